Background: an optimization exercise with open tools, aiming at small area. Do not read the settings as production practice.
At most, simulation tests tie the RTL to the original design; equivalence was not proved.
The runs stand in the order in which they began. Some may have run side by side, so a run need not build on the results above it, and the first need not be the original design.
Not every run is shown, and edits may drop behaviour that the tests do not exercise.
For run 3, only the layout was checked, not whether the RTL still works.
Power figures rest on the tool's default switching activity, not on a simulated workload. No driver is modelled on the clock port, so clocking that relies on it looks cheaper here than on a real chip.

==> design/flow/design.v <==
module letter_div(clk, rst, data_in, data_wr, write_free, letter_out, out_en);
	parameter data_size = 32;	
	parameter START		= 4'b0000;
	parameter IDLE 		= 4'b0001;
	parameter RECEIVE	= 4'b0010;
	parameter CHECK_BL	= 4'b0011;
	input clk;	
	input rst;
	input [data_size-1:0] data_in;	 	 
	input data_wr;						 
	output reg write_free;				 
	output [7:0] letter_out;			 
	output out_en;						 
	reg [7:0] letter_out_reg;			 
	reg data_wr_0;
	reg data_wr_1;
	reg data_wr_2;
	reg data_wr_3;
	reg data_wr_4;	   
	reg data_wr_5;
	reg data_wr_6;	  
	reg data_wr_7;
	reg letter_out_en; 
	reg letter_out_en_1;
	assign out_en = letter_out_en;
	always@(posedge clk or negedge rst)
		if(!rst)
			data_wr_0 <= 0;
		else
			data_wr_0 <= data_wr;
	always@(posedge clk or negedge rst)
		if(!rst)
			data_wr_1 <= 0;
		else
			data_wr_1 <= data_wr_0;
	always@(posedge clk or negedge rst)
		if(!rst)
			data_wr_2 <= 0;
		else
			data_wr_2 <= data_wr_1;
	always@(posedge clk or negedge rst)
		if(!rst)
			data_wr_3 <= 0;
		else
			data_wr_3 <= data_wr_2;
	always@(posedge clk or negedge rst)
		if(!rst)
			data_wr_4 <= 0;
		else
			data_wr_4 <= data_wr_3;
	always@(posedge clk or negedge rst)
		if(!rst)
			data_wr_5 <= 0;
		else
			data_wr_5 <= data_wr_4;
	always@(posedge clk or negedge rst)
		if(!rst)
			data_wr_6 <= 0;
		else
			data_wr_6 <= data_wr_5;
	always@(posedge clk or negedge rst)
		if(!rst)
			data_wr_7 <= 0;
		else
			data_wr_7 <= data_wr_6;
	always@(posedge clk or negedge rst)
		if(!rst)
			letter_out_en <= 0;
		else if(data_wr_1)
			letter_out_en <= 1;
		else if(data_wr_6)
			letter_out_en <= 0;		
	always@(posedge clk or negedge rst)
		if(!rst)
			letter_out_en_1 <= 0;
		else if(data_wr_2)
			letter_out_en_1 <= 1;
		else if(data_wr_6)
			letter_out_en_1 <= 0;
	assign letter_out = letter_out_en_1==1?letter_out_reg:8'h00;
	reg [data_size-1:0] mem_receive;		     
	reg [7:0] mem_letter [15:0];				 
	reg [4:0] current_state;
	reg [3:0] next_state;	  
	reg [3:0] check_pt;					 
	reg [3:0] letter_pt;				 
	reg [3:0] out_pt;					 
	always@(posedge clk or negedge rst)
		if(!rst)
			out_pt <= 0;
		else
			out_pt <= letter_pt;
	always@(posedge clk or negedge rst)
		if(!rst)
			letter_out_reg <= 8'h00;
		else
			letter_out_reg <= mem_letter[out_pt];
	always@(posedge clk or negedge rst)
		if(!rst)
			current_state <= IDLE;
		else
			current_state <= next_state;
	always@*
		begin
			case(current_state)	  
				START:	begin
					if(data_wr == 1)	next_state = RECEIVE;	
					else 				next_state = START;
				end	   
				IDLE:	begin
							if(data_wr == 1)	next_state = RECEIVE;		  
							else 				next_state = IDLE;	  
						end
				RECEIVE:	begin
								next_state = CHECK_BL;		
				end
				CHECK_BL:	begin
								if(check_pt == 1)	next_state = IDLE;	   
								else				next_state = CHECK_BL;
				end
				default:	begin
								next_state = START;
				end
			endcase
		end
	always@(posedge clk)
		case(current_state)	 
			START:	begin
				letter_pt <= 1;		 
				write_free <= 1'b1;
				check_pt <= 7;	
			end
			IDLE:	begin
						write_free <= 1'b1;
						check_pt <= 7;					
			end
			RECEIVE:	begin
							write_free <= 1'b0;
							mem_receive[data_size-1:0] <= data_in;
			end
			CHECK_BL:	begin
							write_free <= 1'b0;					 
							mem_letter[0] <= 8'h00;	 
							case(check_pt)
								7: begin
										if( (mem_receive[7:0]<=8'h2f && mem_receive[7:0]>=8'h20)||(mem_receive[7:0]==8'h3a)||(mem_receive[7:0]==8'h3b)||(mem_receive[7:0]==8'h3f) ) begin
											mem_letter[letter_pt] <= 8'h00;	
										end
										else begin
											mem_letter[letter_pt] <= mem_receive[7:0];
										end	
									end	   
								5: begin
										if( (mem_receive[15:8]<=8'h2f && mem_receive[15:8]>=8'h20)||(mem_receive[15:8]==8'h3a)||(mem_receive[15:8]==8'h3b)||(mem_receive[15:8]==8'h3f) ) begin
											mem_letter[letter_pt] <= 8'h00;	
										end
										else begin
											mem_letter[letter_pt] <= mem_receive[15:8];
										end	
								end
								3: begin
										if( (mem_receive[23:16]<=8'h2f && mem_receive[23:16]>=8'h20)||(mem_receive[23:16]==8'h3a)||(mem_receive[23:16]==8'h3b)||(mem_receive[23:16]==8'h3f) ) begin
											mem_letter[letter_pt] <= 8'h00;	
										end
										else begin
											mem_letter[letter_pt] <= mem_receive[23:16];
										end	
								end
								1: begin
										if( (mem_receive[31:24]<=8'h2f && mem_receive[31:24]>=8'h20)||(mem_receive[31:24]==8'h3a)||(mem_receive[31:24]==8'h3b)||(mem_receive[31:24]==8'h3f) ) begin
											mem_letter[letter_pt] <= 8'h00;	
										end
										else begin
											mem_letter[letter_pt] <= mem_receive[31:24];
										end	
									end
								default: begin
										end
							endcase	
							if(letter_pt == 15) letter_pt <= 1;
							else letter_pt <= letter_pt + 1'b1; 
							check_pt <= check_pt - 2;
			end
			default: begin  end	
		endcase
endmodule
module word_com(clk, rst, data_in, letter_in, row_pt, last_word);
	parameter letter_size = 8; 
	parameter word_length = 128;	 
	parameter word_num	  = 16;		 
	parameter START		= 4'b0000;
	parameter IDLE 		= 4'b0001; 
	parameter COMBINE	= 4'b0010;
	input clk;
	input rst;	
	input data_in;		 
	input [letter_size-1:0] letter_in;		 
	output reg [3:0] row_pt;				 
	output [word_length-1:0] last_word;		 
	reg [word_length-1:0] mem_word [word_num-1:0];		 
	reg [7:0] col_pt;			 
	reg [6:0] i;				 
	wire [3:0] prev_row = row_pt - 4'd1;
	assign last_word = mem_word[prev_row];
	reg [3:0] current_state;
	reg [3:0] next_state; 
	always@(posedge clk or negedge rst)	
		if(!rst)
			current_state <= START;
		else
			current_state <= next_state;
	always@*	  
		begin
			case(current_state)	
				START:	begin  
					if(data_in == 1)	next_state = COMBINE;
					else	next_state = START;
					end
				IDLE:	begin  
					if(data_in == 1)	next_state = COMBINE;
					else	next_state = IDLE;	
					end	
				COMBINE: begin 
					if(data_in == 0)	next_state = IDLE;
					else	next_state = COMBINE;
					end
				default: begin	
					next_state = START;
					end
			endcase
		end	  
	always@(posedge clk)
		case(current_state)
			START: begin 
				row_pt <= 0;
				col_pt <= 0;	  
				for(i=0; i<word_num; i=i+1)
					mem_word[i] <= 128'b0; 
			end
			IDLE: begin
			end	  
			COMBINE: begin	  
				if( data_in && (letter_in==8'h00)&&(col_pt==0)) begin
					row_pt <= row_pt;	
				end
				else if ( data_in && (letter_in==8'h00)&&(col_pt!=0) ) begin	 
					row_pt <= row_pt + 1; 
					col_pt <= 0;
				end	
				else if (col_pt == 128) begin
					row_pt <= row_pt + 1;
					col_pt <= 0;
				end
				else if(data_in == 1) begin
					mem_word[row_pt] <= mem_word[row_pt] + (letter_in<<col_pt);	  
					col_pt <= col_pt + 8;
				end
				else begin
				end
			end
			default: begin
			end
		endcase
endmodule
module mapper(clk, rst, data_in_1, keyword, key_en, data_wr, write_free, pair, pair_out); 
	parameter data_size = 32;	 
	parameter IDLE		=	3'b000;
	parameter RECEIVE0	=	3'b001;
	parameter RECEIVE1	=	3'b010;
	parameter RECEIVE2	=	3'b011;
	parameter RECEIVE3	=	3'b100;	 	 
	parameter COM_IDLE	=	4'b0101;
	parameter COM_DO	=	4'b0110;
	parameter COM_SEND	=	4'b0111;
	parameter SEND0	=	4'b1000;	 
	parameter SEND1	=	4'b1001;
	parameter SEND2	=	4'b1010;
	parameter SEND3	=	4'b1011;
	parameter SEND4 =	4'b1100;
	input clk;
	input rst;
	input [data_size-1:0] data_in_1;	 
	input [data_size-1:0] keyword;		 
	input data_wr;						 
	input key_en;
	wire key_en_reg;
	reg key_en_0;
	reg key_en_1;
	output write_free;					 
	output reg [data_size-1:0] pair;		 
	output pair_out;
	wire data_in_2;						 
	wire [7:0] letter;					 
	reg [3:0] row_pt_reg;						 
	wire row_pt_pulse;
	reg [2:0] current_state;
	reg [2:0] next_state;  
	reg [3:0] com_cu_state;
	reg [3:0] com_ne_state;
	reg [3:0] send_cu_state;
	reg [3:0] send_ne_state;
	reg [data_size-1:0] keyword_0;
	reg [data_size-1:0] keyword_1;
	reg [127:0] keyword_conv;
	wire [3:0] wc_row_pt;					 
	wire [127:0] wc_last_word;				 
	assign pair_out = (send_cu_state == SEND1)||(send_cu_state == SEND2)||(send_cu_state == SEND3)||(send_cu_state == SEND4);		
	always@(posedge clk or negedge rst)
		if(!rst)
			key_en_0 <= 0;
		else
			key_en_0 <= key_en; 
	always@(posedge clk or negedge rst)
		if(!rst)
			key_en_1 <= 0;
		else
			key_en_1 <= key_en_0;
	assign key_en_reg = key_en_1 | key_en;
	always@(posedge clk or negedge rst)
		if(!rst)
			keyword_0 <= 0;
		else if(key_en_reg || key_en)
			keyword_0 <= keyword;
		else
			keyword_0 <= 0;	 
	always@(posedge clk or negedge rst)
		if(!rst)
			keyword_1 <= 0;
		else if(key_en_reg || key_en)
			keyword_1 <= keyword_0;
		else
			keyword_1 <= 0;
	always@(posedge clk or negedge rst)
		if(!rst)
			com_cu_state <= COM_IDLE;
		else
			com_cu_state <= com_ne_state;
	always@*
		case(com_cu_state)
			COM_IDLE: begin	
				if(row_pt_pulse == 1) com_ne_state = COM_DO;
				else com_ne_state = COM_IDLE;
			end
			COM_DO: begin
				if(keyword_conv == wc_last_word) com_ne_state = COM_SEND;
				else	com_ne_state = COM_IDLE;
			end
			COM_SEND: begin	
				com_ne_state = COM_IDLE;
			end		  
			default: begin 
				com_ne_state = COM_IDLE;
			end
		endcase	
	always@(posedge clk)
		case(com_cu_state)	 
			COM_IDLE: begin
			end
			COM_DO: begin 
			end
			default: begin
			end
		endcase
	always@(posedge clk or negedge rst)
		if(!rst)
			row_pt_reg <= 0;
		else
			row_pt_reg <= wc_row_pt; 
	assign row_pt_pulse = wc_row_pt ^ row_pt_reg;		
	always@(posedge clk or negedge rst)
		 if(!rst)
			send_cu_state <= SEND0;
		else
			send_cu_state <= send_ne_state;	
	always@*
		case(send_cu_state)
			SEND0: begin 
				if(com_cu_state == COM_SEND) send_ne_state = SEND1;
				else send_ne_state = SEND0; 
			end
			SEND1: begin 
				send_ne_state = SEND2; 
			end
			SEND2: begin
				send_ne_state = SEND3; 
			end
			SEND3: begin 
				send_ne_state = SEND4; 
			end
			SEND4: begin			 
				send_ne_state = SEND0; 
			end
			default: begin
				send_ne_state = SEND0;
			end
		endcase
	always@(posedge clk)
		case(send_cu_state)
			SEND0: begin 
				pair <= 0;
			end
			SEND1: begin 
				pair <= keyword_conv[31:0];
			end
			SEND2: begin
				pair <= keyword_conv[63:32]; 
			end
			SEND3: begin 
				pair <= keyword_conv[95:64]; 
			end
			SEND4: begin			 
				pair <= keyword_conv[127:96]; 
			end
		endcase
	always@(posedge clk or negedge rst)
		if(!rst)
			current_state <= IDLE;
		else
			current_state <= next_state;
	always@*
		case(current_state)
			IDLE: begin
				if(key_en == 1) next_state = RECEIVE0;
				else	next_state = IDLE;
			end	
			RECEIVE0: begin
				if(key_en == 1) next_state = RECEIVE1;
				else	next_state = IDLE;
			end				
			RECEIVE1: begin
				if(key_en == 1) next_state = RECEIVE2;
				else	next_state = IDLE;
			end
			RECEIVE2: begin
				if(key_en == 1) next_state = RECEIVE3;
				else	next_state = IDLE;
			end
			RECEIVE3: begin
				if(key_en == 1) next_state = IDLE;
				else	next_state = IDLE;
			end
			default: next_state = IDLE;
		endcase
	always@(posedge clk)
		case(current_state)
			IDLE: begin
			end
			RECEIVE0: begin
				keyword_conv[7:0] <= keyword_0[7:0];
				keyword_conv[15:8] <= keyword_0[15:8];
				keyword_conv[23:16] <= keyword_0[23:16];
				keyword_conv[31:24] <= keyword_0[31:24];
			end	 
			RECEIVE1: begin
				keyword_conv[39:32] <= keyword_0[7:0];
				keyword_conv[47:40] <= keyword_0[15:8];
				keyword_conv[55:48] <= keyword_0[23:16];
				keyword_conv[63:56] <= keyword_0[31:24];
			end
			RECEIVE2: begin
				keyword_conv[71:64] <= keyword_0[7:0];
				keyword_conv[79:72] <= keyword_0[15:8];
				keyword_conv[87:80] <= keyword_0[23:16];
				keyword_conv[95:88] <= keyword_0[31:24];
			end
			RECEIVE3: begin
				keyword_conv[103:96] <= keyword_0[7:0];
				keyword_conv[111:104] <= keyword_0[15:8];
				keyword_conv[119:112] <= keyword_0[23:16];
				keyword_conv[127:120] <= keyword_0[31:24];
			end
			default: begin
			end
		endcase	  
	letter_div ld0(
	.clk(clk),
	.rst(rst), 
	.data_in(data_in_1),	 
	.data_wr(data_wr), 
	.write_free(write_free),
	.letter_out(letter),	  
	.out_en(data_in_2));
	word_com wc0(
	.clk(clk),
	.rst(rst), 
	.data_in(data_in_2),  
	.letter_in(letter),
	.row_pt(wc_row_pt),
	.last_word(wc_last_word));
endmodule
module reducer(clk, rst, write_in, pair_in, result);
	parameter data_size = 32; 
	parameter word_length = 128;	
	parameter word_num	  = 16;		
	parameter START		= 4'b0000;
	parameter IDLE 		= 4'b0001; 
	parameter COMBINE	= 4'b0010;
	input clk;
	input rst;	
	input write_in;		 
	input [data_size-1:0] pair_in;		 
	output reg [31:0] result;
	reg [3:0] count; 
	reg count_flag;	  
	reg count_flag_1;
  	always@(posedge clk or negedge rst)
		  if(!rst) begin
			 count_flag <= 0;
		  end
	  	  else 
			count_flag <= write_in;
	always@(posedge clk or negedge rst)
		  if(!rst) begin
			 count_flag_1 <= 0;
		  end
		  else if(write_in && ~count_flag) 
		     count_flag_1 <= 1;
		else
			count_flag_1 <= 0;	   
	always@(posedge clk or negedge rst)	
		if(!rst)
			count <= 0;
		else if(count_flag_1)
			count <= count + 1;
	reg [word_length-1:0] mem_word [word_num-1:0];		 
	reg [word_length-1:0] key_lut [3:0];
	reg [3:0] row_pt;			 
	reg [3:0] row_pt_pre;
	reg [7:0] col_pt;			 
	reg [7:0] pt;                
	reg [2:0] lut_pt;            
	reg [6:0] i;				 
	reg [3:0] current_state;
	reg [3:0] next_state; 
	always@(posedge clk or negedge rst)
		if(!rst)
			row_pt_pre <= 4'b0;
		else
			row_pt_pre <= row_pt;
	wire row_change;		
	assign row_change = (row_pt != row_pt_pre);		
	wire [3:0] prev_row = row_pt - 4'd1;
	always@(posedge clk)	
		if(!rst)
			current_state <= START;
		else
			current_state <= next_state;
	always@*	  
		begin
			case(current_state)	
				START:	begin  
					if(write_in == 1)	next_state = COMBINE;
					else	next_state = START;
					end
				IDLE:	begin  
					if(write_in == 1)	next_state = COMBINE;
					else	next_state = IDLE;	
					end	
				COMBINE: begin 
					if(write_in == 0)	next_state = IDLE;
					else	next_state = COMBINE;
					end
				default: begin	
					next_state = START;
					end
			endcase
		end	  
	always@(posedge clk)
		case(current_state)
			START: begin 
				row_pt <= 0;
				col_pt <= 0;	  
				for(i=0; i<word_num; i=i+1)
					mem_word[i] <= 128'b0; 
			end
			IDLE: begin
			end	  
			COMBINE: begin	  
				if (col_pt == 128) begin
					row_pt <= row_pt + 1;
					col_pt <= 0;
				end
				else if(write_in == 1) begin
					mem_word[row_pt] <= mem_word[row_pt] + (pair_in<<col_pt);	  
					col_pt <= col_pt + 32;
				end
			end
		endcase
  always@(posedge clk)
  if (!rst)
    begin
    lut_pt <= 0;
    pt<= 0;
    result <= 32'b0;
    key_lut[0] <= 128'b0;
    key_lut[1] <= 128'b0;
    key_lut[2] <= 128'b0;
    key_lut[3] <= 128'b0;
  end
    else if ((mem_word[prev_row]!=key_lut[0]) && (mem_word[prev_row]!=key_lut[1]) && (mem_word[prev_row]!=key_lut[2]) && (mem_word[prev_row]!=key_lut[3])  && (col_pt==0)&&(row_change==1))
      begin
        result <= result + (8'b00000001 << pt);
        key_lut[lut_pt] <= mem_word[prev_row];
        lut_pt <= lut_pt +1;
        pt <= pt+8;
      end
      else if ((mem_word[prev_row]==key_lut[0]) && (key_lut[0]!=0)&& (col_pt==0)&&(row_change==1))
      begin
      result[7:0] <= result[7:0] + 1;
      end
      else if ((mem_word[prev_row]==key_lut[1]) && (key_lut[1]!=0)&& (col_pt==0)&&(row_change==1))
           begin
           result[15:8] <= result[15:8] + 1;
           end
      else if ((mem_word[prev_row]==key_lut[2]) && (key_lut[2]!=0)&& (col_pt==0)&&(row_change==1))
                 begin
                 result[23:16] <= result[23:16] + 1;
                 end
                 else if ((mem_word[prev_row]==key_lut[3]) && (key_lut[3]!=0)&& (col_pt==0)&&(row_change==1))
                            begin
                            result[31:24] <= result[31:24] + 1;
                            end
endmodule
module node(clk, rst, textfile, keyword, data_wr, key_en, result);
	parameter data_size = 32;
	input clk;
	input rst;
	input [data_size-1:0] textfile;							 
	input [data_size-1:0] keyword;							 
	input data_wr;											 
	input key_en;											 
	output [31:0] result;								 
	wire [data_size-1:0] pair;								 
	wire pair_out;											 
	wire write_in;											 
	reg pair_out_reg;
	wire pair_out_ext;
	always@(posedge clk or negedge rst)
		if(!rst)
			pair_out_reg <= 1'b0;
		else
			pair_out_reg <= pair_out;  
	assign pair_out_ext = pair_out|pair_out_reg;
	assign write_in = pair_out_ext;		
	wire write_free;
	mapper mapper0(
	.clk(clk),
	.rst(rst),
	.data_in_1(textfile),
	.keyword(keyword),
	.key_en(key_en),
	.data_wr(data_wr),
	.write_free(write_free),
	.pair(pair),
	.pair_out(pair_out)
	);
	reducer reducer0(
	.clk(clk),
	.rst(rst),
	.write_in(write_in),
	.pair_in(pair),
	.result(result)
	);
endmodule
==> design/flow/run.sh <==
#!/bin/bash
# synth_recipe.tcl (not shown) runs the flow's synth.tcl, then flattens the netlist and writes it again
# the make line also repeats each setting of config.mk as NAME=value (left out here)
make -C /OpenROAD-flow-scripts/flow DESIGN_CONFIG=/design/flow/config.mk WORK_HOME=/design/flow/orfs CLKGATE_MAP_FILE= SYNTH_SCRIPT=/design/flow/synth_recipe.tcl finish
==> design/flow/config.mk <==
export PLATFORM = sky130hd
export DESIGN_NAME = node
export DESIGN_NICKNAME = node
export VERILOG_FILES = /design/flow/design.v
export SDC_FILE = /design/flow/constraint.sdc
export NUM_CORES = 4
export LEC_CHECK = 0
export CAP_MARGIN = 20
export CORE_MARGIN = 2
export CORE_UTILIZATION = 40
export SLEW_MARGIN = 20
export SYNTH_MEMORY_MAX_BITS = 8192
==> design/flow/constraint.sdc <==
create_clock -name core_clock -period 10.0 [get_ports {clk}]
set_input_delay 2.0000 -clock core_clock [delete_from_list [all_inputs] [get_ports {clk}]]
set_output_delay 2.0000 -clock core_clock [all_outputs]
set_load 0.01 [all_outputs]
==> out/metrics.yaml, run 1 <==
setup_ws_ns: 1.32
rrSetupSlack_ns: 1.32
syn_area_mm2: 0.266
grt_first_pass_wirelength_um: 1430000
avgRoutedWirePerCell_um: 37.2
avgSynthCellArea_um2: 14.2
hold_buffers: 0
yosys_warnings: 5
cts_root_buffer: "clkbuf_16"
dp_slack_ns: 1.37
cts_tree: "built"
slowest_delay_ns: 0.91
arrival_ns: 9.51
syn2layout_area_growth_pct: 11.6
skew_ns: 0.0877
wl_met3_um: 123000
wl_met1_um: 356000
status: "no timing/DRC/antenna violations"
finalSetupTns_ns: 0
design.core.area_mm2: 0.663
gp_congestion: 1.03
hold_path_depth: 0
ys_ff_latch: 5076
ant_nets: 0
drv_cap: 0
drc: 0
grt_max_degree: 129
worstPathMaxFanout: 16
cts.sinks: 5076
path_clk_slew_ns: 0.06
grtUsageTotal: 0.302
clock_path_buffers: 4
regToRegStartpoint: "mapper0.wc0.col_pt[0]"
grt.overflow.total: 0
drt_iter0_drc: 27100
cts_buffers: 568
criticalPathCategory: "flop to flop"
hold_path_end: "mapper0.key_en_1"
slowest_stage: "a21oi_2"
r2r-end: "mapper0.wc0.mem_word[8][123]"
fmax_mhz: 115
die-width_um: 819
top_regs: "mapper0.wc0.mem_word x2048, reducer0.mem_word x2048, reducer0.key_lut x512"
async_flop_share: 0.0144
slew_viol_final: 0
met2_length_um: 477000
grt_pass1_vias: 179000
post_synth_num_cell_types: 94
fin_crit_sh: 0.868
final_hold_viol_count: 0
yosysSeqAreaShare: 0.570
syn_inst: 18800
layout.nets: 18800
finalSetupViolCount: 0
dp_hpwl_um: 636000
placed_cells: 26700
htreeDepth: 6
hp-class: "flop to flop"
die_h_um: 819
top_layer_used: "met5"
core.rowCount: 299
ys.flop_type: "edfxtp_1"
antenna_found_initial: 58
ioPinCount: 100
avgViaCountPerCell: 6.54
drive_above_1_share: 0.221
synth_edf_count: 4954
io_buffers: 99
clk_latency_ns: 1.14
dr.pass1.iters: 8
startpoint_type: "flop"
fin_cells: 27800
cts_resized: 0
relSlewSlack: 0.118
period_minus_slack_ns: 8.68
cp.required_ns: 10.82
start_util: 0.401
rr_worst_depth: 24
die-area_mm2: 0.671
postCtsSetupBuffers: 0
drt-total-wl_um: 1040000
worstPathCellList: "mux2_2 -> nand2_1 -> o22ai_1 -> and2_0 -> a31oi_1 -> nor2_1 -> a21oi_2 -> nor2_1 -> ha_1 -> nand2_1 -> o21ai_0 -> a21oi_1 -> o211a_1 -> nor4b_1 -> nor3_1 -> a21oi_1 -> a41oi_1 -> o31ai_1 -> a21oi_1 -> o21ai_0 -> a221oi_1 -> xor2_1 -> buf_4 -> nor2_1"
tightestPinTransition_ns: 1.32
fillCellCount: 58500
vias: 182000
worstHoldStart: "mapper0.key_en_0"
cp-end-kind: "flop"
grt_setup_unrepaired: "no"
placed cells by master (no fill, tap or decap), drive strengths merged, types with 66 or more instances in the layout:
cell / Yosys / final
inv: 244 / 278
mux2i: 202 / 202
nor2b: 98 / 98
nand2: 477 / 477
clkinv: 0 / 241
nor4: 267 / 267
nor3: 141 / 141
a21o: 195 / 195
and2: 311 / 311
a21oi: 419 / 419
edfxtp: 4954 / 4954
ha: 295 / 295
mux4: 2507 / 2507
xor2: 502 / 502
dfrtp: 71 / 71
nand3: 109 / 109
clkbuf: 1272 / 710
xnor2: 367 / 367
clkdlybuf4s50: 0 / 98
o21bai: 78 / 78
nor2: 4701 / 4701
nand2b: 66 / 66
buf: 339 / 618
o21ai: 250 / 250
nand4: 242 / 242
cells in the mapped netlist, drive strengths merged (109+ instances only):
cell type,instances,area [µm²]
edfxtp,4954,149000
nor4,267,1690
nand4,242,1510
o21ai,250,1250
xor2,502,4400
a21oi,419,2100
xnor2,367,3210
clkbuf,1272,4770
and2,311,1950
buf,339,1630
inv,244,916
nor3,141,716
a21o,195,1460
nor2,4701,17700
mux2i,202,2030
ha,295,3690
nand2,477,1800
nand3,109,556
mux4,2507,56500
worst max-delay path: cells and delay by family, from the launching register on:
family	cells	cell delay, ns
xor+xnor	1	0.28
compound gates	12	4.83
mux	1	0.40
fa+ha+maj	1	0.47
simple gates	8	1.42
buf+inv	1	0.28
flops	1	0.71
per-stage QoR:
step | hold WS, ns | util | area, µm²
global placement | 0.333 | 0.420 | 278000
finish | 0.347 | 0.448 | 297000
CTS | 0.349 | 0.447 | 296000
floorplan | 0.331 | - | 266000
global route | 0.354 | 0.447 | 296000
detailed placement | 0.337 | 0.420 | 278000
logic make-up (layout without fill, tap and decap cells):
logic type                 Yosys count  after routing  share of synthesized area
buffers and inverters             1855           1992                     0.0276
DFF                               5076           5076                      0.570
AOI/OAI and AO/OA                 1345           1345                     0.0326
xor gates and xnor gates           869            869                     0.0286
other                                0             47                          0
adders and majority gates          297            297                     0.0140
muxes                             2740           2740                      0.221
and+or+nand+nor                   6572           6572                      0.106
cell type report:
| class | count | area (µm²) | share of cell area |
|---|---|---|---|
| Sequential cell | 5076 | 152000 | 0.511 |
| Timing Repair Buffer | 716 | 6630 | 0.0224 |
| Clock buffer | 710 | 15000 | 0.0505 |
| Tap cell | 8879 | 11100 | 0.0375 |
| Antenna cell | 47 | 118 | 0.000397 |
| Inverter | 244 | 916 | 0.00309 |
| Multi-Input combinational cell | 11800 | 108000 | 0.365 |
| Clock inverter | 322 | 2810 | 0.00949 |
routing by layer:
layer,track usage,vias up
met4,0.190,52
li1,-,71100
met5,0,-
met3,0.0742,2822
met1,0.376,94400
met2,0.476,13700
how the worst max path moves through the flow:
stage / slack, ns / end / start / cells after the start
after global placement: 1.62 / mapper0.wc0.mem_word[10][98] / mapper0.wc0.col_pt[6] / 20
after CTS: 1.32 / mapper0.wc0.mem_word[13][98] / mapper0.wc0.col_pt[6] / 20
final: 1.32 / mapper0.wc0.mem_word[8][123] / mapper0.wc0.col_pt[0] / 24
after floorplan: -0.66 / reducer0.key_lut[1][0] / reducer0.row_pt[0] / 21
after detailed placement: 1.37 / mapper0.wc0.mem_word[13][98] / mapper0.wc0.col_pt[6] / 20
after global routing: 1.14 / mapper0.wc0.mem_word[2][122] / mapper0.wc0.col_pt[7] / 22
Power of run 1 is left out: the tool's default activity adds up to more than one toggle a clock period on the data nets, which glitch-free logic cannot reach.
==> inputs of run 2 (changes only) <==
==> design/flow/design.v (replaced) <==
module node(clk, rst, textfile, keyword, data_wr, key_en, result);
	input clk;
	input rst;
	input [31:0] textfile;
	input [31:0] keyword;
	input data_wr;
	input key_en;
	output [31:0] result;
	reg [127:0] kc, ka, kb;
	reg ken_d;
	reg eq_c, eq_a, eq_b;
	reg cur_valid;		 
	reg cur_stored;		 
	reg [1:0] cur_slot;	 
	reg a_valid, b_valid;
	reg [1:0] a_slot, b_slot;
	reg [1:0] nslots;	 
	wire kfirst = key_en & ~ken_d;
	wire kdone  = ken_d & ~key_en;
	wire st_a = cur_valid & ~cur_stored & ~a_valid;
	wire st_b = cur_valid & ~cur_stored & a_valid & ~b_valid;
	always @(posedge clk) begin
		ken_d <= key_en;
		if (key_en) begin
			kc <= {keyword, kc[127:32]};
			ka <= {(st_a ? kc[31:0] : ka[31:0]), ka[127:32]};
			kb <= {(st_b ? kc[31:0] : kb[31:0]), kb[127:32]};
			eq_c <= (kfirst | eq_c) & (keyword == kc[31:0]);
			eq_a <= (kfirst | eq_a) & (keyword == ka[31:0]);
			eq_b <= (kfirst | eq_b) & (keyword == kb[31:0]);
		end
	end
	reg d1, d2, d3, d4;
	reg [15:0] t1;
	reg [7:0] t2;
	always @(posedge clk) begin
		d1 <= data_wr;
		d2 <= d1;
		d3 <= d2;
		d4 <= d3;
		t1 <= textfile[31:16];
		t2 <= t1[15:8];
	end
	wire [7:0] b = data_wr ? textfile[7:0] :
	               d1      ? textfile[15:8] :
	               d2      ? t1[7:0] : t2;
	wire lv = data_wr | d1 | d2 | d3;
	wire sep = (b == 8'h00) || (b[7:4] == 4'h2) || (b == 8'h3a) || (b == 8'h3b) || (b == 8'h3f);
	reg [4:0] col;		 
	reg match;		 
	wire [7:0] kl = kc[{col[3:0], 3'b000} +: 8];
	wire full = col[4];
	wire comp = (lv & sep & (col != 5'd0)) | ((lv & ~sep | d4) & full);
	wire eqw = match & (full | (kl == 8'h00));
	always @(posedge clk or negedge rst)
		if (!rst) begin
			col <= 5'd0;
		end else if (comp) begin
			col <= 5'd0;
		end else if (lv & ~sep) begin
			col <= col + 5'd1;
		end
	always @(posedge clk)
		if (lv & ~sep & ~full)
			match <= ((col == 5'd0) | match) & (b == kl);
	reg s1, s2;
	reg [13:0] r;
	wire s = comp & eqw & ~s2;
	wire f = s & ~(r[0] | r[1] | r[2] | r[3]);
	always @(posedge clk) begin
		s1 <= s;
		s2 <= s1;
	end
	always @(posedge clk or negedge rst)
		if (!rst)
			r <= 14'd0;
		else
			r <= {r[12:0], f};
	wire upd = r[13];
	reg [4:0] c0;
	reg [3:0] c1, c2, c3;
	always @(posedge clk or negedge rst)
		if (!rst) begin
			c0 <= 0; c1 <= 0; c2 <= 0; c3 <= 0;
			cur_valid <= 0; cur_stored <= 0; cur_slot <= 0;
			a_valid <= 0; b_valid <= 0; a_slot <= 0; b_slot <= 0;
			nslots <= 0;
		end else begin
			if (upd) begin
				case (cur_slot)
					2'd0: c0 <= c0 + 5'd1;
					2'd1: c1 <= c1 + 4'd1;
					2'd2: c2 <= c2 + 4'd1;
					2'd3: c3 <= c3 + 4'd1;
				endcase
				if (!cur_valid) begin
					cur_valid <= 1'b1;
					nslots <= nslots + 2'd1;
				end
			end
			if (kdone) begin
				if (st_a) begin a_valid <= 1'b1; a_slot <= cur_slot; end
				if (st_b) begin b_valid <= 1'b1; b_slot <= cur_slot; end
				if (eq_c & cur_valid) begin
					cur_stored <= cur_stored | st_a | st_b;
				end else if (eq_a & a_valid) begin
					cur_valid <= 1'b1; cur_stored <= 1'b1; cur_slot <= a_slot;
				end else if (eq_b & b_valid) begin
					cur_valid <= 1'b1; cur_stored <= 1'b1; cur_slot <= b_slot;
				end else begin
					cur_valid <= 1'b0; cur_stored <= 1'b0; cur_slot <= nslots;
				end
			end
		end
	assign result = {4'b0, c3, 4'b0, c2, 4'b0, c1, 3'b0, c0};
endmodule
==> run 2 against run 1 <==
Via count down 95%. First-iteration DRC count down 97%. Cell area is 93% lower. Register-to-register slack gained 5.8 ns. Synthesized cell count fell by 95%. Critical path depth decreased by 17. Final cell count fell by 94%. Clock skew fell by 0.075 ns. Utilization increased by 2.4 points.
==> out/metrics.yaml, run 2 <==
die-width_um: 215
dp_hpwl_um: 23200
p_total_uw: 4900
grt_pass1_vias: 8614
avgSynthCellArea_um2: 18.9
cts.sinks: 467
final_common_cell: "edfxtp_1"
grt_max_degree: 194
slowest_delay_ns: 0.71
clkPwrFrac: 0.359
netlist_top_cells_count: "edfxtp_1, xnor2_1, mux2_2, dfrtp_1, xor2_1"
finalSetupTns_ns: 0
grtUsageTotal: 0.155
grt_first_pass_wirelength_um: 53800
cts_resized: 0
fmax_mhz: 245
drv_cap: 0
drt-total-wl_um: 35500
vdd_drop_max_mv: 0.151
switching_share: 0.247
finish.utilization: 0.472
timing.hold.ws_ns: 0.325
internal_power_uw: 3690
layout.nets: 1131
syn2layout_area_growth_pct: 16.8
rrSetupSlack_ns: 7.16
die-area_mm2: 0.0463
final_cell_mix: "edfxtp_1, xnor2_1, clkdlybuf4s50_1"
core.rowCount: 77
io_buffers: 84
syn_area_mm2: 0.0178
antenna_cells: 0
antenna_found_initial: 0
dr.pass1.iters: 5
comb_power_share: 0.150
hold_path_depth: 0
htreeDepth: 2
status: "no timing/DRC/antenna violations"
slowest_stage: "clkdlybuf4s50_1"
final_hold_viol_count: 0
ys_ff_latch: 467
setup_ws_ns: 5.91
fin_crit_sh: 0.409
arrival_ns: 4.37
worstPathCellList: "clkdlybuf4s50_1 -> or2b_2 -> o221a_2 -> and2_2 -> a211oi_4 -> o21ai_0 -> inv_1"
finalSetupViolCount: 0
path_clk_slew_ns: 0.06
rr_worst_depth: 6
synth_top_cell_by_area: "edfxtp_1"
p_leak_uw: 0.00721
cp.required_ns: 10.28
cts_root_buffer: "clkbuf_16"
ant_nets: 0
cts_tree: "built"
slew_viol_final: 0
design.core.area_mm2: 0.0441
hp-class: "flop to flop"
skew_ns: 0.0126
drt_iter0_drc: 883
dp_slack_ns: 5.39
post_synth_num_cell_types: 57
start_util: 0.404
die_h_um: 215
clk_latency_ns: 0.57
criticalPathCategory: "input pin to flop"
syn_inst: 942
switching_power_uw: 1210
ys.flop_type: "edfxtp_1"
hold_buffers: 0
synth_top_area_frac: 0.654
period_minus_slack_ns: 4.09
synth.most_common_cell: "edfxtp_1"
avgRoutedWirePerCell_um: 21.1
power_density_mw_per_mm2: 235
top_regs: "ka x128, kb x128, kc x128"
yosys_warnings: 1
ioPinCount: 100
gp_congestion: 0.804
synth_area_leaders: "edfxtp_1, dfrtp_1, mux2_2"
cp-end-kind: "flop"
synth_edf_count: 388
grt_setup_unrepaired: "no"
grt.overflow.total: 0
worstPathMaxFanout: 19
vias: 8504
async_flop_share: 0.103
yosysSeqAreaShare: 0.756
p_seq_frac: 0.492
postCtsSetupBuffers: 0
relSlewSlack: 0.311
clock_path_buffers: 3
drc: 0
cts_buffers: 48
tightestPinTransition_ns: 1.03
startpoint_type: "input pin"
drive_above_1_share: 0.189
avgViaCountPerCell: 5.05
[run 2: area by class of cell]
class | instances | area [µm²]
Clock buffer | 69 | 1360
Inverter | 5 | 18.8
Multi-Input combinational cell | 444 | 4120
Clock inverter | 17 | 183
Timing Repair Buffer | 91 | 908
Fill cell | 3788 | 23300
Sequential cell | 467 | 13500
Tap cell | 592 | 741
[run 2: critical path, delay by kind of cell]
kind | cells | cell delay, ns
AOI/OAI and AO/OA | 3 | 0.86
buffers and inverters | 2 | 0.80
and+or+nand+nor | 2 | 0.71
[run 2: logic make-up after synthesis]
family / synth area share
buffers and inverters: 0.0168
XOR/XNOR: 0.0600
AND/OR/NAND/NOR: 0.0416
flip-flops: 0.756
other: 0.000210
AO/OA/AOI/OAI: 0.0189
adder cells (fa/ha/maj): 0.00421
multiplexers: 0.102
[run 2: worst paths after layout]
| path | startpoint | to |
|---|---|---|
| min reg2reg | t1[12] | t2[4] |
| min | t1[12] | t2[4] |
| max reg2reg | col[0] | s1 |
| max | data_wr | match |
| min in group asynchronous | rst | c0[4] |
| max in group asynchronous | rst | col[0] |
[run 2: metal layers]
layer | wire [µm] | vias to the layer above | share of wire | global-route usage
li1 | - | 3846 | - | -
met1 | 16700 | 4375 | 0.47 | 0.227
met2 | 16200 | 227 | 0.46 | 0.233
met3 | 1920 | 56 | 0.054 | 0.0318
met4 | 713 | 0 | 0.020 | 0.0469
met5 | 0 | - | 0 | 0
[run 2: stage by stage]
step	cell area, µm²	std cells
2_1_floorplan	17900	956
3_3_place_gp	19300	1599
3_5_place_dp	19300	1599
4_1_cts	20800	1685
5_1_grt	20800	1685
6_report	20800	1685
[run 2: power by group through the flow]
stage	clock network [µW]	logic (µW)	registers [µW]
2_1_floorplan	0	529	2390
3_3_place_gp	0	741	2440
3_5_place_dp	0	744	2450
4_1_cts	1810	747	2410
5_1_grt	1880	791	2430
6_report	1760	733	2410
==> inputs of run 3 (changes only) <==
==> design/flow/design.v (replaced) <==
module node(clk, rst, textfile, keyword, data_wr, key_en, result);
	input clk;
	input rst;
	input [31:0] textfile;
	input [31:0] keyword;
	input data_wr;
	input key_en;
	output [31:0] result;
	reg [2:0] ph;
	reg [127:0] kc;
	reg [255:0] kr;
	reg ken_d;
	reg eq_c;		 
	reg er;			 
	reg eqa, eqb;		 
	reg cur_valid;		 
	reg [1:0] cur_slot;	 
	reg a_valid, b_valid;
	reg [1:0] a_slot, b_slot;
	reg [1:0] nslots;	 
	wire kfirst = key_en & ~ken_d;
	wire kdone  = ken_d & ~key_en;
	wire [31:0] m = kc[{ph[1:0], 5'b00000} +: 32];
	wire mr = (kr[31:0] == m);
	wire cp = ~key_en & ~ken_d & (ph[2] ? (a_valid & ~b_valid) : ~a_valid);
	always @(posedge clk or negedge rst)
		if (!rst)
			ph <= 3'd0;
		else
			ph <= ph + 3'd1;
	always @(posedge clk) begin
		ken_d <= key_en;
		if (key_en) begin
			kc <= {keyword, kc[127:32]};
			eq_c <= (kfirst | eq_c) & (keyword == kc[31:0]);
		end
		kr <= {(cp ? m : kr[31:0]), kr[255:32]};
		er <= ((ph[1:0] == 2'd0) | er) & mr;
		if (ph == 3'd3)
			eqa <= er & mr;
		if (ph == 3'd7)
			eqb <= er & mr;
	end
	wire hit_a = eqa & a_valid;
	wire hit_b = eqb & b_valid;
	wire [1:0] idx = cur_valid ? cur_slot : hit_a ? a_slot : hit_b ? b_slot : nslots;
	reg d1, d2, d3, d4;
	reg [7:0] p, q;
	always @(posedge clk) begin
		d1 <= data_wr;
		d2 <= d1;
		d3 <= d2;
		d4 <= d3;
		q <= textfile[31:24];
		p <= d2 ? q : textfile[23:16];
	end
	wire [7:0] b = data_wr ? textfile[7:0] : d1 ? textfile[15:8] : p;
	wire lv = data_wr | d1 | d2 | d3;
	wire sep = (b == 8'h00) || (b[7:4] == 4'h2) || (b == 8'h3a) || (b == 8'h3b) || (b == 8'h3f);
	reg [4:0] col;		 
	reg match;		 
	wire [7:0] kl = kc[{col[3:0], 3'b000} +: 8];
	wire full = col[4];
	wire comp = (lv & sep & (col != 5'd0)) | ((lv & ~sep | d4) & full);
	wire eqw = match & (full | (kl == 8'h00));
	always @(posedge clk or negedge rst)
		if (!rst)
			col <= 5'd0;
		else if (comp)
			col <= 5'd0;
		else if (lv & ~sep)
			col <= col + 5'd1;
	always @(posedge clk)
		if (lv & ~sep & ~full)
			match <= ((col == 5'd0) | match) & (b == kl);
	reg s1, s2;
	reg [13:0] r;
	wire s = comp & eqw & ~s2;
	wire f = s & ~(r[0] | r[1] | r[2] | r[3]);
	always @(posedge clk) begin
		s1 <= s;
		s2 <= s1;
	end
	always @(posedge clk or negedge rst)
		if (!rst)
			r <= 14'd0;
		else
			r <= {r[12:0], f};
	wire upd = r[13];
	reg [4:0] c0;
	reg [3:0] c1, c2, c3;
	always @(posedge clk or negedge rst)
		if (!rst) begin
			c0 <= 0; c1 <= 0; c2 <= 0; c3 <= 0;
			cur_valid <= 0; cur_slot <= 0;
			a_valid <= 0; b_valid <= 0; a_slot <= 0; b_slot <= 0;
			nslots <= 0;
		end else begin
			if (upd) begin
				case (idx)
					2'd0: c0 <= c0 + 5'd1;
					2'd1: c1 <= c1 + 4'd1;
					2'd2: c2 <= c2 + 4'd1;
					2'd3: c3 <= c3 + 4'd1;
				endcase
				cur_valid <= 1'b1;
				cur_slot <= idx;
				if (!cur_valid & !hit_a & !hit_b)
					nslots <= nslots + 2'd1;
			end
			if (kdone) begin
				if (cur_valid & ~a_valid) begin
					a_valid <= 1'b1; a_slot <= cur_slot;
				end else if (cur_valid & ~b_valid) begin
					b_valid <= 1'b1; b_slot <= cur_slot;
				end
				cur_valid <= cur_valid & eq_c;
			end
		end
	assign result = {4'b0, c3, 4'b0, c2, 4'b0, c1, 3'b0, c0};
endmodule
==> run 3 against run 2 <==
Non-clock buffer count is 2 higher. Worst hold slack lost 0.0048 ns. Synthesized cell count fell by 6.2%. Total power decreased by 3.2%. Critical endpoint is now col[2]. Highest routed layer unchanged.
==> out/metrics.yaml, run 3 <==
status: "no timing/DRC/antenna violations"
syn_inst: 884
drt-total-wl_um: 29000
hp-class: "flop to flop"
final_cell_mix: "dfxtp_1, edfxtp_1, clkdlybuf4s50_1"
post_synth_num_cell_types: 51
synth_top_area_frac: 0.373
fmax_mhz: 256
clk_latency_ns: 0.55
netlist_top_cells_count: "dfxtp_1, edfxtp_1, xnor2_1, mux4_2"
critPathLaunch: "data_wr"
dr.pass1.iters: 4
syn2layout_area_growth_pct: 20.3
worstPathCellList: "clkdlybuf4s50_1 -> o21ai_0 -> o31ai_1 -> and4_1 -> a21oi_2 -> a21bo_2 -> a21oi_1"
switching_power_uw: 1130
cp-end-kind: "flop"
grt_max_degree: 70
ys_ff_latch: 462
met2_length_um: 13400
clock_path_buffers: 3
p_leak_uw: 0.00694
synth_area_leaders: "dfxtp_1, edfxtp_1, dfrtp_1"
async_flop_share: 0.108
power_density_mw_per_mm2: 263
core.rowCount: 70
htreeDepth: 2
grt_first_pass_wirelength_um: 45400
worstHoldStart: "kr[179]"
fin_crit_sh: 0.390
drc: 0
ant_nets: 0
avgViaCountPerCell: 4.89
drt_iter0_drc: 475
cts_root_buffer: "clkbuf_16"
grt.overflow.total: 0
regMostFlops: "kr"
start_util: 0.408
final_hold_viol_count: 0
grtUsageTotal: 0.154
ioPinCount: 100
cts_resized: 0
internal_power_uw: 3610
criticalPathCategory: "input pin to flop"
largest_reg_flops: 256
top_layer_used: "met4"
regToRegStartpoint: "ph[0]"
die_h_um: 198
design.core.area_mm2: 0.0368
dp_hpwl_um: 19000
syn_area_mm2: 0.0150
vias: 7385
vdd_drop_max_mv: 0.147
finalSetupViolCount: 0
hold_buffers: 0
clkPwrFrac: 0.395
p_seq_frac: 0.474
ys.flop_type: "dfxtp_1"
synth.most_common_cell: "dfxtp_1"
worstPathMaxFanout: 16
drv_cap: 0
slowest_stage: "clkdlybuf4s50_1"
antenna_found_initial: 1
comb_power_share: 0.131
tightestPinTransition_ns: 1.15
path_clk_slew_ns: 0.06
layout.nets: 1079
period_minus_slack_ns: 3.90
cts_buffers: 48
grt_pass1_vias: 7774
io_buffers: 84
final_common_cell: "dfxtp_1"
switching_share: 0.238
startpoint_type: "input pin"
p_total_uw: 4740
cp.required_ns: 10.46
die-width_um: 198
cts_tree: "built"
top_regs: "kr x256, kc x128, r x14"
relSlewSlack: 0.231
avgRoutedWirePerCell_um: 19.2
die-area_mm2: 0.0391
yosys_warnings: 1
wl_met1_um: 13300
slew_viol_final: 0
skew_ns: 0.0183
cts.sinks: 462
postCtsSetupBuffers: 0
grt_setup_unrepaired: "no"
arrival_ns: 4.36
synth_edf_count: 132
finalSetupTns_ns: 0
gp_congestion: 0.795
yosysSeqAreaShare: 0.721
wl_met3_um: 1530
synth_top_cell_by_area: "dfxtp_1"
avgSynthCellArea_um2: 17.0
drive_above_1_share: 0.198
slowest_delay_ns: 0.80
==> run 3: routing by layer <==
layer | track usage | vias to the layer above
met2 | 0.241 | 177
li1 | - | 3462
met4 | 0.0540 | 0
met3 | 0.0356 | 47
met5 | 0 | -
met1 | 0.212 | 3699
==> run 3: worst paths after layout <==
check                               end  cells past startpoint  slack, ns
worst max-delay path             col[2]                      7       6.10
worst min-delay path            kr[147]                      0       0.32
worst max register to register      eqb                      6       6.84
worst min register to register  kr[147]                      0       0.32
max in group asynchronous         ph[0]                      2       7.99
min in group asynchronous          r[2]                      2       1.55
==> run 3: cells by family (layout without fill, tap and decap cells) <==
family | count (synthesis) | count (layout) | synth area share
flops | 462 | 462 | 0.721
xor+xnor | 89 | 89 | 0.0519
simple gates | 106 | 106 | 0.0373
buf+inv | 47 | 190 | 0.0180
mux | 123 | 123 | 0.142
compound gates | 46 | 46 | 0.0214
other cells | 1 | 16 | 0.000250
fa+ha+maj | 10 | 10 | 0.00834
==> run 3: per-stage QoR <==
| step | cells | instance area (µm²) | setup slack, ns | utilization | hold WS [ns] |
|---|---|---|---|---|---|
| global route | 1509 | 18100 | 5.93 | 0.491 | 0.327 |
| CTS | 1509 | 18100 | 6.13 | 0.491 | 0.321 |
| finish | 1510 | 18100 | 6.10 | 0.491 | 0.320 |
| global placement | 1419 | 16300 | 5.71 | 0.443 | 0.310 |
| floorplan | 898 | 15100 | 6.32 | - | 0.310 |
| detailed placement | 1419 | 16300 | 5.59 | 0.443 | 0.312 |
==> run 3: layout make-up <==
class	count	area, µm²
antenna	1	2.50
clock buffer	69	1520
clock inverter	21	225
fill	3144	18700
inverter	7	26.3
multi-input combinational	389	3970
sequential	462	10800
tap	468	586
timing repair buffer	93	901
==> run 3: worst max-delay path: cells and delay by family <==
| family | cells | cell delay [ns] |
|---|---|---|
| buf+inv | 1 | 0.80 |
| simple gates | 1 | 0.33 |
| compound gates | 5 | 1.23 |
==> run 3: power groups by stage <==
stage	clock (µW)	combinational (µW)	sequential, µW
final	1870	623	2250
after global routing	2010	674	2270
after CTS	1930	633	2250
after detailed placement	0	628	2280
after global placement	0	624	2280
after floorplan	0	463	2240
==> inputs of run 4 (changes only) <==
--- a/design/flow/design.v
+++ b/design/flow/design.v
@@ -81,19 +81,27 @@
 		s1 <= s;
 		s2 <= s1;
 	end
+	always @(posedge clk) begin
+		r[3:0] <= {r[2:0], f};
+		r[8:5] <= r[7:4];
+		r[13:10] <= r[12:9];
+	end
 	always @(posedge clk or negedge rst)
-		if (!rst)
-			r <= 14'd0;
-		else
-			r <= {r[12:0], f};
+		if (!rst) begin
+			r[4] <= 1'b0;
+			r[9] <= 1'b0;
+		end else begin
+			r[4] <= r[3];
+			r[9] <= r[8];
+		end
 	wire upd = r[13];
 	reg [4:0] c0;
 	reg [3:0] c1, c2, c3;
 	always @(posedge clk or negedge rst)
 		if (!rst) begin
 			c0 <= 0; c1 <= 0; c2 <= 0; c3 <= 0;
-			cur_valid <= 0; cur_slot <= 0;
-			a_valid <= 0; b_valid <= 0; a_slot <= 0; b_slot <= 0;
+			cur_valid <= 0;
+			a_valid <= 0; b_valid <= 0;
 			nslots <= 0;
 		end else begin
 			if (upd) begin
@@ -104,18 +112,24 @@
 					2'd3: c3 <= c3 + 4'd1;
 				endcase
 				cur_valid <= 1'b1;
-				cur_slot <= idx;
 				if (!cur_valid & !hit_a & !hit_b)
 					nslots <= nslots + 2'd1;
 			end
 			if (kdone) begin
-				if (cur_valid & ~a_valid) begin
-					a_valid <= 1'b1; a_slot <= cur_slot;
-				end else if (cur_valid & ~b_valid) begin
-					b_valid <= 1'b1; b_slot <= cur_slot;
-				end
+				if (cur_valid & ~a_valid)
+					a_valid <= 1'b1;
+				else if (cur_valid & ~b_valid)
+					b_valid <= 1'b1;
 				cur_valid <= cur_valid & eq_c;
 			end
 		end
+	always @(posedge clk) begin
+		if (upd)
+			cur_slot <= idx;
+		if (kdone & cur_valid & ~a_valid)
+			a_slot <= cur_slot;
+		if (kdone & cur_valid & a_valid & ~b_valid)
+			b_slot <= cur_slot;
+	end
 	assign result = {4'b0, c3, 4'b0, c2, 4'b0, c1, 3'b0, c0};
 endmodule
--- a/design/flow/config.mk
+++ b/design/flow/config.mk
@@ -7,6 +7,9 @@
 export LEC_CHECK = 0
 export CAP_MARGIN = 20
 export CORE_MARGIN = 2
-export CORE_UTILIZATION = 40
+export CORE_UTILIZATION = 70
+export CTS_BUF_LIST = sky130_fd_sc_hd__clkbuf_16
+export CTS_CLUSTER_DIAMETER = 60
+export CTS_CLUSTER_SIZE = 30
 export SLEW_MARGIN = 20
 export SYNTH_MEMORY_MAX_BITS = 8192
==> run 4 against run 3 <==
Sequential power rose by 6%. Non-clock buffer count decreased by 4. Clock skew down 0.0018 ns. Combinational power down 9.5%. Count of clock-buffer cells in the layout is 44 lower. Clock power fell by 41%. Sequential cell count did not move. Critical path type unchanged. Largest power group unchanged.
==> out/metrics.yaml, run 4 <==
ys_ff_latch: 462
cts_buffers: 23
postCtsSetupBuffers: 0
finalSetupViolCount: 0
dp_hpwl_um: 18600
worstHoldStart: "kr[95]"
cts_tree: "built"
cts_resized: 0
arrival_ns: 4.51
grt_pass1_vias: 7509
power_density_mw_per_mm2: 241
die_h_um: 150
vias: 7477
finalSetupTns_ns: 0
rr_worst_depth: 6
syn_area_mm2: 0.0150
syn2layout_area_growth_pct: 12.0
io_buffers: 84
cp.required_ns: 10.49
largest_reg_flops: 256
critPathLaunch: "data_wr"
grtUsageTotal: 0.250
multiInputGateArea_mm2: 0.00394
ff_latch_area_mm2: 0.0108
placed_cells: 1211
hp-class: "flop to flop"
top_layer_used: "met4"
design.core.area_mm2: 0.0210
vdd_drop_max_mv: 0.194
criticalPathCategory: "input pin to flop"
fin_crit_sh: 0.402
synth_area_leaders: "dfxtp_1, edfxtp_1, mux4_2"
worstPathMaxFanout: 16
cts_root_buffer: "clkbuf_16"
synth_top_family_by_area: "multiplexers"
clk_latency_ns: 0.55
relSlewSlack: 0.211
netlist_top_cells_count: "dfxtp_1, edfxtp_1, xnor2_1, mux4_2, mux2_2"
grt.overflow.total: 0
clock_path_buffers: 3
layout.nets: 1039
synthMuxAreaShare: 0.142
avgSynthCellArea_um2: 17.2
avgRoutedWirePerCell_um: 22.1
final_hold_viol_count: 0
drc: 0
hold_buffers: 0
ys.flop_type: "dfxtp_1"
final_common_cell: "dfxtp_1"
wl_met1_um: 11600
fillCellCount: 1096
drv_cap: 0
synth_edf_count: 138
antenna_cells: 0
fin_cells: 1252
wl_met3_um: 1880
avgViaCountPerCell: 5.97
drt-total-wl_um: 27700
synth_xor_xnor_area_share: 0.0508
status: "no timing/DRC/antenna violations"
gp_congestion: 0.856
synthAdderAreaFrac: 0.00835
grt_first_pass_wirelength_um: 42500
rrSetupSlack_ns: 6.67
async_flop_share: 0.0693
fmax_mhz: 249
hold_path_end: "kr[63]"
synth_top_cell_by_area: "dfxtp_1"
yosysSeqAreaShare: 0.720
grt_setup_unrepaired: "no"
period_minus_slack_ns: 4.02
start_util: 0.713
regMostFlops: "kr"
synthSimpleGateAreaFrac: 0.0346
die-area_mm2: 0.0226
cp-end-kind: "flop"
path_clk_slew_ns: 0.10
post_synth_num_cell_types: 57
ant_nets: 0
p_leak_uw: 0.00631
yosys_warnings: 1
die-width_um: 150
skew_ns: 0.0165
startpoint_type: "input pin"
final_cell_mix: "dfxtp_1, edfxtp_1, clkdlybuf4s50_1"
antenna_found_initial: 0
drive_above_1_share: 0.163
synth_top_area_frac: 0.390
drt_iter0_drc: 725
grt_max_degree: 75
top_regs: "kr x256, kc x128, r x14"
htreeDepth: 1
regToRegStartpoint: "ph[0]"
hold_path_depth: 0
r2r-end: "eqa"
core.rowCount: 53
dr.pass1.iters: 5
met2_length_um: 13500
syn_inst: 873
synth.most_common_cell: "dfxtp_1"
synth-compound-area-share: 0.0235
slew_viol_final: 0
tightestPinTransition_ns: 1.18
cts.sinks: 462
ioPinCount: 100
[run 4: cell types whose count changed after synthesis, moves of 3 or more]
cell      change
mux2_2        -5
mux2i_1       -4
nor2_1        -6
nand4_1       -3
dfrtp_1      -18
or4_1         +3
nor3_1        +5
edfxtp_1      +6
nor2b_1       -4
inv_1         +4
dfxtp_1      +12
[run 4: final cells by class]
type | instances | area share
flip-flops and latches | 462 | 0.643
multi-input cells | 374 | 0.235
repair buffers | 89 | 0.0519
clock buffers | 25 | 0.0373
well taps | 275 | 0.0205
clock inverters | 16 | 0.00977
inverters | 11 | 0.00246
[run 4: cells by family after synthesis]
group / Yosys count
flops: 462
mux: 120
simple gates: 95
xor+xnor: 87
buf+inv: 51
compound gates: 47
fa+ha+maj: 10
other cells: 1
[run 4: worst max path at each step]
stage | end | slack (ns) | cells after the start
2_1_floorplan | s1 | 6.48 | 6
3_3_place_gp | s1 | 5.59 | 6
3_5_place_dp | s1 | 5.45 | 6
4_1_cts | s1 | 6.01 | 6
5_1_grt | s1 | 5.85 | 6
6_report | s1 | 5.98 | 6
[run 4: per-stage QoR]
stage / setup slack, ns / area (µm²) / hold WS [ns] / power, µW / util
2_1_floorplan: 6.48 / 15000 / 0.310 / 2780 / -
3_3_place_gp: 5.59 / 16000 / 0.309 / 2930 / 0.761
3_5_place_dp: 5.45 / 16000 / 0.312 / 2980 / 0.761
4_1_cts: 6.01 / 16800 / 0.331 / 4070 / 0.798
5_1_grt: 5.85 / 16800 / 0.329 / 4190 / 0.798
6_report: 5.98 / 16800 / 0.325 / 4050 / 0.798
[run 4: power by group]
group	internal [µW]	switching, µW
Clock	486	613
Sequential	2220	161
Combinational	288	275
Total	3000	1050
[run 4: per-layer routing]
layer | global-route usage | vias to the layer above
li1 | - | 3347
met1 | 0.349 | 3742
met2 | 0.415 | 336
met3 | 0.0394 | 52
met4 | 0.0712 | 0
met5 | 0 | -
[run 4: critical path, stage by stage]
cell	delay, ns
clkdlybuf4s50_1	0.89
mux2i_4	0.36
o211ai_1	0.19
a2111o_1	0.52
o21ai_2	0.30
and4bb_1	0.24
==> inputs of run 5 (changes only) <==
--- a/design/flow/config.mk
+++ b/design/flow/config.mk
@@ -8,8 +8,8 @@
 export CAP_MARGIN = 20
 export CORE_MARGIN = 2
 export CORE_UTILIZATION = 70
-export CTS_BUF_LIST = sky130_fd_sc_hd__clkbuf_16
-export CTS_CLUSTER_DIAMETER = 60
-export CTS_CLUSTER_SIZE = 30
+export CTS_BUF_LIST = sky130_fd_sc_hd__clkbuf_8 sky130_fd_sc_hd__clkbuf_16
+export CTS_CLUSTER_DIAMETER = 100
+export CTS_CLUSTER_SIZE = 24
 export SLEW_MARGIN = 20
 export SYNTH_MEMORY_MAX_BITS = 8192
==> run 5 against run 4 <==
Area after synthesis is the same. Count of clock-buffer cells in the layout shrank 2. Die area is the same. Highest routed layer unchanged.
==> out/metrics.yaml, run 5 <==
status: "no timing/DRC/antenna violations"
async_flop_share: 0.0693
die-width_um: 150
internal_power_uw: 2940
syn_area_mm2: 0.0150
layout.nets: 1039
worstPathMaxFanout: 16
ff_latch_area_mm2: 0.0108
synth_top_cell_by_area: "dfxtp_1"
switching_power_uw: 994
grt_first_pass_wirelength_um: 42400
vdd_drop_max_mv: 0.254
power_density_mw_per_mm2: 236
multiInputGateArea_mm2: 0.00394
synth_area_leaders: "dfxtp_1, edfxtp_1, mux4_2"
switching_share: 0.253
relSlewSlack: 0.237
cts_root_buffer: "clkbuf_16"
ioPinCount: 100
io_buffers: 84
hold_path_end: "kr[179]"
grt_max_degree: 75
finalSetupViolCount: 0
final_common_cell: "dfxtp_1"
drive_above_1_share: 0.149
fillCellCount: 1112
cts_tree: "built"
synth_edf_count: 138
fin_crit_sh: 0.403
largest_reg_flops: 256
synth_top_area_frac: 0.390
p_total_uw: 3930
comb_power_share: 0.143
grtUsageTotal: 0.249
grt_setup_unrepaired: "no"
yosys_warnings: 1
clkPwrFrac: 0.251
synth.most_common_cell: "dfxtp_1"
path_clk_slew_ns: 0.09
post_synth_num_cell_types: 57
grt_pass1_vias: 7499
syn2layout_area_growth_pct: 11.1
p_leak_uw: 0.00629
rrSetupSlack_ns: 6.64
hold_path_depth: 0
clk_latency_ns: 0.54
top_regs: "kr x256, kc x128, r x14"
start_util: 0.713
worstHoldStart: "kr[211]"
dr.pass1.iters: 5
netlist_top_cells_count: "dfxtp_1, edfxtp_1, xnor2_1, mux4_2, mux2_2"
regToRegStartpoint: "ph[0]"
clock_path_buffers: 3
final_hold_viol_count: 0
drt-total-wl_um: 27600
slew_viol_final: 0
drc: 0
drt_iter0_drc: 621
hold_buffers: 0
drv_cap: 0
finalSetupTns_ns: 0
gp_congestion: 0.856
cts_resized: 0
criticalPathCategory: "input pin to flop"
dp_hpwl_um: 18600
r2r-end: "eqb"
ys_ff_latch: 462
syn_inst: 873
ys.flop_type: "dfxtp_1"
avgSynthCellArea_um2: 17.2
finish.utilization: 0.792
cts.sinks: 462
period_minus_slack_ns: 4.03
regMostFlops: "kr"
ant_nets: 0
vias: 7447
cp-end-kind: "flop"
fin_cells: 1251
p_seq_frac: 0.606
core.rowCount: 53
placed_cells: 1211
cp.required_ns: 10.47
avgRoutedWirePerCell_um: 22.1
htreeDepth: 1
grt.overflow.total: 0
avgViaCountPerCell: 5.95
antenna_cells: 0
yosysSeqAreaShare: 0.720
postCtsSetupBuffers: 0
fmax_mhz: 248
tightestPinTransition_ns: 1.14
cts_buffers: 23
die-area_mm2: 0.0226
die_h_um: 150
final_cell_mix: "dfxtp_1, edfxtp_1, clkdlybuf4s50_1"
rr_worst_depth: 6
design.core.area_mm2: 0.0210
arrival_ns: 4.50
skew_ns: 0.0291
startpoint_type: "input pin"
antenna_found_initial: 0
hp-class: "flop to flop"
==> run 5: worst max path at each step <==
stage	startpoint	endpoint	slack, ns	cells after the start
after detailed placement	data_wr	s1	5.45	6
final	data_wr	s1	5.97	6
after CTS	data_wr	s1	6.01	6
after floorplan	textfile[8]	s1	6.48	6
after global placement	data_wr	s1	5.59	6
after global routing	data_wr	s1	5.83	6
==> run 5: power groups by stage <==
stage / registers [µW] / clock network (µW) / logic (µW)
after floorplan: 2330 / 0 / 443
after global placement: 2400 / 0 / 533
after detailed placement: 2420 / 0 / 556
after CTS: 2390 / 1000 / 561
after global routing: 2420 / 1070 / 590
final: 2380 / 988 / 562
==> run 5: cell type report <==
type,count,area share
timing repair buffer,89,0.0523
multi-input combinational,374,0.237
sequential,462,0.648
inverter,11,0.00248
clock buffer,23,0.0346
clock inverter,17,0.00511
tap,275,0.0207
==> run 5: layer usage <==
metal / wire, µm / up-vias / part of all wire / global-route usage
met5: 0 / - / 0 / 0
met4: 625 / 0 / 0.023 / 0.0632
met3: 1550 / 42 / 0.056 / 0.0333
met2: 13700 / 288 / 0.50 / 0.420
met1: 11800 / 3783 / 0.43 / 0.348
li1: - / 3334 / - / -
==> run 5: logic make-up after synthesis <==
family                     after synthesis  share of synthesized area
buffers and inverters                   51                     0.0206
adders and majority gates               10                    0.00835
muxes                                  120                      0.142
DFF                                    462                      0.720
xor gates and xnor gates                87                     0.0508
and+or+nand+nor                         95                     0.0347
other                                    1                   0.000250
AOI/OAI and AO/OA                       47                     0.0235
==> run 5: critical path, cell delays in order <==
cell,delay [ns]
clkdlybuf4s50_1,0.89
mux2i_4,0.36
o211ai_1,0.19
a2111o_1,0.52
o21ai_2,0.30
and4bb_1,0.24
==> run 5: metrics by stage <==
step                hold WS, ns  setup WS (ns)  cell area [µm²]
detailed placement        0.312           5.45            16000
global placement          0.309           5.59            16000
global route              0.328           5.83            16700
finish                    0.319           5.97            16700
CTS                       0.319           6.01            16600
floorplan                 0.310           6.48            15000
==> inputs of run 6 (changes only) <==
==> design/flow/config.mk (replaced) <==
export PLATFORM = sky130hd
export DESIGN_NAME = node
export DESIGN_NICKNAME = node
export VERILOG_FILES = /design/flow/design.v
export SDC_FILE = /design/flow/constraint.sdc
export NUM_CORES = 4
export LEC_CHECK = 0
export CAP_MARGIN = 20
export CORE_MARGIN = 2
export CORE_UTILIZATION = 70
export CTS_BUF_LIST = sky130_fd_sc_hd__clkbuf_16
export CTS_CLUSTER_DIAMETER = 60
export CTS_CLUSTER_SIZE = 34
export SLEW_MARGIN = 20
export SYNTH_MEMORY_MAX_BITS = 8192
==> run 6 against run 5 <==
Via count is 0.31% higher. Non-clock buffer count is the same. Clock power grew 12%. Global-route usage increased by 0.20 points. Highest routed layer unchanged. Final cell count about the same. Still clean. Count of clock-buffer cells in the layout stayed put.
==> out/metrics.yaml, run 6 <==
ioPinCount: 100
largest_reg_flops: 256
drt-total-wl_um: 27800
drive_above_1_share: 0.163
hp-class: "flop to flop"
post_synth_num_cell_types: 57
skew_ns: 0.0257
finalSetupViolCount: 0
path_clk_slew_ns: 0.11
clock_path_buffers: 3
syn_inst: 873
htreeDepth: 1
finalSetupTns_ns: 0
startpoint_type: "input pin"
cp.required_ns: 10.49
synth-compound-area-share: 0.0235
multiInputGateArea_mm2: 0.00394
vias: 7470
io_buffers: 84
slew_viol_final: 0
netlist_top_cells_count: "dfxtp_1, edfxtp_1, xnor2_1, mux4_2, mux2_2"
vdd_drop_max_mv: 0.208
hold_buffers: 0
regMostFlops: "kr"
die-area_mm2: 0.0226
start_util: 0.713
gp_congestion: 0.856
grt.overflow.total: 0
grt_setup_unrepaired: "no"
cts_tree: "built"
fmax_mhz: 249
grtUsageTotal: 0.251
avgSynthCellArea_um2: 17.2
cts_buffers: 23
top_regs: "kr x256, kc x128, r x14"
die_h_um: 150
fin_crit_sh: 0.401
grt_first_pass_wirelength_um: 42600
cp-end-kind: "flop"
synth.most_common_cell: "dfxtp_1"
syn_area_mm2: 0.0150
avgViaCountPerCell: 5.97
drv_cap: 0
drt_iter0_drc: 690
layout.nets: 1039
synthAdderAreaFrac: 0.00835
ys_ff_latch: 462
antenna_found_initial: 0
final_cell_mix: "dfxtp_1, edfxtp_1, clkdlybuf4s50_1"
die-width_um: 150
grt_max_degree: 75
grt_pass1_vias: 7480
period_minus_slack_ns: 4.01
yosysSeqAreaShare: 0.720
dp_hpwl_um: 18600
synth_area_leaders: "dfxtp_1, edfxtp_1, mux4_2"
p_leak_uw: 0.00631
synthSimpleGateAreaFrac: 0.0346
relSlewSlack: 0.248
async_flop_share: 0.0693
synth_top_area_frac: 0.390
postCtsSetupBuffers: 0
ant_nets: 0
core.rowCount: 53
yosys_warnings: 1
syn2layout_area_growth_pct: 12.1
avgRoutedWirePerCell_um: 22.2
power_density_mw_per_mm2: 241
final_hold_viol_count: 0
synth_xor_xnor_area_share: 0.0508
arrival_ns: 4.50
tightestPinTransition_ns: 1.13
synth_top_cell_by_area: "dfxtp_1"
rrSetupSlack_ns: 6.64
ys.flop_type: "dfxtp_1"
ff_latch_area_mm2: 0.0108
synthMuxAreaShare: 0.142
synth_top_family_by_area: "multiplexers"
cts_resized: 0
design.core.area_mm2: 0.0210
fillCellCount: 1102
status: "no timing/DRC/antenna violations"
final_common_cell: "dfxtp_1"
finish.utilization: 0.799
criticalPathCategory: "input pin to flop"
cts_root_buffer: "clkbuf_16"
antenna_cells: 0
worstPathMaxFanout: 16
drc: 0
cts.sinks: 462
clk_latency_ns: 0.56
synth_edf_count: 138
dr.pass1.iters: 5
==> run 6: area by class of cell <==
class | instances | area share
clock inverters | 18 | 0.0136
well taps | 275 | 0.0205
inverters | 11 | 0.00246
repair buffers | 89 | 0.0519
multi-input cells | 374 | 0.235
clock buffers | 23 | 0.0343
flip-flops and latches | 462 | 0.643
==> run 6: where the power goes <==
part	internal [µW]	leakage (µW)	total, µW	switching [µW]
clock network	469	0.000398	1110	640
logic	288	0.00173	563	274
registers	2220	0.00418	2380	161
total	2980	0.00631	4050	1080
==> run 6: cell families after synthesis <==
kind of cell / count (synthesis)
flip-flops: 462
multiplexers: 120
AND/OR/NAND/NOR: 95
XOR/XNOR: 87
buffers and inverters: 51
AO/OA/AOI/OAI: 47
adder cells (fa/ha/maj): 10
other: 1
==> run 6: through the flow <==
stage	std cells	cell area, µm²	total power (µW)	hold WS, ns	worst slack, ns
after detailed placement	1211	16000	2980	0.312	5.45
after global routing	1252	16800	4200	0.319	5.85
after global placement	1211	16000	2930	0.309	5.59
after floorplan	887	15000	2780	0.310	6.48
final	1252	16800	4050	0.322	5.99
after CTS	1252	16800	4080	0.321	6.01
==> run 6: layer usage <==
| metal | global-route usage | vias up | routed length [µm] |
|---|---|---|---|
| met1 | 0.351 | 3778 | 11700 |
| met4 | 0.0764 | 0 | 699 |
| met3 | 0.0361 | 49 | 1790 |
| met5 | 0 | - | 0 |
| met2 | 0.416 | 291 | 13700 |
| li1 | - | 3352 | - |
==> run 6: worst paths after layout <==
check / from / depth (start not counted) / end
min in group asynchronous: rst / 1 / col[2]
worst min-delay path: kr[71] / 0 / kr[39]
worst max register to register: ph[0] / 6 / eqa
max in group asynchronous: rst / 1 / col[0]
worst min register to register: kr[71] / 0 / kr[39]
worst max-delay path: data_wr / 6 / s1
==> run 6: critical path, stage by stage <==
cell and delay, ns:
clkdlybuf4s50_1 0.89, mux2i_4 0.36, o211ai_1 0.19, a2111o_1 0.51, o21ai_2 0.30, and4bb_1 0.24
==> inputs of run 7 (changes only) <==
==> design/flow/flow/run.sh (new file) <==
#!/bin/bash
# Standard ORFS layout with three changes to how it is made:
#  - port buffers use the smallest buffer cell,
#  - buffers inserted by ABC are removed before placement (repair re-adds
#    any that timing or slew needs),
#  - CTS clusters more flip-flops per clock buffer and adds no dummy loads.
set -euo pipefail
export BUFFER_PORTS_ARGS="-buffer_cell sky130_fd_sc_hd__buf_1"
export REMOVE_ABC_BUFFERS=1
export CTS_ARGS="-sink_clustering_enable -repair_clock_nets -sink_clustering_size 34 -sink_clustering_max_diameter 60 -buf_list sky130_fd_sc_hd__clkbuf_16 -dont_use_dummy_load"
bash standard.sh synth > synth.log 2>&1
bash standard.sh finish > layout.log 2>&1
==> design/flow/standard.sh (new file) <==
#!/bin/bash
# synth_recipe.tcl (not shown) runs the flow's synth.tcl, then flattens the netlist and writes it again
# the make line also repeats each setting of config.mk as NAME=value (left out here)
make -C /OpenROAD-flow-scripts/flow DESIGN_CONFIG=/design/flow/config.mk WORK_HOME=/design/flow/orfs CLKGATE_MAP_FILE= SYNTH_SCRIPT=/design/flow/synth_recipe.tcl "${@:-finish}"
--- a/design/flow/config.mk
+++ b/design/flow/config.mk
@@ -8,8 +8,5 @@
 export CAP_MARGIN = 20
 export CORE_MARGIN = 2
 export CORE_UTILIZATION = 70
-export CTS_BUF_LIST = sky130_fd_sc_hd__clkbuf_16
-export CTS_CLUSTER_DIAMETER = 60
-export CTS_CLUSTER_SIZE = 34
 export SLEW_MARGIN = 20
 export SYNTH_MEMORY_MAX_BITS = 8192
removed: design/flow/run.sh
==> run 7 against run 6 <==
Critical path depth stayed put. Critical endpoint is now r[0]. Non-clock buffer count rose by 1. Still clean. Sequential share of layout area increased by 2.9 points. Utilization decreased by 3.5 points. Largest power group unchanged. Highest routed layer unchanged. Worst setup slack improved by 0.21 ns. Largest cell class unchanged.
==> out/metrics.yaml, run 7 <==
yosysSeqAreaShare: 0.720
final_common_cell: "dfxtp_1"
design.core.area_mm2: 0.0210
relSlewSlack: 0.287
largest_reg_flops: 256
fillCellCount: 1189
fmax_mhz: 263
p_total_uw: 3850
final_cell_mix: "dfxtp_1, edfxtp_1, buf_1"
power_density_mw_per_mm2: 240
die-width_um: 150
clock_path_buffers: 3
path_clk_slew_ns: 0.11
start_util: 0.713
postCtsSetupBuffers: 0
avgViaCountPerCell: 5.97
vias: 7373
grt_max_degree: 85
core.rowCount: 53
htreeDepth: 1
r2r-end: "eqb"
cts.sinks: 462
vdd_drop_max_mv: 0.173
hold_buffers: 0
hp-class: "flop to flop"
arrival_ns: 4.25
netlist_top_cells_count: "dfxtp_1, edfxtp_1, xnor2_1, mux4_2, mux2_2"
synth_top_cell_by_area: "dfxtp_1"
io_buffers: 84
grtUsageTotal: 0.249
avgSynthCellArea_um2: 17.2
post_synth_num_cell_types: 57
cts_tree: "built"
skew_ns: 0.0537
rr_worst_depth: 6
grt_first_pass_wirelength_um: 42100
drv_cap: 0
cts_root_buffer: "clkbuf_16"
avgRoutedWirePerCell_um: 22.1
drive_above_1_share: 0.150
criticalPathCategory: "input pin to flop"
rrSetupSlack_ns: 7.00
worstPathMaxFanout: 16
multiInputGateArea_mm2: 0.00394
timing.hold.ws_ns: 0.294
cts_resized: 0
ys.flop_type: "dfxtp_1"
finalSetupTns_ns: 0
gp_congestion: 0.886
clk_latency_ns: 0.54
ys_ff_latch: 462
hold_path_end: "kr[139]"
synth_area_leaders: "dfxtp_1, edfxtp_1, mux4_2"
cp-end-kind: "flop"
die-area_mm2: 0.0226
period_minus_slack_ns: 3.80
dr.pass1.iters: 5
dp_hpwl_um: 18400
antenna_cells: 0
hold_path_depth: 0
regToRegStartpoint: "ph[0]"
cp.required_ns: 10.45
final_hold_viol_count: 0
cts_buffers: 23
layout.nets: 1040
die_h_um: 150
grt.overflow.total: 0
worstHoldStart: "kr[171]"
synth_edf_count: 138
syn2layout_area_growth_pct: 7.17
syn_area_mm2: 0.0150
status: "no timing/DRC/antenna violations"
p_leak_uw: 0.00599
async_flop_share: 0.0693
ioPinCount: 100
drt-total-wl_um: 27300
top_regs: "kr x256, kc x128, r x14"
grt_pass1_vias: 7590
tightestPinTransition_ns: 1.07
antenna_found_initial: 0
synth_top_area_frac: 0.390
synth.most_common_cell: "dfxtp_1"
ant_nets: 0
startpoint_type: "input pin"
grt_setup_unrepaired: "no"
slew_viol_final: 0
drt_iter0_drc: 703
syn_inst: 873
ff_latch_area_mm2: 0.0108
fin_crit_sh: 0.380
drc: 0
finalSetupViolCount: 0
regMostFlops: "kr"
yosys_warnings: 1
==> run 7: cell counts after synthesis <==
Identical to the previous run, type by type.
==> run 7: routing by layer <==
layer	vias to the layer above	wire length, µm	global-route usage
li1	3324	-	-
met1	3728	11500	0.346
met2	278	13300	0.417
met3	43	1720	0.0388
met4	0	743	0.0651
met5	-	0	0
==> run 7: how the worst max path moves through the flow <==
stage | start | end | slack, ns | depth (start not counted)
after floorplan | textfile[8] | s1 | 6.48 | 6
after global placement | data_wr | s1 | 5.88 | 6
after detailed placement | data_wr | r[0] | 5.70 | 6
after CTS | data_wr | r[0] | 6.21 | 6
after global routing | data_wr | r[0] | 6.04 | 6
final | data_wr | r[0] | 6.20 | 6
==> run 7: worst max-delay path: stages <==
cell and delay [ns]:
buf_1 0.60, o21ai_0 0.38, a21bo_2 0.31, a2111o_1 0.43
o21ai_2 0.30, nor3b_2 0.22
==> run 7: per-stage QoR <==
| step | utilization | std cells | cell area, µm² | worst slack [ns] |
|---|---|---|---|---|
| global placement | 0.737 | 1212 | 15500 | 5.88 |
| global route | 0.764 | 1235 | 16100 | 6.04 |
| finish | 0.764 | 1235 | 16100 | 6.20 |
| floorplan | - | 847 | 14800 | 6.48 |
| detailed placement | 0.737 | 1212 | 15500 | 5.70 |
| CTS | 0.764 | 1235 | 16100 | 6.21 |
==> run 7: cell type report <==
cell class,instances,share of cell area
Sequential cell,462,0.672
Multi-Input combinational cell,374,0.245
Clock buffer,23,0.0358
Timing Repair Buffer,90,0.0227
Tap cell,275,0.0214
Inverter,11,0.00257
==> run 7: power by group <==
part	switching (µW)	internal, µW
Sequential	162	2220
Clock	519	411
Combinational	269	265
==> run 7: cells by family (layout without fill, tap and decap cells) <==
| family | count (synthesis) | count (layout) | share of synthesized area |
|---|---|---|---|
| adders and majority gates | 10 | 10 | 0.00835 |
| other | 1 | 15 | 0.000250 |
| xor gates and xnor gates | 87 | 87 | 0.0508 |
| DFF | 462 | 462 | 0.720 |
| and+or+nand+nor | 95 | 95 | 0.0347 |
| muxes | 120 | 120 | 0.142 |
| buffers and inverters | 51 | 124 | 0.0206 |
| AOI/OAI and AO/OA | 47 | 47 | 0.0235 |
==> inputs of run 8 (changes only) <==
--- a/design/flow/design.v
+++ b/design/flow/design.v
@@ -7,6 +7,7 @@
 	input key_en;
 	output [31:0] result;
 	reg [2:0] ph;
+	reg [1:0] cph;
 	reg [127:0] kc;
 	reg [255:0] kr;
 	reg ken_d;
@@ -20,9 +21,11 @@
 	reg [1:0] nslots;	 
 	wire kfirst = key_en & ~ken_d;
 	wire kdone  = ken_d & ~key_en;
-	wire [31:0] m = kc[{ph[1:0], 5'b00000} +: 32];
-	wire mr = (kr[31:0] == m);
-	wire cp = ~key_en & ~ken_d & (ph[2] ? (a_valid & ~b_valid) : ~a_valid);
+	wire full3  = a_valid & b_valid & cur_valid;
+	wire align  = (cph == ph[1:0]);
+	wire rot    = ~key_en & (full3 ? (cph != 2'd0) : align);
+	wire mr = (kr[31:0] == kc[31:0]);
+	wire cp = ~key_en & ~ken_d & align & (ph[2] ? (a_valid & ~b_valid) : ~a_valid);
 	always @(posedge clk or negedge rst)
 		if (!rst)
 			ph <= 3'd0;
@@ -30,11 +33,15 @@
 			ph <= ph + 3'd1;
 	always @(posedge clk) begin
 		ken_d <= key_en;
-		if (key_en) begin
-			kc <= {keyword, kc[127:32]};
+		if (key_en | rot)
+			kc <= {(key_en ? keyword : kc[31:0]), kc[127:32]};
+		if (key_en)
+			cph <= 2'd0;
+		else if (rot)
+			cph <= cph + 2'd1;
+		if (key_en)
 			eq_c <= (kfirst | eq_c) & (keyword == kc[31:0]);
-		end
-		kr <= {(cp ? m : kr[31:0]), kr[255:32]};
+		kr <= {(cp ? kc[31:0] : kr[31:0]), kr[255:32]};
 		er <= ((ph[1:0] == 2'd0) | er) & mr;
 		if (ph == 3'd3)
 			eqa <= er & mr;
@@ -59,7 +66,8 @@
 	wire sep = (b == 8'h00) || (b[7:4] == 4'h2) || (b == 8'h3a) || (b == 8'h3b) || (b == 8'h3f);
 	reg [4:0] col;		 
 	reg match;		 
-	wire [7:0] kl = kc[{col[3:0], 3'b000} +: 8];
+	wire [1:0] kch = col[3:2] - cph;
+	wire [7:0] kl = kc[{kch, col[1:0], 3'b000} +: 8];
 	wire full = col[4];
 	wire comp = (lv & sep & (col != 5'd0)) | ((lv & ~sep | d4) & full);
 	wire eqw = match & (full | (kl == 8'h00));
@@ -82,17 +90,20 @@
 		s2 <= s1;
 	end
 	always @(posedge clk) begin
-		r[3:0] <= {r[2:0], f};
-		r[8:5] <= r[7:4];
-		r[13:10] <= r[12:9];
+		r[2:0] <= {r[1:0], f};
+		r[6:4] <= r[5:3];
+		r[10:8] <= r[9:7];
+		r[13:12] <= r[12:11];
 	end
 	always @(posedge clk or negedge rst)
 		if (!rst) begin
-			r[4] <= 1'b0;
-			r[9] <= 1'b0;
+			r[3] <= 1'b0;
+			r[7] <= 1'b0;
+			r[11] <= 1'b0;
 		end else begin
-			r[4] <= r[3];
-			r[9] <= r[8];
+			r[3] <= r[2];
+			r[7] <= r[6];
+			r[11] <= r[10];
 		end
 	wire upd = r[13];
 	reg [4:0] c0;
@@ -120,7 +131,7 @@
 					a_valid <= 1'b1;
 				else if (cur_valid & ~b_valid)
 					b_valid <= 1'b1;
-				cur_valid <= cur_valid & eq_c;
+				cur_valid <= full3 & eq_c;
 			end
 		end
 	always @(posedge clk) begin
==> run 8 against run 7 <==
Via count decreased by 3.4%. Critical path depth decreased by 2. Largest cell class unchanged. Clock power is 0.9% higher.
==> out/metrics.yaml, run 8 <==
syn_area_mm2: 0.0148
antenna_found_initial: 0
dr.pass1.iters: 5
ff_latch_area_mm2: 0.0108
hold_buffers: 0
slew_viol_final: 0
cts.sinks: 464
vias: 7122
fin_crit_sh: 0.405
multiInputGateArea_mm2: 0.00371
gr-usage-met3: 0.0306
avgSynthCellArea_um2: 16.6
die-width_um: 149
drv_cap: 0
dpl_cell_area_mm2: 0.0153
hold_path_end: "kr[217]"
tightestPinTransition_ns: 0.970
startpoint_type: "input pin"
antenna_cells: 0
clock_path_buffers: 3
finalSetupViolCount: 0
ioPinCount: 100
syn_inst: 890
drc: 0
fin_cells: 1253
layout.nets: 1060
grtUsageTotal: 0.236
ant_nets: 0
final_cell_mix: "dfxtp_1, edfxtp_1, buf_1"
syn2layout_area_growth_pct: 7.37
arrival_ns: 4.17
hold_path_depth: 0
ys.flop_type: "dfxtp_1"
grt_use_met1: 0.325
synth_top_area_frac: 0.396
relSlewSlack: 0.354
dp_hpwl_um: 17100
regMostFlops: "kr"
grt.overflow.total: 0
design.core.area_mm2: 0.0209
async_flop_share: 0.0711
grt_util_met2: 0.402
yosys_warnings: 1
drt-total-wl_um: 25600
fmax_mhz: 247
rr_worst_depth: 5
avgRoutedWirePerCell_um: 20.4
path_delay_family: "buffers and inverters"
drt_iter0_drc: 396
crit_buf_inv: 3
start_util: 0.708
regToRegStartpoint: "cur_valid"
gp_congestion: 0.799
htreeDepth: 1
worstPathMaxFanout: 79
largest_reg_flops: 256
timing.hold.ws_ns: 0.290
period_minus_slack_ns: 4.05
grt_setup_unrepaired: "no"
finalSetupTns_ns: 0
yosysSeqAreaShare: 0.732
final_area_mm2: 0.0159
grt_pass1_vias: 7345
worstPathCellList: "clkbuf_2 -> buf_4 -> nand2b_4 -> buf_4"
rrSetupSlack_ns: 7.14
vdd_drop_max_mv: 0.204
synth.most_common_cell: "dfxtp_1"
synth_edf_count: 138
final_common_cell: "dfxtp_1"
drive_above_1_share: 0.154
ys_ff_latch: 464
cts_buffers: 23
critPathLaunch: "key_en"
cts_resized: 0
power_density_mw_per_mm2: 252
worstHoldStart: "kr[249]"
p_leak_uw: 0.00608
path_clk_slew_ns: 0.10
post_synth_num_cell_types: 48
top_regs: "kr x256, kc x128, r x14"
grt_first_pass_wirelength_um: 40100
skew_ns: 0.0527
cp.required_ns: 10.12
grt-busiest-layer: "met2"
grt_max_degree: 80
postCtsSetupBuffers: 0
r2r-end: "kc[113]"
slowest_stage: "buf_4"
clk_latency_ns: 0.55
placed_cells: 1230
io_buffers: 84
cp-end-kind: "flop"
fillCellCount: 1239
avgViaCountPerCell: 5.68
dp_slack_ns: 5.45
final_hold_viol_count: 0
die-area_mm2: 0.0223
synth_top_cell_by_area: "dfxtp_1"
die_h_um: 149
status: "no timing/DRC/antenna violations"
cts_tree: "built"
hp-class: "flop to flop"
netlist_top_cells_count: "dfxtp_1, edfxtp_1, mux2_2, xnor2_1"
cp_common_cell: "buf_4"
synth_area_leaders: "dfxtp_1, edfxtp_1, mux2_2"
criticalPathCategory: "input pin to flop"
core.rowCount: 53
slowest_delay_ns: 0.86
cts_root_buffer: "clkbuf_16"
setup_ws_ns: 5.95
[run 8: cell count changes after synthesis, sizes merged, moves of 8 or more]
cell	change
a22oi	-16
mux2	+31
mux2i	+25
mux4	-32
nand2	-8
[run 8: per-stage QoR]
stage                     utilization  total power (µW)
after floorplan                     -              2860
after global placement          0.733              3070
after detailed placement        0.733              3110
after CTS                       0.760              4030
after global routing            0.760              4160
final                           0.760              4010
[run 8: cells by family (layout without fill, tap and decap cells)]
group           Yosys count  after routing  synth area share
compound gates           34             34            0.0152
simple gates             91             91            0.0349
buf+inv                  53            127            0.0211
mux                     144            144             0.131
other cells               1             15          0.000253
fa+ha+maj                12             12            0.0101
xor+xnor                 91             91            0.0548
flops                   464            464             0.732
[run 8: worst max-delay path by stage]
stage / end / cells past startpoint
after floorplan: kr[224] / 2
after global placement: kc[13] / 4
after detailed placement: kc[45] / 4
after CTS: kc[24] / 4
after global routing: kc[105] / 4
final: kc[113] / 4
[run 8: final cells by class]
type / instances / area share
Timing Repair Buffer: 90 / 0.0228
Inverter: 14 / 0.00331
Multi-Input combinational cell: 387 / 0.234
Tap cell: 275 / 0.0217
Sequential cell: 464 / 0.682
Clock buffer: 23 / 0.0362
[run 8: power breakdown]
group	switching, µW	internal (µW)	total, µW
sequential	129	2180	2310
clock	527	411	938
combinational	396	366	761
[run 8: layer usage]
layer | vias to the layer above | share of wire
met5 | - | 0
met4 | 0 | 0.021
met3 | 38 | 0.040
met2 | 178 | 0.50
met1 | 3601 | 0.44
li1 | 3305 | -
==> inputs of run 9 (changes only) <==
--- a/design/flow/flow/run.sh
+++ b/design/flow/flow/run.sh
@@ -7,6 +7,6 @@
 set -euo pipefail
 export BUFFER_PORTS_ARGS="-buffer_cell sky130_fd_sc_hd__buf_1"
 export REMOVE_ABC_BUFFERS=1
-export CTS_ARGS="-sink_clustering_enable -repair_clock_nets -sink_clustering_size 34 -sink_clustering_max_diameter 60 -buf_list sky130_fd_sc_hd__clkbuf_16 -dont_use_dummy_load"
+export CTS_ARGS="-sink_clustering_enable -repair_clock_nets -sink_clustering_size 50 -sink_clustering_max_diameter 50 -buf_list sky130_fd_sc_hd__clkbuf_16 -dont_use_dummy_load"
 bash standard.sh synth > synth.log 2>&1
 bash standard.sh finish > layout.log 2>&1
==> run 9 against run 8 <==
Global-route usage is 0.99 points higher. Synthesized cell count stayed put. Area after synthesis stayed put. Cell area is 1.9% higher. Sequential cell count stayed put. Sequential power hardly changed. Worst setup slack worse by 0.017 ns. Combinational power is 0.9% higher. Total power is 6.5% higher. Register-to-register slack hardly changed.
==> out/metrics.yaml, run 9 <==
status: "no timing/DRC/antenna violations"
arrival_ns: 4.17
drive_above_1_share: 0.165
design.core.area_mm2: 0.0209
syn2layout_area_growth_pct: 9.40
dr.pass1.iters: 5
cp.required_ns: 10.10
avgRoutedWirePerCell_um: 21.0
startpoint_type: "input pin"
dp_slack_ns: 5.45
finish.utilization: 0.775
synth_top_area_frac: 0.396
criticalPathCategory: "input pin to flop"
ys.flop_type: "dfxtp_1"
final_common_cell: "dfxtp_1"
synthAdderAreaFrac: 0.0101
cp-end-kind: "flop"
clock_path_buffers: 3
largest_reg_flops: 256
drt-total-wl_um: 26500
power_density_mw_per_mm2: 263
antenna_cells: 0
ioPinCount: 100
regMostFlops: "kr"
start_util: 0.708
period_minus_slack_ns: 4.07
cts_tree: "built"
yosys_warnings: 1
relSlewSlack: 0.351
die-area_mm2: 0.0223
avgSynthCellArea_um2: 16.6
synthMuxAreaShare: 0.131
gp_congestion: 0.799
switching_share: 0.258
avgViaCountPerCell: 5.74
grt_max_degree: 80
syn_area_mm2: 0.0148
ys_ff_latch: 464
cts_root_buffer: "clkbuf_16"
grtUsageTotal: 0.246
layout.nets: 1072
placed_cells: 1230
cts.sinks: 464
antenna_found_initial: 0
synth-compound-area-share: 0.0152
synth_edf_count: 138
top_regs: "kr x256, kc x128, r x14"
p_seq_frac: 0.542
netlist_top_cells_count: "dfxtp_1, edfxtp_1, mux2_2, xnor2_1"
core.rowCount: 53
comb_power_share: 0.180
final_hold_viol_count: 0
async_flop_share: 0.0711
post_synth_num_cell_types: 48
slew_viol_final: 0
skew_ns: 0.0398
fin_cells: 1265
worstPathMaxFanout: 79
finalSetupTns_ns: 0
fmax_mhz: 246
setup_ws_ns: 5.93
syn_inst: 890
io_buffers: 84
yosysSeqAreaShare: 0.732
p_leak_uw: 0.00622
drt_iter0_drc: 426
clk_latency_ns: 0.51
grt_pass1_vias: 7542
internal_power_uw: 3160
fin_crit_sh: 0.407
die_h_um: 149
switching_power_uw: 1100
vias: 7258
tightestPinTransition_ns: 0.973
synth_area_leaders: "dfxtp_1, edfxtp_1, mux2_2"
hold_buffers: 0
path_clk_slew_ns: 0.09
synth_top_cell_by_area: "dfxtp_1"
synth_xor_xnor_area_share: 0.0548
htreeDepth: 2
grt_setup_unrepaired: "no"
p_total_uw: 4260
grt.overflow.total: 0
cts_buffers: 35
final_cell_mix: "dfxtp_1, edfxtp_1, buf_1"
vdd_drop_max_mv: 0.193
synth.most_common_cell: "dfxtp_1"
drc: 0
postCtsSetupBuffers: 0
die-width_um: 149
synthSimpleGateAreaFrac: 0.0349
synth_top_family_by_area: "multiplexers"
finalSetupViolCount: 0
ant_nets: 0
drv_cap: 0
grt_first_pass_wirelength_um: 41200
cts_resized: 0
dp_hpwl_um: 17100
hp-class: "flop to flop"
clkPwrFrac: 0.278
-- run 9: cell counts after synthesis --
Identical to the previous run, type by type.
-- run 9: final cells by class --
cell class	instances	area, µm²
clock buffer	35	876
fill	1186	4700
sequential	464	10800
tap	275	344
timing repair buffer	90	363
multi-input combinational	387	3710
inverter	14	52.6
-- run 9: per-layer routing --
metal | vias to the layer above | GRT usage | wire, µm
li1 | 3336 | - | -
met3 | 52 | 0.0431 | 1380
met4 | 0 | 0.0771 | 647
met1 | 3637 | 0.328 | 11100
met5 | - | 0 | 0
met2 | 233 | 0.417 | 13400
-- run 9: through the flow --
| step | hold WS [ns] | cell area (µm²) |
|---|---|---|
| 2_1_floorplan | 0.310 | 14600 |
| 3_5_place_dp | 0.312 | 15300 |
| 3_3_place_gp | 0.310 | 15300 |
| 6_report | 0.286 | 16200 |
| 4_1_cts | 0.291 | 16200 |
| 5_1_grt | 0.284 | 16200 |
-- run 9: critical path: stages --
cell      delay [ns]
clkbuf_2        0.08
buf_4           0.45
nand2b_4        0.67
buf_4           0.84
-- run 9: cell families after synthesis --
kind of cell,after synthesis
AO/OA/AOI/OAI,34
XOR/XNOR,91
adder cells (fa/ha/maj),12
buffers and inverters,53
flip-flops,464
multiplexers,144
other,1
AND/OR/NAND/NOR,91
-- run 9: final timing paths --
path	from	slack (ns)	depth (start not counted)	to
worst max-delay path	key_en	5.93	4	kc[33]
worst min-delay path	kr[229]	0.29	0	kr[197]
worst max register to register	col[0]	7.14	7	s1
worst min register to register	kr[229]	0.29	0	kr[197]
max in group asynchronous	rst	7.86	1	col[0]
min in group asynchronous	rst	1.56	1	c2[0]
-- run 9: power by group through the flow --
| stage | Combinational [µW] | Sequential (µW) | Clock [µW] |
|---|---|---|---|
| after floorplan | 516 | 2350 | 0 |
| after CTS | 773 | 2310 | 1210 |
| final | 768 | 2310 | 1190 |
| after global placement | 743 | 2330 | 0 |
| after detailed placement | 765 | 2340 | 0 |
| after global routing | 822 | 2330 | 1270 |
==> inputs of run 10 (changes only) <==
--- a/design/flow/flow/run.sh
+++ b/design/flow/flow/run.sh
@@ -7,6 +7,6 @@
 set -euo pipefail
 export BUFFER_PORTS_ARGS="-buffer_cell sky130_fd_sc_hd__buf_1"
 export REMOVE_ABC_BUFFERS=1
-export CTS_ARGS="-sink_clustering_enable -repair_clock_nets -sink_clustering_size 50 -sink_clustering_max_diameter 50 -buf_list sky130_fd_sc_hd__clkbuf_16 -dont_use_dummy_load"
+export CTS_ARGS="-sink_clustering_enable -repair_clock_nets -sink_clustering_size 30 -sink_clustering_max_diameter 120 -buf_list sky130_fd_sc_hd__clkbuf_16 -dont_use_dummy_load"
 bash standard.sh synth > synth.log 2>&1
 bash standard.sh finish > layout.log 2>&1
==> run 10 against run 9 <==
Still clean on timing, DRC and antenna. Via count is 2.5% lower. Clock power decreased by 28%. First-iteration DRC count fell by 6.1%. Largest cell class unchanged.
==> out/metrics.yaml, run 10 <==
cp-end-kind: "flop"
cts_buffers: 19
cp.required_ns: 10.13
synth_top_area_frac: 0.396
fmax_mhz: 247
top_regs: "kr x256, kc x128, r x14"
met2_length_um: 12600
fillCellCount: 1251
drc: 0
hold_path_depth: 0
clock_path_buffers: 3
syn_area_mm2: 0.0148
drive_above_1_share: 0.151
cp_common_cell: "buf_4"
htreeDepth: 1
drv_cap: 0
drt-total-wl_um: 25400
finalSetupViolCount: 0
die_h_um: 149
hp-class: "flop to flop"
ys_ff_latch: 464
arrival_ns: 4.19
design.core.area_mm2: 0.0209
dp_hpwl_um: 17100
avgSynthCellArea_um2: 16.6
avgRoutedWirePerCell_um: 20.3
grt_setup_unrepaired: "no"
largest_reg_flops: 256
regMostFlops: "kr"
fin_crit_sh: 0.405
grt_first_pass_wirelength_um: 39800
core.rowCount: 53
regToRegStartpoint: "col[0]"
drt_iter0_drc: 400
vdd_drop_max_mv: 0.180
power_density_mw_per_mm2: 249
cts_resized: 0
timing.hold.ws_ns: 0.287
grt_max_degree: 80
slew_viol_final: 0
synth_top_cell_by_area: "dfxtp_1"
synth_area_leaders: "dfxtp_1, edfxtp_1, mux2_2"
dr.pass1.iters: 5
top_layer_used: "met4"
die-width_um: 149
cts_root_buffer: "clkbuf_16"
tightestPinTransition_ns: 0.974
async_flop_share: 0.0711
postCtsSetupBuffers: 0
die-area_mm2: 0.0223
synth.most_common_cell: "dfxtp_1"
syn_inst: 890
grt_pass1_vias: 7294
hold_path_end: "kr[52]"
layout.nets: 1056
criticalPathCategory: "input pin to flop"
slowest_delay_ns: 0.85
syn2layout_area_growth_pct: 6.69
grt.overflow.total: 0
startpoint_type: "input pin"
final_hold_viol_count: 0
path_clk_slew_ns: 0.10
worstPathMaxFanout: 79
io_buffers: 84
cts.sinks: 464
wl_met3_um: 1150
antenna_found_initial: 0
yosys_warnings: 1
wl_met1_um: 11000
ant_nets: 0
gp_congestion: 0.799
netlist_top_cells_count: "dfxtp_1, edfxtp_1, mux2_2, xnor2_1"
grtUsageTotal: 0.234
final_common_cell: "dfxtp_1"
synth_edf_count: 138
r2r-end: "s1"
start_util: 0.708
ys.flop_type: "dfxtp_1"
antenna_cells: 0
period_minus_slack_ns: 4.05
rr_worst_depth: 7
status: "no timing/DRC/antenna violations"
p_leak_uw: 0.00603
skew_ns: 0.0472
critPathLaunch: "key_en"
final_cell_mix: "dfxtp_1, edfxtp_1, buf_1"
worstPathCellList: "clkbuf_2 -> buf_4 -> nand2b_4 -> buf_4"
relSlewSlack: 0.350
post_synth_num_cell_types: 48
rrSetupSlack_ns: 7.15
clk_latency_ns: 0.55
finalSetupTns_ns: 0
vias: 7073
hold_buffers: 0
avgViaCountPerCell: 5.66
cts_tree: "built"
yosysSeqAreaShare: 0.732
worstHoldStart: "kr[84]"
slowest_stage: "buf_4"
ioPinCount: 100
==> run 10: changes by cell type in the layout (fill, tap and decap cells not counted), sizes merged <==
cell	delta
clkbuf	-16
==> run 10: critical path, delay by kind of cell <==
family	cells	cell delay [ns]
AND/OR/NAND/NOR	1	0.66
buffers and inverters	3	1.39
==> run 10: worst max-delay path by stage <==
stage          slack (ns)      end
6_report             5.95   kc[13]
5_1_grt              5.84   kc[13]
4_1_cts              6.00   kc[45]
3_5_place_dp         5.45   kc[45]
3_3_place_gp         5.54   kc[13]
2_1_floorplan        4.21  kr[224]
==> run 10: layout make-up <==
cell class	count	area (µm²)	area share
multi-input combinational	387	3710	0.235
inverter	14	52.6	0.00333
clock buffer	19	475	0.0301
timing repair buffer	90	363	0.0230
tap	275	344	0.0218
sequential	464	10800	0.687
==> run 10: stage by stage <==
step | worst slack, ns | power (µW) | cell area, µm² | cells | utilization
finish | 5.95 | 3920 | 15800 | 1249 | 0.756
global route | 5.84 | 4080 | 15800 | 1249 | 0.756
global placement | 5.54 | 3070 | 15300 | 1230 | 0.733
CTS | 6.00 | 3950 | 15800 | 1249 | 0.756
detailed placement | 5.45 | 3110 | 15300 | 1230 | 0.733
floorplan | 4.21 | 2860 | 14600 | 865 | -
==> run 10: power by group <==
group	internal (µW)	total (µW)	leakage [µW]	switching, µW
logic	366	760	0.00157	394
clock network	344	859	0.000234	515
registers	2180	2300	0.00423	129
total	2890	3920	0.00603	1040
==> run 10: kinds of logic (layout without fill, tap and decap cells) <==
group / after synthesis / after routing / share of synthesized area
other: 1 / 15 / 0.000253
AO/OA/AOI/OAI: 34 / 34 / 0.0152
adder cells (fa/ha/maj): 12 / 12 / 0.0101
XOR/XNOR: 91 / 91 / 0.0548
AND/OR/NAND/NOR: 91 / 91 / 0.0349
buffers and inverters: 53 / 123 / 0.0211
multiplexers: 144 / 144 / 0.131
flip-flops: 464 / 464 / 0.732
==> run 10: layer usage <==
layer / global-route usage / vias to the layer above
met5: 0 / -
met2: 0.397 / 184
li1: - / 3290
met3: 0.0287 / 44
met1: 0.326 / 3555
met4: 0.0624 / 0
==> inputs of run 11 (changes only) <==
--- a/design/flow/flow/run.sh
+++ b/design/flow/flow/run.sh
@@ -7,6 +7,6 @@
 set -euo pipefail
 export BUFFER_PORTS_ARGS="-buffer_cell sky130_fd_sc_hd__buf_1"
 export REMOVE_ABC_BUFFERS=1
-export CTS_ARGS="-sink_clustering_enable -repair_clock_nets -sink_clustering_size 30 -sink_clustering_max_diameter 120 -buf_list sky130_fd_sc_hd__clkbuf_16 -dont_use_dummy_load"
+export CTS_ARGS="-sink_clustering_enable -repair_clock_nets -sink_clustering_size 27 -sink_clustering_max_diameter 90 -buf_list sky130_fd_sc_hd__clkbuf_16 -dont_use_dummy_load"
 bash standard.sh synth > synth.log 2>&1
 bash standard.sh finish > layout.log 2>&1
==> run 11 against run 10 <==
Still clean. Area after synthesis unchanged. Critical path depth unchanged. Combinational power about the same. Sequential share of layout area decreased by 0.22 points. Via count increased by 0.78%. Clock skew rose by 0.0087 ns. Cell area up 0.32%. Non-clock buffer count unchanged. Synthesized cell count did not move. Worst hold slack worse by 0.013 ns. Largest cell class unchanged.
==> out/metrics.yaml, run 11 <==
htreeDepth: 1
hp-class: "flop to flop"
placed_cells: 1230
drt-total-wl_um: 25700
postCtsSetupBuffers: 0
finalSetupViolCount: 0
avgViaCountPerCell: 5.70
vias: 7128
status: "no timing/DRC/antenna violations"
dr.pass1.iters: 5
worstPathMaxFanout: 79
top_regs: "kr x256, kc x128, r x14"
grt_pass1_vias: 7429
fin_crit_sh: 0.403
tightestPinTransition_ns: 0.973
cp-end-kind: "flop"
drive_above_1_share: 0.153
synth_top_cell_by_area: "dfxtp_1"
drt_iter0_drc: 395
design.core.area_mm2: 0.0209
vdd_drop_max_mv: 0.208
cts_buffers: 21
start_util: 0.708
regMostFlops: "kr"
final_cell_mix: "dfxtp_1, edfxtp_1, buf_1"
synth_area_leaders: "dfxtp_1, edfxtp_1, mux2_2"
grt_max_degree: 80
io_buffers: 84
drv_cap: 0
ys_ff_latch: 464
cts_resized: 0
startpoint_type: "input pin"
power_density_mw_per_mm2: 250
ioPinCount: 100
dp_slack_ns: 5.45
largest_reg_flops: 256
criticalPathCategory: "input pin to flop"
clock_path_buffers: 3
finish.utilization: 0.758
final_common_cell: "dfxtp_1"
cp.required_ns: 10.16
grt.overflow.total: 0
drc: 0
fin_cells: 1251
post_synth_num_cell_types: 48
path_clk_slew_ns: 0.10
skew_ns: 0.0559
yosys_warnings: 1
period_minus_slack_ns: 4.03
rr_worst_depth: 7
cts_root_buffer: "clkbuf_16"
clk_latency_ns: 0.53
ys.flop_type: "dfxtp_1"
timing.hold.ws_ns: 0.274
netlist_top_cells_count: "dfxtp_1, edfxtp_1, mux2_2, xnor2_1"
grt_first_pass_wirelength_um: 40100
grtUsageTotal: 0.236
gp_congestion: 0.799
arrival_ns: 4.19
cts_tree: "built"
ant_nets: 0
final_hold_viol_count: 0
synth.most_common_cell: "dfxtp_1"
die_h_um: 149
core.rowCount: 53
relSlewSlack: 0.351
die-area_mm2: 0.0223
layout.nets: 1058
yosysSeqAreaShare: 0.732
avgSynthCellArea_um2: 16.6
setup_ws_ns: 5.97
dp_hpwl_um: 17100
hold_buffers: 0
synth_edf_count: 138
avgRoutedWirePerCell_um: 20.6
async_flop_share: 0.0711
grt_setup_unrepaired: "no"
slew_viol_final: 0
finalSetupTns_ns: 0
p_leak_uw: 0.00605
synth_top_area_frac: 0.396
syn_area_mm2: 0.0148
syn2layout_area_growth_pct: 7.03
die-width_um: 149
syn_inst: 890
fmax_mhz: 248
antenna_cells: 0
hold_path_depth: 0
cts.sinks: 464
antenna_found_initial: 0
## run 11: changes by cell type in the layout (fill, tap and decap cells not counted), sizes merged
cell	before	now
clkbuf	21	23
## run 11: critical path: stages
cell and delay, ns:
clkbuf_2 0.08, buf_4 0.46, nand2b_4 0.66, buf_4 0.84
## run 11: layout make-up
type	count	area, µm²
clock buffers	21	526
well taps	275	344
fillers	1246	5050
flip-flops and latches	464	10800
repair buffers	90	363
multi-input cells	387	3710
inverters	14	52.6
## run 11: where the power goes
| group | switching (µW) | internal [µW] |
|---|---|---|
| sequential | 129 | 2180 |
| combinational | 394 | 366 |
| clock | 517 | 378 |
## run 11: kinds of logic after synthesis
| logic type | after synthesis | share of synthesized area |
|---|---|---|
| compound gates | 34 | 0.0152 |
| xor+xnor | 91 | 0.0548 |
| fa+ha+maj | 12 | 0.0101 |
| buf+inv | 53 | 0.0211 |
| flops | 464 | 0.732 |
| mux | 144 | 0.131 |
| other cells | 1 | 0.000253 |
| simple gates | 91 | 0.0349 |
## run 11: metrics by stage
stage	total power (µW)	area, µm²
after floorplan	2860	14600
after global placement	3070	15300
after detailed placement	3110	15300
after CTS	3990	15800
after global routing	4120	15800
final	3960	15800
## run 11: final timing paths
| path | from | end | slack [ns] |
|---|---|---|---|
| min | kr[44] | kr[12] | 0.27 |
| max reg2reg | col[0] | s1 | 7.19 |
| min reg2reg | kr[44] | kr[12] | 0.27 |
| min in group asynchronous | rst | col[3] | 1.55 |
| max in group asynchronous | rst | col[0] | 7.88 |
| max | key_en | kc[32] | 5.97 |
## run 11: per-layer routing
| metal | share of wire | global-route usage |
|---|---|---|
| met1 | 0.43 | 0.319 |
| met2 | 0.51 | 0.405 |
| met3 | 0.045 | 0.0364 |
| met4 | 0.018 | 0.0576 |
| met5 | 0 | 0 |
==> inputs of run 12 (changes only) <==
--- a/design/flow/flow/run.sh
+++ b/design/flow/flow/run.sh
@@ -7,6 +7,6 @@
 set -euo pipefail
 export BUFFER_PORTS_ARGS="-buffer_cell sky130_fd_sc_hd__buf_1"
 export REMOVE_ABC_BUFFERS=1
-export CTS_ARGS="-sink_clustering_enable -repair_clock_nets -sink_clustering_size 27 -sink_clustering_max_diameter 90 -buf_list sky130_fd_sc_hd__clkbuf_16 -dont_use_dummy_load"
+export CTS_ARGS="-sink_clustering_enable -repair_clock_nets -sink_clustering_size 33 -sink_clustering_max_diameter 120 -buf_list sky130_fd_sc_hd__clkbuf_16 -dont_use_dummy_load"
 bash standard.sh synth > synth.log 2>&1
 bash standard.sh finish > layout.log 2>&1
--- a/design/flow/config.mk
+++ b/design/flow/config.mk
@@ -7,6 +7,6 @@
 export LEC_CHECK = 0
 export CAP_MARGIN = 20
 export CORE_MARGIN = 2
-export CORE_UTILIZATION = 70
+export CORE_UTILIZATION = 85
 export SLEW_MARGIN = 20
 export SYNTH_MEMORY_MAX_BITS = 8192
==> run 12 against run 11 <==
Still clean. Combinational power grew 11%. Sequential power is essentially flat. Non-clock buffer count is the same. Final cell count shrank 4.2%. Cell area shrank 0.84%. Utilization grew 16 points. Critical path depth grew 2. Fmax is essentially flat. Clock skew grew 0.025 ns. Via count grew 15%. Die area shrank 17%. Global-route usage grew 16 points. Critical path type unchanged. Critical endpoint is now col[2]. Largest power group unchanged.
==> out/metrics.yaml, run 12 <==
status: "no timing/DRC/antenna violations"
syn_inst: 890
gp_congestion: 0.843
die_h_um: 136
top_regs: "kr x256, kc x128, r x14"
die-area_mm2: 0.0185
drt-total-wl_um: 36000
avgRoutedWirePerCell_um: 30.1
grt_setup_unrepaired: "no"
cts_resized: 0
antenna_found_initial: 0
path_clk_slew_ns: 0.12
avgSynthCellArea_um2: 16.6
ys.flop_type: "dfxtp_1"
final_hold_viol_count: 0
design.core.area_mm2: 0.0172
cp_common_cell: "o21ai_0"
yosys_warnings: 1
p_total_uw: 4040
synth_top_area_frac: 0.396
period_minus_slack_ns: 4.04
p_leak_uw: 0.00602
netlist_top_cells_count: "dfxtp_1, edfxtp_1, mux2_2, xnor2_1"
slew_viol_final: 0
drive_above_1_share: 0.151
finalSetupViolCount: 0
rr_worst_depth: 8
skew_ns: 0.0807
hold_buffers: 0
clk_latency_ns: 0.54
dp_hpwl_um: 21300
slowest_stage: "or4_4"
fin_crit_sh: 0.404
core.rowCount: 48
postCtsSetupBuffers: 0
cts_tree: "built"
regMostFlops: "kr"
synth_edf_count: 138
finalSetupTns_ns: 0
avgViaCountPerCell: 6.85
cp-end-kind: "flop"
drv_cap: 0
final_common_cell: "dfxtp_1"
fillCellCount: 510
startpoint_type: "input pin"
grt_max_degree: 97
vias: 8210
post_synth_num_cell_types: 48
cp.depth: 6
timing.hold.ws_ns: 0.314
hp-class: "flop to flop"
drc: 0
async_flop_share: 0.0711
io_buffers: 84
grt_pass1_vias: 8526
ioPinCount: 100
fmax_mhz: 248
arrival_ns: 4.51
ys_ff_latch: 464
grt_first_pass_wirelength_um: 52800
synth_area_leaders: "dfxtp_1, edfxtp_1, mux2_2"
grtUsageTotal: 0.400
grt.overflow.total: 0
dr.pass1.iters: 10
tightestPinTransition_ns: 0.880
relSlewSlack: 0.408
largest_reg_flops: 256
die-width_um: 136
slowest_delay_ns: 0.60
syn_area_mm2: 0.0148
drt_iter0_drc: 928
criticalPathCategory: "input pin to flop"
worstPathCellList: "buf_1 -> o21ai_0 -> or4_4 -> a211oi_2 -> o21ai_0 -> a21oi_1"
cp.required_ns: 10.47
clock_path_buffers: 3
antenna_cells: 0
ant_nets: 0
cts_buffers: 18
cts_root_buffer: "clkbuf_16"
final_cell_mix: "dfxtp_1, edfxtp_1, buf_1"
layout.nets: 1055
hold_path_depth: 0
cts.sinks: 464
worstPathMaxFanout: 17
multiInputGateArea_mm2: 0.00371
power_density_mw_per_mm2: 257
finish.utilization: 0.914
syn2layout_area_growth_pct: 6.13
crit_buf_inv: 1
path_delay_family: "compound AO/OA/AOI/OAI gates"
synth_top_cell_by_area: "dfxtp_1"
ff_latch_area_mm2: 0.0108
start_util: 0.861
synth.most_common_cell: "dfxtp_1"
vdd_drop_max_mv: 0.239
htreeDepth: 1
yosysSeqAreaShare: 0.732
==> run 12: where the power goes <==
| group | switching (µW) | internal [µW] | total (µW) |
|---|---|---|---|
| registers | 166 | 2180 | 2340 |
| logic | 477 | 367 | 844 |
| clock network | 521 | 327 | 848 |
==> run 12: metal layers <==
layer / share of wire / up-vias / routed length, µm / GRT usage
met2: 0.50 / 667 / 18000 / 0.669
met5: 0 / - / 0 / 0
li1: - / 3298 / - / -
met4: 0.068 / 0 / 2450 / 0.231
met3: 0.094 / 206 / 3380 / 0.0951
met1: 0.34 / 4039 / 12200 / 0.480
==> run 12: kinds of logic (layout without fill, tap and decap cells) <==
group | Yosys count | after routing | synth area share
xor gates and xnor gates | 91 | 91 | 0.0548
buffers and inverters | 53 | 122 | 0.0211
AOI/OAI and AO/OA | 34 | 34 | 0.0152
other | 1 | 15 | 0.000253
adders and majority gates | 12 | 12 | 0.0101
and+or+nand+nor | 91 | 91 | 0.0349
DFF | 464 | 464 | 0.732
muxes | 144 | 144 | 0.131
==> run 12: cell type report <==
cell class	count	area share
timing repair buffer	90	0.0233
multi-input combinational	387	0.237
clock buffer	18	0.0287
inverter	14	0.00335
tap	225	0.0179
sequential	464	0.690
==> run 12: path summary, 6_finish.rpt <==
path	from	to	slack [ns]
setup / recovery	data_wr	col[2]	5.96
hold / removal	kr[250]	kr[218]	0.31
setup reg to reg	col[2]	s1	6.84
hold reg to reg	kr[250]	kr[218]	0.31
max in group asynchronous	rst	col[0]	7.91
min in group asynchronous	rst	c2[0]	1.53
==> run 12: worst register-to-register path, cell delays in order, from the launching register on <==
cell	delay (ns)
dfrtp_1	0.51
inv_1	0.11
ha_1	0.20
xnor3_2	0.69
mux2i_1	0.23
mux2i_1	0.61
nor4_1	0.12
a21oi_1	0.34
and4bb_1	0.26
==> run 12: through the flow <==
stage          cells  area [µm²]  setup WS (ns)
3_5_place_dp    1180       15200           5.45
2_1_floorplan    865       14600           4.21
3_3_place_gp    1180       15200           5.62
4_1_cts         1198       15700           5.99
5_1_grt         1198       15700           5.83
6_report        1198       15700           5.96
==> inputs of run 13 (changes only) <==
--- a/design/flow/flow/run.sh
+++ b/design/flow/flow/run.sh
@@ -7,6 +7,6 @@
 set -euo pipefail
 export BUFFER_PORTS_ARGS="-buffer_cell sky130_fd_sc_hd__buf_1"
 export REMOVE_ABC_BUFFERS=1
-export CTS_ARGS="-sink_clustering_enable -repair_clock_nets -sink_clustering_size 33 -sink_clustering_max_diameter 120 -buf_list sky130_fd_sc_hd__clkbuf_16 -dont_use_dummy_load"
+export CTS_ARGS="-sink_clustering_enable -repair_clock_nets -sink_clustering_size 32 -sink_clustering_max_diameter 120 -buf_list sky130_fd_sc_hd__clkbuf_16 -dont_use_dummy_load"
 bash standard.sh synth > synth.log 2>&1
 bash standard.sh finish > layout.log 2>&1
--- a/design/flow/config.mk
+++ b/design/flow/config.mk
@@ -7,6 +7,6 @@
 export LEC_CHECK = 0
 export CAP_MARGIN = 20
 export CORE_MARGIN = 2
-export CORE_UTILIZATION = 85
+export CORE_UTILIZATION = 70
 export SLEW_MARGIN = 20
 export SYNTH_MEMORY_MAX_BITS = 8192
==> run 13 against run 12 <==
Synthesized cell count unchanged. Sequential share of layout area fell by 0.25 points. Non-clock buffer count stayed put. Global-route usage decreased by 17 points. Fmax is essentially flat. Die area grew 21%. Clock skew fell by 0.035 ns. Critical path depth down 2. Largest power group unchanged.
==> out/metrics.yaml, run 13 <==
status: "no timing/DRC/antenna violations"
syn_area_mm2: 0.0148
timing.hold.ws_ns: 0.288
async_flop_share: 0.0711
dp_slack_ns: 5.45
yosys_warnings: 1
avgRoutedWirePerCell_um: 20.3
netlist_top_cells_count: "dfxtp_1, edfxtp_1, mux2_2, xnor2_1"
ant_nets: 0
grt_setup_unrepaired: "no"
top_regs: "kr x256, kc x128, r x14"
core.rowCount: 53
hold_buffers: 0
postCtsSetupBuffers: 0
synth.most_common_cell: "dfxtp_1"
hold_path_end: "kr[12]"
hp-class: "flop to flop"
slew_viol_final: 0
final_common_cell: "dfxtp_1"
grtUsageTotal: 0.232
finish.utilization: 0.754
hold_path_depth: 0
drt_iter0_drc: 452
final_hold_viol_count: 0
grt_max_degree: 80
arrival_ns: 4.18
post_synth_num_cell_types: 48
finalSetupTns_ns: 0
cp-end-kind: "flop"
p_seq_frac: 0.591
grt.overflow.total: 0
clock_path_buffers: 3
regToRegStartpoint: "col[0]"
synth_area_leaders: "dfxtp_1, edfxtp_1, mux2_2"
drv_cap: 0
antenna_found_initial: 0
cts_root_buffer: "clkbuf_16"
cts_buffers: 18
vias: 7025
ys.flop_type: "dfxtp_1"
path_clk_slew_ns: 0.12
power_density_mw_per_mm2: 248
regMostFlops: "kr"
drive_above_1_share: 0.150
start_util: 0.708
switching_share: 0.264
startpoint_type: "input pin"
dp_hpwl_um: 17100
layout.nets: 1055
syn_inst: 890
io_buffers: 84
criticalPathCategory: "input pin to flop"
synth_top_cell_by_area: "dfxtp_1"
syn2layout_area_growth_pct: 6.52
htreeDepth: 1
gp_congestion: 0.799
p_leak_uw: 0.00601
grt_pass1_vias: 7262
worstPathMaxFanout: 79
fmax_mhz: 248
ioPinCount: 100
avgViaCountPerCell: 5.63
grt_first_pass_wirelength_um: 39500
largest_reg_flops: 256
cts_tree: "built"
period_minus_slack_ns: 4.04
switching_power_uw: 1030
die-width_um: 149
ys_ff_latch: 464
avgSynthCellArea_um2: 16.6
tightestPinTransition_ns: 0.967
design.core.area_mm2: 0.0209
synth_edf_count: 138
synth_top_area_frac: 0.396
dr.pass1.iters: 4
cts_resized: 0
cp.required_ns: 10.14
vdd_drop_max_mv: 0.182
fin_crit_sh: 0.404
rr_worst_depth: 7
finalSetupViolCount: 0
skew_ns: 0.0452
clk_latency_ns: 0.53
drt-total-wl_um: 25300
worstHoldStart: "kr[44]"
internal_power_uw: 2870
die_h_um: 149
relSlewSlack: 0.355
rrSetupSlack_ns: 7.13
final_cell_mix: "dfxtp_1, edfxtp_1, buf_1"
p_total_uw: 3900
cts.sinks: 464
setup_ws_ns: 5.96
yosysSeqAreaShare: 0.732
comb_power_share: 0.195
antenna_cells: 0
drc: 0
clkPwrFrac: 0.215
die-area_mm2: 0.0223
r2r-end: "s1"
## run 13: final cells by class
| class | instances | area [µm²] |
|---|---|---|
| Fill cell | 1252 | 5130 |
| Sequential cell | 464 | 10800 |
| Tap cell | 275 | 344 |
| Clock buffer | 18 | 450 |
| Inverter | 14 | 52.6 |
| Timing Repair Buffer | 90 | 363 |
| Multi-Input combinational cell | 387 | 3710 |
## run 13: power groups by stage
stage / Sequential [µW] / Clock, µW / Combinational (µW)
after CTS: 2310 / 850 / 769
after floorplan: 2350 / 0 / 516
final: 2300 / 838 / 759
after global routing: 2330 / 909 / 819
after detailed placement: 2340 / 0 / 765
after global placement: 2330 / 0 / 743
## run 13: worst max-delay path by stage
stage                start      end  slack [ns]  cells after the start
finish              key_en   kc[85]        5.96                      4
global route        key_en    kc[5]        5.85                      4
CTS                 key_en   kc[29]        6.00                      4
detailed placement  key_en   kc[45]        5.45                      4
global placement    key_en   kc[13]        5.54                      4
floorplan           key_en  kr[224]        4.21                      2
## run 13: worst max-delay path: stages
cell and delay [ns]:
clkbuf_2 0.07, buf_4 0.45, nand2b_4 0.66, buf_4 0.86
## run 13: routing by layer
metal	global-route usage	vias up	share of wire
li1	-	3296	-
met1	0.326	3519	0.43
met2	0.395	175	0.50
met3	0.0284	35	0.054
met4	0.0505	0	0.017
met5	0	-	0
## run 13: metrics by stage
step	instances	cell area (µm²)
after floorplan	865	14600
after global placement	1230	15300
after detailed placement	1230	15300
after CTS	1248	15800
after global routing	1248	15800
final	1248	15800
## run 13: logic make-up (layout without fill, tap and decap cells)
group,Yosys count,in the layout,share of synthesized area
AOI/OAI and AO/OA,34,34,0.0152
xor gates and xnor gates,91,91,0.0548
adders and majority gates,12,12,0.0101
buffers and inverters,53,122,0.0211
DFF,464,464,0.732
muxes,144,144,0.131
other,1,15,0.000253
and+or+nand+nor,91,91,0.0349
==> inputs of run 14 (changes only) <==
--- a/design/flow/flow/run.sh
+++ b/design/flow/flow/run.sh
@@ -7,6 +7,6 @@
 set -euo pipefail
 export BUFFER_PORTS_ARGS="-buffer_cell sky130_fd_sc_hd__buf_1"
 export REMOVE_ABC_BUFFERS=1
-export CTS_ARGS="-sink_clustering_enable -repair_clock_nets -sink_clustering_size 32 -sink_clustering_max_diameter 120 -buf_list sky130_fd_sc_hd__clkbuf_16 -dont_use_dummy_load"
+export CTS_ARGS="-sink_clustering_enable -repair_clock_nets -sink_clustering_size 34 -sink_clustering_max_diameter 110 -buf_list sky130_fd_sc_hd__clkbuf_16 -dont_use_dummy_load"
 bash standard.sh synth > synth.log 2>&1
 bash standard.sh finish > layout.log 2>&1
==> run 14 against run 13 <==
Synthesized cell count stayed put. Global-route usage is 0.088 points higher. Worst hold slack better by 0.0060 ns. Non-clock buffer count stayed put. Register-to-register slack better by 0.05 ns. Routed wire length hardly changed. Largest cell class unchanged.
==> out/metrics.yaml, run 14 <==
syn_area_mm2: 0.0148
clk_latency_ns: 0.51
regToRegStartpoint: "cur_valid"
grt_pass1_vias: 7308
ant_nets: 0
grt_max_degree: 80
drt_iter0_drc: 353
syn_inst: 890
final_cell_mix: "dfxtp_1, edfxtp_1, buf_1"
dr.pass1.iters: 5
design.core.area_mm2: 0.0209
cts_buffers: 17
cts_resized: 0
avgSynthCellArea_um2: 16.6
fin_cells: 1247
antenna_cells: 0
relSlewSlack: 0.342
synth_edf_count: 138
die-area_mm2: 0.0223
grt_first_pass_wirelength_um: 39700
gp_congestion: 0.799
cp.required_ns: 10.14
power_density_mw_per_mm2: 246
synth.most_common_cell: "dfxtp_1"
worstPathMaxFanout: 79
hp-class: "flop to flop"
synth_area_leaders: "dfxtp_1, edfxtp_1, mux2_2"
cts.sinks: 464
fmax_mhz: 246
p_leak_uw: 0.00600
grtUsageTotal: 0.233
finalSetupViolCount: 0
cp-end-kind: "flop"
path_clk_slew_ns: 0.11
drive_above_1_share: 0.149
period_minus_slack_ns: 4.07
startpoint_type: "input pin"
criticalPathCategory: "input pin to flop"
fin_crit_sh: 0.407
top_regs: "kr x256, kc x128, r x14"
avgRoutedWirePerCell_um: 20.3
drc: 0
yosys_warnings: 1
ys_ff_latch: 464
io_buffers: 84
critPathLaunch: "key_en"
slew_viol_final: 0
post_synth_num_cell_types: 48
die_h_um: 149
final_hold_viol_count: 0
placed_cells: 1230
layout.nets: 1054
ioPinCount: 100
fillCellCount: 1252
drv_cap: 0
grt_setup_unrepaired: "no"
async_flop_share: 0.0711
synth_top_area_frac: 0.396
dp_hpwl_um: 17100
clock_path_buffers: 3
hold_buffers: 0
tightestPinTransition_ns: 0.987
start_util: 0.708
worstHoldStart: "kr[84]"
die-width_um: 149
status: "no timing/DRC/antenna violations"
largest_reg_flops: 256
netlist_top_cells_count: "dfxtp_1, edfxtp_1, mux2_2, xnor2_1"
finalSetupTns_ns: 0
avgViaCountPerCell: 5.68
htreeDepth: 1
arrival_ns: 4.21
drt-total-wl_um: 25300
vdd_drop_max_mv: 0.177
cts_root_buffer: "clkbuf_16"
vias: 7088
postCtsSetupBuffers: 0
syn2layout_area_growth_pct: 6.35
cts_tree: "built"
synth_top_cell_by_area: "dfxtp_1"
ys.flop_type: "dfxtp_1"
antenna_found_initial: 0
core.rowCount: 53
grt.overflow.total: 0
regMostFlops: "kr"
skew_ns: 0.0346
yosysSeqAreaShare: 0.732
final_common_cell: "dfxtp_1"
-- run 14: cell counts after synthesis --
Identical to the previous run, type by type.
-- run 14: cells by family after synthesis --
group / synth area share
buffers and inverters: 0.0211
AO/OA/AOI/OAI: 0.0152
XOR/XNOR: 0.0548
AND/OR/NAND/NOR: 0.0349
adder cells (fa/ha/maj): 0.0101
multiplexers: 0.131
flip-flops: 0.732
other: 0.000253
-- run 14: final timing paths --
| check | endpoint | slack [ns] | cells after the start |
|---|---|---|---|
| min in group asynchronous | r[3] | 1.56 | 1 |
| max in group asynchronous | col[0] | 7.88 | 1 |
| setup reg to reg | kc[13] | 7.18 | 5 |
| hold / removal | kr[52] | 0.29 | 0 |
| setup / recovery | kc[13] | 5.93 | 4 |
| hold reg to reg | kr[52] | 0.29 | 0 |
-- run 14: metrics by stage --
stage	utilization	hold slack, ns	setup WS, ns	total power, µW	cell area [µm²]
floorplan	-	0.310	4.21	2860	14600
global placement	0.733	0.310	5.54	3070	15300
detailed placement	0.733	0.312	5.45	3110	15300
CTS	0.753	0.300	6.01	3910	15700
global route	0.753	0.301	5.84	4040	15700
finish	0.753	0.294	5.93	3880	15700
-- run 14: worst max-delay path, stage by stage --
cell and delay, ns:
clkbuf_2 0.08, buf_4 0.46, nand2b_4 0.66, buf_4 0.85
-- run 14: per-layer routing --
| layer | routed length, µm | part of all wire | vias to the layer above | track usage |
|---|---|---|---|---|
| met5 | 0 | 0 | - | 0 |
| met4 | 507 | 0.020 | 0 | 0.0543 |
| met3 | 1280 | 0.050 | 39 | 0.0339 |
| met2 | 12600 | 0.50 | 188 | 0.399 |
| met1 | 10900 | 0.43 | 3569 | 0.320 |
| li1 | - | - | 3292 | - |
-- run 14: cell type report --
cell class                 instances  area, µm²  share of cell area
sequential                       464      10800               0.689
inverter                          14       52.6             0.00334
multi-input combinational        387       3710               0.236
tap                              275        344              0.0219
timing repair buffer              90        363              0.0231
clock buffer                      17        425              0.0270
-- run 14: power by group --
group	switching, µW	total (µW)	internal, µW
logic	394	759	366
registers	128	2300	2180
clock network	503	813	310
total	1020	3880	2850
==> inputs of run 15 (changes only) <==
--- a/design/flow/design.v
+++ b/design/flow/design.v
@@ -14,11 +14,12 @@
 	reg eq_c;		 
 	reg er;			 
 	reg eqa, eqb;		 
+	reg [4:0] c0;
+	reg [3:0] c1, c2, c3;
 	reg cur_valid;		 
 	reg [1:0] cur_slot;	 
-	reg a_valid, b_valid;
-	reg [1:0] a_slot, b_slot;
-	reg [1:0] nslots;	 
+	reg a_valid;		 
+	reg b_valid;		 
 	wire kfirst = key_en & ~ken_d;
 	wire kdone  = ken_d & ~key_en;
 	wire full3  = a_valid & b_valid & cur_valid;
@@ -50,7 +51,8 @@
 	end
 	wire hit_a = eqa & a_valid;
 	wire hit_b = eqb & b_valid;
-	wire [1:0] idx = cur_valid ? cur_slot : hit_a ? a_slot : hit_b ? b_slot : nslots;
+	reg [1:0] nslots;	 
+	wire [1:0] idx = cur_valid ? cur_slot : hit_a ? 2'd0 : hit_b ? 2'd1 : nslots;
 	reg d1, d2, d3, d4;
 	reg [7:0] p, q;
 	always @(posedge clk) begin
@@ -106,8 +108,6 @@
 			r[11] <= r[10];
 		end
 	wire upd = r[13];
-	reg [4:0] c0;
-	reg [3:0] c1, c2, c3;
 	always @(posedge clk or negedge rst)
 		if (!rst) begin
 			c0 <= 0; c1 <= 0; c2 <= 0; c3 <= 0;
@@ -129,7 +129,7 @@
 			if (kdone) begin
 				if (cur_valid & ~a_valid)
 					a_valid <= 1'b1;
-				else if (cur_valid & ~b_valid)
+				else if (cur_valid & ~b_valid & (cur_slot != 2'd0))
 					b_valid <= 1'b1;
 				cur_valid <= full3 & eq_c;
 			end
@@ -137,10 +137,6 @@
 	always @(posedge clk) begin
 		if (upd)
 			cur_slot <= idx;
-		if (kdone & cur_valid & ~a_valid)
-			a_slot <= cur_slot;
-		if (kdone & cur_valid & a_valid & ~b_valid)
-			b_slot <= cur_slot;
 	end
 	assign result = {4'b0, c3, 4'b0, c2, 4'b0, c1, 3'b0, c0};
 endmodule
==> design/flow/flow/run.sh (replaced) <==
#!/bin/bash
# Standard ORFS layout with these changes to how it is made:
#  - port buffers use the smallest buffer cell,
#  - buffers inserted by ABC are removed before placement (repair re-adds
#    any that timing or slew needs),
#  - CTS clusters more flip-flops per clock buffer and adds no dummy loads,
#  - the constant outputs share the tie cell synthesis made.
set -euo pipefail
export BUFFER_PORTS_ARGS="-buffer_cell sky130_fd_sc_hd__buf_1"
export REMOVE_ABC_BUFFERS=1
export SKIP_REPAIR_TIE_FANOUT=1
export CTS_ARGS="-sink_clustering_enable -repair_clock_nets -sink_clustering_size 32 -sink_clustering_max_diameter 120 -buf_list sky130_fd_sc_hd__clkbuf_16 -dont_use_dummy_load"
bash standard.sh synth > synth.log 2>&1
bash standard.sh finish > layout.log 2>&1
==> run 15 against run 14 <==
Total power increased by 1.0%. Count of clock-buffer cells in the layout increased by 1. Cell area decreased by 0.67%. Die area decreased by 0.49%.
==> out/metrics.yaml, run 15 <==
ioPinCount: 100
ys.flop_type: "dfxtp_1"
clkPwrFrac: 0.210
fmax_mhz: 250
finalSetupTns_ns: 0
slowest_stage: "buf_4"
tightestPinTransition_ns: 1.12
syn2layout_area_growth_pct: 6.18
largest_reg_flops: 256
layout.nets: 1032
synth_top_area_frac: 0.398
endpoint: "kc[107]"
internal_power_uw: 2880
cts.sinks: 460
syn_inst: 881
ant_nets: 0
finalSetupViolCount: 0
final_cell_mix: "dfxtp_1, edfxtp_1, buf_1"
antenna_found_initial: 0
cts_root_buffer: "clkbuf_16"
drc: 0
netlist_top_cells_count: "dfxtp_1, edfxtp_1, mux2_2, xnor2_1, dfrtp_1"
worstPathMaxFanout: 83
design.core.area_mm2: 0.0208
grt_setup_unrepaired: "no"
slowest_delay_ns: 0.89
finish.utilization: 0.751
drt-total-wl_um: 24900
grt_use_met1: 0.320
grt-busiest-layer: "met2"
avgRoutedWirePerCell_um: 20.3
die_h_um: 149
cp_common_cell: "buf_4"
cp.depth: 4
grtUsageTotal: 0.229
avgSynthCellArea_um2: 16.7
io_buffers: 84
grt_first_pass_wirelength_um: 38600
async_flop_share: 0.0717
postCtsSetupBuffers: 0
final_hold_viol_count: 0
critPathLaunch: "key_en"
gp_congestion: 0.869
top_regs: "kr x256, kc x128, r x14"
slew_viol_final: 0
dr.pass1.iters: 5
antenna_cells: 0
start_util: 0.707
vias: 6997
die-width_um: 149
syn_area_mm2: 0.0147
synth_top_cell_by_area: "dfxtp_1"
regToRegStartpoint: "col[2]"
relSlewSlack: 0.252
crit_buf_inv: 3
gr-usage-met3: 0.0266
htreeDepth: 1
ys_ff_latch: 460
yosysSeqAreaShare: 0.728
dp_slack_ns: 5.46
criticalPathCategory: "input pin to flop"
synth_edf_count: 134
cp.required_ns: 10.15
p_seq_frac: 0.594
grt_pass1_vias: 7196
regMostFlops: "kr"
post_synth_num_cell_types: 52
r2r-end: "r[0]"
period_minus_slack_ns: 4.01
fin_crit_sh: 0.401
hold_buffers: 0
arrival_ns: 4.16
path_delay_family: "buffers and inverters"
status: "no timing/DRC/antenna violations"
vdd_drop_max_mv: 0.202
startpoint_type: "input pin"
clk_latency_ns: 0.52
switching_share: 0.264
drv_cap: 0
drt_iter0_drc: 359
rr_worst_depth: 8
skew_ns: 0.0485
comb_power_share: 0.196
grt_util_met2: 0.385
clock_path_buffers: 3
power_density_mw_per_mm2: 251
p_leak_uw: 0.00593
hp-class: "flop to flop"
grt.overflow.total: 0
drive_above_1_share: 0.151
dp_hpwl_um: 17200
grt_max_degree: 84
path_clk_slew_ns: 0.11
synth_area_leaders: "dfxtp_1, edfxtp_1, mux2_2"
worstPathCellList: "clkbuf_2 -> buf_4 -> nand2b_4 -> buf_4"
yosys_warnings: 1
synth.most_common_cell: "dfxtp_1"
core.rowCount: 53
final_common_cell: "dfxtp_1"
setup_ws_ns: 5.99
cp-end-kind: "flop"
avgViaCountPerCell: 5.71
rrSetupSlack_ns: 6.86
cts_resized: 0
die-area_mm2: 0.0222
switching_power_uw: 1030
cts_tree: "built"
cts_buffers: 18
run 15: cell types whose count changed after synthesis, moves of 4 or more:
cell,change
mux4_1,+7
a211oi_1,+4
edfxtp_1,-4
mux4_2,-7
and3_1,-4
run 15: metrics by stage:
stage	std cells	power (µW)	hold slack (ns)	cell area, µm²
finish	1225	3920	0.274	15600
global route	1225	4090	0.283	15600
CTS	1225	3950	0.279	15600
detailed placement	1207	3130	0.312	15200
global placement	1207	3100	0.310	15200
floorplan	842	2890	0.310	14500
run 15: worst min path at each step:
stage                        from       to  slack [ns]  cells after the start
final                      kr[71]   kr[39]        0.27                      0
after global routing      kr[151]  kr[119]        0.28                      0
after CTS                  kr[71]   kr[39]        0.28                      0
after detailed placement  kr[198]  kr[166]        0.31                      0
after global placement    kr[169]  kr[137]        0.31                      0
after floorplan            kr[32]    kr[0]        0.31                      0
run 15: cell families (layout without fill, tap and decap cells):
| logic type | count (synthesis) | after routing | synth area share |
|---|---|---|---|
| buf+inv | 50 | 119 | 0.0207 |
| other cells | 1 | 1 | 0.000255 |
| xor+xnor | 91 | 91 | 0.0551 |
| fa+ha+maj | 12 | 12 | 0.0102 |
| flops | 460 | 460 | 0.728 |
| compound gates | 38 | 38 | 0.0188 |
| simple gates | 83 | 83 | 0.0309 |
| mux | 146 | 146 | 0.136 |
run 15: power by group through the flow:
stage	clock network, µW	logic [µW]	registers (µW)
2_1_floorplan	0	526	2360
3_3_place_gp	0	750	2350
3_5_place_dp	0	766	2370
4_1_cts	848	771	2330
5_1_grt	909	830	2350
6_report	823	768	2330
run 15: per-layer routing:
layer / vias up / part of all wire
met5: - / 0
met4: 0 / 0.028
met3: 46 / 0.048
met2: 220 / 0.48
met1: 3468 / 0.44
li1: 3263 / -
run 15: cell type report:
| type | count | area (µm²) |
|---|---|---|
| sequential | 460 | 10700 |
| fill | 1243 | 5190 |
| multi-input combinational | 371 | 3710 |
| clock buffer | 18 | 450 |
| timing repair buffer | 90 | 363 |
| tap | 275 | 344 |
| inverter | 11 | 41.3 |
run 15: worst reg2reg max path, delay by kind of cell, from the launching register on:
family | cells | cell delay (ns)
xor+xnor | 1 | 0.97
simple gates | 1 | 0.33
flops | 1 | 0.43
compound gates | 2 | 0.51
buf+inv | 1 | 0.10
fa+ha+maj | 1 | 0.19
mux | 2 | 0.52
==> inputs of run 16 (changes only) <==
--- a/design/flow/design.v
+++ b/design/flow/design.v
@@ -115,13 +115,11 @@
 			a_valid <= 0; b_valid <= 0;
 			nslots <= 0;
 		end else begin
+			c0 <= c0 + {4'd0, upd & (idx == 2'd0)};
+			c1 <= c1 + {3'd0, upd & (idx == 2'd1)};
+			c2 <= c2 + {3'd0, upd & (idx == 2'd2)};
+			c3 <= c3 + {3'd0, upd & (idx == 2'd3)};
 			if (upd) begin
-				case (idx)
-					2'd0: c0 <= c0 + 5'd1;
-					2'd1: c1 <= c1 + 4'd1;
-					2'd2: c2 <= c2 + 4'd1;
-					2'd3: c3 <= c3 + 4'd1;
-				endcase
 				cur_valid <= 1'b1;
 				if (!cur_valid & !hit_a & !hit_b)
 					nslots <= nslots + 2'd1;
==> run 16 against run 15 <==
Still clean on timing, DRC and antenna. Cell area shrank 1.5%. Sequential share of layout area grew 1.1 points. Final cell count fell by 2.1%.
==> out/metrics.yaml, run 16 <==
avgSynthCellArea_um2: 16.8
die-area_mm2: 0.0218
arrival_ns: 4.38
synth_top_area_frac: 0.406
cts_tree: "built"
drv_cap: 0
synth_top_cell_by_area: "dfxtp_1"
hp-class: "flop to flop"
multiInputGateArea_mm2: 0.00346
criticalPathCategory: "input pin to flop"
avgRoutedWirePerCell_um: 21.1
die_h_um: 148
final_cell_mix: "dfxtp_1, edfxtp_1, buf_1"
ys_ff_latch: 460
synth_area_leaders: "dfxtp_1, edfxtp_1, mux2_2"
grt.overflow.total: 0
power_density_mw_per_mm2: 264
drc: 0
fmax_mhz: 254
postCtsSetupBuffers: 0
ioPinCount: 100
comb_power_share: 0.203
htreeDepth: 1
yosysSeqAreaShare: 0.741
dr.pass1.iters: 5
clkPwrFrac: 0.203
dp_hpwl_um: 17300
antenna_cells: 0
worstPathMaxFanout: 13
internal_power_uw: 2960
ff_latch_area_mm2: 0.0107
slew_viol_final: 0
finalSetupTns_ns: 0
vias: 6784
syn2layout_area_growth_pct: 6.47
cts_root_buffer: "clkbuf_16"
antenna_found_initial: 0
p_seq_frac: 0.594
die-width_um: 148
cp-end-kind: "flop"
grtUsageTotal: 0.238
ant_nets: 0
finalSetupViolCount: 0
core.rowCount: 52
grt_max_degree: 97
layout.nets: 1015
clock_path_buffers: 3
netlist_top_cells_count: "dfxtp_1, edfxtp_1, mux2_2, xnor2_1, dfrtp_1"
avgViaCountPerCell: 5.66
design.core.area_mm2: 0.0202
period_minus_slack_ns: 3.94
grt_setup_unrepaired: "no"
final_hold_viol_count: 0
yosys_warnings: 1
dp_slack_ns: 5.50
clk_latency_ns: 0.53
skew_ns: 0.0480
cts.sinks: 460
hold_buffers: 0
grt_pass1_vias: 7062
synth_edf_count: 134
rr_worst_depth: 7
final_common_cell: "dfxtp_1"
relSlewSlack: 0.395
tightestPinTransition_ns: 0.904
vdd_drop_max_mv: 0.213
regMostFlops: "kr"
ys.flop_type: "dfxtp_1"
gp_congestion: 0.830
hold_path_depth: 0
timing.hold.ws_ns: 0.274
start_util: 0.714
grt_first_pass_wirelength_um: 39500
syn_inst: 860
path_clk_slew_ns: 0.11
switching_share: 0.272
p_leak_uw: 0.00581
drt_iter0_drc: 452
async_flop_share: 0.0717
switching_power_uw: 1110
startpoint_type: "input pin"
cp.required_ns: 10.44
top_regs: "kr x256, kc x128, r x14"
fillCellCount: 1180
drt-total-wl_um: 25300
syn_area_mm2: 0.0145
status: "no timing/DRC/antenna violations"
cts_buffers: 18
cts_resized: 0
post_synth_num_cell_types: 45
drive_above_1_share: 0.150
fin_crit_sh: 0.394
largest_reg_flops: 256
synth.most_common_cell: "dfxtp_1"
io_buffers: 84
setup_ws_ns: 6.06
[run 16: through the flow]
stage | instance area (µm²) | instances | util | total power (µW)
2_1_floorplan | 14200 | 821 | - | 2990
3_3_place_gp | 14900 | 1181 | 0.738 | 3230
3_5_place_dp | 14900 | 1181 | 0.738 | 3280
4_1_cts | 15400 | 1199 | 0.760 | 4090
5_1_grt | 15400 | 1199 | 0.761 | 4240
6_report | 15400 | 1199 | 0.761 | 4070
[run 16: cells by family after synthesis]
| group | count (synthesis) | share of synthesized area |
|---|---|---|
| AOI/OAI and AO/OA | 42 | 0.0223 |
| and+or+nand+nor | 79 | 0.0291 |
| buffers and inverters | 53 | 0.0199 |
| xor gates and xnor gates | 91 | 0.0571 |
| DFF | 460 | 0.741 |
| other | 1 | 0.000259 |
| muxes | 118 | 0.116 |
| adders and majority gates | 16 | 0.0139 |
[run 16: layout make-up]
cell class                      count  area share
Sequential cell                   460       0.696
Multi-Input combinational cell    347       0.225
Clock buffer                       18      0.0293
Timing Repair Buffer               90      0.0238
Tap cell                          270      0.0220
Inverter                           14     0.00341
[run 16: power by group through the flow]
stage	combinational, µW	sequential [µW]	clock [µW]
CTS	828	2420	847
global placement	798	2430	0
finish	825	2420	828
floorplan	546	2440	0
detailed placement	823	2460	0
global route	879	2450	910
[run 16: worst paths after layout]
path / from / to / slack (ns)
max in group asynchronous: rst / col[0] / 7.90
min: kr[198] / kr[166] / 0.27
min in group asynchronous: rst / col[0] / 1.55
min reg2reg: kr[198] / kr[166] / 0.27
max reg2reg: col[0] / s1 / 7.08
max: data_wr / s1 / 6.06
[run 16: critical path, stage by stage]
cell,delay (ns)
buf_1,0.43
mux2i_1,0.42
a21boi_0,0.18
o2111ai_1,0.48
a21oi_1,0.16
o22ai_1,0.45
nor3b_1,0.26
[run 16: routing by layer]
metal,vias to the layer above,part of all wire,GRT usage
met5,-,0,0
met2,202,0.49,0.399
met1,3368,0.44,0.333
met3,32,0.056,0.0361
li1,3182,-,-
met4,0,0.019,0.0587
==> inputs of run 17 (changes only) <==
--- a/design/flow/flow/run.sh
+++ b/design/flow/flow/run.sh
@@ -9,6 +9,6 @@
 export BUFFER_PORTS_ARGS="-buffer_cell sky130_fd_sc_hd__buf_1"
 export REMOVE_ABC_BUFFERS=1
 export SKIP_REPAIR_TIE_FANOUT=1
-export CTS_ARGS="-sink_clustering_enable -repair_clock_nets -sink_clustering_size 32 -sink_clustering_max_diameter 120 -buf_list sky130_fd_sc_hd__clkbuf_16 -dont_use_dummy_load"
+export CTS_ARGS="-sink_clustering_enable -repair_clock_nets -sink_clustering_size 33 -sink_clustering_max_diameter 80 -buf_list sky130_fd_sc_hd__clkbuf_16 -dont_use_dummy_load"
 bash standard.sh synth > synth.log 2>&1
 bash standard.sh finish > layout.log 2>&1
--- a/design/flow/config.mk
+++ b/design/flow/config.mk
@@ -7,6 +7,7 @@
 export LEC_CHECK = 0
 export CAP_MARGIN = 20
 export CORE_MARGIN = 2
-export CORE_UTILIZATION = 70
+export CORE_UTILIZATION = 80
+export PLACE_DENSITY = 0.92
 export SLEW_MARGIN = 20
 export SYNTH_MEMORY_MAX_BITS = 8192
==> run 17 against run 16 <==
Synthesized cell count did not move. Routed wire length is 12% higher. Global-route usage rose by 6.0 points. Sequential power is essentially flat. Final cell count shrank 3.5%. Highest routed layer unchanged. Sequential cell count did not move.
==> out/metrics.yaml, run 17 <==
p_leak_uw: 0.00580
antenna_found_initial: 0
path_clk_slew_ns: 0.11
fin_crit_sh: 0.411
grt_max_degree: 80
relSlewSlack: 0.316
synth_area_leaders: "dfxtp_1, edfxtp_1, mux2_2"
regMostFlops: "kr"
period_minus_slack_ns: 4.11
hp-class: "flop to flop"
fillCellCount: 772
startpoint_type: "input pin"
dp_slack_ns: 5.47
rr_worst_depth: 6
cts.sinks: 460
switching_power_uw: 1160
antenna_cells: 0
hold_path_depth: 0
dr.pass1.iters: 5
die-width_um: 138
cts_root_buffer: "clkbuf_16"
syn_area_mm2: 0.0145
fmax_mhz: 244
yosys_warnings: 1
internal_power_uw: 2950
vdd_drop_max_mv: 0.240
hold_buffers: 0
path_delay_family: "buffers and inverters"
top_regs: "kr x256, kc x128, r x14"
largest_reg_flops: 256
slowest_delay_ns: 0.89
design.core.area_mm2: 0.0178
cts_buffers: 17
grt.overflow.total: 0
fin_cells: 1157
final_hold_viol_count: 0
drc: 0
avgViaCountPerCell: 6.28
placed_cells: 1140
ys.flop_type: "dfxtp_1"
synth.most_common_cell: "dfxtp_1"
worstPathCellList: "clkbuf_2 -> buf_4 -> nand2b_4 -> buf_4"
clk_latency_ns: 0.54
gp_congestion: 0.874
drt_iter0_drc: 651
die_h_um: 138
layout.nets: 1014
finalSetupViolCount: 0
worstPathMaxFanout: 79
ys_ff_latch: 460
post_synth_num_cell_types: 45
drive_above_1_share: 0.149
setup_ws_ns: 5.89
p_seq_frac: 0.594
criticalPathCategory: "input pin to flop"
drv_cap: 0
avgSynthCellArea_um2: 16.8
synth_edf_count: 134
grtUsageTotal: 0.298
switching_share: 0.282
cp.depth: 4
clkPwrFrac: 0.200
cp-end-kind: "flop"
cp_common_cell: "buf_4"
synth_top_cell_by_area: "dfxtp_1"
start_util: 0.810
htreeDepth: 1
cts_tree: "built"
core.rowCount: 49
status: "no timing/DRC/antenna violations"
arrival_ns: 4.24
slowest_stage: "buf_4"
ioPinCount: 100
syn2layout_area_growth_pct: 5.91
cts_resized: 0
ant_nets: 0
async_flop_share: 0.0717
final_common_cell: "dfxtp_1"
grt_pass1_vias: 7513
drt-total-wl_um: 28400
netlist_top_cells_count: "dfxtp_1, edfxtp_1, mux2_2, xnor2_1, dfrtp_1"
crit_buf_inv: 3
io_buffers: 84
clock_path_buffers: 3
vias: 7262
final_cell_mix: "dfxtp_1, edfxtp_1, buf_1"
die-area_mm2: 0.0192
comb_power_share: 0.206
synth_top_area_frac: 0.406
grt_setup_unrepaired: "no"
skew_ns: 0.0494
syn_inst: 860
avgRoutedWirePerCell_um: 24.6
finalSetupTns_ns: 0
power_density_mw_per_mm2: 268
grt_first_pass_wirelength_um: 43400
yosysSeqAreaShare: 0.741
tightestPinTransition_ns: 1.03
dp_hpwl_um: 18400
postCtsSetupBuffers: 0
cp.required_ns: 10.13
slew_viol_final: 0
[run 17: worst paths after layout]
path	startpoint	end	slack, ns
max	key_en	kc[111]	5.89
min	kr[58]	kr[26]	0.32
max reg2reg	cph[1]	kc[111]	7.08
min reg2reg	kr[58]	kr[26]	0.32
max in group asynchronous	rst	col[0]	7.87
min in group asynchronous	rst	col[4]	1.57
[run 17: kinds of logic after synthesis]
family / Yosys count / share of synthesized area
buffers and inverters: 53 / 0.0199
and+or+nand+nor: 79 / 0.0291
xor gates and xnor gates: 91 / 0.0571
adders and majority gates: 16 / 0.0139
muxes: 118 / 0.116
AOI/OAI and AO/OA: 42 / 0.0223
DFF: 460 / 0.741
other: 1 / 0.000259
[run 17: cell type report]
| class | instances | area [µm²] | area share |
|---|---|---|---|
| inverters | 14 | 52.6 | 0.00343 |
| multi-input cells | 347 | 3460 | 0.226 |
| clock buffers | 17 | 425 | 0.0278 |
| repair buffers | 90 | 363 | 0.0237 |
| flip-flops and latches | 460 | 10700 | 0.700 |
| well taps | 229 | 287 | 0.0187 |
[run 17: metrics by stage]
stage / instance area (µm²) / hold slack (ns) / util / total power (µW)
floorplan: 14200 / 0.310 / - / 2990
global placement: 14900 / 0.310 / 0.834 / 3210
detailed placement: 14900 / 0.312 / 0.834 / 3290
CTS: 15300 / 0.315 / 0.858 / 4090
global route: 15300 / 0.327 / 0.858 / 4230
finish: 15300 / 0.318 / 0.858 / 4110
[run 17: metal layers]
| metal | vias to the layer above | track usage | part of all wire |
|---|---|---|---|
| met1 | 3587 | 0.391 | 0.37 |
| met2 | 417 | 0.511 | 0.51 |
| met3 | 84 | 0.0558 | 0.085 |
| li1 | 3174 | - | - |
| met5 | - | 0 | 0 |
| met4 | 0 | 0.102 | 0.038 |
[run 17: power by group through the flow]
| stage | sequential (µW) | combinational, µW | clock (µW) |
|---|---|---|---|
| 3_5_place_dp | 2470 | 820 | 0 |
| 3_3_place_gp | 2430 | 783 | 0 |
| 5_1_grt | 2460 | 889 | 876 |
| 4_1_cts | 2440 | 835 | 822 |
| 2_1_floorplan | 2440 | 546 | 0 |
| 6_report | 2440 | 847 | 819 |
==> inputs of run 18 (changes only) <==
--- a/design/flow/flow/run.sh
+++ b/design/flow/flow/run.sh
@@ -9,6 +9,6 @@
 export BUFFER_PORTS_ARGS="-buffer_cell sky130_fd_sc_hd__buf_1"
 export REMOVE_ABC_BUFFERS=1
 export SKIP_REPAIR_TIE_FANOUT=1
-export CTS_ARGS="-sink_clustering_enable -repair_clock_nets -sink_clustering_size 33 -sink_clustering_max_diameter 80 -buf_list sky130_fd_sc_hd__clkbuf_16 -dont_use_dummy_load"
+export CTS_ARGS="-sink_clustering_enable -repair_clock_nets -sink_clustering_size 32 -sink_clustering_max_diameter 120 -buf_list {sky130_fd_sc_hd__clkbuf_8 sky130_fd_sc_hd__clkbuf_16} -sink_clustering_buffer sky130_fd_sc_hd__clkbuf_16 -root_buf sky130_fd_sc_hd__clkbuf_8 -tree_buf sky130_fd_sc_hd__clkbuf_8 -dont_use_dummy_load"
 bash standard.sh synth > synth.log 2>&1
 bash standard.sh finish > layout.log 2>&1
--- a/design/flow/config.mk
+++ b/design/flow/config.mk
@@ -7,7 +7,6 @@
 export LEC_CHECK = 0
 export CAP_MARGIN = 20
 export CORE_MARGIN = 2
-export CORE_UTILIZATION = 80
-export PLACE_DENSITY = 0.92
+export CORE_UTILIZATION = 70
 export SLEW_MARGIN = 20
 export SYNTH_MEMORY_MAX_BITS = 8192
==> run 18 against run 17 <==
Still clean. Via count shrank 6.3%. Final cell count grew 3.6%. Routed wire length shrank 11%. Count of clock-buffer cells in the layout grew 1. Register-to-register slack is essentially flat. Critical path depth grew 3. Worst hold slack lost 0.040 ns. Die area grew 14%. Sequential power is essentially flat. Critical path type unchanged.
==> out/metrics.yaml, run 18 <==
grt_max_degree: 97
layout.nets: 1015
postCtsSetupBuffers: 0
slowest_stage: "o2111ai_1"
htreeDepth: 1
die-area_mm2: 0.0218
cts.sinks: 460
relSlewSlack: 0.372
startpoint_type: "input pin"
start_util: 0.714
cp-end-kind: "flop"
synth_area_leaders: "dfxtp_1, edfxtp_1, mux2_2"
dp_hpwl_um: 17300
hold_buffers: 0
ff_latch_area_mm2: 0.0107
syn2layout_area_growth_pct: 6.23
p_leak_uw: 0.00580
cts_resized: 0
top_regs: "kr x256, kc x128, r x14"
skew_ns: 0.0496
yosysSeqAreaShare: 0.741
slew_viol_final: 0
design.core.area_mm2: 0.0202
vdd_drop_max_mv: 0.210
status: "no timing/DRC/antenna violations"
grt_first_pass_wirelength_um: 39400
multiInputGateArea_mm2: 0.00346
regMostFlops: "kr"
drt-total-wl_um: 25200
period_minus_slack_ns: 3.89
final_common_cell: "dfxtp_1"
synth_edf_count: 134
path_clk_slew_ns: 0.11
gp_congestion: 0.830
worstPathMaxFanout: 13
synth.most_common_cell: "dfxtp_1"
grt.overflow.total: 0
avgRoutedWirePerCell_um: 21.0
finalSetupViolCount: 0
antenna_found_initial: 0
async_flop_share: 0.0717
core.rowCount: 52
clk_latency_ns: 0.59
power_density_mw_per_mm2: 263
arrival_ns: 4.39
final_hold_viol_count: 0
drc: 0
syn_inst: 860
die_h_um: 148
io_buffers: 84
drt_iter0_drc: 523
vias: 6803
drive_above_1_share: 0.150
worstPathCellList: "buf_1 -> mux2i_1 -> a21boi_0 -> o2111ai_1 -> a21oi_1 -> o22ai_1 -> nor3b_1"
die-width_um: 148
hp-class: "flop to flop"
finalSetupTns_ns: 0
cts_buffers: 18
fillCellCount: 1183
antenna_cells: 0
cts_root_buffer: "clkbuf_8"
cp.required_ns: 10.50
dr.pass1.iters: 7
grt_setup_unrepaired: "no"
largest_reg_flops: 256
synth_top_cell_by_area: "dfxtp_1"
clock_path_buffers: 3
ys_ff_latch: 460
ys.flop_type: "dfxtp_1"
cts_tree: "built"
slowest_delay_ns: 0.49
tightestPinTransition_ns: 0.938
ioPinCount: 100
yosys_warnings: 1
p_total_uw: 4030
fin_crit_sh: 0.389
final_cell_mix: "dfxtp_1, edfxtp_1, buf_1"
drv_cap: 0
grtUsageTotal: 0.237
fmax_mhz: 257
synth_top_area_frac: 0.406
syn_area_mm2: 0.0145
ant_nets: 0
netlist_top_cells_count: "dfxtp_1, edfxtp_1, mux2_2, xnor2_1, dfrtp_1"
criticalPathCategory: "input pin to flop"
avgSynthCellArea_um2: 16.8
grt_pass1_vias: 7056
post_synth_num_cell_types: 45
avgViaCountPerCell: 5.67
[run 18: cell counts after synthesis]
No cell type changed its count.
[run 18: metal layers]
layer	routed length, µm	global-route usage	share of wire	vias to the layer above
li1	-	-	-	3184
met1	10900	0.333	0.43	3373
met2	12300	0.397	0.49	215
met3	1510	0.0370	0.060	31
met4	455	0.0577	0.018	0
met5	0	0	0	-
[run 18: cell families (layout without fill, tap and decap cells)]
logic type      Yosys count  in the layout  synth area share
xor+xnor                 91             91            0.0571
other cells               1              1          0.000259
buf+inv                  53            122            0.0199
flops                   460            460             0.741
mux                     118            118             0.116
compound gates           42             42            0.0223
fa+ha+maj                16             16            0.0139
simple gates             79             79            0.0291
[run 18: path summary, 6_finish.rpt]
kind | slack [ns] | cells past startpoint | end | from
hold / removal | 0.28 | 0 | kr[102] | kr[134]
hold reg to reg | 0.28 | 0 | kr[102] | kr[134]
max in group asynchronous | 7.96 | 1 | col[0] | rst
setup reg to reg | 7.08 | 7 | s1 | col[0]
setup / recovery | 6.11 | 7 | s1 | data_wr
min in group asynchronous | 1.49 | 1 | col[0] | rst
[run 18: report_power, final]
group	total [µW]	internal (µW)	leakage [µW]	switching, µW
Sequential	2420	2250	0.00418	169
Clock	793	298	0.000206	496
Combinational	824	387	0.00142	437
[run 18: cell type report]
cell class                      instances  area share
Clock buffer                           18      0.0271
Multi-Input combinational cell        347       0.226
Inverter                               14     0.00342
Tap cell                              270      0.0220
Timing Repair Buffer                   90      0.0239
Sequential cell                       460       0.698
[run 18: per-stage QoR]
stage	cells	setup slack, ns	hold WS, ns	util	cell area [µm²]
final	1199	6.11	0.277	0.759	15400
after global routing	1199	5.86	0.273	0.759	15400
after global placement	1181	5.62	0.310	0.738	14900
after detailed placement	1181	5.50	0.312	0.738	14900
after CTS	1199	6.14	0.277	0.759	15400
after floorplan	821	4.21	0.310	-	14200
[run 18: critical path, delay by kind of cell]
kind            cells  cell delay (ns)
compound gates      4             1.28
buf+inv             1             0.43
mux                 1             0.42
simple gates        1             0.26
==> inputs of run 19 (changes only) <==
==> design/flow/flow/run.sh (replaced) <==
#!/bin/bash
# Standard ORFS layout with these changes to how it is made:
#  - port buffers use the smallest buffer cell,
#  - buffers inserted by ABC are removed before placement (repair re-adds
#    any that timing or slew needs),
#  - CTS clusters more flip-flops per clock buffer and adds no dummy loads,
#  - the constant outputs share the tie cell synthesis made.
set -euo pipefail
export BUFFER_PORTS_ARGS="-buffer_cell sky130_fd_sc_hd__buf_1"
export REMOVE_ABC_BUFFERS=1
export SKIP_REPAIR_TIE_FANOUT=1
export CTS_ARGS="-sink_clustering_enable -repair_clock_nets -sink_clustering_size 32 -sink_clustering_max_diameter 120 -buf_list {sky130_fd_sc_hd__clkbuf_4 sky130_fd_sc_hd__clkbuf_16} -sink_clustering_buffer sky130_fd_sc_hd__clkbuf_16 -root_buf sky130_fd_sc_hd__clkbuf_4 -tree_buf sky130_fd_sc_hd__clkbuf_4 -dont_use_dummy_load"
bash standard.sh synth > synth.log 2>&1
bash standard.sh finish > layout.log 2>&1
==> run 19 against run 18 <==
Final cell count about the same. Critical endpoint unchanged. Critical path type unchanged. Die area unchanged. Critical path depth unchanged. Utilization down 0.080 points. Area after synthesis unchanged. Sequential share of layout area up 0.074 points. Sequential power about the same. Non-clock buffer count unchanged.
==> out/metrics.yaml, run 19 <==
die-width_um: 148
criticalPathCategory: "input pin to flop"
synth_top_area_frac: 0.406
slowest_delay_ns: 0.48
cp-end-kind: "flop"
tightestPinTransition_ns: 0.940
worstHoldStart: "kr[134]"
finalSetupViolCount: 0
synth.most_common_cell: "dfxtp_1"
placed_cells: 1181
final_cell_mix: "dfxtp_1, edfxtp_1, buf_1"
syn_area_mm2: 0.0145
post_synth_num_cell_types: 45
clock_path_buffers: 3
cp.required_ns: 10.65
postCtsSetupBuffers: 0
fmax_mhz: 267
status: "no timing/DRC/antenna violations"
avgViaCountPerCell: 5.66
cts_buffers: 18
gp_congestion: 0.830
core.rowCount: 52
die-area_mm2: 0.0218
cts_resized: 0
finish.utilization: 0.758
drt-total-wl_um: 25300
worstPathCellList: "buf_1 -> mux2i_1 -> a21boi_0 -> o2111ai_1 -> a21oi_1 -> o22ai_1 -> nor3b_1"
arrival_ns: 4.39
vias: 6789
drt_iter0_drc: 519
drv_cap: 0
power_density_mw_per_mm2: 262
final_hold_viol_count: 0
top_regs: "kr x256, kc x128, r x14"
r2r-end: "s1"
slowest_stage: "o2111ai_1"
antenna_found_initial: 1
grt_first_pass_wirelength_um: 39300
skew_ns: 0.0500
finalSetupTns_ns: 0
synth_top_cell_by_area: "dfxtp_1"
cts_root_buffer: "clkbuf_4"
avgSynthCellArea_um2: 16.8
start_util: 0.714
grt_pass1_vias: 7046
hp-class: "flop to flop"
period_minus_slack_ns: 3.74
worstPathMaxFanout: 13
grt_setup_unrepaired: "no"
dp_hpwl_um: 17300
rrSetupSlack_ns: 7.08
cts.sinks: 460
fin_cells: 1200
yosys_warnings: 1
syn_inst: 860
hold_path_depth: 0
path_clk_slew_ns: 0.11
grt_max_degree: 97
yosysSeqAreaShare: 0.741
rr_worst_depth: 7
cts_tree: "built"
ys_ff_latch: 460
hold_path_end: "kr[102]"
synth_edf_count: 134
hold_buffers: 0
ant_nets: 0
clk_latency_ns: 0.74
drc: 0
synth_area_leaders: "dfxtp_1, edfxtp_1, mux2_2"
largest_reg_flops: 256
avgRoutedWirePerCell_um: 21.1
die_h_um: 148
timing.hold.ws_ns: 0.277
regMostFlops: "kr"
layout.nets: 1015
grt.overflow.total: 0
startpoint_type: "input pin"
fin_crit_sh: 0.374
design.core.area_mm2: 0.0202
p_leak_uw: 0.00579
slew_viol_final: 0
vdd_drop_max_mv: 0.209
regToRegStartpoint: "col[0]"
drive_above_1_share: 0.150
final_common_cell: "dfxtp_1"
htreeDepth: 1
io_buffers: 84
ys.flop_type: "dfxtp_1"
ioPinCount: 100
grtUsageTotal: 0.236
async_flop_share: 0.0717
relSlewSlack: 0.371
dr.pass1.iters: 5
netlist_top_cells_count: "dfxtp_1, edfxtp_1, mux2_2, xnor2_1, dfrtp_1"
syn2layout_area_growth_pct: 6.12
run 19: how the worst max path moves through the flow:
stage	from	end	slack, ns	cells past startpoint
2_1_floorplan	key_en	kr[224]	4.21	2
3_3_place_gp	key_en	kc[15]	5.62	4
3_5_place_dp	key_en	kc[87]	5.50	4
4_1_cts	data_wr	s1	6.30	7
5_1_grt	data_wr	s1	6.00	7
6_report	data_wr	s1	6.26	7
run 19: worst max-delay path: cells and delay by family:
kind                   cells  cell delay (ns)
buffers and inverters      1             0.43
and+or+nand+nor            1             0.26
AOI/OAI and AO/OA          4             1.29
muxes                      1             0.42
run 19: layer usage:
metal / global-route usage / share of wire
met3: 0.0386 / 0.059
met5: 0 / 0
met4: 0.0558 / 0.018
met2: 0.397 / 0.49
met1: 0.330 / 0.44
run 19: where the power goes:
group / switching (µW) / total (µW) / internal [µW]
registers: 169 / 2420 / 2250
clock network: 496 / 777 / 280
logic: 439 / 825 / 387
total: 1100 / 4020 / 2910
run 19: area by class of cell:
class,instances,area [µm²]
flip-flops and latches,460,10700
fillers,1185,4900
inverters,14,52.6
repair buffers,90,367
multi-input cells,347,3460
clock buffers,18,398
well taps,270,338
diodes,1,2.50
run 19: metrics by stage:
| step | worst slack, ns | cell area, µm² | power, µW |
|---|---|---|---|
| global route | 6.00 | 15300 | 4190 |
| detailed placement | 5.50 | 14900 | 3280 |
| floorplan | 4.21 | 14200 | 2990 |
| CTS | 6.30 | 15300 | 4040 |
| finish | 6.26 | 15300 | 4020 |
| global placement | 5.62 | 14900 | 3230 |
run 19: cells by family after synthesis:
| logic type | synth area share |
|---|---|
| muxes | 0.116 |
| xor gates and xnor gates | 0.0571 |
| and+or+nand+nor | 0.0291 |
| DFF | 0.741 |
| buffers and inverters | 0.0199 |
| AOI/OAI and AO/OA | 0.0223 |
| other | 0.000259 |
| adders and majority gates | 0.0139 |
==> inputs of run 20 (changes only) <==
--- a/design/flow/flow/run.sh
+++ b/design/flow/flow/run.sh
@@ -3,7 +3,8 @@
 #  - port buffers use the smallest buffer cell,
 #  - buffers inserted by ABC are removed before placement (repair re-adds
 #    any that timing or slew needs),
-#  - CTS clusters more flip-flops per clock buffer and adds no dummy loads,
+#  - CTS clusters more flip-flops per clock buffer, uses small buffers above
+#    the leaf level and adds no dummy loads,
 #  - the constant outputs share the tie cell synthesis made.
 set -euo pipefail
 export BUFFER_PORTS_ARGS="-buffer_cell sky130_fd_sc_hd__buf_1"
==> run 20 against run 19 <==
Still clean on timing, DRC and antenna. Synthesized cell count did not move. Die area did not move. Clock skew did not move. Area after synthesis did not move. Global-route usage did not move. Via count did not move. Final cell count did not move. Combinational power barely moved. Cell area did not move. Total power did not move. Fmax did not move. Critical path type unchanged. Largest cell class unchanged. Highest routed layer unchanged.
==> out/metrics.yaml, run 20 <==
status: "no timing/DRC/antenna violations"
design.core.area_mm2: 0.0202
grt.overflow.total: 0
postCtsSetupBuffers: 0
grt_pass1_vias: 7046
crit_buf_inv: 1
finalSetupTns_ns: 0
core.rowCount: 52
hold_path_depth: 0
start_util: 0.714
syn2layout_area_growth_pct: 6.12
final_hold_viol_count: 0
setup_ws_ns: 6.26
die-area_mm2: 0.0218
avgRoutedWirePerCell_um: 21.1
slew_viol_final: 0
fin_crit_sh: 0.374
cp.required_ns: 10.65
synth_top_area_frac: 0.406
die_h_um: 148
die-width_um: 148
vias: 6789
final_common_cell: "dfxtp_1"
yosys_warnings: 1
cp.depth: 7
final_area_mm2: 0.0153
slowest_stage: "o2111ai_1"
grt_setup_unrepaired: "no"
clock_path_buffers: 3
regMostFlops: "kr"
hold_buffers: 0
p_total_uw: 4020
path_delay_family: "compound AO/OA/AOI/OAI gates"
cp-end-kind: "flop"
synth_top_family_by_area: "multiplexers"
arrival_ns: 4.39
io_buffers: 84
largest_reg_flops: 256
syn_area_mm2: 0.0145
synthMuxAreaShare: 0.116
grtUsageTotal: 0.236
p_leak_uw: 0.00579
avgSynthCellArea_um2: 16.8
syn_inst: 860
tightestPinTransition_ns: 0.940
startpoint_type: "input pin"
dp_slack_ns: 5.50
avgViaCountPerCell: 5.66
layout.nets: 1015
hp-class: "flop to flop"
ioPinCount: 100
antenna_found_initial: 1
rr_worst_depth: 7
slowest_delay_ns: 0.48
fmax_mhz: 267
synth-compound-area-share: 0.0223
finish.utilization: 0.758
clk_latency_ns: 0.74
ys.flop_type: "dfxtp_1"
synthAdderAreaFrac: 0.0139
final_cell_mix: "dfxtp_1, edfxtp_1, buf_1"
drv_cap: 0
synth_edf_count: 134
drt_iter0_drc: 519
top_regs: "kr x256, kc x128, r x14"
skew_ns: 0.0500
cts_root_buffer: "clkbuf_4"
finalSetupViolCount: 0
cts_buffers: 18
relSlewSlack: 0.371
grt_first_pass_wirelength_um: 39300
ys_ff_latch: 460
synthSimpleGateAreaFrac: 0.0291
yosysSeqAreaShare: 0.741
vdd_drop_max_mv: 0.209
htreeDepth: 1
synth.most_common_cell: "dfxtp_1"
post_synth_num_cell_types: 45
cts_resized: 0
synth_area_leaders: "dfxtp_1, edfxtp_1, mux2_2"
path_clk_slew_ns: 0.11
fillCellCount: 1185
synth_xor_xnor_area_share: 0.0571
netlist_top_cells_count: "dfxtp_1, edfxtp_1, mux2_2, xnor2_1, dfrtp_1"
cts.sinks: 460
dr.pass1.iters: 5
dpl_cell_area_mm2: 0.0149
drt-total-wl_um: 25300
async_flop_share: 0.0717
worstPathMaxFanout: 13
drc: 0
gp_congestion: 0.830
worstPathCellList: "buf_1 -> mux2i_1 -> a21boi_0 -> o2111ai_1 -> a21oi_1 -> o22ai_1 -> nor3b_1"
criticalPathCategory: "input pin to flop"
power_density_mw_per_mm2: 262
synth_top_cell_by_area: "dfxtp_1"
grt_max_degree: 97
dp_hpwl_um: 17300
drive_above_1_share: 0.150
period_minus_slack_ns: 3.74
cts_tree: "built"
ant_nets: 0
-- run 20: cell counts in the layout (fill, tap and decap cells not counted) --
Identical to the previous run, type by type.
-- run 20: worst paths after layout --
kind / start / end / slack, ns
max: data_wr / s1 / 6.26
min: kr[134] / kr[102] / 0.28
max reg2reg: col[0] / s1 / 7.08
min reg2reg: kr[134] / kr[102] / 0.28
max in group asynchronous: rst / col[0] / 8.09
min in group asynchronous: rst / col[1] / 1.35
-- run 20: kinds of logic (layout without fill, tap and decap cells) --
logic type,count (synthesis),in the layout
AND/OR/NAND/NOR,79,79
XOR/XNOR,91,91
multiplexers,118,118
other,1,2
flip-flops,460,460
adder cells (fa/ha/maj),16,16
AO/OA/AOI/OAI,42,42
buffers and inverters,53,122
-- run 20: final cells by class --
cell class / instances / area (µm²) / area share
timing repair buffer: 90 / 367 / 0.0239
tap: 270 / 338 / 0.0220
sequential: 460 / 10700 / 0.699
multi-input combinational: 347 / 3460 / 0.226
clock buffer: 18 / 398 / 0.0259
antenna: 1 / 2.50 / 0.000163
inverter: 14 / 52.6 / 0.00343
-- run 20: report_power, final --
| group | leakage (µW) | switching (µW) | internal (µW) | total [µW] |
|---|---|---|---|---|
| combinational | 0.00142 | 439 | 387 | 825 |
| sequential | 0.00418 | 169 | 2250 | 2420 |
| clock | 0.000199 | 496 | 280 | 777 |
-- run 20: per-layer routing --
metal	share of wire	GRT usage	routed length [µm]	vias up
li1	-	-	-	3187
met1	0.44	0.330	11000	3371
met2	0.49	0.397	12300	198
met3	0.059	0.0386	1480	33
met4	0.018	0.0558	467	0
met5	0	0	0	-
-- run 20: through the flow --
step / hold slack (ns) / std cells
after detailed placement: 0.312 / 1181
after floorplan: 0.310 / 821
final: 0.277 / 1200
after global placement: 0.310 / 1181
after global routing: 0.273 / 1200
after CTS: 0.277 / 1199
==> inputs of run 21 (changes only) <==
==> design/flow/config.mk (replaced) <==
export PLATFORM = sky130hd
export DESIGN_NAME = node
export DESIGN_NICKNAME = node
export VERILOG_FILES = /design/flow/design.v
export SDC_FILE = /design/flow/constraint.sdc
export NUM_CORES = 4
export LEC_CHECK = 0
export CAP_MARGIN = 0
export CORE_MARGIN = 2
export CORE_UTILIZATION = 70
export SLEW_MARGIN = 0
export SYNTH_MEMORY_MAX_BITS = 8192
==> run 21 against run 20 <==
Critical path depth decreased by 3. Combinational power barely moved. Clock power about the same. Final cell count did not move. Synthesized cell count is the same. Total power about the same. First-iteration DRC count is the same. Via count decreased by 0.18%. Clock skew barely moved. Routed wire length about the same. Critical endpoint is now kc[76].
==> out/metrics.yaml, run 21 <==
status: "no timing/DRC/antenna violations"
finalSetupViolCount: 0
cp.required_ns: 10.33
yosys_warnings: 1
start_util: 0.714
io_buffers: 84
regMostFlops: "kr"
syn_inst: 860
ys.flop_type: "dfxtp_1"
die_h_um: 148
slew_viol_final: 0
synth_top_cell_by_area: "dfxtp_1"
syn2layout_area_growth_pct: 6.09
final_common_cell: "dfxtp_1"
die-area_mm2: 0.0218
cp-end-kind: "flop"
cts_root_buffer: "clkbuf_4"
ioPinCount: 100
clk_latency_ns: 0.74
fin_crit_sh: 0.380
synth_edf_count: 134
post_synth_num_cell_types: 45
cts_buffers: 18
grtUsageTotal: 0.236
p_leak_uw: 0.00579
worstPathMaxFanout: 96
grt_max_degree: 97
p_total_uw: 4020
grt_pass1_vias: 7046
drt_iter0_drc: 519
relSlewSlack: 0.188
dp_hpwl_um: 17300
ys_ff_latch: 460
cts_tree: "built"
core.rowCount: 52
ant_nets: 0
postCtsSetupBuffers: 0
tightestPinTransition_ns: 1.22
fillCellCount: 1185
drt-total-wl_um: 25300
criticalPathCategory: "input pin to flop"
grt_setup_unrepaired: "no"
design.core.area_mm2: 0.0202
die-width_um: 148
drv_cap: 0
clock_path_buffers: 3
drive_above_1_share: 0.150
synth_area_leaders: "dfxtp_1, edfxtp_1, mux2_2"
avgViaCountPerCell: 5.65
final_hold_viol_count: 0
vias: 6777
startpoint_type: "input pin"
avgRoutedWirePerCell_um: 21.1
finalSetupTns_ns: 0
skew_ns: 0.0500
grt_first_pass_wirelength_um: 39300
dr.pass1.iters: 5
fmax_mhz: 263
antenna_found_initial: 1
final_cell_mix: "dfxtp_1, edfxtp_1, buf_1"
synth.most_common_cell: "dfxtp_1"
grt.overflow.total: 0
gp_congestion: 0.830
avgSynthCellArea_um2: 16.8
hp-class: "flop to flop"
cts.sinks: 460
syn_area_mm2: 0.0145
netlist_top_cells_count: "dfxtp_1, edfxtp_1, mux2_2, xnor2_1, dfrtp_1"
async_flop_share: 0.0717
drc: 0
arrival_ns: 4.13
period_minus_slack_ns: 3.80
cts_resized: 0
power_density_mw_per_mm2: 262
yosysSeqAreaShare: 0.741
synth_top_area_frac: 0.406
largest_reg_flops: 256
hold_buffers: 0
path_clk_slew_ns: 0.11
htreeDepth: 1
layout.nets: 1015
top_regs: "kr x256, kc x128, r x14"
vdd_drop_max_mv: 0.209
[run 21: changes by cell type in the layout (fill, tap and decap cells not counted)]
cell	previous run	this run
buf_4	5	6
buf_6	1	0
[run 21: cell type report]
type,instances,area [µm²],area share
diodes,1,2.50,0.000163
flip-flops and latches,460,10700,0.699
repair buffers,90,363,0.0237
multi-input cells,347,3460,0.226
inverters,14,52.6,0.00343
clock buffers,18,398,0.0259
well taps,270,338,0.0220
[run 21: through the flow]
| stage | std cells | instance area (µm²) | setup slack, ns | utilization | hold WS, ns |
|---|---|---|---|---|---|
| 5_1_grt | 1200 | 15300 | 6.00 | 0.758 | 0.273 |
| 6_report | 1200 | 15300 | 6.20 | 0.758 | 0.277 |
| 3_5_place_dp | 1181 | 14900 | 5.50 | 0.738 | 0.312 |
| 4_1_cts | 1199 | 15300 | 6.30 | 0.758 | 0.277 |
| 2_1_floorplan | 821 | 14200 | 4.21 | - | 0.310 |
| 3_3_place_gp | 1181 | 14900 | 5.62 | 0.738 | 0.310 |
[run 21: final timing paths]
kind	start	endpoint	slack (ns)	cells past startpoint
max	key_en	kc[76]	6.20	4
min	kr[134]	kr[102]	0.28	0
max reg2reg	col[0]	s1	7.08	7
min reg2reg	kr[134]	kr[102]	0.28	0
max in group asynchronous	rst	col[0]	8.08	1
min in group asynchronous	rst	col[1]	1.36	1
[run 21: cells by family (layout without fill, tap and decap cells)]
kind of cell / after synthesis / in the layout / share of synthesized area
buffers and inverters: 53 / 122 / 0.0199
xor gates and xnor gates: 91 / 91 / 0.0571
and+or+nand+nor: 79 / 79 / 0.0291
other: 1 / 2 / 0.000259
AOI/OAI and AO/OA: 42 / 42 / 0.0223
DFF: 460 / 460 / 0.741
muxes: 118 / 118 / 0.116
adders and majority gates: 16 / 16 / 0.0139
[run 21: critical path, stage by stage]
cell and delay, ns:
clkbuf_2 0.08, buf_4 0.44, nand2b_4 0.52, buf_4 0.98
[run 21: routing by layer]
| layer | routed length [µm] | GRT usage | part of all wire |
|---|---|---|---|
| met5 | 0 | 0 | 0 |
| met4 | 467 | 0.0558 | 0.018 |
| met3 | 1460 | 0.0386 | 0.058 |
| met2 | 12300 | 0.397 | 0.49 |
| met1 | 11000 | 0.330 | 0.44 |
[run 21: power breakdown]
part	internal [µW]	switching [µW]	leakage, µW
Combinational	386	439	0.00142
Clock	280	495	0.000199
Sequential	2250	169	0.00418
Total	2910	1100	0.00579
==> inputs of run 22 (changes only) <==
--- a/design/flow/flow/run.sh
+++ b/design/flow/flow/run.sh
@@ -10,6 +10,6 @@
 export BUFFER_PORTS_ARGS="-buffer_cell sky130_fd_sc_hd__buf_1"
 export REMOVE_ABC_BUFFERS=1
 export SKIP_REPAIR_TIE_FANOUT=1
-export CTS_ARGS="-sink_clustering_enable -repair_clock_nets -sink_clustering_size 32 -sink_clustering_max_diameter 120 -buf_list {sky130_fd_sc_hd__clkbuf_4 sky130_fd_sc_hd__clkbuf_16} -sink_clustering_buffer sky130_fd_sc_hd__clkbuf_16 -root_buf sky130_fd_sc_hd__clkbuf_4 -tree_buf sky130_fd_sc_hd__clkbuf_4 -dont_use_dummy_load"
+export CTS_ARGS="-sink_clustering_enable -repair_clock_nets -sink_clustering_size 33 -sink_clustering_max_diameter 80 -buf_list {sky130_fd_sc_hd__clkbuf_4 sky130_fd_sc_hd__clkbuf_16} -sink_clustering_buffer sky130_fd_sc_hd__clkbuf_16 -root_buf sky130_fd_sc_hd__clkbuf_4 -tree_buf sky130_fd_sc_hd__clkbuf_4 -dont_use_dummy_load"
 bash standard.sh synth > synth.log 2>&1
 bash standard.sh finish > layout.log 2>&1
==> design/flow/config.mk (replaced) <==
export PLATFORM = sky130hd
export DESIGN_NAME = node
export DESIGN_NICKNAME = node
export VERILOG_FILES = /design/flow/design.v
export SDC_FILE = /design/flow/constraint.sdc
export NUM_CORES = 4
export LEC_CHECK = 0
export CAP_MARGIN = 20
export CORE_MARGIN = 2
export CORE_UTILIZATION = 80
export PLACE_DENSITY = 0.92
export SLEW_MARGIN = 20
export SYNTH_MEMORY_MAX_BITS = 8192
==> run 22 against run 21 <==
Still clean on timing, DRC and antenna. Sequential power hardly changed. Worst setup slack lost 0.097 ns. Non-clock buffer count unchanged. First-iteration DRC count increased by 47%. Area after synthesis is the same. Critical path depth unchanged. Cell area decreased by 0.50%. Register-to-register slack better by 0.04 ns. Die area is 12% lower. Clock power down 1%.
==> out/metrics.yaml, run 22 <==
syn_area_mm2: 0.0145
synth.most_common_cell: "dfxtp_1"
grt_pass1_vias: 7544
avgViaCountPerCell: 6.27
hp-class: "flop to flop"
synthAdderAreaFrac: 0.0139
slew_viol_final: 0
final_hold_viol_count: 0
ant_nets: 0
cts_buffers: 17
core.rowCount: 49
placed_cells: 1140
design.core.area_mm2: 0.0178
layout.nets: 1014
antenna_found_initial: 1
gp_congestion: 0.874
criticalPathCategory: "input pin to flop"
hold_buffers: 0
htreeDepth: 1
yosys_warnings: 1
die-width_um: 138
drc: 0
path_clk_slew_ns: 0.11
timing.hold.ws_ns: 0.262
period_minus_slack_ns: 3.90
async_flop_share: 0.0717
cts.sinks: 460
cts_resized: 0
avgSynthCellArea_um2: 16.8
fin_cells: 1158
drive_above_1_share: 0.149
multiInputGateArea_mm2: 0.00346
grtUsageTotal: 0.302
arrival_ns: 4.20
tightestPinTransition_ns: 1.01
synth-compound-area-share: 0.0223
clock_path_buffers: 3
largest_reg_flops: 256
fillCellCount: 764
cp.required_ns: 10.30
slowest_delay_ns: 0.90
slowest_stage: "buf_4"
regMostFlops: "kr"
p_leak_uw: 0.00578
rrSetupSlack_ns: 7.12
worstPathMaxFanout: 79
finalSetupTns_ns: 0
syn2layout_area_growth_pct: 5.57
synth_top_family_by_area: "multiplexers"
synth_area_leaders: "dfxtp_1, edfxtp_1, mux2_2"
vdd_drop_max_mv: 0.225
top_regs: "kr x256, kc x128, r x14"
synthSimpleGateAreaFrac: 0.0291
fmax_mhz: 257
postCtsSetupBuffers: 0
cp_common_cell: "buf_4"
drt_iter0_drc: 765
die_h_um: 138
die-area_mm2: 0.0192
io_buffers: 84
relSlewSlack: 0.324
cts_root_buffer: "clkbuf_4"
synth_edf_count: 134
power_density_mw_per_mm2: 266
grt.overflow.total: 0
drv_cap: 0
synthMuxAreaShare: 0.116
worstPathCellList: "clkbuf_2 -> buf_4 -> nand2b_4 -> buf_4"
dr.pass1.iters: 5
grt_setup_unrepaired: "no"
status: "no timing/DRC/antenna violations"
ioPinCount: 100
synth_xor_xnor_area_share: 0.0571
ys_ff_latch: 460
synth_top_cell_by_area: "dfxtp_1"
fin_crit_sh: 0.390
ff_latch_area_mm2: 0.0107
cts_tree: "built"
finish.utilization: 0.855
netlist_top_cells_count: "dfxtp_1, edfxtp_1, mux2_2, xnor2_1, dfrtp_1"
yosysSeqAreaShare: 0.741
synth_top_area_frac: 0.406
final_common_cell: "dfxtp_1"
syn_inst: 860
final_cell_mix: "dfxtp_1, edfxtp_1, buf_1"
skew_ns: 0.0990
clk_latency_ns: 0.76
vias: 7260
ys.flop_type: "dfxtp_1"
grt_max_degree: 80
start_util: 0.810
avgRoutedWirePerCell_um: 24.8
dp_hpwl_um: 18400
grt_first_pass_wirelength_um: 43800
startpoint_type: "input pin"
finalSetupViolCount: 0
cp-end-kind: "flop"
post_synth_num_cell_types: 45
drt-total-wl_um: 28800
## run 22: final timing paths
kind | endpoint | from | cells past startpoint
min | kr[26] | kr[58] | 0
min in group asynchronous | col[4] | rst | 1
max reg2reg | kc[15] | cph[0] | 6
min reg2reg | kr[26] | kr[58] | 0
max in group asynchronous | col[0] | rst | 1
max | kc[15] | key_en | 4
## run 22: logic make-up (layout without fill, tap and decap cells)
logic type / Yosys count / in the layout
muxes: 118 / 118
and+or+nand+nor: 79 / 79
other: 1 / 2
adders and majority gates: 16 / 16
DFF: 460 / 460
AOI/OAI and AO/OA: 42 / 42
buffers and inverters: 53 / 121
xor gates and xnor gates: 91 / 91
## run 22: layout make-up
cell class	instances	share of cell area
flip-flops and latches	460	0.702
diodes	1	0.000164
well taps	229	0.0188
clock buffers	17	0.0244
inverters	14	0.00344
repair buffers	90	0.0238
multi-input cells	347	0.227
## run 22: power by group
group	internal, µW	total [µW]	switching [µW]
Clock	265	767	503
Combinational	387	841	454
Sequential	2250	2450	196
## run 22: metal layers
layer	track usage	vias up	share of wire
li1	-	3175	-
met1	0.390	3605	0.38
met2	0.514	401	0.50
met3	0.0547	79	0.077
met4	0.121	0	0.040
met5	0	-	0
## run 22: metrics by stage
step | area (µm²) | power [µW] | setup WS [ns]
after floorplan | 14200 | 2990 | 4.21
after global placement | 14900 | 3210 | 5.62
after detailed placement | 14900 | 3290 | 5.47
after CTS | 15300 | 4040 | 6.20
after global routing | 15300 | 4180 | 5.97
final | 15300 | 4050 | 6.10
## run 22: critical path: cells and delay by family
kind	cells	cell delay [ns]
buffers and inverters	3	1.43
and+or+nand+nor	1	0.68
==> inputs of run 23 (changes only) <==
==> design/flow/run.sh (new file) <==
#!/bin/bash
# synth_recipe.tcl (not shown) runs the flow's synth.tcl, then flattens the netlist and writes it again
# the make line also repeats each setting of config.mk as NAME=value (left out here)
make -C /OpenROAD-flow-scripts/flow DESIGN_CONFIG=/design/flow/config.mk WORK_HOME=/design/flow/orfs CLKGATE_MAP_FILE= SYNTH_SCRIPT=/design/flow/synth_recipe.tcl finish
--- a/design/flow/config.mk
+++ b/design/flow/config.mk
@@ -7,7 +7,9 @@
 export LEC_CHECK = 0
 export CAP_MARGIN = 20
 export CORE_MARGIN = 2
-export CORE_UTILIZATION = 80
-export PLACE_DENSITY = 0.92
+export CORE_UTILIZATION = 70
+export CTS_BUF_LIST = sky130_fd_sc_hd__clkbuf_16
+export CTS_CLUSTER_DIAMETER = 120
+export CTS_CLUSTER_SIZE = 32
 export SLEW_MARGIN = 20
 export SYNTH_MEMORY_MAX_BITS = 8192
removed: design/flow/flow/run.sh
removed: design/flow/standard.sh
==> run 23 against run 22 <==
Still clean on timing, DRC and antenna. Clock skew is 0.069 ns lower. Area after synthesis stayed put. Non-clock buffer count is 2 lower. Clock power is 15% higher. Total power is 2.7% higher. Critical path type unchanged. Critical endpoint is now kc[78]. Largest power group unchanged.
==> out/metrics.yaml, run 23 <==
status: "no timing/DRC/antenna violations"
cp-end-kind: "flop"
hold_buffers: 0
drive_above_1_share: 0.146
final_common_cell: "dfxtp_1"
criticalPathCategory: "input pin to flop"
fillCellCount: 1105
skew_ns: 0.0300
async_flop_share: 0.0717
yosys_warnings: 1
drc: 0
dr.pass1.iters: 5
largest_reg_flops: 256
finalSetupTns_ns: 0
die_h_um: 148
synth_top_area_frac: 0.406
ys.flop_type: "dfxtp_1"
regMostFlops: "kr"
fmax_mhz: 233
cp.required_ns: 10.13
synth.most_common_cell: "dfxtp_1"
cts_tree: "built"
path_clk_slew_ns: 0.11
drt_iter0_drc: 443
synth_edf_count: 134
clock_path_buffers: 3
crit_buf_inv: 2
post_synth_num_cell_types: 45
final_hold_viol_count: 0
path_delay_family: "buffers and inverters"
fin_crit_sh: 0.429
ioPinCount: 100
netlist_top_cells_count: "dfxtp_1, edfxtp_1, mux2_2, xnor2_1, dfrtp_1"
avgRoutedWirePerCell_um: 21.4
slowest_delay_ns: 0.88
final_cell_mix: "dfxtp_1, edfxtp_1, clkdlybuf4s50_1"
power_density_mw_per_mm2: 260
slowest_stage: "buf_4"
syn_area_mm2: 0.0145
drt-total-wl_um: 26300
relSlewSlack: 0.216
clk_latency_ns: 0.53
fin_cells: 1225
finalSetupViolCount: 0
layout.nets: 1027
syn_inst: 860
core.rowCount: 52
postCtsSetupBuffers: 0
grt_first_pass_wirelength_um: 40600
grtUsageTotal: 0.244
avgViaCountPerCell: 5.68
antenna_found_initial: 0
arrival_ns: 4.41
dp_hpwl_um: 17100
die-width_um: 148
avgSynthCellArea_um2: 16.8
syn2layout_area_growth_pct: 10.9
cts_root_buffer: "clkbuf_16"
slew_viol_final: 0
antenna_cells: 0
worstPathMaxFanout: 80
vdd_drop_max_mv: 0.174
top_regs: "kr x256, kc x128, r x14"
die-area_mm2: 0.0218
p_leak_uw: 0.00615
yosysSeqAreaShare: 0.741
drv_cap: 0
gp_congestion: 0.840
grt_pass1_vias: 7304
htreeDepth: 1
ant_nets: 0
startpoint_type: "input pin"
tightestPinTransition_ns: 1.16
cts_buffers: 18
setup_ws_ns: 5.71
finish.utilization: 0.792
vias: 6962
dp_slack_ns: 5.18
synth_top_cell_by_area: "dfxtp_1"
placed_cells: 1193
start_util: 0.714
design.core.area_mm2: 0.0202
synth_area_leaders: "dfxtp_1, edfxtp_1, mux2_2"
io_buffers: 84
ys_ff_latch: 460
grt_setup_unrepaired: "no"
cts_resized: 0
grt.overflow.total: 0
worstPathCellList: "buf_2 -> nand2b_4 -> buf_4"
cts.sinks: 460
hp-class: "flop to flop"
period_minus_slack_ns: 4.29
grt_max_degree: 81
[run 23: changes by cell type in the layout (fill, tap and decap cells not counted), sizes merged]
| cell | change |
|---|---|
| buf | -82 |
| clkdlybuf4s50 | +82 |
| conb | +14 |
| inv | +13 |
| diode | -1 |
[run 23: per-layer routing]
layer	wire (µm)	GRT usage	vias to the layer above
met5	0	0	-
li1	-	-	3195
met4	826	0.0784	0
met3	1600	0.0435	49
met2	13100	0.420	238
met1	10700	0.320	3480
[run 23: final timing paths]
kind | startpoint | endpoint | slack (ns) | cells after the start
min reg2reg | kr[61] | kr[29] | 0.33 | 0
min | kr[61] | kr[29] | 0.33 | 0
max reg2reg | col[0] | r[0] | 7.06 | 7
min in group asynchronous | rst | col[1] | 1.53 | 1
max | key_en | kc[78] | 5.71 | 3
max in group asynchronous | rst | col[0] | 7.96 | 1
[run 23: cell type report]
| class | instances | area [µm²] | area share |
|---|---|---|---|
| clock inverters | 13 | 65.1 | 0.00406 |
| flip-flops and latches | 460 | 10700 | 0.669 |
| clock buffers | 19 | 475 | 0.0297 |
| multi-input cells | 361 | 3520 | 0.219 |
| repair buffers | 88 | 861 | 0.0537 |
| inverters | 14 | 52.6 | 0.00328 |
| well taps | 270 | 338 | 0.0211 |
[run 23: report_power, final]
group	switching, µW	internal, µW
registers	171	2250
logic	450	410
clock network	528	356
total	1150	3010
[run 23: logic make-up (layout without fill, tap and decap cells)]
group                    Yosys count  after routing  synth area share
XOR/XNOR                          91             91            0.0571
buffers and inverters             53            134            0.0199
AO/OA/AOI/OAI                     42             42            0.0223
AND/OR/NAND/NOR                   79             79            0.0291
other                              1             15          0.000259
flip-flops                       460            460             0.741
multiplexers                     118            118             0.116
adder cells (fa/ha/maj)           16             16            0.0139
[run 23: per-stage QoR]
step	cell area, µm²	hold WS [ns]	power, µW
after detailed placement	15500	0.312	3300
after global placement	15500	0.312	3260
after CTS	16000	0.332	4170
final	16000	0.330	4160
after floorplan	14500	0.310	3020
after global routing	16000	0.330	4320

==> separate check: timing with driven ports <==
The flow's constraints put no driver on any port. The routed layouts listed below were extracted and timed again, unchanged, in two steps. Step 1 assumes that a clkbuf_16 drives the clock port and a buf_2 every other input. Step 2 times the ports against the registers' clock, not the clock port: input delays grow and output delays shrink by t, the midpoint of the rising clock arrivals with the driver on. a / b / c = no drivers / after step 1 / after step 2; a / b = the first two.
run | t (ns) | setup slack, ns | worst register clock-pin slew, ns
run 1 | 1.239 | 1.319 / 1.319 / 1.319 | 0.07 / 0.07
run 2 | 0.610 | 5.914 / 5.938 / 5.328 | 0.06 / 0.06
run 3 | 0.595 | 6.097 / 6.119 / 5.524 | 0.06 / 0.06
run 4 | 0.590 | 5.983 / 6.005 / 5.415 | 0.10 / 0.10
run 5 | 0.581 | 5.971 / 5.994 / 5.413 | 0.10 / 0.10
run 6 | 0.589 | 5.987 / 6.006 / 5.417 | 0.11 / 0.11
run 7 | 0.566 | 6.199 / 6.218 / 5.652 | 0.11 / 0.11
run 8 | 0.573 | 5.949 / 5.969 / 5.396 | 0.11 / 0.11
run 9 | 0.548 | 5.932 / 5.957 / 5.408 | 0.09 / 0.09
run 10 | 0.569 | 5.948 / 5.969 / 5.401 | 0.11 / 0.11
run 11 | 0.547 | 5.966 / 5.985 / 5.437 | 0.10 / 0.10
run 12 | 0.545 | 5.962 / 5.980 / 5.434 | 0.12 / 0.12
run 13 | 0.556 | 5.961 / 5.984 / 5.427 | 0.12 / 0.12
run 14 | 0.542 | 5.931 / 5.948 / 5.406 | 0.12 / 0.12
run 15 | 0.542 | 5.993 / 6.015 / 5.472 | 0.12 / 0.12
run 16 | 0.551 | 6.060 / 6.082 / 5.531 | 0.12 / 0.12
run 17 | 0.558 | 5.894 / 5.914 / 5.356 | 0.12 / 0.12
run 18 | 0.611 | 6.110 / 6.129 / 5.518 | 0.12 / 0.12
run 19 | 0.758 | 6.261 / 6.280 / 5.522 | 0.12 / 0.12
run 20 | 0.758 | 6.261 / 6.280 / 5.522 | 0.12 / 0.12
run 21 | 0.758 | 6.202 / 6.221 / 5.463 | 0.12 / 0.12
run 22 | 0.756 | 6.105 / 6.128 / 5.371 | 0.12 / 0.12
run 23 | 0.561 | 5.715 / 5.725 / 5.164 | 0.12 / 0.12
After both steps every run listed still meets setup and hold.
